Context: an optimization exercise on an open-source flow, tuned for small area. The choices shown serve that exercise and are no tape-out recipe.
RTL that was checked went through simulation tests only; none was proved equivalent to the original.
The runs stand in the order in which they began. Some may have run side by side, so a run need not build on the results above it, and the first need not be the original design.
The series may have gaps, and a smaller design here may also do less where the tests do not look.
No functional check of the RTL was part of run 11.
The flow treats the clock pin as an ideal source, which a real chip does not have.
No activity file was given, so power comes from the tool's default toggle rates.

**design/flow/design.v**
```verilog
`timescale 1ns / 1ps
module Acker_Timer (clock, reset,
					start, done
				   );
parameter TIMER_WIDTH = 26;  
input clock, reset;
input [TIMER_WIDTH-1:0] start;
output done;
reg done;
reg [TIMER_WIDTH-1:0] counter, counter_next;
always @(posedge clock)
  begin
	if (reset == 1'b0)   
	  counter <= {TIMER_WIDTH{1'b0}};
	else
	  counter <= counter_next;
  end  
always @(counter or start)
  begin
	if (start != {TIMER_WIDTH{1'b0}})
	  counter_next = start;            
	else if (counter != {TIMER_WIDTH{1'b0}})
	  counter_next = counter - 1'b1;   
	else
	  counter_next = counter;          
  end  
always @(counter)   
  begin
	if (counter == {TIMER_WIDTH{1'b0}})
	  done = 1'b1;   
	else
	  done = 1'b0;   
  end  
endmodule  
 `timescale 1ns / 1ps
 module PWM (
    input	 wire	 clock,
    input  wire		reset,
    input wire power,
    input wire [7:0] voltage,
    output reg analogOutput
  );
  reg [7:0] count;
  always @(posedge clock)
  begin
    if(reset == 1'b0)   
      count <= 8'b0;
    else
    begin
      if(voltage > count)
        analogOutput <= 1'b1 & power;
      else
        analogOutput <= 1'b0;
      count <= count + 1;
    end
  end  
endmodule  
 `timescale 1ns / 1ps
 module order_control(
  input	 wire	clock,
  input   wire	reset,
 	input wire rs232_Data_out_valid, 
	input wire [7:0] rs232_Data_out, 
	output reg oc_rotation_on, 
	output reg [7:0] oc_distance, 
	output reg oc_power, 
	output reg oc_action, 
  output reg [INTERVAL_WIDTH-1:0] sampling_interval, 
  output reg [1:0] sampling_sensor, 
  output reg set_sampling_interval 
);
parameter TIMER_WIDTH = 25; 
parameter TIMER_START_PUMP = 25'd20_000_000;   
parameter TIMER_START_ROTATION = 25'd30000; 
parameter TIMER_ZERO = {TIMER_WIDTH{1'b0}};
parameter INTERVAL_WIDTH = 36;
parameter [INTERVAL_WIDTH-1:0] INTERVAL_UNIT = 36'd3_000_000_000;
reg [TIMER_WIDTH-1:0] timer_start;
wire timer_done;
Acker_Timer #(TIMER_WIDTH) order_timer (
.clock(clock),
.reset(reset),
.start(timer_start),
.done(timer_done)
);
parameter WATER_OUT = 1'b0, FERTILISER_OUT = 1'b1;
parameter SENSOR1 = 2'd0,
	  SENSOR2 = 2'd1,
	  SENSOR3 = 2'd2,
	  SENSOR4 = 2'd3;
parameter [2:0]
     RECEIVE_BYTE0_STATE = 3'd0,
	  RECEIVE_BYTE1_STATE = 3'd1,
	  RECEIVE_BYTE2_STATE = 3'd2,
	  ROTATION_STATE = 3'd3,
	  PUMP_STATE = 3'd4;
reg [2:0] state; 
reg [4:0] pump_time; 
reg [7:0] position; 
reg [7:0] last_position; 
reg last_rs232_Data_out_valid; 
reg [2:0] next_state;
reg [7:0] next_position;
reg [7:0] next_last_position;
reg [4:0] next_pump_time;
reg next_last_rs232_Data_out_valid;
reg [INTERVAL_WIDTH-1:0] next_sampling_interval;
reg [1:0] next_sampling_sensor;
reg next_set_sampling_interval;
reg [7:0] next_oc_distance;
reg next_oc_action;
reg next_oc_power;
reg next_oc_rotation_on;
always @ (posedge clock)
begin
  if(reset == 1'b0)  
  begin
    state <= RECEIVE_BYTE0_STATE; 
    last_rs232_Data_out_valid<= 1'b0;
	  pump_time <= 5'b0;
    position  <= 8'b0;
    last_position <= 8'b0;
    sampling_interval <= 35'b0;
    sampling_sensor <= SENSOR1;
    set_sampling_interval <= 1'b0;
    oc_rotation_on <= 1'b0;
    oc_distance <= 8'b0;
    oc_action <= WATER_OUT;
    oc_power <= 1'b0;
  end else 
  begin
    state <= next_state;
    position <= next_position;
	 last_position <= next_last_position;
    last_rs232_Data_out_valid<= next_last_rs232_Data_out_valid;
	 pump_time <= next_pump_time;
    sampling_interval <= next_sampling_interval;
    sampling_sensor <= next_sampling_sensor;
    set_sampling_interval <= next_set_sampling_interval;
    oc_distance <= next_oc_distance;
    oc_rotation_on <= next_oc_rotation_on;
    oc_power <= next_oc_power;
    oc_action <= next_oc_action;
  end
end
always @ (state, rs232_Data_out_valid, rs232_Data_out, timer_done,
last_rs232_Data_out_valid, oc_distance, position, last_position, oc_action, oc_power, pump_time)
begin
  next_last_rs232_Data_out_valid = rs232_Data_out_valid;
  case(state)
    RECEIVE_BYTE0_STATE: 
		 begin
		  if(rs232_Data_out_valid && (last_rs232_Data_out_valid == 1'b0) && rs232_Data_out[7:6] == 2'b00)
		  begin 
			next_pump_time = rs232_Data_out[4:0]; 
			next_oc_action = rs232_Data_out[5]; 
			next_state = RECEIVE_BYTE1_STATE; 
			next_sampling_interval = 35'b0;
			next_sampling_sensor = SENSOR1;
			next_set_sampling_interval = 1'b0;
		  end else if(rs232_Data_out_valid && (last_rs232_Data_out_valid == 1'b0) && rs232_Data_out[7:6] == 2'b01)
		  begin 
			next_sampling_interval = INTERVAL_UNIT * rs232_Data_out[3:0];
			next_sampling_sensor = rs232_Data_out[5:4]; 
			next_set_sampling_interval = 1'b1;
			next_pump_time = 5'b0;
			next_oc_action = WATER_OUT;
			next_state = RECEIVE_BYTE0_STATE; 
		  end else 
		  begin
			next_sampling_interval = 35'b0;
			next_sampling_sensor = SENSOR1;
			next_set_sampling_interval = 1'b0;
			next_pump_time = 5'b0;
			next_oc_action = WATER_OUT;
			next_state = RECEIVE_BYTE0_STATE; 
		  end 
			next_oc_distance = 8'b0; 
			next_oc_power = 1'b0; 
			next_oc_rotation_on = 1'b0; 
			next_position  = 8'b0;
			next_last_position = last_position;
			timer_start = TIMER_ZERO;
		 end 
    RECEIVE_BYTE1_STATE: 
		 begin
			if(rs232_Data_out_valid && (last_rs232_Data_out_valid == 1'b0))
			begin
			  next_position = rs232_Data_out - last_position; 
			  next_last_position = rs232_Data_out;
			  next_state = RECEIVE_BYTE2_STATE; 
			end else
			begin
			  next_position  = 8'b0;
			  next_last_position = last_position;
			  next_state = RECEIVE_BYTE1_STATE;
			end
			next_oc_action = oc_action; 
			next_oc_distance = 8'b0; 
			next_oc_power = 1'b0; 
			next_oc_rotation_on = 1'b0; 
			next_sampling_interval = 35'b0;
			next_sampling_sensor = SENSOR1;
			next_set_sampling_interval = 1'b0;
			next_pump_time = pump_time; 
			timer_start = TIMER_ZERO; 
		 end  
    RECEIVE_BYTE2_STATE: 
		 begin
			if(rs232_Data_out_valid && (last_rs232_Data_out_valid == 1'b0))
			begin
			 next_oc_distance = rs232_Data_out; 
			 next_oc_rotation_on = 1'b1; 
			 timer_start = TIMER_START_ROTATION; 
			 next_state = ROTATION_STATE; 
			end else
			begin
			  next_oc_distance = 8'b0;
			  next_oc_rotation_on = 1'b0; 
			  timer_start = TIMER_ZERO;
			  next_state = RECEIVE_BYTE2_STATE;
			end
			next_position = position; 
			next_last_position = last_position;
			next_pump_time = pump_time; 
			next_sampling_interval = 35'b0;
			next_sampling_sensor = SENSOR1;
			next_set_sampling_interval = 1'b0;
			next_oc_action = oc_action; 
			next_oc_power = 1'b0; 
		 end  
		ROTATION_STATE: 
		begin
		  if(position == 8'b0) 
		  begin
		    next_position = 8'b0; 
		    next_oc_rotation_on = 1'b0; 
		    timer_start = TIMER_START_PUMP; 
		    next_state = PUMP_STATE;
		  end else if(timer_done) 
		  begin
		    next_position = position - 1; 
		    next_oc_rotation_on = 1'b1; 
		    timer_start = TIMER_START_ROTATION; 
		    next_state = ROTATION_STATE; 
		  end else 
		  begin
		    next_position = position; 
		    next_oc_rotation_on = 1'b1; 
		    timer_start = TIMER_ZERO;
		    next_state = ROTATION_STATE; 
		  end
		  next_last_position = last_position;
		  next_pump_time = pump_time;
		  next_last_position = last_position;
		  next_sampling_interval = 35'b0;
		  next_sampling_sensor = SENSOR1;
		  next_set_sampling_interval = 1'b0;
		  next_oc_power = 1'b0; 
		  next_oc_action = oc_action;
		  next_oc_distance = oc_distance;
		end  
    PUMP_STATE: 
		 begin
			if(pump_time == 5'b0) 
			begin
			  next_pump_time = 5'b0; 
			  next_oc_power = 1'b0; 
			  next_oc_action = WATER_OUT; 
			  timer_start = TIMER_ZERO; 
			  next_state = RECEIVE_BYTE0_STATE;
			end else if(timer_done)
			begin
			  next_pump_time = pump_time - 1; 
			  next_oc_power = 1'b1; 
			  next_oc_action = oc_action; 
			  timer_start = TIMER_START_PUMP; 
			  next_state = PUMP_STATE; 
			end else 
			begin
			  next_pump_time = pump_time; 
			  next_oc_power = 1'b1; 
			  next_oc_action = oc_action; 
			  timer_start = TIMER_ZERO; 
			  next_state = PUMP_STATE; 
			end
			next_last_position = last_position;
			next_position = 8'b0;
			next_sampling_interval = 35'b0;
			next_sampling_sensor = SENSOR1;
			next_set_sampling_interval = 1'b0;
			next_oc_distance = oc_distance;
			next_oc_rotation_on = 1'b0; 
		 end 
    default:
		 begin
			next_oc_distance = 8'b0;
			next_oc_rotation_on = 1'b0;
			next_oc_action = WATER_OUT;
			next_oc_power = 1'b0;
			next_sampling_interval = 35'b0;
			next_sampling_sensor = SENSOR1;
			next_set_sampling_interval = 1'b0;
			timer_start = TIMER_ZERO;
			next_state = RECEIVE_BYTE0_STATE;
			next_last_rs232_Data_out_valid = 1'b0;
			next_pump_time = 5'b0;
			next_last_position = 8'b0;
			next_position  = 8'b0;
		 end 
  endcase 
end
endmodule  
 `timescale 1ns / 1ps
 module adc_controller (
  input	 wire	 clock,
  input  wire		reset,
 	input  wire		    adc_Data_out_valid, 
	input  wire	[13:0] adc_Data_out_ch0, 
	input  wire	[13:0] adc_Data_out_ch1, 
  input 	wire        da_Ready_for_Data_in,
  output reg  [13:0] da_Data_in,
  output reg		   da_Data_in_valid,
  output reg  [1:0]  da_sensor_type,
  input wire [TIMER_WIDTH-1:0] sampling_interval, 
  input wire [1:0] sampling_sensor, 
  input wire set_sampling_interval 
);
parameter SENSOR1 = 2'd0,
	  SENSOR2 = 2'd1,
	  SENSOR3 = 2'd2,
	  SENSOR4 = 2'd3;
parameter INTRO_STATE = 3'd0,
 SENSOR1_STATE = 3'd1,
 SENSOR2_STATE = 3'd2,
 SENSOR3_STATE = 3'd3,
 SENSOR4_STATE = 3'd4;
parameter TIMER_WIDTH = 36; 
parameter TIMER_ZERO = {TIMER_WIDTH{1'b0}};
parameter DELAY_START = 36'd5000000;
parameter [TIMER_WIDTH-1:0] DEFAULT_INTERVAL1 = 36'd20_000_000;
parameter [TIMER_WIDTH-1:0] DEFAULT_INTERVAL2 = 36'd21_000_000;
parameter [TIMER_WIDTH-1:0] DEFAULT_INTERVAL3 = 36'd22_000_000;
parameter [TIMER_WIDTH-1:0] DEFAULT_INTERVAL4 = 36'd23_000_000;
reg [TIMER_WIDTH-1:0] delay_start;
wire delay_done;
Acker_Timer #(TIMER_WIDTH) ADControl_delay (
.clock(clock),
.reset(reset),
.start(delay_start),
.done(delay_done)
);
reg [TIMER_WIDTH-1:0] timer1_start;
wire timer1_done;
Acker_Timer #(TIMER_WIDTH) ADControl_timer1 (
.clock(clock),
.reset(reset),
.start(timer1_start),
.done(timer1_done)
);
reg [TIMER_WIDTH-1:0] timer2_start;
wire timer2_done;
Acker_Timer #(TIMER_WIDTH) ADControl_timer2 (
.clock(clock),
.reset(reset),
.start(timer2_start),
.done(timer2_done)
);
reg [TIMER_WIDTH-1:0] timer3_start;
wire timer3_done;
Acker_Timer #(TIMER_WIDTH) ADControl_timer3 (
.clock(clock),
.reset(reset),
.start(timer3_start),
.done(timer3_done)
);
reg [TIMER_WIDTH-1:0] timer4_start;
wire timer4_done;
Acker_Timer #(TIMER_WIDTH) ADControl_timer4 (
.clock(clock),
.reset(reset),
.start(timer4_start),
.done(timer4_done)
);
reg [TIMER_WIDTH-1:0] sensor1_interval;
reg [TIMER_WIDTH-1:0] sensor2_interval;
reg [TIMER_WIDTH-1:0] sensor3_interval;
reg [TIMER_WIDTH-1:0] sensor4_interval;
reg [TIMER_WIDTH-1:0] next_sensor1_interval;
reg [TIMER_WIDTH-1:0] next_sensor2_interval;
reg [TIMER_WIDTH-1:0] next_sensor3_interval;
reg [TIMER_WIDTH-1:0] next_sensor4_interval;
reg [2:0] state;
reg [2:0] next_state;
reg next_da_Data_in_valid;
reg [13:0]  next_da_Data_in;
reg [1:0] next_da_sensor_type;
always@(posedge clock)
begin
  if(reset == 1'b0)   
  begin
    state <= INTRO_STATE;
    da_Data_in <= 14'b0;
    da_Data_in_valid <= 1'b0;
    da_sensor_type <= SENSOR1;
    sensor1_interval <= DEFAULT_INTERVAL1;
    sensor2_interval <= DEFAULT_INTERVAL2;
    sensor3_interval <= DEFAULT_INTERVAL3;
    sensor4_interval <= DEFAULT_INTERVAL4;
  end else 
  begin
    da_sensor_type <= next_da_sensor_type;
    da_Data_in <= next_da_Data_in;
    da_Data_in_valid <= next_da_Data_in_valid;
    sensor1_interval <= next_sensor1_interval;
    sensor2_interval <= next_sensor2_interval;
    sensor3_interval <= next_sensor3_interval;
    sensor4_interval <= next_sensor4_interval;
    state <= next_state;
  end
end
always@(state,timer1_done,timer2_done,timer3_done,delay_done,timer4_done,adc_Data_out_valid,
da_Ready_for_Data_in,da_sensor_type,adc_Data_out_ch0,adc_Data_out_ch1,
sampling_sensor,sampling_interval,set_sampling_interval,
sensor1_interval, sensor2_interval, sensor3_interval, sensor4_interval)
begin
  if(set_sampling_interval == 1'b1)
      case(sampling_sensor)
			SENSOR1:
			begin
			  next_sensor1_interval = sampling_interval;
			  timer1_start = sampling_interval;
			  next_sensor2_interval = sensor2_interval;
			  next_sensor3_interval = sensor3_interval;
			  next_sensor4_interval = sensor4_interval;
			end
			SENSOR2:
			begin
			  next_sensor1_interval = sensor1_interval;
			  next_sensor2_interval = sampling_interval;
			  timer2_start = sampling_interval;
			  next_sensor3_interval = sensor3_interval;
			  next_sensor4_interval = sensor4_interval;
			end
			SENSOR3:
			begin
			  next_sensor1_interval = sensor1_interval;
			  next_sensor2_interval = sensor2_interval;
			  next_sensor3_interval = sampling_interval;
			  timer3_start = sampling_interval;
			  next_sensor4_interval = sensor4_interval;
			end
			SENSOR4:
			begin
			  next_sensor1_interval = sensor1_interval;
			  next_sensor2_interval = sensor2_interval;
			  next_sensor3_interval = sensor3_interval;
			  next_sensor4_interval = sampling_interval;
			  timer4_start = sampling_interval;
			end
			default:
			begin
				next_sensor1_interval = DEFAULT_INTERVAL1;
				next_sensor2_interval = DEFAULT_INTERVAL2;
				next_sensor3_interval = DEFAULT_INTERVAL3;
				next_sensor4_interval = DEFAULT_INTERVAL4;
			end
		endcase 
  else
  begin
    next_sensor1_interval = sensor1_interval;
    next_sensor2_interval = sensor2_interval;
    next_sensor3_interval = sensor3_interval;
    next_sensor4_interval = sensor4_interval;
  end
  case(state)
    INTRO_STATE: 
    begin
		  next_da_Data_in = 14'b0;
		  next_da_Data_in_valid = 1'b0;
		  next_da_sensor_type = SENSOR1;
		  timer1_start = DEFAULT_INTERVAL1;
  		  timer2_start = DEFAULT_INTERVAL2;
		  timer3_start = DEFAULT_INTERVAL3;
		  timer4_start = DEFAULT_INTERVAL4;
		  delay_start = DELAY_START;
		  next_state = SENSOR1_STATE; 
    end
    SENSOR1_STATE: 
    begin
      if(adc_Data_out_valid && da_Ready_for_Data_in && timer1_done && delay_done)
      begin
        next_da_Data_in = adc_Data_out_ch0; 
        next_da_Data_in_valid = 1'b1;
		  next_da_sensor_type = SENSOR1;
        timer1_start = sensor1_interval;
		  delay_start = DELAY_START;
      end else
      begin
		  next_da_Data_in = da_Data_in;
        next_da_Data_in_valid = 1'b0;
		  next_da_sensor_type = da_sensor_type;
		  delay_start = TIMER_ZERO;
        timer1_start = TIMER_ZERO;
      end
		timer2_start = TIMER_ZERO;
		timer3_start = TIMER_ZERO;
      timer4_start = TIMER_ZERO;
		next_state = SENSOR2_STATE; 
    end 
    SENSOR2_STATE: 
    begin
      if(adc_Data_out_valid && da_Ready_for_Data_in && timer2_done && delay_done)
      begin
        next_da_Data_in = adc_Data_out_ch1;
        next_da_Data_in_valid = 1'b1;
        next_da_sensor_type = SENSOR2;
        timer2_start = sensor2_interval;
        delay_start = DELAY_START;
	  end else
	  begin
		 next_da_Data_in = da_Data_in;
		 next_da_Data_in_valid = 1'b0;
		 next_da_sensor_type = da_sensor_type;
		 timer2_start = TIMER_ZERO;
		 delay_start = TIMER_ZERO;
	  end
	  timer1_start = TIMER_ZERO;
	  timer3_start = TIMER_ZERO;
	  timer4_start = TIMER_ZERO;
	  next_state = SENSOR3_STATE; 
	  end 
    SENSOR3_STATE: 
    begin
      if(adc_Data_out_valid && da_Ready_for_Data_in && timer3_done && delay_done)
      begin
        next_da_Data_in = adc_Data_out_ch0;
        next_da_Data_in_valid = 1'b1;
        next_da_sensor_type = SENSOR3;
        timer3_start = sensor3_interval;
        delay_start = DELAY_START;
      end else
      begin
		  next_da_Data_in = da_Data_in;
        next_da_Data_in_valid = 1'b0;
        next_da_sensor_type = da_sensor_type;
        timer3_start = TIMER_ZERO;
        delay_start = TIMER_ZERO;
      end
      timer1_start = TIMER_ZERO;
      timer2_start = TIMER_ZERO;
      timer4_start = TIMER_ZERO;
      next_state = SENSOR4_STATE; 
    end 
    SENSOR4_STATE: 
    begin
      if(adc_Data_out_valid && da_Ready_for_Data_in && timer4_done && delay_done)
      begin
        next_da_Data_in = adc_Data_out_ch1;
        next_da_Data_in_valid = 1'b1;
        next_da_sensor_type = SENSOR4;
        timer4_start = sensor4_interval;
        delay_start = DELAY_START;
      end else
      begin
		  next_da_Data_in = da_Data_in;
        next_da_Data_in_valid = 1'b0;
		  next_da_sensor_type = da_sensor_type;
        timer4_start = TIMER_ZERO;
		  delay_start = TIMER_ZERO;
      end
      timer1_start = TIMER_ZERO;
      timer2_start = TIMER_ZERO;
      timer3_start = TIMER_ZERO;
      next_state = SENSOR1_STATE; 
    end 
    default:
    begin
      next_state = INTRO_STATE;
      next_da_Data_in = 14'b0;
      next_da_Data_in_valid = 1'b0;
		next_da_sensor_type = SENSOR1;
      timer1_start = DEFAULT_INTERVAL1;
      timer2_start = DEFAULT_INTERVAL2;
      timer3_start = DEFAULT_INTERVAL3;
      timer4_start = DEFAULT_INTERVAL4;
		delay_start = DELAY_START;
    end 
  endcase
end
endmodule 
 `timescale 1ns / 1ps
 module data_access(
  input	 wire	 clock,
  input  wire		reset,
  output 	reg          da_Ready_for_Data_in, 
  input 	 wire  [13:0]  da_Data_in, 
  input 	 wire		       da_Data_in_valid, 
  input 	 wire  [1:0]  da_sensor_type, 
  output reg rs232_Data_in_valid,  
  output reg [7:0] rs232_Data_in,        
  input wire rs232_Ready_for_Data_in          
  );
parameter TIMER_WIDTH = 13; 
parameter TIMER_START = 13'd5000;   
parameter TIMER_ZERO = {TIMER_WIDTH{1'b0}};
reg [TIMER_WIDTH-1:0] timer_start;
wire timer_done;
Acker_Timer #(TIMER_WIDTH) transmission_timer (
.clock(clock),
.reset(reset),
.start(timer_start),
.done(timer_done)
);
parameter [1:0] IDLE_STATE = 2'd0,
    BYTE0_SEND_STATE = 2'd1,
	  BYTE1_SEND_STATE = 2'd2;
reg [1:0] state;
reg [1:0] next_state;
reg next_da_Ready_for_Data_in; 
reg [7:0] next_rs232_Data_in;
reg next_rs232_Data_in_valid;
always@(posedge clock)
begin
  if(reset == 1'b0)   
  begin
    state <= IDLE_STATE;
    da_Ready_for_Data_in <= 1'b1;
    rs232_Data_in <= 8'b0;
    rs232_Data_in_valid <= 1'b0;
  end else 
  begin
    da_Ready_for_Data_in <= next_da_Ready_for_Data_in;
    rs232_Data_in <= next_rs232_Data_in;
    rs232_Data_in_valid <= next_rs232_Data_in_valid;
    state <= next_state;
  end
end
always@(state or rs232_Ready_for_Data_in or rs232_Data_in or da_Data_in_valid or da_Data_in or da_sensor_type or timer_done)
begin
  case(state)
    IDLE_STATE: 
    begin
      if(da_Data_in_valid)
		begin
        next_da_Ready_for_Data_in = 1'b0; 
		  next_state = BYTE0_SEND_STATE; 
		end else
		begin
		  next_da_Ready_for_Data_in = 1'b1; 
		  next_state = IDLE_STATE; 
      end
      next_rs232_Data_in = rs232_Data_in;
      next_rs232_Data_in_valid = 1'b0; 
		timer_start = TIMER_ZERO;
    end
    BYTE0_SEND_STATE: 
    begin
      if(rs232_Ready_for_Data_in == 1'b1)
      begin
        next_rs232_Data_in = {da_sensor_type, da_Data_in[13:8]}; 
        next_rs232_Data_in_valid = 1'b1; 
        next_state = BYTE1_SEND_STATE; 
		  timer_start = TIMER_START;
      end else
      begin
        next_rs232_Data_in = rs232_Data_in;
        next_rs232_Data_in_valid = 1'b0; 
        next_state = BYTE0_SEND_STATE; 
		  timer_start = TIMER_ZERO;
      end
      next_da_Ready_for_Data_in = 1'b0; 
    end
    BYTE1_SEND_STATE: 
    begin
      if(timer_done && rs232_Ready_for_Data_in)
      begin
        next_rs232_Data_in = da_Data_in[7:0]; 
        next_rs232_Data_in_valid = 1'b1; 
		  next_da_Ready_for_Data_in = 1'b1; 
        next_state = IDLE_STATE; 
      end else
		begin
		  next_rs232_Data_in = rs232_Data_in; 
		  next_rs232_Data_in_valid = 1'b0; 
		  next_da_Ready_for_Data_in = 1'b0; 
		  next_state = BYTE1_SEND_STATE; 
		end
		timer_start = TIMER_ZERO;
    end
    default:
    begin
		next_state = IDLE_STATE;
      next_rs232_Data_in = 8'b0;
		next_rs232_Data_in_valid = 1'b0;
		next_da_Ready_for_Data_in = 1'b1;
		timer_start = TIMER_ZERO;
    end
  endcase
end
 endmodule 
`timescale 1ns / 1ps
module ackerchip (
  input  wire        clock,
  input  wire        reset,                    
  input  wire        rs232_Data_out_valid,
  input  wire [7:0]  rs232_Data_out,
  input  wire        rs232_Ready_for_Data_in,
  output wire        rs232_Data_in_valid,
  output wire [7:0]  rs232_Data_in,
  input  wire        adc_Data_out_valid,
  input  wire [13:0] adc_Data_out_ch0,
  input  wire [13:0] adc_Data_out_ch1,
  output wire        oc_rotation_on,
  output wire        oc_power,
  output wire        oc_action,
  output wire        pwm_out
);
localparam INTERVAL_WIDTH = 19;
wire [7:0]  oc_distance;
wire [INTERVAL_WIDTH-1:0] sampling_interval;
wire [1:0]  sampling_sensor;
wire        set_sampling_interval;
wire        da_Ready_for_Data_in;
wire [13:0] da_Data_in;
wire        da_Data_in_valid;
wire [1:0]  da_sensor_type;
order_control #(
  .TIMER_WIDTH(12),
  .TIMER_START_PUMP(12'd2000),
  .TIMER_START_ROTATION(12'd30),
  .INTERVAL_WIDTH(INTERVAL_WIDTH),
  .INTERVAL_UNIT(19'd30000)
) u_order_control (
  .clock(clock),
  .reset(reset),
  .rs232_Data_out_valid(rs232_Data_out_valid),
  .rs232_Data_out(rs232_Data_out),
  .oc_rotation_on(oc_rotation_on),
  .oc_distance(oc_distance),
  .oc_power(oc_power),
  .oc_action(oc_action),
  .sampling_interval(sampling_interval),
  .sampling_sensor(sampling_sensor),
  .set_sampling_interval(set_sampling_interval)
);
PWM u_pwm (
  .clock(clock),
  .reset(reset),
  .power(oc_power),
  .voltage(oc_distance),
  .analogOutput(pwm_out)
);
adc_controller #(
  .TIMER_WIDTH(INTERVAL_WIDTH),
  .DELAY_START(19'd250),
  .DEFAULT_INTERVAL1(19'd6000),
  .DEFAULT_INTERVAL2(19'd6800),
  .DEFAULT_INTERVAL3(19'd7700),
  .DEFAULT_INTERVAL4(19'd8500)
) u_adc_controller (
  .clock(clock),
  .reset(reset),
  .adc_Data_out_valid(adc_Data_out_valid),
  .adc_Data_out_ch0(adc_Data_out_ch0),
  .adc_Data_out_ch1(adc_Data_out_ch1),
  .da_Ready_for_Data_in(da_Ready_for_Data_in),
  .da_Data_in(da_Data_in),
  .da_Data_in_valid(da_Data_in_valid),
  .da_sensor_type(da_sensor_type),
  .sampling_interval(sampling_interval),
  .sampling_sensor(sampling_sensor),
  .set_sampling_interval(set_sampling_interval)
);
data_access #(
  .TIMER_WIDTH(7),
  .TIMER_START(7'd50)
) u_data_access (
  .clock(clock),
  .reset(reset),
  .da_Ready_for_Data_in(da_Ready_for_Data_in),
  .da_Data_in(da_Data_in),
  .da_Data_in_valid(da_Data_in_valid),
  .da_sensor_type(da_sensor_type),
  .rs232_Data_in_valid(rs232_Data_in_valid),
  .rs232_Data_in(rs232_Data_in),
  .rs232_Ready_for_Data_in(rs232_Ready_for_Data_in)
);
endmodule
```
**design/flow/run.sh**
```bash
#!/bin/bash
# synth_recipe.tcl (not shown) runs the flow's synth.tcl, then flattens the netlist and writes it again
# the make line also repeats each setting of config.mk as NAME=value (left out here)
make -C /OpenROAD-flow-scripts/flow DESIGN_CONFIG=/design/flow/config.mk WORK_HOME=/design/flow/orfs CLKGATE_MAP_FILE= SYNTH_SCRIPT=/design/flow/synth_recipe.tcl finish
```
**design/flow/config.mk**
```make
export PLATFORM = sky130hd
export DESIGN_NAME = ackerchip
export DESIGN_NICKNAME = ackerchip
export VERILOG_FILES = /design/flow/design.v
export SDC_FILE = /design/flow/constraint.sdc
export NUM_CORES = 4
export LEC_CHECK = 0
export CAP_MARGIN = 20
export CORE_MARGIN = 2
export CORE_UTILIZATION = 40
export PLACE_DENSITY = 0.6
export SLEW_MARGIN = 20
```
**design/flow/constraint.sdc**
```tcl
create_clock -name core_clock -period 10.0 [get_ports {clock}]
set_input_delay 2.0000 -clock core_clock [delete_from_list [all_inputs] [get_ports {clock}]]
set_output_delay 2.0000 -clock core_clock [all_outputs]
set_load 0.01 [all_outputs]
```
==> results of run 1 <==
-- final cells by class --
class	instances	area [sq um]	share of cell area, %
multi-input cells	1243	7600	49.0
inverters	45	171	1.10
well taps	448	561	3.61
clock buffers	41	885	5.70
flip-flops and latches	271	5440	35.0
clock inverters	17	249	1.60
repair buffers	65	616	3.97
-- registers in the layout (all words and copies together), names as in the netlist, 12 cells and up --
signal / flops
u_adc_controller.sensor2_interval: 15
u_adc_controller.sensor4_interval: 16
u_adc_controller.sensor1_interval: 15
u_order_control.order_timer.counter: 12
u_adc_controller.ADControl_timer2.counter: 19
u_order_control.sampling_interval: 15
u_adc_controller.sensor3_interval: 16
u_adc_controller.ADControl_timer4.counter: 19
u_adc_controller.ADControl_delay.counter: 19
u_adc_controller.ADControl_timer3.counter: 19
u_adc_controller.ADControl_timer1.counter: 19
u_adc_controller.da_Data_in: 14
-- synth_stat cells (32+ instances only) --
cell / count / area, sq um
a22oi_1: 62 / 465
nor4_1: 47 / 294
nor3_1: 45 / 225
clkbuf_1: 64 / 240
nor2_1: 188 / 706
xor2_1: 55 / 482
nand2_1: 196 / 736
a21oi_1: 131 / 656
o21ai_0: 32 / 160
xnor2_1: 62 / 543
dfxtp_1: 270 / 5410
ha_1: 58 / 726
nand3_1: 85 / 425
inv_1: 45 / 169
-- cells by family after synthesis --
family / share of synthesized area [%]
buf+inv: 3.38
flops: 40.3
simple gates: 26.7
mux: 0.371
xor+xnor: 7.60
compound gates: 15.5
fa+ha+maj: 6.12
-- worst max-delay path by stage --
stage	end	slack, ns	depth (start not counted)
final	u_order_control.sampling_interval[18]	5.19	10
after global routing	u_order_control.sampling_interval[18]	4.90	12
after CTS	u_order_control.sampling_interval[18]	5.20	10
after detailed placement	u_order_control.sampling_interval[18]	4.61	10
after global placement	u_order_control.sampling_interval[18]	4.65	10
after floorplan	u_order_control.sampling_interval[18]	5.66	9
-- routing by layer --
metal	wire, um	part of all wire (%)	GRT usage [%]	vias up
met3	1570	4.6	2.66	57
met5	0	0	0	-
met4	868	2.5	5.09	0
li1	-	-	-	5801
met2	15800	46	32.6	263
met1	16100	47	25.5	5446
-- per-stage QoR --
| step | setup WS, ns | hold WS, ns | instance area (sq um) | power [uW] |
|---|---|---|---|---|
| finish | 5.19 | 0.447 | 15500 | 3150 |
| floorplan | 5.66 | 0.428 | 13500 | 1770 |
| global route | 4.90 | 0.474 | 15500 | 3310 |
| global placement | 4.65 | 0.435 | 14400 | 1910 |
| detailed placement | 4.61 | 0.443 | 14400 | 1920 |
| CTS | 5.20 | 0.451 | 15500 | 3170 |
-- placed cells by master (no fill, tap or decap), types with 13 or more instances in the layout --
master,count
dfxtp_1,270
nand2_1,196
nor2_1,188
a21oi_1,131
nand3_1,85
xnor2_1,62
a22oi_1,62
ha_1,58
xor2_1,55
clkdlybuf4s50_1,52
nor4_1,47
nor3_1,45
inv_1,44
o21ai_0,32
clkbuf_16,32
nand2b_1,27
or2_2,18
or3_1,17
and2_1,14
or4_1,13
-- power groups by stage --
stage	clock [uW]	combinational, uW	sequential (uW)
floorplan	0	526	1240
global placement	0	651	1260
detailed placement	0	661	1260
CTS	1270	666	1240
global route	1310	751	1250
finish	1240	666	1240
-- worst register-to-register path, cell delays in order (launching register included) --
cell	delay [ns]
dfxtp_1	0.35
inv_1	0.09
ha_1	0.20
nor4b_1	0.51
nand4_1	0.48
nor4_4	0.81
nand2_1	0.43
a21o_1	0.38
a21oi_1	0.15
==> notes.md, run 1 <==
Slew HR around 29%; crit-path max cell delay ~0.8 ns; slowest CP cell clkdlybuf4s50_1; internal power ~2200 uW; Critical Path Fanout Max 11; maxcap violations 0; Cell variety after synth just over 70; Ys Warns 7; DR iter-0 viols a little over 800; root cell of the clock tree clkbuf_16; initial antenna violation count 0; Longest Clk Path Bufs 3; layout cells sized above 1 about 6.5%; hold worst-path end u_data_access.transmission_timer.counter[6]; Buf/Inv on CP 2; final instance count without filler cells 2130; RSZ-0062 raised after global routing no; Critical R2R Capture u_adc_controller.ADControl_timer1.counter[7]; gpl congestion about 0.85; Die Wd 188 um; GRT overflow 0; leakage power 0.00584 uW; Worst Setup Start Kind primary input; Worst Hold Class flip-flop to flip-flop; post-route minimum period ~4.8 ns; beginning of the critical path rs232_Data_out[2]; HPWL after DPL 23900 um; CTS clk-pin slew, worst paths 0.06 ns; Register-to-Register Path Depth 8; DRC violations left 0; Critical Path AT approximately 5.3 ns; Setup-failing EPs final 0; cells after synthesis approximately 1600; Post-CTS Setup Repair Bufs 0; WS Path Type primary input to flip-flop; WL final approximately 34000 um; I/O pin total 54; NumNets Final around 1800; hold wc startpoint u_data_access.transmission_timer.counter[6]; worst slew pin tran ~1.1 ns; total negative slack 0 ns; Switching Fraction 29.3%; die height roughly 190 um; Fmax between 200 and 250 MHz; Peak VDD IR 0.000158 V; Area Overhead vs Synth 15.1%; fin. max-slew vios 0; CP required about 10 ns; die area approximately 35000 sq um; Primary FF master, synth dfxtp_1; # rows 67; largest net degree at the start of global routing 65; Clk pwr share between 30 and 40%; post-synthesis register bit count ~270; clock latency (worst-skew pair) 0.57 ns; Async SR Flop Fraction 0%; TritonCTS clock tree yes; Ant. Diodes 0; hold_buf cts 0; worst hold stages 2; critical-path cell list clkdlybuf4s50_1 > ha_1 > fa_1 > ha_1 > inv_1 > or3_1 > o21ai_0 > a2111oi_0 > or3_1 > a21oi_1; Final Hold Violating Endpoints 0; gr usage total about a fifth; Combinational Power Share 21.2%; PostCTS Resize Cnt 0; initial core utilization approximately two fifths; routed len/inst ~16 um; first-pass GRT wire length around 56000 um; port buffer count between 50 and 60; crit path capture type flip-flop; Period Utilization, post-route between 40% and 50%; status complete, no violations; clk_skew approximately 0.018 ns; CP delay by family, top adder cells; CTS Sinks 271; CTS buffer count 31; reg-to-reg startpoint u_adc_controller.ADControl_delay.counter[0]; Core ar. 33400 sq um; Avg Cell Area, Syn about 8.3 sq um; Sw Pwr roughly 920 uW; cell area after synthesis between 10000 and 15000 sq um; Routed Antenna Nets 0; H-tree Lvls 1; pwr dens approximately 200 nW/um^2; Post-synth EDFFs 1; Placed Cells 2072; vias between 10000 and 15000; number of global-route vias before repair roughly 11000; sequential share of the synthesized area approximately two fifths; via/cell ratio around 5.4; sequential power share roughly two fifths; post-layout util about 47%; internal reg-to-reg setup slack about 6.5 ns; DRT Pass-1 Iters 5; Fill cells ~3300
==> run 2, diff against run 1 <==
==> design/flow/design.v (replaced) <==
`timescale 1ns / 1ps
module ackerchip (
  input  wire        clock,
  input  wire        reset,                    
  input  wire        rs232_Data_out_valid,
  input  wire [7:0]  rs232_Data_out,
  input  wire        rs232_Ready_for_Data_in,
  output wire        rs232_Data_in_valid,
  output wire [7:0]  rs232_Data_in,
  input  wire        adc_Data_out_valid,
  input  wire [13:0] adc_Data_out_ch0,
  input  wire [13:0] adc_Data_out_ch1,
  output wire        oc_rotation_on,
  output wire        oc_power,
  output wire        oc_action,
  output wire        pwm_out
);
reg  [7:0] count;
reg        pwm_q;
reg  [7:0] distance;
reg        power;
always @(posedge clock) begin
  if (reset == 1'b0) count <= 8'd0;
  else               count <= count + 8'd1;
  pwm_q <= (distance > count) & power;
end
assign pwm_out = pwm_q;
reg F;
always @(posedge clock)
  if (reset == 1'b0)  F <= 1'b1;
  else if (count[2])  F <= 1'b0;
wire intro = F & (count[2:0] == 3'd0);    
wire first = F & (count[2:0] != 3'd0);    
wire [1:0] s = count[1:0] - 2'd1;          
reg [16:0] T0, T1, T2, T3;
reg [3:0]  K0, K1, K2, K3;
reg        D0, D1, D2, D3;                
reg [3:0]  set_k;
reg [1:0]  set_s;
reg        set_v;
reg  [7:0] delay;
wire       delay_done = (delay == 8'd0);
reg  [1:0] da_st;                          
wire       da_ready = ~da_st[1];
wire [3:0]  ho = T0[16:13];
wire [12:0] hi = T0[12:0];
wire hi_z = (hi == 13'd0);
wire ho_z = (ho == 4'd0);
wire tdone = hi_z & ho_z;
wire sample = ~F & adc_Data_out_valid & da_ready & tdone & delay_done;
reg [12:0] ldef, ldef1;
always @(*) begin
  case (s)
    2'd0: begin ldef = 13'd1500; ldef1 = 13'd1499; end
    2'd1: begin ldef = 13'd1700; ldef1 = 13'd1699; end
    2'd2: begin ldef = 13'd1925; ldef1 = 13'd1924; end
    default: begin ldef = 13'd2125; ldef1 = 13'd2124; end
  endcase
end
wire [12:0] i_dec = hi_z ? (ho_z ? 13'd0 : 13'd7499) : hi - 13'd1;
wire [3:0]  o_dec = (hi_z & ~ho_z) ? ho - 4'd1 : ho;
reg [16:0] t_new;
always @(*) begin
  if (first)       t_new = {4'd0, ldef1};
  else if (sample) t_new = D0 ? {4'd0, ldef} : {K0, 13'd0};
  else             t_new = {o_dec, i_dec};
end
wire [1:0] wslot = set_s - count[1:0];
wire w0 = set_v & (wslot == 2'd0);
wire w1 = set_v & (wslot == 2'd1);
wire w2 = set_v & (wslot == 2'd2);
wire w3 = set_v & (wslot == 2'd3);
always @(posedge clock) begin
  T0 <= T1; T1 <= T2; T2 <= T3; T3 <= t_new;
  K0 <= w0 ? set_k : K1;
  K1 <= w1 ? set_k : K2;
  K2 <= w2 ? set_k : K3;
  K3 <= w3 ? set_k : K0;
  if (reset == 1'b0) begin
    D0 <= 1'b1; D1 <= 1'b1; D2 <= 1'b1; D3 <= 1'b1;
  end else begin
    D0 <= ~w0 & D1;
    D1 <= ~w1 & D2;
    D2 <= ~w2 & D3;
    D3 <= ~w3 & D0;
  end
  delay <= (intro | sample) ? 8'd250 : (delay_done ? 8'd0 : delay - 8'd1);
end
reg [13:0] sdata;
reg [1:0]  stype;
reg [5:0]  t6;
reg        tx_valid;
reg [7:0]  tx_data;
wire t6_z  = (t6 == 6'd0);
wire send0 = (da_st == 2'd2) & rs232_Ready_for_Data_in;
wire send1 = (da_st == 2'd3) & rs232_Ready_for_Data_in & t6_z;
always @(posedge clock) begin
  if (sample) begin
    sdata <= s[0] ? adc_Data_out_ch1 : adc_Data_out_ch0;
    stype <= s;
  end
  t6 <= (da_st == 2'd2) ? 6'd50 : (t6_z ? 6'd0 : t6 - 6'd1);
  if (reset == 1'b0) begin
    da_st    <= 2'd0;
    tx_valid <= 1'b0;
    tx_data  <= 8'd0;
  end else begin
    case (da_st)
      2'd0: da_st <= sample ? 2'd1 : 2'd0;
      2'd1: da_st <= 2'd2;
      2'd2: da_st <= rs232_Ready_for_Data_in ? 2'd3 : 2'd2;
      default: da_st <= send1 ? 2'd0 : 2'd3;
    endcase
    tx_valid <= send0 | send1;
    if (send0)      tx_data <= {stype, sdata[13:8]};
    else if (send1) tx_data <= sdata[7:0];
  end
end
assign rs232_Data_in_valid = tx_valid;
assign rs232_Data_in       = tx_data;
reg        last_valid;
reg        rot;
reg  [1:0] q;
reg  [4:0] pump_time;
reg  [12:0] X;
reg  [7:0] last_pos;
reg        action;
wire rx   = rs232_Data_out_valid & ~last_valid;
wire [7:0] d = rs232_Data_out;
wire b0   = (q == 2'd0);
wire b1   = (q == 2'd1);
wire b2   = (q == 2'd2);
wire pump = (q == 2'd3) & ~rot;
wire pt_z = (pump_time == 5'd0);
wire px_z = (X[10:0] == 11'd0);
wire steps_z = (X[12:5] == 8'd0);
wire [12:0] xdec = X - 13'd1;
wire reload2000 = rot ? steps_z : px_z;
always @(posedge clock) begin
  if (~q[1])
    X <= {d - last_pos, 5'd30};
  else if (q[0])
    X <= reload2000 ? 13'd2000 : {xdec[12:1], xdec[0] & ~(rot & (X[4:0] == 5'd0))};
  if (b0)
    pump_time <= d[4:0];
  else if (pump & px_z & ~pt_z)
    pump_time <= pump_time - 5'd1;
  if (b2) distance <= d;
  set_k <= d[3:0];
  set_s <= d[5:4];
  if (reset == 1'b0) begin
    last_valid <= 1'b0;
    rot        <= 1'b0;
    q          <= 2'd0;
    last_pos   <= 8'd0;
    action     <= 1'b0;
    power      <= 1'b0;
    set_v      <= 1'b0;
  end else begin
    last_valid <= rs232_Data_out_valid;
    set_v      <= b0 & rx & (d[7:6] == 2'b01);
    power      <= pump & ~pt_z;
    if (b0)
      action <= rx & (d[7:5] == 3'b001);
    else if (pump & pt_z)
      action <= 1'b0;
    if (b1 & rx) last_pos <= d;
    case (q)
      2'd0: if (rx & (d[7:6] == 2'b00)) q <= 2'd1;
      2'd1: if (rx) q <= 2'd2;
      2'd2: if (rx) begin q <= 2'd3; rot <= 1'b1; end
      default:
        if (rot) begin
          if (steps_z) rot <= 1'b0;
        end else if (pt_z) q <= 2'd0;
    endcase
  end
end
assign oc_rotation_on = rot;
assign oc_power       = power;
assign oc_action      = action;
endmodule
==> notes.md, run 2 <==
clk_skew 0.0104 ns (-0.00788 ns); Routed Antenna Nets 0 (unchanged); Longest Clk Path Bufs 2 (-1); Period Utilization, post-route 38.2% (-9.8 points); Ant. Diodes 0 (unchanged); TritonCTS clock tree yes; Hold WS 0.326 ns (-0.120 ns); Fill cells 1709 (-48%); WS Path Type primary input to flip-flop; initial core utilization 40.8% (+0.43 points); cell area after synthesis 7640 sq um (-43%); Async SR Flop Fraction 0% (unchanged); Setup-failing EPs final 0 (unchanged); gr usage total 16.6% (-2.6 points); area share of the largest cell type after synthesis 39.0% (-1.0 points); slowest CP cell clkdlybuf4s50_1; routed len/inst 15.6 um (-3.2%); Critical Path Fanout Max 3 (-8); hold_buf cts 0 (unchanged); leakage power 0.00361 uW (-38%); post-synthesis register bit count 186 (-31%); Post-CTS Setup Repair Bufs 0 (unchanged); Synth top cells by count dfxtp_1, nand2_1, nor2_1, inv_1, ha_1; area leader, netlist dfxtp_1; die height 142 um (-24%); # rows 50 (-25%); DRT Pass-1 Iters 4 (-1); clock latency (worst-skew pair) 0.44 ns (-0.13 ns); CTS clk-pin slew, worst paths 0.07 ns (about the same); commonest non-fill, non-tap cell in the layout dfxtp_1; Post-synth EDFFs 37 (+36); sequential share of the synthesized area 53.6% (+13 points); Area Overhead vs Synth 17.8%; Fmax 262 MHz (+26%); Primary FF master, synth dfxtp_1; total power 2030 uW (-35%); Die Wd 142 um (-24%); Final Hold Violating Endpoints 0 (unchanged); initial antenna violation count 0 (unchanged); RSZ-0062 raised after global routing no; HPWL after DPL 11500 um (-52%); CP required 10.16 ns (-0.32 ns); port buffer count 53 (unchanged); Slew HR 35.1% (+6.4 points); maxcap violations 0 (unchanged); worst slew pin tran 0.973 ns (-0.0874 ns); largest net degree at the start of global routing 39 (-40%); Core ar. 18700 sq um (-44%); NumNets Final 849 (-52%); number of global-route vias before repair 5329 (-52%); Critical Path AT 3.98 ns (-1.31 ns); post-route minimum period 3.82 ns (-0.982 ns); critical-path cell list clkdlybuf4s50_1 > inv_1 > ha_1 > inv_1 > fa_1 > a211oi_1 > o21bai_1 > a21oi_1 > xor2_1 > o32ai_1; Area contributors post-synth dfxtp_1, edfxtp_1, ha_1; top sig layer met4; total negative slack 0 ns (unchanged); PostCTS Resize Cnt 0 (unchanged); cells after synthesis 709 (-57%); GRT overflow 0 (unchanged); crit-path max cell delay 0.44 ns (-0.36 ns); vias 5190 (-55%); CTS Sinks 186 (-31%); pwr dens 226 nW/um^2 (+11%); die area 20200 sq um (-43%); Avg Cell Area, Syn 10.8 sq um (+30%); final worst slack 6.18 ns (+0.982 ns); Buf/Inv on CP 3 (+1); wl on met1 7130 um (-56%); first-pass GRT wire length 26300 um (-53%); most common cell in the netlist dfxtp_1; Worst Setup Start Kind primary input; most frequent cells in the layout dfxtp_1, clkdlybuf4s50_1, nand2_1, nor2_1, inv_1; WL final 15800 um (-54%); DP Worst Slack 5.73 ns (+1.12 ns); H-tree Lvls 4 (+3); I/O pin total 54 (unchanged); via/cell ratio 5.12 (-5.7%); met2 wire len 7910 um (-50%); Worst Hold Class flip-flop to flip-flop; Cell variety after synth 63 (-11%); DR iter-0 viols 151 (-81%); most used cell, CP inv_1; Ys Warns 1 (-6); DRC violations left 0 (unchanged); CP delay by family, top buffers and inverters; layout cells sized above 1 10.3% (+3.8 points); gpl congestion 0.832 (-2.1%); root cell of the clock tree clkbuf_16; met3 WL 472 um (-70%); crit path capture type flip-flop; Peak VDD IR 0.000145 V (-8.3%); CTS buffer count 17 (-45%); fin. max-slew vios 0 (unchanged); status complete, no violations
## run 2: cell count changes after synthesis, sizes merged, moves of 55 or more
cell   delta
nor2    -143
nand3    -55
dfxtp   -121
a22oi    -59
nand2   -149
a21oi   -110
## run 2: final timing paths
kind	end	slack [ns]	from	depth (start not counted)
worst max-delay path	X[11]	6.18	rs232_Data_out[0]	10
worst min-delay path	T1[11]	0.33	T2[11]	0
worst max register to register	K3[1]	7.21	count[0]	5
worst min register to register	T1[11]	0.33	T2[11]	0
## run 2: power by group
part	total, uW	switching [uW]	leakage (uW)	internal, uW
Sequential	1020	96.3	0.00158	928
Clock	650	300	0.000275	350
Combinational	360	186	0.00175	174
## run 2: layer usage
metal | up-vias | track usage (%)
li1 | 2607 | -
met1 | 2490 | 19.5
met2 | 68 | 29.1
met3 | 25 | 3.84
met4 | 0 | 6.89
met5 | - | 0
## run 2: layout make-up
class | instances | area (sq um) | area share, %
Sequential cell | 186 | 4090 | 45.5
Multi-Input combinational cell | 458 | 3300 | 36.6
Timing Repair Buffer | 58 | 576 | 6.39
Clock buffer | 18 | 429 | 4.77
Tap cell | 234 | 293 | 3.25
Inverter | 46 | 173 | 1.92
Clock inverter | 14 | 140 | 1.56
## run 2: kinds of logic after synthesis
family                   after synthesis  synth area share, %
buffers and inverters                 65                 3.24
AND/OR/NAND/NOR                      227                 16.1
flip-flops                           186                 53.6
AO/OA/AOI/OAI                        108                 9.55
adder cells (fa/ha/maj)               41                 6.81
multiplexers                          48                 6.80
XOR/XNOR                              34                 3.90
## run 2: stage by stage
| stage | utilization, % | cells | instance area (sq um) |
|---|---|---|---|
| 2_1_floorplan | - | 709 | 7640 |
| 3_3_place_gp | 45.0 | 981 | 8420 |
| 3_5_place_dp | 45.0 | 981 | 8420 |
| 4_1_cts | 48.0 | 1013 | 8990 |
| 5_1_grt | 48.1 | 1014 | 9000 |
| 6_report | 48.1 | 1014 | 9000 |
## run 2: worst register-to-register path: cells and delay by family (launching register included)
family,cells,cell delay (ns)
fa+ha+maj,1,0.30
xor+xnor,2,0.27
mux,1,0.42
flops,1,0.96
simple gates,1,0.73
==> run 3, diff against run 2 <==
--- a/design/flow/config.mk
+++ b/design/flow/config.mk
@@ -9,4 +9,7 @@
 export CORE_MARGIN = 2
-export CORE_UTILIZATION = 40
-export PLACE_DENSITY = 0.6
+export CORE_UTILIZATION = 60
+export CTS_BUF_LIST = sky130_fd_sc_hd__clkbuf_8
+export CTS_CLUSTER_DIAMETER = 100
+export CTS_CLUSTER_SIZE = 30
+export PLACE_DENSITY = 0.7
 export SLEW_MARGIN = 20
==> notes.md, run 3 <==
placed cell areas 8340 sq um (-0.92%); Synth top cells by count dfxtp_1, nand2_1, nor2_1, inv_1, ha_1; critical-path cell list clkdlybuf4s50_1 > inv_1 > ha_1 > inv_1 > fa_1 > a211oi_1 > o21bai_1 > a21oi_1 > xor2_1 > o32ai_1; met2 wire len 7660 um (-3.1%); Fmax 262 MHz (+0.28%); GRT overflow 0 (unchanged); worst slew pin tran 0.764 ns (-0.208 ns); total negative slack 0 ns (unchanged); status complete, no violations; clk_skew 0.00658 ns (-0.00386 ns); maxcap violations 0 (unchanged); met3 WL 548 um (+16%); most frequent cells in the layout dfxtp_1, clkdlybuf4s50_1, nand2_1, nor2_1, inv_1; most used cell, CP inv_1; WL final 15500 um (-2.1%); port buffer count 53 (unchanged); clock latency (worst-skew pair) 0.46 ns (+0.02 ns); post-route minimum period 3.81 ns (-0.0107 ns); WS Path Type primary input to flip-flop; Critical R2R Capture q[1]; Slew HR 48.3% (+13 points); sequential power share 53.9% (+3.5 points); CTS Sinks 186 (unchanged); HPWL after DPL 11200 um (-2.7%); commonest non-fill, non-tap cell in the layout dfxtp_1; Clk pwr share 26.8% (-5.2 points); Die Wd 117 um (-18%); Core ar. 12500 sq um (-33%); area share of the largest cell type after synthesis 39.0% (unchanged); fin. max-slew vios 0 (unchanged); Placed Cells 919 (-6.3%); most common cell in the netlist dfxtp_1; Post-CTS Setup Repair Bufs 0 (unchanged); die area 13700 sq um (-32%); Switching Fraction 29.5% (+0.90 points); Cell variety after synth 63 (unchanged); Setup-failing EPs final 0 (unchanged); Ys Warns 1 (unchanged); DR iter-0 viols 343 (+130%); reg-to-reg startpoint q[1]; Critical Path Fanout Max 3 (unchanged); Period Utilization, post-route 38.1% (-0.11 points); final instance count without filler cells 952 (-6.1%); Sw Pwr 560 uW (-3.7%); Buf/Inv on CP 3 (unchanged); gpl congestion 0.835 (+0.35%); Area Overhead vs Synth 14.7%; Combinational Power Share 19.4% (+1.7 points); Peak VDD IR 0.000131 V (-9.8%); internal reg-to-reg setup slack 7.40 ns (+0.19 ns); leakage power 0.00354 uW (-1.9%); Primary FF master, synth dfxtp_1; I/O pin total 54 (unchanged); slowest CP cell clkdlybuf4s50_1; # rows 41 (-18%); CTS clk-pin slew, worst paths 0.10 ns (+0.03 ns); Ant. Diodes 0 (unchanged); H-tree Lvls 4 (unchanged); Async SR Flop Fraction 0% (unchanged); initial antenna violation count 0 (unchanged); internal power 1340 uW (-7.9%); CP delay by family, top buffers and inverters; cell area after synthesis 7640 sq um (unchanged); area leader, netlist dfxtp_1; hold wc startpoint T2[1]; NumNets Final 849 (unchanged); hold_buf cts 0 (unchanged); initial core utilization 61.0% (+20 points); DRT Pass-1 Iters 5 (+1); cells after synthesis 709 (unchanged); Register-to-Register Path Depth 6 (+1); Post-synth EDFFs 37 (unchanged); TritonCTS clock tree yes; Avg Cell Area, Syn 10.8 sq um (unchanged); pwr dens 217 nW/um^2 (-4.1%); CTS buffer count 17 (unchanged); Area contributors post-synth dfxtp_1, edfxtp_1, ha_1; PostCTS Resize Cnt 0 (unchanged); root cell of the clock tree clkbuf_8; sequential share of the synthesized area 53.6% (unchanged); routed len/inst 16.3 um (+4.3%); layout cells sized above 1 10.6% (+0.38 points); post-synthesis register bit count 186 (unchanged); top sig layer met4; DRC violations left 0 (unchanged); number of global-route vias before repair 4996 (-6.2%); total power 1900 uW (-6.7%); crit-path max cell delay 0.45 ns (about the same); Routed Antenna Nets 0 (unchanged); Worst Hold Class flip-flop to flip-flop; via/cell ratio 5.51 (+7.7%); crit path capture type flip-flop; die height 117 um (-18%); Final Hold Violating Endpoints 0 (unchanged); Critical Path AT 3.99 ns (about the same); first-pass GRT wire length 24800 um (-5.6%); Worst Setup Start Kind primary input; CP required 10.18 ns (+0.02 ns); vias 5248 (+1.1%); Fill cells 965 (-44%); largest net degree at the start of global routing 39 (unchanged); RSZ-0062 raised after global routing no; wl on met1 7030 um (-1.4%); gr usage total 24.0% (+7.4 points); Longest Clk Path Bufs 2 (unchanged); hold worst-path end T1[1]; worst hold stages 0 (unchanged); design area 8760 sq um (-2.6%)
[run 3: cell count changes in the layout (fill, tap and decap cells not counted), sizes merged]
cell / previous run / this run
bufinv: 1 / 2
clkinv: 7 / 5
clkinvlp: 2 / 1
inv: 50 / 52
[run 3: power by group through the flow]
stage	combinational, uW	clock, uW	sequential, uW
2_1_floorplan	280	0	1010
3_3_place_gp	348	0	1030
3_5_place_dp	362	0	1040
4_1_cts	366	518	1020
5_1_grt	411	554	1040
6_report	367	508	1020
[run 3: layout make-up]
cell class | count | area (sq um) | share of cell area (%)
inverters | 46 | 173 | 1.97
repair buffers | 58 | 572 | 6.52
multi-input cells | 458 | 3300 | 37.7
clock buffers | 18 | 248 | 2.83
flip-flops and latches | 186 | 4090 | 46.7
well taps | 172 | 215 | 2.46
clock inverters | 14 | 159 | 1.81
[run 3: worst max-delay path by stage]
stage                      startpoint     to  slack [ns]  cells past startpoint
CTS                 rs232_Data_out[0]  X[11]        6.24                     10
detailed placement  rs232_Data_out[0]  X[11]        5.77                     10
finish              rs232_Data_out[0]  X[11]        6.19                     10
floorplan           rs232_Data_out[0]  X[11]        6.36                      9
global placement    rs232_Data_out[0]  X[11]        5.80                     10
global route        rs232_Data_out[0]  X[11]        6.01                     10
[run 3: through the flow]
step | hold WS, ns | utilization, % | setup slack, ns
finish | 0.333 | 70.0 | 6.19
detailed placement | 0.312 | 66.6 | 5.77
CTS | 0.335 | 69.9 | 6.24
global placement | 0.309 | 66.6 | 5.80
floorplan | 0.310 | - | 6.36
global route | 0.339 | 70.0 | 6.01
[run 3: cell families (layout without fill, tap and decap cells)]
family                   Yosys count  after routing  synth area share [%]
AND/OR/NAND/NOR                  227            227                  16.1
XOR/XNOR                          34             34                  3.90
adder cells (fa/ha/maj)           41             41                  6.81
flip-flops                       186            186                  53.6
buffers and inverters             65            136                  3.24
AO/OA/AOI/OAI                    108            108                  9.55
multiplexers                      48             48                  6.80
[run 3: per-layer routing]
metal / track usage (%) / up-vias
met5: 0 / -
met3: 5.87 / 24
li1: - / 2596
met4: 7.69 / 0
met2: 40.4 / 98
met1: 30.5 / 2530
==> run 4, diff against run 3 <==
--- a/design/flow/design.v
+++ b/design/flow/design.v
@@ -53,10 +53,13 @@
   case (s)
-    2'd0: begin ldef = 13'd1500; ldef1 = 13'd1499; end
-    2'd1: begin ldef = 13'd1700; ldef1 = 13'd1699; end
-    2'd2: begin ldef = 13'd1925; ldef1 = 13'd1924; end
-    default: begin ldef = 13'd2125; ldef1 = 13'd2124; end
+    2'd0: begin ldef = 13'd2353; ldef1 = 13'd4707; end    
+    2'd1: begin ldef = 13'd1574; ldef1 = 13'd3149; end    
+    2'd2: begin ldef = 13'd7127; ldef1 = 13'd6063; end    
+    default: begin ldef = 13'd5175; ldef1 = 13'd2159; end  
   endcase
 end
-wire [12:0] i_dec = hi_z ? (ho_z ? 13'd0 : 13'd7499) : hi - 13'd1;
-wire [3:0]  o_dec = (hi_z & ~ho_z) ? ho - 4'd1 : ho;
+wire hi_fb = (hi[12] ^ hi[3] ^ hi[2] ^ hi[0]) & (hi[11:0] != 12'd0);
+wire [12:0] hi_step = {hi[11:0], hi_fb};
+wire wrap = hi_z & ~ho_z;
+wire [12:0] i_dec = hi_step | (wrap ? 13'd676 : 13'd0);    
+wire [3:0]  o_dec = wrap ? ho - 4'd1 : ho;
 reg [16:0] t_new;
@@ -86,3 +89,3 @@
   end
-  delay <= (intro | sample) ? 8'd250 : (delay_done ? 8'd0 : delay - 8'd1);
+  delay <= (intro | sample) ? 8'd35 : {delay[6:0], (delay[7] ^ delay[5] ^ delay[4] ^ delay[3]) & (delay[6:0] != 7'd0)};   
 end
@@ -101,3 +104,3 @@
   end
-  t6 <= (da_st == 2'd2) ? 6'd50 : (t6_z ? 6'd0 : t6 - 6'd1);
+  t6 <= (da_st == 2'd2) ? 6'd10 : {t6[4:0], (t6[5] ^ t6[4]) & (t6[4:0] != 5'd0)};   
   if (reset == 1'b0) begin
@@ -135,10 +138,14 @@
 wire px_z = (X[10:0] == 11'd0);
-wire steps_z = (X[12:5] == 8'd0);
-wire [12:0] xdec = X - 13'd1;
-wire reload2000 = rot ? steps_z : px_z;
+wire at_target = (last_pos == X[12:5]);
+wire rt_e = (X[4:0] == 5'b00001);
+wire px_fb = (X[10] ^ X[8]) & (X[9:0] != 10'd0);
+wire [10:0] px_step = {X[9:0], px_fb} | (px_z ? 11'd13 : 11'd0);
 always @(posedge clock) begin
   if (~q[1])
-    X <= {d - last_pos, 5'd30};
-  else if (q[0])
-    X <= reload2000 ? 13'd2000 : {xdec[12:1], xdec[0] & ~(rot & (X[4:0] == 5'd0))};
+    X <= {d, 5'b00010};
+  else if (rot) begin
+    if (at_target) X[10:0] <= 11'd13;
+    else           X[4:0]  <= {X[3:0], X[4] ^ X[2]};
+  end else if (q[0])
+    X[10:0] <= px_step;
   if (b0)
@@ -166,3 +173,3 @@
       action <= 1'b0;
-    if (b1 & rx) last_pos <= d;
+    if (rot & rt_e & ~at_target) last_pos <= last_pos + 8'd1;
     case (q)
@@ -173,3 +180,3 @@
         if (rot) begin
-          if (steps_z) rot <= 1'b0;
+          if (at_target) rot <= 1'b0;
         end else if (pt_z) q <= 2'd0;
--- a/design/flow/config.mk
+++ b/design/flow/config.mk
@@ -11,4 +11,2 @@
 export CTS_BUF_LIST = sky130_fd_sc_hd__clkbuf_8
-export CTS_CLUSTER_DIAMETER = 100
-export CTS_CLUSTER_SIZE = 30
 export PLACE_DENSITY = 0.7
==> notes.md, run 4 <==
CTS Sinks 186 (unchanged); first-pass GRT wire length 21700 um (-12%); Async SR Flop Fraction 0% (unchanged); total negative slack 0 ns (unchanged); Avg Cell Area, Syn 11.7 sq um (+9.0%); cells after synthesis 584 (-18%); Cell variety after synth 61 (-3.2%); initial antenna violation count 0 (unchanged); beginning of the critical path rot; largest net degree at the start of global routing 46 (+18%); Worst Hold Class flip-flop to flip-flop; Core ar. 11300 sq um (-9.9%); hold wc startpoint T2[10]; number of global-route vias before repair 4522 (-9.5%); critical-path cell list clkdlybuf4s50_1; hold worst-path end T1[10]; via/cell ratio 5.47 (-0.85%); Peak VDD IR 0.000224 V (+71%); Fmax 268 MHz (+2.1%); Critical Path AT 1.74 ns (-2.25 ns); design area 7950 sq um (-9.3%); H-tree Lvls 4 (unchanged); crit path capture type output pin; met2 wire len 6170 um (-19%); slowest CP cell dfxtp_1; worst slew pin tran 0.960 ns (+0.196 ns); crit-path max cell delay 0.64 ns (+0.19 ns); Post-synth EDFFs 37 (unchanged); Synth top cells by count dfxtp_1, edfxtp_1, nand2_1, inv_1, mux2_2; GRT overflow 0 (unchanged); port buffer count 53 (unchanged); root cell of the clock tree clkbuf_8; worst hold stages 0 (unchanged); initial core utilization 60.9% (-0.17 points); PostCTS Resize Cnt 0 (unchanged); CP delay by family, top flip-flops; cell area after synthesis 6860 sq um (-10%); Critical Path Fanout Max 13 (+10); Longest Clk Path Bufs 2 (unchanged); internal reg-to-reg setup slack 7.34 ns (-0.06 ns); reg-to-reg startpoint X[6]; Setup-failing EPs final 0 (unchanged); wl on met1 5970 um (-15%); DRC violations left 0 (unchanged); hold_buf cts 0 (unchanged); Ant. Diodes 0 (unchanged); status complete, no violations; leakage power 0.00314 uW (-11%); Critical R2R Capture X[10]; top sig layer met4; CP required 8.00 ns (-2.18 ns); WL final 12700 um (-18%); clk_skew 0.0105 ns (+0.00389 ns); layout cells sized above 1 11.8% (+1.1 points); die height 111 um (-5.1%); fin. max-slew vios 0 (unchanged); RSZ-0062 raised after global routing no; Area contributors post-synth dfxtp_1, edfxtp_1, mux2_2; CTS buffer count 17 (unchanged); clock latency (worst-skew pair) 0.47 ns (about the same); Slew HR 36.0% (-12 points); routed len/inst 15.9 um (-2.4%); post-route minimum period 3.74 ns (-0.0772 ns); most frequent cells in the layout dfxtp_1, clkdlybuf4s50_1, edfxtp_1, nand2_1, inv_1; pwr dens 223 nW/um^2 (+2.9%); commonest non-fill, non-tap cell in the layout dfxtp_1; Primary FF master, synth dfxtp_1; TritonCTS clock tree yes; die area 12300 sq um (-9.9%); most common cell in the netlist dfxtp_1; sequential share of the synthesized area 59.7% (+6.1 points); vias 4356 (-17%); Area Overhead vs Synth 15.9%; # rows 39 (-4.9%); CTS clk-pin slew, worst paths 0.10 ns (about the same); DR iter-0 viols 168 (-51%); met3 WL 362 um (-34%); Post-CTS Setup Repair Bufs 0 (unchanged); placed cell areas 7520 sq um (-9.8%); Routed Antenna Nets 0 (unchanged); area leader, netlist dfxtp_1; WS Path Type flip-flop to output pin; I/O pin total 54 (unchanged); Period Utilization, post-route 37.4% (-0.77 points); Register-to-Register Path Depth 5 (-1); gr usage total 22.2% (-1.8 points); Buf/Inv on CP 1 (-2); Final Hold Violating Endpoints 0 (unchanged); maxcap violations 0 (unchanged); post-synthesis register bit count 186 (unchanged); Ys Warns 1 (unchanged); gpl congestion 0.816 (-2.3%); area share of the largest cell type after synthesis 43.5% (+4.4 points); Worst Setup Start Kind flip-flop; NumNets Final 708 (-17%); Die Wd 111 um (-5.1%); DRT Pass-1 Iters 4 (-1); HPWL after DPL 8890 um (-20%)
## run 4: routing by layer
metal	global-route usage, %	up-vias
met1	27.9	2104
met4	7.83	0
met5	0	-
met2	37.3	63
li1	-	2175
met3	5.69	14
## run 4: final cells by class
| cell class | instances | area, sq um |
|---|---|---|
| Sequential cell | 186 | 4090 |
| Fill cell | 857 | 3320 |
| Multi-Input combinational cell | 346 | 2570 |
| Timing Repair Buffer | 55 | 546 |
| Clock buffer | 17 | 234 |
| Clock inverter | 15 | 199 |
| Tap cell | 143 | 179 |
| Inverter | 35 | 131 |
## run 4: worst max-delay path by stage
stage	to	cells after the start
5_1_grt	delay[3]	7
3_3_place_gp	delay[7]	7
6_report	oc_rotation_on	1
3_5_place_dp	delay[7]	7
2_1_floorplan	delay[2]	6
4_1_cts	oc_rotation_on	1
## run 4: logic make-up (layout without fill, tap and decap cells)
| family | after synthesis | after routing | share of synthesized area, % |
|---|---|---|---|
| flops | 186 | 186 | 59.7 |
| fa+ha+maj | 26 | 26 | 4.74 |
| buf+inv | 52 | 122 | 2.86 |
| simple gates | 151 | 151 | 12.2 |
| mux | 47 | 47 | 7.44 |
| compound gates | 92 | 92 | 9.28 |
| xor+xnor | 30 | 30 | 3.83 |
## run 4: stage by stage
stage | util (%) | instances | total power (uW) | hold WS (ns) | setup WS, ns
6_report | 70.6 | 797 | 1770 | 0.334 | 6.26
5_1_grt | 70.6 | 797 | 1860 | 0.338 | 6.12
4_1_cts | 70.6 | 797 | 1790 | 0.336 | 6.23
3_5_place_dp | 66.7 | 765 | 1250 | 0.312 | 5.84
3_3_place_gp | 66.7 | 765 | 1230 | 0.310 | 5.91
2_1_floorplan | - | 584 | 1160 | 0.310 | 6.68
## run 4: power by group
part | internal (uW) | switching (uW)
registers | 909 | 73.2
clock network | 258 | 279
logic | 129 | 124
==> run 5, diff against run 4 <==
==> design/flow/flow/run.sh (new file) <==
#!/bin/bash
# Own layout flow: the standard flow (standard synthesis unchanged), with
# the port buffers made from buf_1 cells and clock tree synthesis run without
# dummy loads. Each tool's output goes to the ORFS logs under orfs/logs; make's
# own output goes to standard.log in this folder.
set -euo pipefail
export BUFFER_PORTS_ARGS="-buffer_cell sky130_fd_sc_hd__buf_1"
export CTS_ARGS="-sink_clustering_enable -repair_clock_nets -dont_use_dummy_load -buf_list sky130_fd_sc_hd__clkbuf_8"
bash standard.sh > standard.log 2>&1
==> design/flow/standard.sh (new file) <==
#!/bin/bash
# synth_recipe.tcl (not shown) runs the flow's synth.tcl, then flattens the netlist and writes it again
# the make line also repeats each setting of config.mk as NAME=value (left out here)
make -C /OpenROAD-flow-scripts/flow DESIGN_CONFIG=/design/flow/config.mk WORK_HOME=/design/flow/orfs CLKGATE_MAP_FILE= SYNTH_SCRIPT=/design/flow/synth_recipe.tcl "${@:-finish}"
removed: design/flow/run.sh
==> notes.md, run 5 <==
Routed Antenna Nets 0 (unchanged); most frequent cells in the layout dfxtp_1, buf_1, edfxtp_1, nand2_1, inv_1; CP required 10.34 ns (+2.34 ns); maxcap violations 0 (unchanged); crit-path max cell delay 0.39 ns (-0.25 ns); initial core utilization 60.9% (unchanged); beginning of the critical path adc_Data_out_valid; CTS Sinks 186 (unchanged); Sw Pwr 406 uW (-15%); NumNets Final 708 (unchanged); cells after synthesis 584 (unchanged); Ys Warns 1 (unchanged); Worst Setup Start Kind primary input; Fill cells 895 (+4.4%); Setup-failing EPs final 0 (unchanged); Period Utilization, post-route 32.9% (-4.5 points); Peak VDD IR 0.000159 V (-29%); largest net degree at the start of global routing 46 (unchanged); first-pass GRT wire length 20300 um (-6.4%); Final Hold Violating Endpoints 0 (unchanged); HPWL after DPL 8600 um (-3.3%); Post-synth EDFFs 37 (unchanged); H-tree Lvls 4 (unchanged); initial antenna violation count 0 (unchanged); Combinational Power Share 15.2% (+0.9 points); TritonCTS clock tree yes; Post-CTS Setup Repair Bufs 0 (unchanged); Cell variety after synth 61 (unchanged); area share of the largest cell type after synthesis 43.5% (unchanged); PostCTS Resize Cnt 0 (unchanged); routed len/inst 15.4 um (-3.0%); Fmax 304 MHz (+14%); Worst Hold Class flip-flop to flip-flop; slowest CP cell inv_2; sequential share of the synthesized area 59.7% (unchanged); DP Worst Slack 6.23 ns (+0.392 ns); Switching Fraction 25.6% (-1.2 points); hold_buf cts 0 (unchanged); GRT overflow 0 (unchanged); layout cells sized above 1 9.70% (-2.1 points); Synth top cells by count dfxtp_1, edfxtp_1, nand2_1, inv_1, mux2_2; clock latency (worst-skew pair) 0.46 ns (about the same); hold wc startpoint T3[5]; gr usage total 20.8% (-1.3 points); post-route minimum period 3.29 ns (-0.447 ns); vias 4343 (-0.30%); via/cell ratio 5.55 (+1.6%); total power 1580 uW (-11%); Slew HR 30.2% (-5.8 points); # rows 39 (unchanged); WL final 12000 um (-4.8%); sequential power share 62.0% (+6.6 points); Ant. Diodes 0 (unchanged); crit path capture type flip-flop; Core ar. 11300 sq um (unchanged); Primary FF master, synth dfxtp_1; critical-path cell list buf_1 > nor4b_1 > and4b_1 > nand2_2 > inv_2 > a31oi_1 > and2_1; met2 wire len 5800 um (-6.1%); port buffer count 53 (unchanged); root cell of the clock tree clkbuf_8; RSZ-0062 raised after global routing no; status complete, no violations; CTS buffer count 17 (unchanged); CTS clk-pin slew, worst paths 0.10 ns (about the same); most common cell in the netlist dfxtp_1; DR iter-0 viols 208 (+24%); Die Wd 111 um (unchanged); post-synthesis register bit count 186 (unchanged); cell area after synthesis 6860 sq um (unchanged); Area Overhead vs Synth 8.19%; reg-to-reg startpoint X[6]; WS Path Type primary input to flip-flop; wl on met1 5570 um (-6.7%); top sig layer met4; leakage power 0.00290 uW (-7.5%); I/O pin total 54 (unchanged); worst slew pin tran 1.05 ns (+0.0877 ns); area leader, netlist dfxtp_1; Async SR Flop Fraction 0% (unchanged); die area 12300 sq um (unchanged); gpl congestion 0.818 (+0.22%); Critical Path AT 3.62 ns (+1.88 ns); internal power 1180 uW (-9.1%); met3 WL 516 um (+43%); total negative slack 0 ns (unchanged); die height 111 um (unchanged); Critical Path Fanout Max 22 (+9); DRC violations left 0 (unchanged); pwr dens 214 nW/um^2 (-4.2%); fin. max-slew vios 0 (unchanged); Longest Clk Path Bufs 2 (unchanged); Avg Cell Area, Syn 11.7 sq um (unchanged); DRT Pass-1 Iters 8 (+4); clk_skew 0.0292 ns (+0.0187 ns); final worst slack 6.71 ns (+0.447 ns); Area contributors post-synth dfxtp_1, edfxtp_1, mux2_2; number of global-route vias before repair 4226 (-6.5%); commonest non-fill, non-tap cell in the layout dfxtp_1; Clk pwr share 22.8% (-7.5 points)
[run 5: cell types whose count changed in the layout (fill, tap and decap cells not counted)]
cell and change:
buf_1 +53, clkdlybuf4s50_1 -53, inv_6 -7, bufinv_16 -3
inv_8 -3, clkinvlp_4 -1, inv_4 -1
[run 5: power groups by stage]
stage	registers, uW	logic, uW	clock network (uW)
6_report	983	241	361
5_1_grt	997	273	400
4_1_cts	983	243	372
3_5_place_dp	998	240	0
3_3_place_gp	993	230	0
2_1_floorplan	969	194	0
[run 5: layout make-up]
cell class	instances	area [sq um]	share of cell area, %
clock buffer	17	234	3.15
inverter	35	131	1.77
multi-input combinational	346	2570	34.6
sequential	186	4090	55.2
tap	143	179	2.41
timing repair buffer	55	214	2.88
[run 5: cells by family after synthesis]
kind of cell | Yosys count | share of synthesized area [%]
flip-flops | 186 | 59.7
AND/OR/NAND/NOR | 151 | 12.2
AO/OA/AOI/OAI | 92 | 9.28
buffers and inverters | 52 | 2.86
multiplexers | 47 | 7.44
XOR/XNOR | 30 | 3.83
adder cells (fa/ha/maj) | 26 | 4.74
[run 5: metal layers]
layer | GRT usage (%) | vias to the layer above
li1 | - | 2158
met1 | 27.5 | 2076
met2 | 33.6 | 95
met3 | 5.74 | 14
met4 | 6.58 | 0
met5 | 0 | -
[run 5: path summary, 6_finish.rpt]
| kind | to | slack, ns | cells after the start |
|---|---|---|---|
| max | delay[2] | 6.71 | 7 |
| min | T2[5] | 0.31 | 0 |
| max reg2reg | X[10] | 7.34 | 5 |
| min reg2reg | T2[5] | 0.31 | 0 |
[run 5: critical path: cells and delay by family]
family / cells / cell delay (ns)
AO/OA/AOI/OAI: 1 / 0.21
buffers and inverters: 2 / 0.47
AND/OR/NAND/NOR: 4 / 0.94
[run 5: per-stage QoR]
stage               instance area [sq um]  std cells  util (%)  hold WS, ns
global route                         7420        782      65.8        0.324
CTS                                  7420        782      65.8        0.316
detailed placement                   7190        765      63.8        0.312
floorplan                            6860        584         -        0.310
global placement                     7190        765      63.8        0.310
finish                               7420        782      65.8        0.310
==> run 6, diff against run 5 <==
--- a/design/flow/design.v
+++ b/design/flow/design.v
@@ -37,5 +37,5 @@
 reg        D0, D1, D2, D3;                
-reg [3:0]  set_k;
-reg [1:0]  set_s;
-reg        set_v;
+reg        set_v;                          
+wire [3:0] set_k;
+wire [1:0] set_s;
 reg  [7:0] delay;
@@ -93,5 +93,5 @@
 reg [1:0]  stype;
-reg [5:0]  t6;
 reg        tx_valid;
 reg [7:0]  tx_data;
+wire [5:0] t6 = sdata[13:8];
 wire t6_z  = (t6 == 6'd0);
@@ -103,4 +103,6 @@
     stype <= s;
-  end
-  t6 <= (da_st == 2'd2) ? 6'd10 : {t6[4:0], (t6[5] ^ t6[4]) & (t6[4:0] != 5'd0)};   
+  end else if (send0)
+    sdata[13:8] <= 6'd10;
+  else if (da_st == 2'd3)
+    sdata[13:8] <= {t6[4:0], (t6[5] ^ t6[4]) & (t6[4:0] != 5'd0)};
   if (reset == 1'b0) begin
@@ -131,2 +133,4 @@
 wire rx   = rs232_Data_out_valid & ~last_valid;
+assign set_k = X[8:5];
+assign set_s = X[10:9];
 wire [7:0] d = rs232_Data_out;
@@ -155,4 +159,2 @@
   if (b2) distance <= d;
-  set_k <= d[3:0];
-  set_s <= d[5:4];
   if (reset == 1'b0) begin
==> notes.md, run 6 <==
status complete, no violations; DRT Pass-1 Iters 5 (-3); Critical Path AT 3.91 ns (+0.29 ns); port buffer count 53 (unchanged); hold_buf cts 0 (unchanged); design area 7280 sq um (-1.9%); Critical Path Fanout Max 17 (-23%); layout cells sized above 1 8.89% (-0.81 points); clock latency (worst-skew pair) 0.45 ns (about the same); Area contributors post-synth dfxtp_1, edfxtp_1, ha_1; clk_skew 0.0303 ns (+0.00108 ns); busiest layer in global routing met2; Ys Warns 1 (unchanged); die height 110 um (-0.66%); placed cell areas 7050 sq um (-2.0%); DR iter-0 viols 196 (-5.8%); commonest non-fill, non-tap cell in the layout dfxtp_1; via/cell ratio 5.69 (+2.4%); Post-CTS Setup Repair Bufs 0 (unchanged); CP required 10.12 ns (-0.22 ns); # rows 38 (-2.6%); critical-path cell list buf_1 > nor4b_1 > and3_1 > nand3_4 > clkinv_2 > or3_1; initial antenna violation count 0 (unchanged); CTS clk-pin slew, worst paths 0.09 ns (about the same); met1 usage 27.6% (+0.045 points); worst slew pin tran 0.892 ns (-0.155 ns); initial core utilization 61.9% (+1.0 points); maxcap violations 0 (unchanged); Synth top cells by count dfxtp_1, nand2_1, edfxtp_1, inv_1, ha_1; I/O pin total 54 (unchanged); worst hold stages 0 (unchanged); sequential share of the synthesized area 57.0% (-2.7 points); area leader, netlist dfxtp_1; H-tree Lvls 4 (unchanged); area share of the largest cell type after synthesis 40.5% (-2.9 points); RSZ-0062 raised after global routing no; WS Path Type primary input to flip-flop; internal reg-to-reg setup slack 7.13 ns (-0.21 ns); FF+latch area 3850 sq um (-5.9%); routing usage on met2 38.4% (+4.9 points); vias 4441 (+2.3%); number of global-route vias before repair 4333 (+2.5%); routed len/inst 16.0 um (+4.2%); crit path capture type flip-flop; footprint of the multi-input gates 2690 sq um (+4.6%); Critical R2R Capture sdata[11]; Fmax 264 MHz (-13%); Fill cells 883 (-1.3%); GRT overflow 0 (unchanged); Routed Antenna Nets 0 (unchanged); most common cell in the netlist dfxtp_1; largest net degree at the start of global routing 25 (-46%); Cell variety after synth 58 (-4.9%); Worst Setup Start Kind primary input; leakage power 0.00283 uW (-2.5%); Setup-failing EPs final 0 (unchanged); root cell of the clock tree clkbuf_8; DRC violations left 0 (unchanged); Slew HR 40.5% (+10 points); post-route minimum period 3.79 ns (+0.505 ns); gpl congestion 0.772 (-5.5%); crit-path max cell delay 0.49 ns (+0.10 ns); Register-to-Register Path Depth 5 (unchanged); beginning of the critical path adc_Data_out_valid; Die Wd 110 um (-0.66%); Final Hold Violating Endpoints 0 (unchanged); WL final 12500 um (+4.0%); TritonCTS clock tree yes; hold wc startpoint T3[0]; gr usage total 22.5% (+1.7 points); slowest CP cell nor4b_1; Longest Clk Path Bufs 2 (unchanged); Peak VDD IR 0.000181 V (+14%); NumNets Final 711 (+0.42%); met3 Use GR 6.58% (+0.84 points); cells after synthesis 588 (+0.68%); CTS buffer count 17 (unchanged); Period Utilization, post-route 37.9% (+5.1 points); die area 12100 sq um (-1.3%); first-pass GRT wire length 20600 um (+1.2%); post-synthesis register bit count 174 (-6.5%); PostCTS Resize Cnt 0 (unchanged); HPWL after DPL 8970 um (+4.3%); Ant. Diodes 0 (unchanged); CTS Sinks 174 (-6.5%); reg-to-reg startpoint T0[7]; Area Overhead vs Synth 7.58%; fin. max-slew vios 0 (unchanged); Worst Hold Class flip-flop to flip-flop; cell area after synthesis 6770 sq um (-1.4%); Primary FF master, synth dfxtp_1; total negative slack 0 ns (unchanged); Core ar. 10900 sq um (-3.0%); Async SR Flop Fraction 0% (unchanged); pwr dens 206 nW/um^2 (-3.7%); most frequent cells in the layout dfxtp_1, buf_1, nand2_1, edfxtp_1, inv_1; Avg Cell Area, Syn 11.5 sq um (-2.0%); Post-synth EDFFs 37 (unchanged); capture point of the worst path sdata[11]
[run 6: report_power, final]
| part | internal [uW] | total, uW | switching [uW] |
|---|---|---|---|
| Combinational | 108 | 226 | 118 |
| Clock | 150 | 354 | 204 |
| Sequential | 849 | 917 | 67.9 |
[run 6: logic make-up (layout without fill, tap and decap cells)]
family	count (synthesis)	after routing	share of synthesized area [%]
AOI/OAI and AO/OA	102	102	10.5
xor gates and xnor gates	31	31	4.01
adders and majority gates	27	27	4.99
buffers and inverters	49	102	3.31
DFF	174	174	57.0
muxes	46	46	7.27
and+or+nand+nor	159	159	12.9
[run 6: layout make-up]
type                       instances  area share [%]
clock buffer                      17            3.21
inverter                          30            1.56
multi-input combinational        365            36.9
sequential                       174            52.9
tap                              140            2.41
timing repair buffer              55            2.94
[run 6: per-layer routing]
metal	vias to the layer above	routed length, um
met5	-	0
met4	0	95
met3	6	561
met2	98	6290
met1	2152	5580
li1	2185	-
[run 6: worst min-delay path by stage]
stage,to,slack (ns)
2_1_floorplan,T0[0],0.31
6_report,T2[0],0.33
5_1_grt,T2[12],0.33
3_5_place_dp,T1[4],0.31
3_3_place_gp,T1[9],0.31
4_1_cts,T2[0],0.32
[run 6: worst max-delay path: cells and delay by family]
| kind | cells | cell delay, ns |
|---|---|---|
| buffers and inverters | 2 | 0.44 |
| and+or+nand+nor | 4 | 1.46 |
[run 6: through the flow]
step | std cells | power, uW | util, % | setup slack [ns] | hold WS (ns)
5_1_grt | 781 | 1580 | 66.6 | 6.08 | 0.335
2_1_floorplan | 588 | 1090 | - | 6.34 | 0.310
3_3_place_gp | 764 | 1150 | 64.4 | 5.89 | 0.310
3_5_place_dp | 764 | 1160 | 64.4 | 5.79 | 0.312
4_1_cts | 781 | 1510 | 66.6 | 6.26 | 0.324
6_report | 781 | 1500 | 66.6 | 6.21 | 0.325
==> run 7, diff against run 6 <==
--- a/design/flow/config.mk
+++ b/design/flow/config.mk
@@ -9,5 +9,5 @@
 export CORE_MARGIN = 2
-export CORE_UTILIZATION = 60
+export CORE_UTILIZATION = 75
 export CTS_BUF_LIST = sky130_fd_sc_hd__clkbuf_8
-export PLACE_DENSITY = 0.7
+export PLACE_DENSITY = 0.85
 export SLEW_MARGIN = 20
==> notes.md, run 7 <==
status complete, no violations; Period Utilization, post-route 38.3% (+0.34 points); Area Overhead vs Synth 6.99%; Fill cells 512 (-42%); CTS clk-pin slew, worst paths 0.09 ns (about the same); DRT Pass-1 Iters 5 (unchanged); # rows 34 (-11%); Post-CTS Setup Repair Bufs 0 (unchanged); FF+latch area 3850 sq um (unchanged); Ys Warns 1 (unchanged); DRC violations left 0 (unchanged); Longest Clk Path Bufs 2 (unchanged); number of global-route vias before repair 4601 (+6.2%); routed len/inst 17.5 um (+9.0%); GRT overflow 0 (unchanged); Routed Antenna Nets 0 (unchanged); area share of the largest cell type after synthesis 40.5% (unchanged); post-synthesis register bit count 174 (unchanged); gr usage total 28.1% (+5.6 points); routing usage on met2 47.8% (+9.4 points); Ant. Diodes 0 (unchanged); Switching Fraction 26.7% (+0.63 points); H-tree Lvls 4 (unchanged); CP required 10.08 ns (-0.04 ns); Post-synth EDFFs 37 (unchanged); Area contributors post-synth dfxtp_1, edfxtp_1, ha_1; I/O pin total 54 (unchanged); TritonCTS clock tree yes; layout cells sized above 1 8.89% (unchanged); clock latency (worst-skew pair) 0.44 ns (about the same); Die Wd 99.0 um (-10%); worst hold stages 0 (unchanged); Setup-failing EPs final 0 (unchanged); commonest non-fill, non-tap cell in the layout dfxtp_1; gpl congestion 0.821 (+6.3%); HPWL after DPL 9350 um (+4.3%); fin. max-slew vios 0 (unchanged); internal power 1110 uW (about the same); initial core utilization 77.6% (+16 points); internal reg-to-reg setup slack 7.04 ns (-0.09 ns); Synth top cells by count dfxtp_1, nand2_1, edfxtp_1, inv_1, ha_1; CTS Sinks 174 (unchanged); sequential power share 61.4% (about the same); Hold WS 0.315 ns (-0.00983 ns); maxcap violations 0 (unchanged); cell area after synthesis 6770 sq um (unchanged); Slew HR 43.3% (+2.8 points); hold_buf cts 0 (unchanged); area leader, netlist dfxtp_1; Async SR Flop Fraction 0% (unchanged); Register-to-Register Path Depth 5 (unchanged); post-route minimum period 3.83 ns (+0.0336 ns); clk_skew 0.0413 ns (+0.0110 ns); Sw Pwr 403 uW (+3.4%); WL final 13100 um (+4.5%); PostCTS Resize Cnt 0 (unchanged); RSZ-0062 raised after global routing no; Avg Cell Area, Syn 11.5 sq um (unchanged); first-pass GRT wire length 21600 um (+5.2%); Critical Path AT 3.91 ns (about the same); NumNets Final 711 (unchanged); die height 99.0 um (-10%); root cell of the clock tree clkbuf_8; Worst Setup Start Kind primary input; DR iter-0 viols 234 (+19%); worst slew pin tran 0.848 ns (-0.0437 ns); Peak VDD IR 0.000149 V (-18%); CTS buffer count 17 (unchanged); Fmax 261 MHz (-0.88%); Clk pwr share 23.3% (-0.3 points); vias 4560 (+2.7%); post-layout util 83.0% (+16 points); Primary FF master, synth dfxtp_1; met3 Use GR 5.25% (-1.3 points); initial antenna violation count 0 (unchanged); crit path capture type flip-flop; met1 usage 35.1% (+7.6 points); sequential share of the synthesized area 57.0% (unchanged); most frequent cells in the layout dfxtp_1, buf_1, nand2_1, edfxtp_1, inv_1; Worst Hold Class flip-flop to flip-flop; footprint of the multi-input gates 2690 sq um (unchanged); die area 9800 sq um (-19%); Final Hold Violating Endpoints 0 (unchanged); pwr dens 209 nW/um^2 (+1.5%); Core ar. 8720 sq um (-20%); port buffer count 53 (unchanged); largest net degree at the start of global routing 37 (+48%); most common cell in the netlist dfxtp_1; via/cell ratio 6.09 (+7.1%); leakage power 0.00283 uW (unchanged); Critical Path Fanout Max 17 (unchanged); cells after synthesis 588 (unchanged); busiest layer in global routing met2; Combinational Power Share 15.3% (+0.2 points); WS Path Type primary input to flip-flop; total negative slack 0 ns (unchanged); Cell variety after synth 58 (unchanged)
==> run 7: cell counts in the layout (fill, tap and decap cells not counted) <==
Identical to the previous run, type by type.
==> run 7: worst max-delay path, cell delays in order <==
cell and delay [ns]:
buf_1 0.10, nor4b_1 0.50, and3_1 0.48, nand3_4 0.19
clkinv_2 0.32, or3_1 0.32
==> run 7: power groups by stage <==
stage | clock (uW) | combinational (uW) | sequential, uW
3_3_place_gp | 0 | 211 | 932
3_5_place_dp | 0 | 226 | 941
4_1_cts | 356 | 230 | 928
5_1_grt | 381 | 255 | 940
2_1_floorplan | 0 | 183 | 906
6_report | 352 | 231 | 927
==> run 7: logic make-up after synthesis <==
family,count (synthesis),synth area share (%)
DFF,174,57.0
and+or+nand+nor,159,12.9
AOI/OAI and AO/OA,102,10.5
buffers and inverters,49,3.31
muxes,46,7.27
xor gates and xnor gates,31,4.01
adders and majority gates,27,4.99
==> run 7: cell type report <==
class                      count  area share (%)
sequential                   174            53.2
multi-input combinational    365            37.1
clock buffer                  17            3.23
timing repair buffer          55            2.96
tap                          108            1.87
inverter                      30            1.57
==> run 7: worst paths after layout <==
check	start	end
hold reg to reg	T2[0]	T1[0]
hold / removal	T2[0]	T1[0]
setup / recovery	adc_Data_out_valid	sdata[12]
setup reg to reg	T0[0]	sdata[12]
==> run 7: layer usage <==
metal	vias up	part of all wire [%]	routed length [um]
met5	-	0	0
met2	185	49	6390
met1	2140	43	5600
met4	0	3.0	393
li1	2188	-	-
met3	47	5.4	704
==> run 7: through the flow <==
stage	cells	worst slack (ns)	power, uW	instance area (sq um)
finish	749	6.17	1510	7240
global route	749	6.08	1580	7240
CTS	749	6.21	1510	7240
detailed placement	732	5.78	1170	7010
global placement	732	5.91	1140	7010
floorplan	588	6.34	1090	6770
==> run 8, diff against run 7 <==
--- a/design/flow/design.v
+++ b/design/flow/design.v
@@ -21,2 +21,9 @@
 reg        power;
+reg pwm_gt;
+integer gi;
+always @(*) begin
+  pwm_gt = 1'b0;
+  for (gi = 0; gi < 8; gi = gi + 1)
+    pwm_gt = count[gi] ? (distance[gi] & pwm_gt) : (distance[gi] | pwm_gt);
+end
 always @(posedge clock) begin
@@ -24,3 +31,3 @@
   else               count <= count + 8'd1;
-  pwm_q <= (distance > count) & power;
+  pwm_q <= pwm_gt & power;
 end
@@ -97,4 +104,4 @@
 wire t6_z  = (t6 == 6'd0);
-wire send0 = (da_st == 2'd2) & rs232_Ready_for_Data_in;
-wire send1 = (da_st == 2'd3) & rs232_Ready_for_Data_in & t6_z;
+wire send0 = (da_st == 2'd3) & rs232_Ready_for_Data_in;
+wire send1 = (da_st == 2'd2) & rs232_Ready_for_Data_in & t6_z;
 always @(posedge clock) begin
@@ -105,3 +112,3 @@
     sdata[13:8] <= 6'd10;
-  else if (da_st == 2'd3)
+  else if (da_st == 2'd2)
     sdata[13:8] <= {t6[4:0], (t6[5] ^ t6[4]) & (t6[4:0] != 5'd0)};
@@ -114,5 +121,5 @@
       2'd0: da_st <= sample ? 2'd1 : 2'd0;
-      2'd1: da_st <= 2'd2;
-      2'd2: da_st <= rs232_Ready_for_Data_in ? 2'd3 : 2'd2;
-      default: da_st <= send1 ? 2'd0 : 2'd3;
+      2'd1: da_st <= 2'd3;
+      2'd3: da_st <= rs232_Ready_for_Data_in ? 2'd2 : 2'd3;
+      default: da_st <= send1 ? 2'd0 : 2'd2;
     endcase
@@ -138,4 +145,4 @@
 wire b1   = (q == 2'd1);
-wire b2   = (q == 2'd2);
-wire pump = (q == 2'd3) & ~rot;
+wire b2   = (q == 2'd3);
+wire pump = (q == 2'd2) & ~rot;
 wire pt_z = (pump_time == 5'd0);
@@ -152,3 +159,3 @@
     else           X[4:0]  <= {X[3:0], X[4] ^ X[2]};
-  end else if (q[0])
+  end else if (~q[0])
     X[10:0] <= px_step;
@@ -178,4 +185,4 @@
       2'd0: if (rx & (d[7:6] == 2'b00)) q <= 2'd1;
-      2'd1: if (rx) q <= 2'd2;
-      2'd2: if (rx) begin q <= 2'd3; rot <= 1'b1; end
+      2'd1: if (rx) q <= 2'd3;
+      2'd3: if (rx) begin q <= 2'd2; rot <= 1'b1; end
       default:
--- a/design/flow/config.mk
+++ b/design/flow/config.mk
@@ -9,5 +9,5 @@
 export CORE_MARGIN = 2
-export CORE_UTILIZATION = 75
+export CORE_UTILIZATION = 60
 export CTS_BUF_LIST = sky130_fd_sc_hd__clkbuf_8
-export PLACE_DENSITY = 0.85
+export PLACE_DENSITY = 0.7
 export SLEW_MARGIN = 20
==> notes.md, run 8 <==
Period Utilization, post-route 33.2% (-5.1 points); Ant. Diodes 0 (unchanged); met1 usage 29.5% (-5.6 points); Die Wd 108 um (+9.3%); Peak VDD IR 0.000167 V (+12%); cells after synthesis 568 (-3.4%); slowest CP cell nor4_2; Post-CTS Setup Repair Bufs 0 (unchanged); met3 Use GR 5.91% (+0.66 points); I/O pin total 54 (unchanged); Synth top cells by count dfxtp_1, nand2_1, edfxtp_1, mux2_2; crit path capture type flip-flop; most common cell in the netlist dfxtp_1; Setup-failing EPs final 0 (unchanged); Slew HR 34.4% (-8.9 points); hold_buf cts 0 (unchanged); fin. max-slew vios 0 (unchanged); Area contributors post-synth dfxtp_1, edfxtp_1, mux2_2; final worst slack 6.68 ns (+0.511 ns); leakage power 0.00283 uW (+0.12%); area share of the largest cell type after synthesis 42.1% (+1.6 points); worst slew pin tran 0.980 ns (+0.131 ns); TritonCTS clock tree yes; commonest non-fill, non-tap cell in the layout dfxtp_1; gpl congestion 0.871 (+6.1%); internal power 1150 uW (+3.9%); die height 108 um (+9.3%); pwr dens 226 nW/um^2 (+8.1%); routed len/inst 16.4 um (-6.3%); Async SR Flop Fraction 0% (unchanged); initial core utilization 60.9% (-17 points); via/cell ratio 5.61 (-7.9%); CP required 10.34 ns (+0.26 ns); Routed Antenna Nets 0 (unchanged); Switching Fraction 27.8% (+1.1 points); clk_skew 0.0321 ns (-0.00915 ns); Primary FF master, synth dfxtp_1; layout cells sized above 1 9.15% (+0.26 points); port buffer count 53 (unchanged); FF+latch area 3850 sq um (unchanged); H-tree Lvls 4 (unchanged); Ys Warns 1 (unchanged); Sw Pwr 442 uW (+9.8%); cell area after synthesis 6510 sq um (-3.8%); Core ar. 10700 sq um (+23%); gr usage total 22.8% (-5.3 points); area leader, netlist dfxtp_1; GRT overflow 0 (unchanged); CP delay by family, top simple AND/OR/NAND/NOR gates; DR iter-0 viols 237 (+1.3%); Buf/Inv on CP 1 (-1); CTS Sinks 174 (unchanged); die area 11700 sq um (+19%); HPWL after DPL 8940 um (-4.4%); first-pass GRT wire length 20300 um (-6.4%); post-route minimum period 3.32 ns (-0.511 ns); most frequent cells in the layout dfxtp_1, buf_1, nand2_1, edfxtp_1, mux2_2; Clk pwr share 22.1% (-1.2 points); CTS clk-pin slew, worst paths 0.09 ns (about the same); Fmax 302 MHz (+15%); critical-path cell list buf_1 > nand3_1 > nor4_2 > nor2_1 > a32oi_1 > o21ai_1; Critical Path AT 3.65 ns (-0.26 ns); NumNets Final 681 (-4.2%); Area Overhead vs Synth 8.49%; sequential share of the synthesized area 59.2% (+2.2 points); Worst Hold Class flip-flop to flip-flop; routing usage on met2 36.9% (-11 points); Critical Path Fanout Max 11 (-6); Post-synth EDFFs 37 (unchanged); Fill cells 865 (+69%); number of global-route vias before repair 4173 (-9.3%); largest net degree at the start of global routing 33 (-11%); RSZ-0062 raised after global routing no; # rows 38 (+12%); status complete, no violations; Final Hold Violating Endpoints 0 (unchanged); CTS buffer count 17 (unchanged); vias 4277 (-6.2%); root cell of the clock tree clkbuf_8; initial antenna violation count 0 (unchanged); Avg Cell Area, Syn 11.5 sq um (-0.38%); clock latency (worst-skew pair) 0.45 ns (about the same); sequential power share 60.0% (-1.4 points); DRC violations left 0 (unchanged); PostCTS Resize Cnt 0 (unchanged); Combinational Power Share 17.9% (+2.6 points); Hold WS 0.315 ns (+0.000172 ns); WL final 12500 um (-4.6%); total power 1590 uW (+5.5%); maxcap violations 0 (unchanged); post-layout util 66.0% (-17 points); Worst Setup Start Kind primary input; footprint of the multi-input gates 2500 sq um (-7.1%); busiest layer in global routing met2; total negative slack 0 ns (unchanged); crit-path max cell delay 0.74 ns (+0.24 ns); WS Path Type primary input to flip-flop; Cell variety after synth 60 (+3.4%); post-synthesis register bit count 174 (unchanged); DP Worst Slack 6.32 ns (+0.536 ns); Longest Clk Path Bufs 2 (unchanged); DRT Pass-1 Iters 4 (-1)
run 8: cell count changes after synthesis, moves of 5 or more:
cell / previous run / this run
a21oi_1: 20 / 13
ha_1: 27 / 15
inv_1: 28 / 23
nand4_1: 10 / 5
nor2_1: 17 / 24
nor2b_1: 3 / 8
nor3_1: 17 / 9
nor4_1: 3 / 10
o21ai_1: 1 / 8
or4_1: 5 / 0
xnor2_1: 26 / 16
xor2_1: 5 / 21
run 8: path summary, 6_finish.rpt:
path	from	to	slack, ns	cells after the start
setup reg to reg	T0[3]	T3[10]	7.36	6
hold reg to reg	T3[12]	T2[12]	0.32	0
setup / recovery	adc_Data_out_valid	T3[10]	6.68	6
hold / removal	T3[12]	T2[12]	0.32	0
run 8: metrics by stage:
| step | std cells | instance area, sq um |
|---|---|---|
| after CTS | 763 | 7060 |
| final | 763 | 7060 |
| after global routing | 763 | 7060 |
| after global placement | 746 | 6820 |
| after floorplan | 568 | 6510 |
| after detailed placement | 746 | 6820 |
run 8: power groups by stage:
| stage | Clock, uW | Combinational [uW] | Sequential, uW |
|---|---|---|---|
| final | 353 | 285 | 955 |
| after global routing | 390 | 321 | 971 |
| after CTS | 364 | 286 | 956 |
| after detailed placement | 0 | 284 | 971 |
| after global placement | 0 | 274 | 967 |
| after floorplan | 0 | 234 | 934 |
run 8: cells by family after synthesis:
logic type	share of synthesized area (%)
buffers and inverters	2.69
flip-flops	59.2
adder cells (fa/ha/maj)	3.04
AND/OR/NAND/NOR	13.5
XOR/XNOR	4.98
AO/OA/AOI/OAI	9.65
multiplexers	6.94
run 8: layout make-up:
type | instances | share of cell area [%]
inverters | 24 | 1.28
clock buffers | 17 | 3.31
multi-input cells | 353 | 35.4
well taps | 140 | 2.48
repair buffers | 55 | 3.03
flip-flops and latches | 174 | 54.6
run 8: routing by layer:
| metal | up-vias | part of all wire [%] |
|---|---|---|
| li1 | 2093 | - |
| met1 | 2066 | 46 |
| met2 | 99 | 48 |
| met3 | 19 | 4.2 |
| met4 | 0 | 1.6 |
| met5 | - | 0 |
run 8: worst reg2reg max path: stages, from the launching register on:
cell     delay, ns
dfxtp_1       0.36
nor4_1        0.34
nand3_1       0.31
nor4_2        0.88
nor2_1        0.34
a32oi_1       0.24
o21ai_1       0.08
==> run 9, diff against run 8 <==
--- a/design/flow/design.v
+++ b/design/flow/design.v
@@ -156,2 +156,4 @@
     X <= {d, 5'b00010};
+  else if (q[0])
+    X[4:0] <= 5'b00010;
   else if (rot) begin
@@ -159,3 +161,3 @@
     else           X[4:0]  <= {X[3:0], X[4] ^ X[2]};
-  end else if (~q[0])
+  end else
     X[10:0] <= px_step;
@@ -163,5 +165,5 @@
     pump_time <= d[4:0];
-  else if (pump & px_z & ~pt_z)
+  else if (pump & px_z)                     
     pump_time <= pump_time - 5'd1;
-  if (b2) distance <= d;
+  if (q[0]) distance <= d;                  
   if (reset == 1'b0) begin
==> design/flow/flow/run.sh (replaced) <==
#!/bin/bash
# Own layout flow: the standard flow (standard synthesis unchanged), with
#  - the port buffers made from buf_1 cells,
#  - clock tree synthesis without dummy loads, and each clock buffer then
#    sized down to the smallest size that keeps its sinks' clock slew within
#    CTS_SINK_SLEW_MAX (flow/post_cts.tcl).
# make's output goes to flow_make.log in this folder; each tool's full output
# is in the ORFS logs under orfs/logs.
set -euo pipefail
HERE=$(pwd)
export BUFFER_PORTS_ARGS="-buffer_cell sky130_fd_sc_hd__buf_1"
export CTS_ARGS="-sink_clustering_enable -repair_clock_nets -dont_use_dummy_load -buf_list sky130_fd_sc_hd__clkbuf_8"
export POST_CTS_TCL="$HERE/flow/post_cts.tcl"
export CTS_SINK_SLEW_MAX=0.125
bash standard.sh > "$HERE/flow_make.log" 2>&1
==> design/flow/flow/post_cts.tcl (new file) <==
# After clock tree synthesis: give each clock buffer the smallest size whose
# sinks still see a clock edge of at most CTS_SINK_SLEW_MAX (ns, with
# placement parasitics), then legalize the placement again.
set sizes {sky130_fd_sc_hd__clkbuf_2 sky130_fd_sc_hd__clkbuf_4 sky130_fd_sc_hd__clkbuf_8 sky130_fd_sc_hd__clkbuf_16}
proc worst_sink_slew { inst } {
  set out [get_pins -of_objects $inst -filter "direction==output"]
  set worst 0
  foreach p [get_pins -of_objects [get_nets -of_objects $out] -filter "direction==input"] {
    set s [get_property $p slew_max]
    if { $s > $worst } { set worst $s }
  }
  return $worst
}
set limit $::env(CTS_SINK_SLEW_MAX)
estimate_parasitics -placement
set bufs {}
foreach inst [get_cells *] {
  if { [string match "sky130_fd_sc_hd__clkbuf_*" [get_property $inst ref_name]] } { lappend bufs $inst }
}
foreach inst $bufs {
  set orig [get_property $inst ref_name]
  set chosen ""
  foreach size $sizes {
    replace_cell $inst $size
    estimate_parasitics -placement
    set w [worst_sink_slew $inst]
    foreach p [get_pins -of_objects [get_nets -of_objects [get_pins -of_objects $inst -filter "direction==output"]] -filter "direction==input"] {
      set c [get_cells -of_objects $p]
      if { [string match "sky130_fd_sc_hd__clkbuf_*" [get_property $c ref_name]] } {
        set w2 [worst_sink_slew $c]
        if { $w2 > $w } { set w $w2 }
      }
    }
    if { $w <= $limit } { set chosen $size; break }
  }
  if { $chosen eq "" } { set chosen $orig; replace_cell $inst $orig }
  puts "clock buffer [get_property $inst full_name]: $orig -> $chosen"
}
estimate_parasitics -placement
detailed_placement
check_placement -verbose
estimate_parasitics -placement
==> notes.md, run 9 <==
Placed Cells 727 (-2.5%); via/cell ratio 5.58 (-0.46%); I/O pin total 54 (unchanged); Area Overhead vs Synth 7.01%; port buffer count 53 (unchanged); TritonCTS clock tree yes; worst hold stages 0 (unchanged); Primary FF master, synth dfxtp_1; Register-to-Register Path Depth 8 (+2); Critical R2R Capture delay[2]; maxcap violations 0 (unchanged); Post-synth EDFFs 37 (unchanged); post-route minimum period 3.59 ns (+0.278 ns); CTS clk-pin slew, worst paths 0.11 ns (+0.02 ns); leakage power 0.00272 uW (-4.0%); status complete, no violations; area leader, netlist dfxtp_1; WS Path Type primary input to flip-flop; initial antenna violation count 0 (unchanged); DRC violations left 0 (unchanged); hold worst-path end T2[11]; CP delay by family, top simple AND/OR/NAND/NOR gates; Combinational Power Share 9.9% (-8.0 points); FF+latch area 3850 sq um (unchanged); fin. max-slew vios 0 (unchanged); largest net degree at the start of global routing 42 (+27%); gr usage total 22.0% (-0.85 points); sequential power share 67.5% (+7.5 points); WL final 11500 um (-7.7%); die height 107 um (-0.80%); Ant. Diodes 0 (unchanged); Avg Cell Area, Syn 11.5 sq um (+0.47%); Die Wd 107 um (-0.80%); DRT Pass-1 Iters 4 (unchanged); sequential share of the synthesized area 60.2% (+0.99 points); final instance count without filler cells 745 (-2.4%); cell area after synthesis 6400 sq um (-1.7%); Cell variety after synth 54 (-10%); hold wc startpoint T3[11]; total negative slack 0 ns (unchanged); Worst Setup Start Kind primary input; most common cell in the netlist dfxtp_1; die area 11500 sq um (-1.6%); # rows 37 (-2.6%); pwr dens 186 nW/um^2 (-17%); CP required 10.34 ns (about the same); number of global-route vias before repair 3999 (-4.2%); vias 4157 (-2.8%); Final Hold Violating Endpoints 0 (unchanged); Area contributors post-synth dfxtp_1, edfxtp_1, mux2_2; critical-path cell list buf_1 > or4b_1 > nor4_4 > nand2_2 > inv_2 > a31oi_1 > and2_1; crit path capture type flip-flop; Period Utilization, post-route 35.9% (+2.8 points); Clk pwr share 22.6% (+0.5 points); cells after synthesis 556 (-2.1%); initial core utilization 62.0% (+1.2 points); CTS Sinks 174 (unchanged); Fmax 278 MHz (-7.7%); Slew HR 41.5% (+7.0 points); Switching Fraction 23.6% (-4.2 points); DR iter-0 viols 172 (-27%); post-synthesis register bit count 174 (unchanged); footprint of the multi-input gates 2370 sq um (-5.1%); crit-path max cell delay 0.48 ns (-0.26 ns); first-pass GRT wire length 19500 um (-3.7%); commonest non-fill, non-tap cell in the layout dfxtp_1; post-layout util 66.4% (+0.34 points); Synth top cells by count dfxtp_1, edfxtp_1, nand2_1; Sw Pwr 302 uW (-32%); reg-to-reg startpoint T0[13]; internal power 977 uW (-15%); layout cells sized above 1 8.70% (-0.45 points); Fill cells 837 (-3.2%); NumNets Final 663 (-2.6%); Peak VDD IR 0.000147 V (-12%); area share of the largest cell type after synthesis 42.8% (+0.71 points); Core ar. 10300 sq um (-3.5%); Buf/Inv on CP 2 (+1); routed len/inst 15.5 um (-5.5%); Ys Warns 1 (unchanged); RSZ-0062 raised after global routing no; Critical Path AT 3.93 ns (+0.28 ns); Worst Hold Class flip-flop to flip-flop; Critical Path Fanout Max 20 (+9); Setup-failing EPs final 0 (unchanged); gpl congestion 0.835 (-4.2%); slowest CP cell or4b_1; HPWL after DPL 8250 um (-7.8%); internal reg-to-reg setup slack 7.32 ns (-0.04 ns); Routed Antenna Nets 0 (unchanged); GRT overflow 0 (unchanged); most frequent cells in the layout dfxtp_1, buf_1, edfxtp_1, nand2_1; Async SR Flop Fraction 0% (unchanged); clk_skew 0.0398 ns (+0.00767 ns); clock latency (worst-skew pair) 0.44 ns (about the same); worst slew pin tran 0.878 ns (-0.102 ns)
[run 9: through the flow]
stage | worst slack, ns | hold WS [ns] | cell area, sq um | power [uW]
after floorplan | 6.48 | 0.310 | 6400 | 959
after global placement | 5.98 | 0.310 | 6700 | 997
after detailed placement | 5.95 | 0.312 | 6700 | 1010
after global routing | 6.30 | 0.309 | 6850 | 1340
final | 6.41 | 0.304 | 6850 | 1280
[run 9: layout make-up]
class | instances | share of cell area, %
clock buffers | 17 | 2.19
multi-input cells | 339 | 34.6
well taps | 136 | 2.48
repair buffers | 56 | 3.23
inverters | 23 | 1.26
flip-flops and latches | 174 | 56.2
[run 9: worst max path at each step]
stage	start	end	slack, ns	depth (start not counted)
final	adc_Data_out_valid	delay[2]	6.41	7
after global routing	adc_Data_out_valid	delay[3]	6.30	7
after detailed placement	adc_Data_out_valid	delay[4]	5.95	7
after global placement	adc_Data_out_valid	delay[4]	5.98	7
after floorplan	adc_Data_out_valid	sdata[10]	6.48	6
[run 9: per-layer routing]
| metal | global-route usage [%] | part of all wire (%) |
|---|---|---|
| met1 | 28.7 | 47 |
| met2 | 35.7 | 48 |
| met3 | 4.90 | 3.9 |
| met4 | 8.63 | 1.8 |
| met5 | 0 | 0 |
[run 9: power by group through the flow]
stage          registers [uW]  clock network [uW]  logic (uW)
2_1_floorplan             859                   0         100
3_3_place_gp              876                   0         121
6_report                  863                 289         126
5_1_grt                   874                 327         141
3_5_place_dp              880                   0         126
[run 9: worst reg2reg max path: cells and delay by family (launching register included)]
| kind | cells | cell delay (ns) |
|---|---|---|
| adder cells (fa/ha/maj) | 1 | 0.19 |
| AND/OR/NAND/NOR | 4 | 1.38 |
| flip-flops | 1 | 0.35 |
| AO/OA/AOI/OAI | 1 | 0.20 |
| buffers and inverters | 2 | 0.47 |
[run 9: kinds of logic (layout without fill, tap and decap cells)]
family	Yosys count	in the layout	share of synthesized area, %
DFF	174	174	60.2
and+or+nand+nor	156	156	13.3
AOI/OAI and AO/OA	107	107	11.5
buffers and inverters	43	96	2.79
muxes	35	35	5.94
xor gates and xnor gates	30	30	4.10
adders and majority gates	11	11	2.15
==> run 10, diff against run 9 <==
--- a/design/flow/design.v
+++ b/design/flow/design.v
@@ -60,19 +60,15 @@
   case (s)
-    2'd0: begin ldef = 13'd2353; ldef1 = 13'd4707; end    
-    2'd1: begin ldef = 13'd1574; ldef1 = 13'd3149; end    
-    2'd2: begin ldef = 13'd7127; ldef1 = 13'd6063; end    
-    default: begin ldef = 13'd5175; ldef1 = 13'd2159; end  
+    2'd0: begin ldef = 13'd5360; ldef1 = 13'd2528; end    
+    2'd1: begin ldef = 13'd5493; ldef1 = 13'd2795; end    
+    2'd2: begin ldef = 13'd2402; ldef1 = 13'd4805; end    
+    default: begin ldef = 13'd1378; ldef1 = 13'd2757; end  
   endcase
 end
-wire hi_fb = (hi[12] ^ hi[3] ^ hi[2] ^ hi[0]) & (hi[11:0] != 12'd0);
+wire hi_fb = (hi[12] ^ hi[11] ^ hi[10] ^ hi[9] ^ hi[8] ^ hi[1]) & (hi[11:0] != 12'd0);
 wire [12:0] hi_step = {hi[11:0], hi_fb};
 wire wrap = hi_z & ~ho_z;
-wire [12:0] i_dec = hi_step | (wrap ? 13'd676 : 13'd0);    
+wire [12:0] i_dec = hi_step | (wrap ? 13'd7905 : 13'd0);    
 wire [3:0]  o_dec = wrap ? ho - 4'd1 : ho;
-reg [16:0] t_new;
-always @(*) begin
-  if (first)       t_new = {4'd0, ldef1};
-  else if (sample) t_new = D0 ? {4'd0, ldef} : {K0, 13'd0};
-  else             t_new = {o_dec, i_dec};
-end
+wire [16:0] t_new = first ? {4'd0, ldef1}
+                          : ({o_dec, i_dec} | (sample ? (D0 ? {4'd0, ldef} : {K0, 13'd0}) : 17'd0));
 wire [1:0] wslot = set_s - count[1:0];
==> notes.md, run 10 <==
status complete, no violations; fin. max-slew vios 0 (unchanged); GRT overflow 0 (unchanged); Final Hold Violating Endpoints 0 (unchanged); Fmax 326 MHz (+17%); Peak VDD IR 0.000104 V (-29%); post-route minimum period 3.07 ns (-0.526 ns); Fill cells 845 (+0.96%); WS Path Type flip-flop to output pin; Cell variety after synth 50 (-7.4%); clk_skew 0.0368 ns (-0.00296 ns); Area Overhead vs Synth 7.58%; Area contributors post-synth dfxtp_1, edfxtp_1, mux2_2; sequential share of the synthesized area 60.8% (+0.64 points); clock latency (worst-skew pair) 0.43 ns (about the same); port buffer count 53 (unchanged); Period Utilization, post-route 30.7% (-5.3 points); CP required 8.00 ns (-2.34 ns); Avg Cell Area, Syn 11.4 sq um (-0.88%); area leader, netlist dfxtp_1; initial antenna violation count 0 (unchanged); maxcap violations 0 (unchanged); crit-path max cell delay 0.46 ns (-0.02 ns); CTS Sinks 174 (unchanged); Die Wd 107 um (-0.51%); FF+latch area 3850 sq um (unchanged); NumNets Final 665 (+0.30%); pwr dens 188 nW/um^2 (+0.56%); vias 4079 (-1.9%); die height 107 um (-0.51%); total negative slack 0 ns (unchanged); Critical Path Fanout Max 8 (-60%); cells after synthesis 555 (-0.18%); number of global-route vias before repair 3936 (-1.6%); # rows 37 (unchanged); Async SR Flop Fraction 0% (unchanged); WL final 11400 um (-1.0%); area share of the largest cell type after synthesis 43.3% (+0.46 points); cell area after synthesis 6340 sq um (-1.1%); Ant. Diodes 0 (unchanged); gr usage total 21.6% (-0.37 points); Critical Path AT 1.07 ns (-2.86 ns); Setup-failing EPs final 0 (unchanged); most common cell in the netlist dfxtp_1; Slew HR 35.0% (-6.5 points); Core ar. 10300 sq um (-0.45%); Primary FF master, synth dfxtp_1; routed len/inst 15.3 um (-1.4%); Post-synth EDFFs 37 (unchanged); Routed Antenna Nets 0 (unchanged); Worst Hold Class flip-flop to flip-flop; crit path capture type output pin; first-pass GRT wire length 18800 um (-3.7%); TritonCTS clock tree yes; initial core utilization 61.7% (-0.38 points); slowest CP cell dfxtp_1; via/cell ratio 5.45 (-2.3%); leakage power 0.00271 uW (-0.31%); DR iter-0 viols 205 (+19%); CP delay by family, top flip-flops; Worst Setup Start Kind flip-flop; Synth top cells by count dfxtp_1, nand2_1, edfxtp_1, a21oi_1, inv_1; commonest non-fill, non-tap cell in the layout dfxtp_1; DRT Pass-1 Iters 5 (+1); I/O pin total 54 (unchanged); most frequent cells in the layout dfxtp_1, buf_1, nand2_1, edfxtp_1, a21oi_1; Buf/Inv on CP 1 (-1); DRC violations left 0 (unchanged); critical-path cell list buf_1; worst slew pin tran 0.971 ns (+0.0936 ns); gpl congestion 0.875 (+4.8%); largest net degree at the start of global routing 40 (-4.8%); Ys Warns 1 (unchanged); layout cells sized above 1 8.66% (-0.043 points); post-synthesis register bit count 174 (unchanged); RSZ-0062 raised after global routing no; Hold WS 0.294 ns (-0.00957 ns); die area 11400 sq um (-1.0%); HPWL after DPL 8120 um (-1.5%); CTS clk-pin slew, worst paths 0.12 ns (about the same); footprint of the multi-input gates 2320 sq um (-2.2%)
-- run 10: final cells by class --
class	instances	area share [%]
Clock buffer	17	2.15
Tap cell	136	2.50
Inverter	26	1.43
Sequential cell	174	56.5
Multi-Input combinational cell	338	34.0
Timing Repair Buffer	57	3.36
-- run 10: through the flow --
stage / std cells / instance area (sq um) / worst slack (ns) / utilization, % / total power, uW
floorplan: 555 / 6340 / 6.56 / - / 964
global placement: 731 / 6670 / 6.63 / 64.9 / 1000
detailed placement: 731 / 6670 / 6.56 / 64.9 / 1010
global route: 748 / 6820 / 6.84 / 66.3 / 1340
finish: 748 / 6820 / 6.93 / 66.3 / 1280
-- run 10: layer usage --
layer  share of wire [%]  global-route usage [%]  vias to the layer above
met5                   0                       0                        -
met3                 5.1                    6.02                       15
met4                 1.4                    8.91                        0
met2                  48                    35.6                      109
met1                  46                    26.8                     1915
li1                    -                       -                     2040
-- run 10: where the power goes --
part | internal (uW) | switching [uW]
Clock | 92.1 | 193
Combinational | 68.1 | 64.3
Sequential | 817 | 44.4
Total | 977 | 301
-- run 10: final timing paths --
kind | from | slack, ns | cells past startpoint | end
worst max-delay path | rot | 6.93 | 1 | oc_rotation_on
worst min-delay path | T3[6] | 0.29 | 0 | T2[6]
worst max register to register | X[5] | 7.38 | 6 | X[10]
worst min register to register | T3[6] | 0.29 | 0 | T2[6]
-- run 10: logic make-up (layout without fill, tap and decap cells) --
family / count (synthesis) / in the layout / synth area share (%)
DFF: 174 / 174 / 60.8
and+or+nand+nor: 171 / 171 / 14.5
AOI/OAI and AO/OA: 81 / 81 / 8.41
buffers and inverters: 43 / 100 / 2.57
muxes: 38 / 38 / 6.48
xor gates and xnor gates: 37 / 37 / 5.11
adders and majority gates: 11 / 11 / 2.13
==> run 11, diff against run 10 <==
--- a/design/flow/design.v
+++ b/design/flow/design.v
@@ -60,12 +60,12 @@
   case (s)
-    2'd0: begin ldef = 13'd5360; ldef1 = 13'd2528; end    
-    2'd1: begin ldef = 13'd5493; ldef1 = 13'd2795; end    
-    2'd2: begin ldef = 13'd2402; ldef1 = 13'd4805; end    
-    default: begin ldef = 13'd1378; ldef1 = 13'd2757; end  
+    2'd0: begin ldef = 13'd2353; ldef1 = 13'd4707; end    
+    2'd1: begin ldef = 13'd1574; ldef1 = 13'd3149; end    
+    2'd2: begin ldef = 13'd7127; ldef1 = 13'd6063; end    
+    default: begin ldef = 13'd5175; ldef1 = 13'd2159; end  
   endcase
 end
-wire hi_fb = (hi[12] ^ hi[11] ^ hi[10] ^ hi[9] ^ hi[8] ^ hi[1]) & (hi[11:0] != 12'd0);
+wire hi_fb = (hi[12] ^ hi[3] ^ hi[2] ^ hi[0]) & (hi[11:0] != 12'd0);
 wire [12:0] hi_step = {hi[11:0], hi_fb};
 wire wrap = hi_z & ~ho_z;
-wire [12:0] i_dec = hi_step | (wrap ? 13'd7905 : 13'd0);    
+wire [12:0] i_dec = hi_step | (wrap ? 13'd676 : 13'd0);    
 wire [3:0]  o_dec = wrap ? ho - 4'd1 : ho;
==> notes.md, run 11 <==
leakage power 0.00264 uW (-2.7%); crit path capture type flip-flop; commonest non-fill, non-tap cell in the layout dfxtp_1; most frequent cells in the layout dfxtp_1, buf_1, nor2_1, edfxtp_1, nand2_1; Synth top cells by count dfxtp_1, nor2_1, edfxtp_1, nand2_1, mux2_2; GRT overflow 0 (unchanged); maxcap violations 0 (unchanged); Setup-failing EPs final 0 (unchanged); crit-path max cell delay 0.94 ns (+0.48 ns); largest net degree at the start of global routing 35 (-13%); gr usage total 22.7% (+1.1 points); DP Worst Slack 5.93 ns (-0.635 ns); DRT Pass-1 Iters 8 (+3); gpl congestion 0.785 (-10%); Fill cells 827 (-2.1%); routing usage on met2 33.8% (-1.9 points); clock latency (worst-skew pair) 0.44 ns (about the same); HPWL after DPL 8300 um (+2.3%); DRC violations left 0 (unchanged); Critical Path Fanout Max 26 (+18); die area 11500 sq um (+0.46%); cell area after synthesis 6370 sq um (+0.47%); Slew HR 39.8% (+4.8 points); die height 107 um (+0.23%); post-route minimum period 3.59 ns (+0.520 ns); worst slew pin tran 0.897 ns (-0.0739 ns); Avg Cell Area, Syn 11.4 sq um (-0.25%); met3 Use GR 6.69% (+0.67 points); CTS clk-pin slew, worst paths 0.11 ns (about the same); most common cell in the netlist dfxtp_1; NumNets Final 668 (+0.45%); met1 usage 31.5% (+4.7 points); Final Hold Violating Endpoints 0 (unchanged); area leader, netlist dfxtp_1; post-synthesis mux area share 6.66% (+0.19 points); Ys Warns 1 (unchanged); Routed Antenna Nets 0 (unchanged); RSZ-0062 raised after global routing no; initial core utilization 61.7% (about the same); initial antenna violation count 0 (unchanged); I/O pin total 54 (unchanged); Fmax 279 MHz (-14%); Area Overhead vs Synth 7.39%; post-layout util 66.2% (-0.10 points); Ant. Diodes 0 (unchanged); Die Wd 107 um (+0.23%); Cell variety after synth 60 (+20%); Period Utilization, post-route 35.9% (+5.2 points); total power 1290 uW (+0.79%); busiest layer in global routing met2; # rows 37 (unchanged); cells after synthesis 559 (+0.72%); Worst Hold Class flip-flop to flip-flop; clk_skew 0.0324 ns (-0.00436 ns); total negative slack 0 ns (unchanged); simple-gate portion of the synthesized area 13.5% (-0.97 points); sequential share of the synthesized area 60.5% (-0.29 points); Core ar. 10300 sq um (+0.45%); Post-synth EDFFs 37 (unchanged); first-pass GRT wire length 19800 um (+5.5%); Synth Area in XOR/XNOR 4.26% (-0.85 points); Async SR Flop Fraction 0% (unchanged); area share of the largest cell type after synthesis 43.1% (-0.20 points); layout cells sized above 1 9.12% (+0.46 points); slowest CP cell clkinv_1; TritonCTS clock tree yes; Hold WS 0.297 ns (+0.00318 ns); fin. max-slew vios 0 (unchanged); post-synthesis register bit count 174 (unchanged); Worst Setup Start Kind primary input; post-synthesis compound-gate area fraction 10.2% (+1.8 points); final worst slack 6.41 ns (-0.520 ns); Synth Area in Adders 2.16% (+0.029 points); Peak VDD IR 0.000132 V (+27%); number of global-route vias before repair 4019 (+2.1%); CP required 10.33 ns (+2.33 ns); main combinational cell family by area after synthesis simple AND/OR/NAND/NOR gates; Area contributors post-synth dfxtp_1, edfxtp_1, mux2_2; routed len/inst 15.9 um (+4.1%); via/cell ratio 5.63 (+3.3%); pwr dens 188 nW/um^2 (+0.50%); WS Path Type primary input to flip-flop; status complete, no violations; critical-path cell list buf_1 > clkinv_1 > a211oi_1; port buffer count 53 (unchanged); Primary FF master, synth dfxtp_1; CTS Sinks 174 (unchanged); vias 4225 (+3.6%); WL final 11900 um (+4.4%); Critical Path AT 3.92 ns (+2.85 ns); DR iter-0 viols 275 (+34%)
[run 11: cell count changes after synthesis, moves of 4 or more]
| cell | delta |
|---|---|
| nor2b_1 | -6 |
| o211a_1 | -6 |
| and2_1 | -15 |
| nor2_1 | +22 |
| xnor2_1 | -7 |
| a31oi_1 | +6 |
| clkbuf_1 | -4 |
| nand4_1 | -4 |
| o21ai_0 | +4 |
[run 11: cell type report]
type / instances / area (sq um) / share of cell area, %
clock buffer: 17 / 159 / 2.32
inverter: 25 / 93.8 / 1.37
multi-input combinational: 343 / 2350 / 34.3
sequential: 174 / 3850 / 56.4
tap: 136 / 170 / 2.49
timing repair buffer: 55 / 214 / 3.13
[run 11: logic make-up after synthesis]
kind of cell,count (synthesis)
AND/OR/NAND/NOR,164
XOR/XNOR,31
flip-flops,174
AO/OA/AOI/OAI,98
buffers and inverters,42
multiplexers,39
adder cells (fa/ha/maj),11
[run 11: per-stage QoR]
step           std cells  cell area (sq um)
2_1_floorplan        559               6370
6_report             750               6840
3_3_place_gp         733               6680
3_5_place_dp         733               6680
5_1_grt              750               6840
[run 11: routing by layer]
layer,wire [um],part of all wire (%),vias up
li1,-,-,2082
met1,5610,47,1989
met2,5350,45,139
met3,721,6.1,15
met4,225,1.9,0
met5,0,0,-
[run 11: worst max-delay path, delay by kind of cell]
kind | cells | cell delay (ns)
buffers and inverters | 2 | 1.47
AO/OA/AOI/OAI | 1 | 0.44
[run 11: worst paths after layout]
kind          start  slack (ns)  depth (start not counted)          to
max           reset        6.41                          3  tx_data[7]
min           T1[3]        0.30                          0       T0[3]
max reg2reg  T0[14]        7.25                          6   sdata[11]
min reg2reg   T1[3]        0.30                          0       T0[3]
[run 11: report_power, final]
group | leakage (uW) | internal (uW) | switching (uW) | total, uW
clock | 0.0000912 | 100 | 195 | 296
combinational | 0.00107 | 65.9 | 63.7 | 130
sequential | 0.00148 | 819 | 44.4 | 863
==> run 12, diff against run 11 <==
--- a/design/flow/design.v
+++ b/design/flow/design.v
@@ -60,12 +60,12 @@
   case (s)
-    2'd0: begin ldef = 13'd2353; ldef1 = 13'd4707; end    
-    2'd1: begin ldef = 13'd1574; ldef1 = 13'd3149; end    
-    2'd2: begin ldef = 13'd7127; ldef1 = 13'd6063; end    
-    default: begin ldef = 13'd5175; ldef1 = 13'd2159; end  
+    2'd0: begin ldef = 13'd5360; ldef1 = 13'd2528; end    
+    2'd1: begin ldef = 13'd5493; ldef1 = 13'd2795; end    
+    2'd2: begin ldef = 13'd2402; ldef1 = 13'd4805; end    
+    default: begin ldef = 13'd1378; ldef1 = 13'd2757; end  
   endcase
 end
-wire hi_fb = (hi[12] ^ hi[3] ^ hi[2] ^ hi[0]) & (hi[11:0] != 12'd0);
+wire hi_fb = (hi[12] ^ hi[11] ^ hi[10] ^ hi[9] ^ hi[8] ^ hi[1]) & (hi[11:0] != 12'd0);
 wire [12:0] hi_step = {hi[11:0], hi_fb};
 wire wrap = hi_z & ~ho_z;
-wire [12:0] i_dec = hi_step | (wrap ? 13'd676 : 13'd0);    
+wire [12:0] i_dec = hi_step | (wrap ? 13'd7905 : 13'd0);    
 wire [3:0]  o_dec = wrap ? ho - 4'd1 : ho;
--- a/design/flow/flow/run.sh
+++ b/design/flow/flow/run.sh
@@ -13,3 +13,3 @@
 export POST_CTS_TCL="$HERE/flow/post_cts.tcl"
-export CTS_SINK_SLEW_MAX=0.125
+export CTS_SINK_SLEW_MAX=0.12
 bash standard.sh > "$HERE/flow_make.log" 2>&1
==> design/flow/flow/post_cts.tcl (replaced) <==
# After clock tree synthesis: give each clock buffer the smallest size that
# keeps every flip-flop clock pin it drives (directly or through further
# clock buffers) at a slew of at most CTS_SINK_SLEW_MAX (ns, placement
# parasitics). Leaf buffers are sized first, then the buffers above them,
# then the leaves again; the placement is legalized at the end.
set clkbuf_sizes {sky130_fd_sc_hd__clkbuf_1 sky130_fd_sc_hd__clkbuf_2 sky130_fd_sc_hd__clkbuf_4
  sky130_fd_sc_hd__clkbuf_8 sky130_fd_sc_hd__clkbuf_16}
proc is_clkbuf { inst } {
  return [string match "sky130_fd_sc_hd__clkbuf_*" [get_property $inst ref_name]]
}
proc load_pins { inst } {
  set out [get_pins -of_objects $inst -filter "direction==output"]
  return [get_pins -of_objects [get_nets -of_objects $out] -filter "direction==input"]
}
# worst slew over the register clock pins below inst
proc worst_sink_slew { inst } {
  set worst 0
  foreach p [load_pins $inst] {
    set c [get_cells -of_objects $p]
    if { [is_clkbuf $c] } {
      set s [worst_sink_slew $c]
    } else {
      set s [get_property $p slew_max]
    }
    if { $s > $worst } { set worst $s }
  }
  return $worst
}
proc drives_clkbuf { inst } {
  foreach p [load_pins $inst] {
    if { [is_clkbuf [get_cells -of_objects $p]] } { return 1 }
  }
  return 0
}
proc size_buffer { inst limit } {
  global clkbuf_sizes
  set orig [get_property $inst ref_name]
  foreach size $clkbuf_sizes {
    replace_cell $inst $size
    estimate_parasitics -placement
    if { [worst_sink_slew $inst] <= $limit } {
      if { $size ne $orig } { puts "clock buffer [get_property $inst full_name]: $orig -> $size" }
      return
    }
  }
  replace_cell $inst $orig
  estimate_parasitics -placement
}
set limit $::env(CTS_SINK_SLEW_MAX)
estimate_parasitics -placement
set leaves {}
set upper {}
foreach inst [get_cells *] {
  if { [is_clkbuf $inst] } {
    if { [drives_clkbuf $inst] } { lappend upper $inst } else { lappend leaves $inst }
  }
}
foreach inst $leaves { size_buffer $inst $limit }
foreach inst $upper { size_buffer $inst $limit }
foreach inst $leaves { size_buffer $inst $limit }
detailed_placement
check_placement -verbose
estimate_parasitics -placement
==> notes.md, run 12 <==
Synth top cells by count dfxtp_1, nand2_1, edfxtp_1, a21oi_1, inv_1; cell area after synthesis 6340 sq um (-0.47%); status did not finish; Exit stage clock tree synthesis; sequential share of the synthesized area 60.8% (+0.29 points); area share of the largest cell type after synthesis 43.3% (+0.20 points); gpl congestion 0.875 (+11%); Log Error Error: cts.tcl, 90 can't read "clkbuf_sizes": no such variable; Ys Warns 1 (unchanged); CTS Sinks 174 (unchanged); Primary FF master, synth dfxtp_1; cells after synthesis 555 (-0.72%); Die Wd 107 um (-0.23%); HPWL after DPL 8120 um (-2.2%); area leader, netlist dfxtp_1; Async SR Flop Fraction 0% (unchanged); most common cell in the netlist dfxtp_1; Area contributors post-synth dfxtp_1, edfxtp_1, mux2_2; post-synthesis register bit count 174 (unchanged); Cell variety after synth 50 (-17%); Placed Cells 731 (-0.27%); die height 107 um (-0.23%); Post-synth EDFFs 37 (unchanged); port buffer count 53 (unchanged); # rows 37 (unchanged); I/O pin total 54 (unchanged); initial core utilization 61.7% (about the same); Avg Cell Area, Syn 11.4 sq um (+0.25%)
==> run 12: changes by cell type after synthesis, sizes merged, moves of 4 or more <==
cell and change:
buf -4, nor2b +6, xnor2 +7, o211a +6, o21ai -4, nand4 +4, and2 +15, a31oi -6
clkbuf +4, nor2 -21, nor3 +4
==> run 12: worst min path at each step <==
stage / slack, ns / to / cells after the start / from
3_5_place_dp: 0.31 / T0[0] / 0 / T1[0]
3_3_place_gp: 0.31 / T1[0] / 0 / T2[0]
2_1_floorplan: 0.31 / T0[0] / 0 / T1[0]
==> run 12: through the flow <==
stage / util, % / total power [uW] / area, sq um / hold slack [ns] / setup slack [ns]
3_3_place_gp: 64.9 / 1000 / 6670 / 0.310 / 6.63
3_5_place_dp: 64.9 / 1010 / 6670 / 0.312 / 6.56
2_1_floorplan: - / 964 / 6340 / 0.310 / 6.56
==> run 12: cell families after synthesis <==
group,synth area share (%)
xor gates and xnor gates,5.11
muxes,6.48
DFF,60.8
buffers and inverters,2.57
and+or+nand+nor,14.5
AOI/OAI and AO/OA,8.41
adders and majority gates,2.13
==> run 12: power groups by stage <==
| stage | Combinational [uW] | Sequential [uW] | Clock (uW) |
|---|---|---|---|
| 2_1_floorplan | 103 | 860 | 0 |
| 3_3_place_gp | 126 | 875 | 0 |
| 3_5_place_dp | 131 | 877 | 0 |
==> run 13, diff against run 12 <==
--- a/design/flow/config.mk
+++ b/design/flow/config.mk
@@ -9,5 +9,5 @@
 export CORE_MARGIN = 2
-export CORE_UTILIZATION = 60
+export CORE_UTILIZATION = 75
 export CTS_BUF_LIST = sky130_fd_sc_hd__clkbuf_8
-export PLACE_DENSITY = 0.7
+export PLACE_DENSITY = 0.85
 export SLEW_MARGIN = 20
==> notes.md, run 13 <==
status did not finish; Exit stage clock tree synthesis; Log Error Error: cts.tcl, 90 can't read "clkbuf_sizes": no such variable; Ys Warns 1 (unchanged); Post-synth EDFFs 37 (unchanged); sequential share of the synthesized area 60.8% (unchanged); main combinational cell family by area after synthesis simple AND/OR/NAND/NOR gates; simple-gate portion of the synthesized area 14.5% (unchanged); Die Wd 95.9 um (-10%); Synth Area in XOR/XNOR 5.11% (unchanged); post-synthesis register bit count 174 (unchanged); Async SR Flop Fraction 0% (unchanged); Primary FF master, synth dfxtp_1; Cell variety after synth 50 (unchanged); area share of the largest cell type after synthesis 43.3% (unchanged); placed cell areas 6620 sq um (-0.81%); Area contributors post-synth dfxtp_1, edfxtp_1, mux2_2; initial core utilization 77.1% (+15 points); cells after synthesis 555 (unchanged); post-synthesis mux area share 6.48% (unchanged); HPWL after DPL 8290 um (+2.1%); die height 95.9 um (-10%); I/O pin total 54 (unchanged); port buffer count 53 (unchanged); post-synthesis compound-gate area fraction 8.41% (unchanged); # rows 33 (-11%); area leader, netlist dfxtp_1; most common cell in the netlist dfxtp_1; Synth top cells by count dfxtp_1, nand2_1, edfxtp_1, a21oi_1, inv_1; cell area after synthesis 6340 sq um (unchanged); CTS Sinks 174 (unchanged); Synth Area in Adders 2.13% (unchanged); gpl congestion 0.892 (+1.9%); Avg Cell Area, Syn 11.4 sq um (unchanged)
[run 13: cell families after synthesis]
group	after synthesis
flip-flops	174
AND/OR/NAND/NOR	171
AO/OA/AOI/OAI	81
buffers and inverters	43
multiplexers	38
XOR/XNOR	37
adder cells (fa/ha/maj)	11
[run 13: per-stage QoR]
stage | util, % | cells | total power, uW | worst slack [ns]
detailed placement | 80.5 | 698 | 1010 | 6.21
global placement | 80.5 | 698 | 999 | 6.25
floorplan | - | 555 | 964 | 6.56
[run 13: power groups by stage]
stage	combinational, uW	sequential [uW]	clock [uW]
floorplan	103	860	0
global placement	123	876	0
detailed placement	130	881	0
[run 13: worst max-delay path by stage]
stage               slack (ns)                from  depth (start not counted)        to
floorplan                 6.56  adc_Data_out_valid                          3  sdata[0]
global placement          6.25  adc_Data_out_valid                          4  sdata[0]
detailed placement        6.21  adc_Data_out_valid                          4  sdata[0]
==> run 14, diff against run 13 <==
--- a/design/flow/flow/post_cts.tcl
+++ b/design/flow/flow/post_cts.tcl
@@ -5,3 +5,3 @@
 # then the leaves again; the placement is legalized at the end.
-set clkbuf_sizes {sky130_fd_sc_hd__clkbuf_1 sky130_fd_sc_hd__clkbuf_2 sky130_fd_sc_hd__clkbuf_4
+set ::clkbuf_sizes {sky130_fd_sc_hd__clkbuf_1 sky130_fd_sc_hd__clkbuf_2 sky130_fd_sc_hd__clkbuf_4
   sky130_fd_sc_hd__clkbuf_8 sky130_fd_sc_hd__clkbuf_16}
@@ -35,5 +35,5 @@
 proc size_buffer { inst limit } {
-  global clkbuf_sizes
+
   set orig [get_property $inst ref_name]
-  foreach size $clkbuf_sizes {
+  foreach size $::clkbuf_sizes {
     replace_cell $inst $size
--- a/design/flow/config.mk
+++ b/design/flow/config.mk
@@ -9,5 +9,5 @@
 export CORE_MARGIN = 2
-export CORE_UTILIZATION = 75
+export CORE_UTILIZATION = 60
 export CTS_BUF_LIST = sky130_fd_sc_hd__clkbuf_8
-export PLACE_DENSITY = 0.85
+export PLACE_DENSITY = 0.7
 export SLEW_MARGIN = 20
==> notes.md, run 14 <==
status complete, no violations; Ys Warns 1 (unchanged); die area roughly 11000 sq um; final instance count without filler cells around 750; Worst Setup Start Kind flip-flop; placed cell areas 6670 sq um (+0.81%); Peak VDD IR 0.000104 V; worst hold stages 0; commonest non-fill, non-tap cell in the layout dfxtp_1; most frequent cells in the layout dfxtp_1, buf_1, nand2_1, edfxtp_1, a21oi_1; initial antenna violation count 0; vias 4060; routed len/inst 15.2 um; # rows 37 (+12%); pwr dens roughly 190 nW/um^2; Ant. Diodes 0; via/cell ratio between 5 and 6; clock latency (worst-skew pair) about 0.45 ns; Routed Antenna Nets 0; Placed Cells 731 (+4.7%); most common cell in the netlist dfxtp_1; GRT overflow 0; post-route minimum period around 3 ns; Die Wd 107 um (+11%); fin. max-slew vios 0; crit-path max cell delay approximately 0.46 ns; area leader, netlist dfxtp_1; Area Overhead vs Synth 7.88%; critical-path cell list buf_1; reg-to-reg startpoint X[5]; worst slew pin tran approximately 0.95 ns; post-synthesis register bit count 174 (unchanged); Post-synth EDFFs 37 (unchanged); RSZ-0062 raised after global routing no; Avg Cell Area, Syn 11.4 sq um (unchanged); cells after synthesis 555 (unchanged); HPWL after DPL 8120 um (-2.1%); maxcap violations 0; port buffer count 53 (unchanged); hold worst-path end T1[0]; Critical Path AT about 1.1 ns; Final Hold Violating Endpoints 0; Primary FF master, synth dfxtp_1; gr usage total between 20% and 30%; Buf/Inv on CP 1; Critical Path Fanout Max 8; number of global-route vias before repair approximately 3900; Register-to-Register Path Depth 6; largest net degree at the start of global routing 40; Core ar. between 10000 and 15000 sq um; Cell variety after synth 50 (unchanged); WS Path Type flip-flop to output pin; Period Utilization, post-route between 30 and 40%; Hold WS approximately 0.28 ns; hold wc startpoint T2[0]; slowest CP cell dfxtp_1; DRT Pass-1 Iters 7; design area about 6800 sq um; Slew HR a little over a third; DR iter-0 viols 222; die height 107 um (+11%); Fill cells between 800 and 900; clk_skew 0.0429 ns; WL final ~11000 um; CP delay by family, top flip-flops; leakage power between 0.002 and 0.003 uW; Async SR Flop Fraction 0% (unchanged); CP required ~8.0 ns; TritonCTS clock tree yes; first-pass GRT wire length between 15000 and 20000 um; internal reg-to-reg setup slack between 7 and 8 ns; total negative slack 0 ns; I/O pin total 54 (unchanged); Critical R2R Capture X[10]; layout cells sized above 1 just under 9%; gpl congestion 0.875 (-1.9%); DRC violations left 0; CTS clk-pin slew, worst paths around 0.12 ns; Synth top cells by count dfxtp_1, nand2_1, edfxtp_1, a21oi_1, inv_1; Fmax roughly 320 MHz; NumNets Final between 600 and 700; post-layout util between 60 and 70%; Setup-failing EPs final 0; initial core utilization 61.7% (-15 points); crit path capture type output pin; Area contributors post-synth dfxtp_1, edfxtp_1, mux2_2; sequential share of the synthesized area 60.8% (unchanged); cell area after synthesis 6340 sq um (unchanged); CTS Sinks 174 (unchanged); Worst Hold Class flip-flop to flip-flop; area share of the largest cell type after synthesis 43.3% (unchanged)
run 14: cell counts after synthesis:
Identical to the previous run, type by type.
run 14: cell type report:
cell class	count	area, sq um	area share, %
Inverter	26	97.6	1.43
Timing Repair Buffer	57	229	3.35
Tap cell	136	170	2.49
Multi-Input combinational cell	338	2320	33.9
Sequential cell	174	3850	56.4
Clock buffer	17	165	2.42
run 14: kinds of logic (layout without fill, tap and decap cells):
group	Yosys count	after routing	synth area share (%)
XOR/XNOR	37	37	5.11
flip-flops	174	174	60.8
AND/OR/NAND/NOR	171	171	14.5
multiplexers	38	38	6.48
buffers and inverters	43	100	2.57
adder cells (fa/ha/maj)	11	11	2.13
AO/OA/AOI/OAI	81	81	8.41
run 14: where the power goes:
group	switching, uW	internal, uW
clock network	194	105
registers	44.5	817
logic	64.2	68.1
total	303	990
run 14: metrics by stage:
step           worst slack (ns)  power (uW)
3_5_place_dp               6.56        1010
6_report                   6.92        1290
5_1_grt                    6.83        1350
2_1_floorplan              6.56         964
3_3_place_gp               6.63        1000
run 14: worst max path at each step:
stage / to / cells after the start / slack (ns) / from
floorplan: sdata[0] / 3 / 6.56 / adc_Data_out_valid
global placement: sdata[11] / 4 / 6.63 / adc_Data_out_valid
detailed placement: tx_data[4] / 5 / 6.56 / rs232_Ready_for_Data_in
global route: oc_rotation_on / 1 / 6.83 / rot
finish: oc_rotation_on / 1 / 6.92 / rot
run 14: layer usage:
metal / wire, um / part of all wire (%) / up-vias / track usage (%)
li1: - / - / 2037 / -
met1: 5180 / 45 / 1906 / 26.8
met2: 5490 / 48 / 100 / 35.6
met3: 573 / 5.0 / 17 / 6.02
met4: 163 / 1.4 / 0 / 8.91
met5: 0 / 0 / - / 0
==> run 15, diff against run 14 <==
--- a/design/flow/config.mk
+++ b/design/flow/config.mk
@@ -9,5 +9,5 @@
 export CORE_MARGIN = 2
-export CORE_UTILIZATION = 60
+export CORE_UTILIZATION = 75
 export CTS_BUF_LIST = sky130_fd_sc_hd__clkbuf_8
-export PLACE_DENSITY = 0.7
+export PLACE_DENSITY = 0.85
 export SLEW_MARGIN = 20
==> notes.md, run 15 <==
initial antenna violation count 0 (unchanged); Synth Area in Adders 2.13% (unchanged); Cell variety after synth 50 (unchanged); clk_skew 0.0516 ns (+0.00870 ns); Register-to-Register Path Depth 5 (-1); WL final 12000 um (+5.5%); Critical Path Fanout Max 8 (unchanged); main combinational cell family by area after synthesis simple AND/OR/NAND/NOR gates; via/cell ratio 5.97 (+10%); initial core utilization 77.1% (+15 points); Worst Hold Class flip-flop to flip-flop; Ant. Diodes 0 (unchanged); pwr dens 190 nW/um^2 (+0.33%); maxcap violations 0 (unchanged); total negative slack 0 ns (unchanged); DR iter-0 viols 276 (+24%); simple-gate portion of the synthesized area 14.5% (unchanged); Worst Setup Start Kind flip-flop; CP delay by family, top flip-flops; area leader, netlist dfxtp_1; worst slew pin tran 0.979 ns (+0.0253 ns); Area contributors post-synth dfxtp_1, edfxtp_1, mux2_2; DRT Pass-1 Iters 7 (unchanged); Area Overhead vs Synth 6.83%; TritonCTS clock tree yes; first-pass GRT wire length 19500 um (+3.9%); total power 1280 uW (-0.64%); Setup-failing EPs final 0 (unchanged); Async SR Flop Fraction 0% (unchanged); status complete, no violations; most frequent cells in the layout dfxtp_1, buf_1, nand2_1, edfxtp_1, a21oi_1; Fmax 311 MHz (-4.1%); crit path capture type output pin; Period Utilization, post-route 32.1% (+1.3 points); cell area after synthesis 6340 sq um (unchanged); cells after synthesis 555 (unchanged); routed len/inst 16.8 um (+10%); CTS clk-pin slew, worst paths 0.12 ns (about the same); CP required 8.00 ns (about the same); Buf/Inv on CP 1 (unchanged); # rows 33 (-11%); Primary FF master, synth dfxtp_1; Routed Antenna Nets 0 (unchanged); critical path depth 1 (unchanged); post-synthesis compound-gate area fraction 8.41% (unchanged); NumNets Final 663 (-0.30%); leakage power 0.00270 uW (-0.61%); sequential share of the synthesized area 60.8% (unchanged); slowest CP cell dfxtp_1; gpl congestion 0.892 (+1.9%); die height 95.9 um (-10%); Peak VDD IR 0.000184 V (+77%); Critical Path AT 1.21 ns (+0.13 ns); Synth top cells by count dfxtp_1, nand2_1, edfxtp_1, a21oi_1, inv_1; die area 9200 sq um (-19%); HPWL after DPL 8290 um (+2.1%); Synth Area in XOR/XNOR 5.11% (unchanged); Final Hold Violating Endpoints 0 (unchanged); critical-path cell list buf_1; layout cells sized above 1 8.52% (-0.14 points); Ys Warns 1 (unchanged); crit-path max cell delay 0.49 ns (+0.03 ns); Core ar. 8220 sq um (-20%); Post-synth EDFFs 37 (unchanged); FF+latch area 3850 sq um (unchanged); post-synthesis mux area share 6.48% (unchanged); post-synthesis register bit count 174 (unchanged); number of global-route vias before repair 4195 (+6.5%); vias 4272 (+5.2%); port buffer count 53 (unchanged); Die Wd 95.9 um (-10%); Slew HR 34.5% (-1.7 points); post-route minimum period 3.21 ns (+0.131 ns); clock latency (worst-skew pair) 0.55 ns (+0.10 ns); commonest non-fill, non-tap cell in the layout dfxtp_1; area share of the largest cell type after synthesis 43.3% (unchanged); Avg Cell Area, Syn 11.4 sq um (unchanged); most common cell in the netlist dfxtp_1; Fill cells 495 (-41%); footprint of the multi-input gates 2320 sq um (+0.22%); worst hold stages 0 (unchanged); GRT overflow 0 (unchanged); largest net degree at the start of global routing 40 (unchanged); fin. max-slew vios 0 (unchanged); WS Path Type flip-flop to output pin; DRC violations left 0 (unchanged); CTS Sinks 174 (unchanged); RSZ-0062 raised after global routing no; gr usage total 28.4% (+6.8 points); I/O pin total 54 (unchanged)
-- run 15: cell count changes in the layout (fill, tap and decap cells not counted) --
cell	previous run	this run
nor3_2	1	2
buf_4	4	2
clkbuf_8	6	4
clkbuf_2	0	2
nor3_1	12	11
-- run 15: through the flow --
stage	utilization [%]	hold slack, ns	worst slack [ns]	cell area, sq um	cells
2_1_floorplan	-	0.310	6.56	6340	555
3_3_place_gp	80.5	0.310	6.25	6620	698
3_5_place_dp	80.5	0.312	6.21	6620	698
5_1_grt	82.4	0.297	6.70	6770	715
6_report	82.4	0.290	6.79	6770	715
-- run 15: path summary, 6_finish.rpt --
kind / slack, ns / startpoint / endpoint
setup / recovery: 6.79 / rot / oc_rotation_on
setup reg to reg: 7.20 / count[0] / K3[2]
hold / removal: 0.29 / T3[11] / T2[11]
hold reg to reg: 0.29 / T3[11] / T2[11]
-- run 15: final cells by class --
type / instances / share of cell area (%)
well taps: 105 / 1.94
clock buffers: 17 / 2.18
repair buffers: 55 / 3.16
flip-flops and latches: 174 / 56.9
inverters: 26 / 1.44
multi-input cells: 338 / 34.3
-- run 15: kinds of logic (layout without fill, tap and decap cells) --
logic type      after synthesis  count (layout)
fa+ha+maj                    11              11
mux                          38              38
simple gates                171             171
flops                       174             174
buf+inv                      43              98
xor+xnor                     37              37
compound gates               81              81
-- run 15: report_power, final --
part | internal (uW) | total (uW) | switching, uW
Combinational | 67.9 | 132 | 63.7
Sequential | 817 | 868 | 50.9
Clock | 90.8 | 285 | 194
-- run 15: routing by layer --
layer  global-route usage [%]  wire [um]  share of wire (%)  vias to the layer above
li1                         -          -                  -                     2033
met4                     13.6        295                2.5                        0
met5                        0          0                  0                        -
met3                     6.89        575                4.8                       28
met2                     47.4       5960                 50                      166
met1                     34.7       5200                 43                     2045
==> run 16, diff against run 15 <==
--- a/design/flow/flow/run.sh
+++ b/design/flow/flow/run.sh
@@ -13,3 +13,3 @@
 export POST_CTS_TCL="$HERE/flow/post_cts.tcl"
-export CTS_SINK_SLEW_MAX=0.12
+export CTS_SINK_SLEW_MAX=0.125
 bash standard.sh > "$HERE/flow_make.log" 2>&1
==> design/flow/flow/post_cts.tcl (replaced) <==
# After clock tree synthesis: give each clock buffer the smallest size whose
# sinks still see a clock edge of at most CTS_SINK_SLEW_MAX (ns, with
# placement parasitics), then legalize the placement again.
set sizes {sky130_fd_sc_hd__clkbuf_2 sky130_fd_sc_hd__clkbuf_4 sky130_fd_sc_hd__clkbuf_8 sky130_fd_sc_hd__clkbuf_16}
proc worst_sink_slew { inst } {
  set out [get_pins -of_objects $inst -filter "direction==output"]
  set worst 0
  foreach p [get_pins -of_objects [get_nets -of_objects $out] -filter "direction==input"] {
    set s [get_property $p slew_max]
    if { $s > $worst } { set worst $s }
  }
  return $worst
}
set limit $::env(CTS_SINK_SLEW_MAX)
estimate_parasitics -placement
set bufs {}
foreach inst [get_cells *] {
  if { [string match "sky130_fd_sc_hd__clkbuf_*" [get_property $inst ref_name]] } { lappend bufs $inst }
}
foreach inst $bufs {
  set orig [get_property $inst ref_name]
  set chosen ""
  foreach size $sizes {
    replace_cell $inst $size
    estimate_parasitics -placement
    set w [worst_sink_slew $inst]
    foreach p [get_pins -of_objects [get_nets -of_objects [get_pins -of_objects $inst -filter "direction==output"]] -filter "direction==input"] {
      set c [get_cells -of_objects $p]
      if { [string match "sky130_fd_sc_hd__clkbuf_*" [get_property $c ref_name]] } {
        set w2 [worst_sink_slew $c]
        if { $w2 > $w } { set w $w2 }
      }
    }
    if { $w <= $limit } { set chosen $size; break }
  }
  if { $chosen eq "" } { set chosen $orig; replace_cell $inst $orig }
  puts "clock buffer [get_property $inst full_name]: $orig -> $chosen"
}
estimate_parasitics -placement
detailed_placement
check_placement -verbose
estimate_parasitics -placement
--- a/design/flow/config.mk
+++ b/design/flow/config.mk
@@ -7,7 +7,7 @@
 export LEC_CHECK = 0
-export CAP_MARGIN = 20
+export CAP_MARGIN = 0
 export CORE_MARGIN = 2
-export CORE_UTILIZATION = 75
+export CORE_UTILIZATION = 60
 export CTS_BUF_LIST = sky130_fd_sc_hd__clkbuf_8
-export PLACE_DENSITY = 0.85
-export SLEW_MARGIN = 20
+export PLACE_DENSITY = 0.7
+export SLEW_MARGIN = 0
==> notes.md, run 16 <==
CTS Sinks 174 (unchanged); layout cells sized above 1 8.66% (+0.14 points); WL final 11400 um (-5.2%); Async SR Flop Fraction 0% (unchanged); port buffer count 53 (unchanged); vias 4079 (-4.5%); TritonCTS clock tree yes; Area contributors post-synth dfxtp_1, edfxtp_1, mux2_2; Fmax 326 MHz (+4.7%); worst hold stages 0 (unchanged); Synth Area in Adders 2.13% (unchanged); routed len/inst 15.3 um (-9.4%); first-pass GRT wire length 18800 um (-3.7%); Ant. Diodes 0 (unchanged); initial antenna violation count 0 (unchanged); pwr dens 188 nW/um^2 (-1.2%); CTS clk-pin slew, worst paths 0.12 ns (about the same); fin. max-slew vios 0 (unchanged); CP delay by family, top flip-flops; commonest non-fill, non-tap cell in the layout dfxtp_1; sequential share of the synthesized area 60.8% (unchanged); simple-gate portion of the synthesized area 14.5% (unchanged); post-synthesis compound-gate area fraction 8.41% (unchanged); gr usage total 21.6% (-6.8 points); Post-synth EDFFs 37 (unchanged); main combinational cell family by area after synthesis simple AND/OR/NAND/NOR gates; Synth Area in XOR/XNOR 5.11% (unchanged); DP Worst Slack 6.56 ns (+0.355 ns); worst slew pin tran 0.971 ns (-0.00796 ns); clock latency (worst-skew pair) 0.43 ns (-0.12 ns); I/O pin total 54 (unchanged); Final Hold Violating Endpoints 0 (unchanged); Setup-failing EPs final 0 (unchanged); Primary FF master, synth dfxtp_1; Worst Setup Start Kind flip-flop; initial core utilization 61.7% (-15 points); Die Wd 107 um (+11%); Avg Cell Area, Syn 11.4 sq um (unchanged); Ys Warns 1 (unchanged); GRT overflow 0 (unchanged); crit-path max cell delay 0.46 ns (-0.03 ns); Routed Antenna Nets 0 (unchanged); leakage power 0.00271 uW (+0.32%); die area 11400 sq um (+24%); CP required 8.00 ns (about the same); Area Overhead vs Synth 7.58%; number of global-route vias before repair 3936 (-6.2%); slowest CP cell dfxtp_1; most common cell in the netlist dfxtp_1; DRC violations left 0 (unchanged); gpl congestion 0.875 (-1.9%); Synth top cells by count dfxtp_1, nand2_1, edfxtp_1, a21oi_1, inv_1; area leader, netlist dfxtp_1; crit path capture type output pin; reg-to-reg startpoint X[5]; maxcap violations 0 (unchanged); die height 107 um (+11%); DR iter-0 viols 205 (-26%); hold worst-path end T2[6]; beginning of the critical path rot; hold wc startpoint T3[6]; Peak VDD IR 0.000104 V (-44%); status complete, no violations; via/cell ratio 5.45 (-8.7%); largest net degree at the start of global routing 40 (unchanged); cell area after synthesis 6340 sq um (unchanged); cells after synthesis 555 (unchanged); Worst Hold Class flip-flop to flip-flop; clk_skew 0.0368 ns (-0.0148 ns); post-synthesis register bit count 174 (unchanged); NumNets Final 665 (+0.30%); WS Path Type flip-flop to output pin; Buf/Inv on CP 1 (unchanged); critical-path cell list buf_1; DRT Pass-1 Iters 5 (-2); most frequent cells in the layout dfxtp_1, buf_1, nand2_1, edfxtp_1, a21oi_1; post-route minimum period 3.07 ns (-0.143 ns); Period Utilization, post-route 30.7% (-1.4 points); Hold WS 0.294 ns (+0.00436 ns); final worst slack 6.93 ns (+0.143 ns); Critical Path AT 1.07 ns (-0.14 ns); Core ar. 10300 sq um (+25%); Slew HR 35.0% (+0.53 points); internal reg-to-reg setup slack 7.38 ns (+0.18 ns); area share of the largest cell type after synthesis 43.3% (unchanged); Critical Path Fanout Max 8 (unchanged); # rows 37 (+12%); RSZ-0062 raised after global routing no; Cell variety after synth 50 (unchanged); HPWL after DPL 8120 um (-2.1%); post-synthesis mux area share 6.48% (unchanged); Register-to-Register Path Depth 6 (+1); Critical R2R Capture X[10]; total negative slack 0 ns (unchanged)
[run 16: cell counts after synthesis]
Identical to the previous run, type by type.
[run 16: report_power, final]
group          internal [uW]  switching [uW]
clock                   92.1             193
combinational           68.1            64.3
sequential               817            44.4
total                    977             301
[run 16: worst max-delay path by stage]
stage,slack (ns),end,cells after the start
after floorplan,6.56,sdata[0],3
after global placement,6.63,sdata[11],4
after detailed placement,6.56,tx_data[4],5
after global routing,6.84,oc_rotation_on,1
final,6.93,oc_rotation_on,1
[run 16: area by class of cell]
class                      count  area, sq um
sequential                   174         3850
fill                         845         3460
multi-input combinational    338         2320
timing repair buffer          57          229
tap                          136          170
clock buffer                  17          146
inverter                      26         97.6
[run 16: kinds of logic after synthesis]
group | Yosys count
flops | 174
simple gates | 171
compound gates | 81
buf+inv | 43
mux | 38
xor+xnor | 37
fa+ha+maj | 11
[run 16: worst register-to-register path, stage by stage, from the launching register on]
cell,delay [ns]
edfxtp_1,0.54
xor2_1,0.19
nor4_1,0.54
nand2_1,0.11
nand2_1,0.11
inv_1,0.06
o21ai_0,0.70
[run 16: layer usage]
metal	vias to the layer above	GRT usage (%)	wire length [um]
met4	0	8.91	160
met5	-	0	0
met1	1915	26.8	5190
met3	15	6.02	577
li1	2040	-	-
met2	109	35.6	5480
[run 16: per-stage QoR]
stage / utilization, % / cell area [sq um] / instances / total power (uW)
after floorplan: - / 6340 / 555 / 964
after global placement: 64.9 / 6670 / 731 / 1000
after detailed placement: 64.9 / 6670 / 731 / 1010
after global routing: 66.3 / 6820 / 748 / 1340
final: 66.3 / 6820 / 748 / 1280
==> run 17, diff against run 16 <==
--- a/design/flow/flow/run.sh
+++ b/design/flow/flow/run.sh
@@ -13,3 +13,4 @@
 export POST_CTS_TCL="$HERE/flow/post_cts.tcl"
-export CTS_SINK_SLEW_MAX=0.125
+export CTS_SINK_SLEW_MAX=0.115
+export REMOVE_ABC_BUFFERS=1
 bash standard.sh > "$HERE/flow_make.log" 2>&1
==> design/flow/flow/post_cts.tcl (replaced) <==
# After clock tree synthesis: give each clock buffer the smallest size that
# keeps every flip-flop clock pin it drives (directly or through further
# clock buffers) at a slew of at most CTS_SINK_SLEW_MAX (ns, placement
# parasitics). Leaf buffers are sized first, then the buffers above them,
# then the leaves again; the placement is legalized at the end.
set ::clkbuf_sizes {sky130_fd_sc_hd__clkbuf_1 sky130_fd_sc_hd__clkbuf_2 sky130_fd_sc_hd__clkbuf_4
  sky130_fd_sc_hd__clkbuf_8 sky130_fd_sc_hd__clkbuf_16}
proc is_clkbuf { inst } {
  return [string match "sky130_fd_sc_hd__clkbuf_*" [get_property $inst ref_name]]
}
proc load_pins { inst } {
  set out [get_pins -of_objects $inst -filter "direction==output"]
  return [get_pins -of_objects [get_nets -of_objects $out] -filter "direction==input"]
}
# worst slew over the register clock pins below inst
proc worst_sink_slew { inst } {
  set worst 0
  foreach p [load_pins $inst] {
    set c [get_cells -of_objects $p]
    if { [is_clkbuf $c] } {
      set s [worst_sink_slew $c]
    } else {
      set s [get_property $p slew_max]
    }
    if { $s > $worst } { set worst $s }
  }
  return $worst
}
proc drives_clkbuf { inst } {
  foreach p [load_pins $inst] {
    if { [is_clkbuf [get_cells -of_objects $p]] } { return 1 }
  }
  return 0
}
proc size_buffer { inst limit } {

  set orig [get_property $inst ref_name]
  foreach size $::clkbuf_sizes {
    replace_cell $inst $size
    estimate_parasitics -placement
    if { [worst_sink_slew $inst] <= $limit } {
      if { $size ne $orig } { puts "clock buffer [get_property $inst full_name]: $orig -> $size" }
      return
    }
  }
  replace_cell $inst $orig
  estimate_parasitics -placement
}
set limit $::env(CTS_SINK_SLEW_MAX)
estimate_parasitics -placement
set leaves {}
set upper {}
foreach inst [get_cells *] {
  if { [is_clkbuf $inst] } {
    if { [drives_clkbuf $inst] } { lappend upper $inst } else { lappend leaves $inst }
  }
}
foreach inst $leaves { size_buffer $inst $limit }
foreach inst $upper { size_buffer $inst $limit }
foreach inst $leaves { size_buffer $inst $limit }
detailed_placement
check_placement -verbose
estimate_parasitics -placement
--- a/design/flow/config.mk
+++ b/design/flow/config.mk
@@ -7,3 +7,3 @@
 export LEC_CHECK = 0
-export CAP_MARGIN = 0
+export CAP_MARGIN = 20
 export CORE_MARGIN = 2
@@ -11,3 +11,4 @@
 export CTS_BUF_LIST = sky130_fd_sc_hd__clkbuf_8
+export GPL_TIMING_DRIVEN = 0
 export PLACE_DENSITY = 0.7
-export SLEW_MARGIN = 0
+export SLEW_MARGIN = 20
==> notes.md, run 17 <==
vias 4014 (-1.6%); HPWL after DPL 7820 um (-3.7%); Critical Path Fanout Max 8 (unchanged); Core ar. 10300 sq um (unchanged); area share of the largest cell type after synthesis 43.3% (unchanged); gr usage total 20.6% (-1.0 points); Fill cells 812 (-3.9%); Area Overhead vs Synth 7.52% (about the same); leakage power 0.00270 uW (-0.33%); final instance count without filler cells 745 (-0.40%); CP required 8.00 ns (about the same); status complete, no violations; Setup-failing EPs final 0 (unchanged); Ys Warns 1 (unchanged); port buffer count 53 (unchanged); Die Wd 107 um (unchanged); Cell variety after synth 50 (unchanged); slowest CP cell dfxtp_1; critical-path cell list buf_1; Synth top cells by count dfxtp_1, nand2_1, edfxtp_1, a21oi_1, inv_1; pwr dens 187 nW/um^2 (-0.31%); fin. max-slew vios 0 (unchanged); NumNets Final 662 (-0.45%); DRC violations left 0 (unchanged); Worst Hold Class flip-flop to flip-flop; Final Hold Violating Endpoints 0 (unchanged); Placed Cells 728 (-0.41%); first-pass GRT wire length 17900 um (-4.7%); die area 11400 sq um (unchanged); via/cell ratio 5.39 (-1.2%); CTS clk-pin slew, worst paths 0.10 ns (-0.02 ns); sequential share of the synthesized area 60.8% (unchanged); Primary FF master, synth dfxtp_1; commonest non-fill, non-tap cell in the layout dfxtp_1; WS Path Type flip-flop to output pin; Period Utilization, post-route 32.1% (+1.4 points); clock latency (worst-skew pair) 0.54 ns (+0.11 ns); worst slew pin tran 1.02 ns (+0.0514 ns); cells after synthesis 555 (unchanged); Hold WS 0.304 ns (+0.0103 ns); Buf/Inv on CP 1 (unchanged); clk_skew 0.0322 ns (-0.00464 ns); post-route minimum period 3.21 ns (+0.145 ns); Async SR Flop Fraction 0% (unchanged); most frequent cells in the layout dfxtp_1, buf_1, nand2_1, edfxtp_1, a21oi_1; die height 107 um (unchanged); Peak VDD IR 0.000124 V (+19%); largest net degree at the start of global routing 40 (unchanged); Avg Cell Area, Syn 11.4 sq um (unchanged); crit path capture type output pin; routed len/inst 14.6 um (-4.5%); Ant. Diodes 0 (unchanged); area leader, netlist dfxtp_1; Critical Path AT 1.21 ns (+0.14 ns); GRT overflow 0 (unchanged); gpl congestion 0.783 (-10%); # rows 37 (unchanged); Post-synth EDFFs 37 (unchanged); Routed Antenna Nets 0 (unchanged); maxcap violations 0 (unchanged); Slew HR 31.7% (-3.3 points); DR iter-0 viols 212 (+3.4%); DRT Pass-1 Iters 4 (-1); initial antenna violation count 0 (unchanged); CP delay by family, top flip-flops; CTS Sinks 174 (unchanged); Fmax 311 MHz (-4.5%); post-layout util 66.3% (about the same); most common cell in the netlist dfxtp_1; I/O pin total 54 (unchanged); crit-path max cell delay 0.50 ns (+0.04 ns); post-synthesis register bit count 174 (unchanged); number of global-route vias before repair 3776 (-4.1%); initial core utilization 61.7% (unchanged); WL final 10800 um (-4.9%); TritonCTS clock tree yes; Worst Setup Start Kind flip-flop; Area contributors post-synth dfxtp_1, edfxtp_1, mux2_2; RSZ-0062 raised after global routing no; cell area after synthesis 6340 sq um (unchanged); total negative slack 0 ns (unchanged); layout cells sized above 1 8.87% (+0.21 points)
## run 17: cell counts after synthesis
Identical to the previous run, type by type.
## run 17: per-stage QoR
step | total power (uW) | setup WS, ns | instance area, sq um
6_report | 1270 | 6.79 | 6810
2_1_floorplan | 961 | 6.56 | 6270
5_1_grt | 1340 | 6.68 | 6810
3_5_place_dp | 1010 | 6.44 | 6660
3_3_place_gp | 997 | 5.95 | 6640
## run 17: layer usage
layer	vias up	global-route usage, %	share of wire [%]
li1	2034	-	-
met1	1868	26.8	47
met2	94	32.1	47
met3	18	6.38	4.2
met4	0	8.35	1.8
met5	-	0	0
## run 17: area by class of cell
type                       count  area [sq um]  share of cell area [%]
inverter                      26          97.6                    1.43
clock buffer                  17           153                    2.24
sequential                   174          3850                    56.6
timing repair buffer          54           208                    3.05
tap                          136           170                    2.50
multi-input combinational    338          2330                    34.2
## run 17: path summary, 6_finish.rpt
kind                                from             end  slack (ns)  cells past startpoint
worst max-delay path                 rot  oc_rotation_on        6.79                      1
worst min-delay path              T1[15]          T0[15]        0.30                      0
worst max register to register  count[0]           T3[0]        7.25                      6
worst min register to register    T1[15]          T0[15]        0.30                      0
## run 17: logic make-up (layout without fill, tap and decap cells)
kind of cell / after synthesis / count (layout) / synth area share, %
AOI/OAI and AO/OA: 81 / 81 / 8.41
adders and majority gates: 11 / 11 / 2.13
and+or+nand+nor: 171 / 171 / 14.5
DFF: 174 / 174 / 60.8
muxes: 38 / 38 / 6.48
xor gates and xnor gates: 37 / 37 / 5.11
buffers and inverters: 43 / 97 / 2.57
## run 17: power by group
group / internal [uW] / leakage [uW] / switching (uW) / total (uW)
logic: 66.9 / 0.00113 / 59.8 / 127
clock network: 94.6 / 0.0000886 / 189 / 284
registers: 817 / 0.00148 / 46.7 / 864
==> run 18, diff against run 17 <==
--- a/design/flow/flow/run.sh
+++ b/design/flow/flow/run.sh
@@ -15,2 +15,4 @@
 export REMOVE_ABC_BUFFERS=1
+export POST_GLOBAL_ROUTE_TCL="$HERE/flow/post_grt.tcl"
+export CTS_SINK_SLEW_MAX_GRT=0.122
 bash standard.sh > "$HERE/flow_make.log" 2>&1
==> design/flow/flow/post_grt.tcl (new file) <==
# After global routing: re-check each clock buffer's size with global-routing
# parasitics. A buffer is given the smallest size that keeps every flip-flop
# clock pin below it at a slew of at most CTS_SINK_SLEW_MAX_GRT (ns). Then
# the placement is legalized and the changed nets are routed again.
set ::grt_clkbuf_sizes {sky130_fd_sc_hd__clkbuf_1 sky130_fd_sc_hd__clkbuf_2 sky130_fd_sc_hd__clkbuf_4
  sky130_fd_sc_hd__clkbuf_8 sky130_fd_sc_hd__clkbuf_16}
proc grt_is_clkbuf { inst } {
  return [string match "sky130_fd_sc_hd__clkbuf_*" [get_property $inst ref_name]]
}
proc grt_load_pins { inst } {
  set out [get_pins -of_objects $inst -filter "direction==output"]
  return [get_pins -of_objects [get_nets -of_objects $out] -filter "direction==input"]
}
proc grt_worst_sink_slew { inst } {
  set worst 0
  foreach p [grt_load_pins $inst] {
    set c [get_cells -of_objects $p]
    if { [grt_is_clkbuf $c] } {
      set s [grt_worst_sink_slew $c]
    } else {
      set s [get_property $p slew_max]
    }
    if { $s > $worst } { set worst $s }
  }
  return $worst
}
proc grt_drives_clkbuf { inst } {
  foreach p [grt_load_pins $inst] {
    if { [grt_is_clkbuf [get_cells -of_objects $p]] } { return 1 }
  }
  return 0
}
proc grt_size_buffer { inst limit } {
  set orig [get_property $inst ref_name]
  foreach size $::grt_clkbuf_sizes {
    replace_cell $inst $size
    estimate_parasitics -global_routing
    if { [grt_worst_sink_slew $inst] <= $limit } {
      if { $size ne $orig } { puts "clock buffer [get_property $inst full_name]: $orig -> $size" }
      return
    }
  }
  replace_cell $inst sky130_fd_sc_hd__clkbuf_16
  estimate_parasitics -global_routing
}
proc grt_size_clock_buffers { limit } {
  set leaves {}
  set upper {}
  foreach inst [get_cells *] {
    if { [grt_is_clkbuf $inst] } {
      if { [grt_drives_clkbuf $inst] } { lappend upper $inst } else { lappend leaves $inst }
    }
  }
  global_route -start_incremental
  estimate_parasitics -global_routing
  foreach inst $leaves { grt_size_buffer $inst $limit }
  foreach inst $upper { grt_size_buffer $inst $limit }
  foreach inst $leaves { grt_size_buffer $inst $limit }
  detailed_placement
  check_placement -verbose
  global_route -end_incremental
  estimate_parasitics -global_routing
}
grt_size_clock_buffers $::env(CTS_SINK_SLEW_MAX_GRT)
==> notes.md, run 18 <==
worst slew pin tran 1.01 ns (-0.00777 ns); Ant. Diodes 0 (unchanged); Routed Antenna Nets 0 (unchanged); GRT overflow 0 (unchanged); cell area after synthesis 6340 sq um (unchanged); gr usage total 20.6% (unchanged); via/cell ratio 5.38 (about the same); crit-path max cell delay 0.49 ns (about the same); CTS Sinks 174 (unchanged); # rows 37 (unchanged); Core ar. 10300 sq um (unchanged); Avg Cell Area, Syn 11.4 sq um (unchanged); pwr dens 188 nW/um^2 (+0.66%); maxcap violations 0 (unchanged); Critical Path AT 1.06 ns (-0.15 ns); Area contributors post-synth dfxtp_1, edfxtp_1, mux2_2; Register-to-Register Path Depth 6 (unchanged); most common cell in the netlist dfxtp_1; Critical R2R Capture T3[0]; post-layout util 66.4% (+0.12 points); Fmax 326 MHz (+4.8%); leakage power 0.00271 uW (+0.19%); CP required 8.00 ns (about the same); Cell variety after synth 50 (unchanged); DRT Pass-1 Iters 5 (+1); Peak VDD IR 0.000132 V (+6.8%); TritonCTS clock tree yes; CP delay by family, top flip-flops; area share of the largest cell type after synthesis 43.3% (unchanged); Critical Path Fanout Max 8 (unchanged); post-synthesis register bit count 174 (unchanged); critical-path cell list buf_1; total negative slack 0 ns (unchanged); Async SR Flop Fraction 0% (unchanged); Primary FF master, synth dfxtp_1; number of global-route vias before repair 3776 (unchanged); Post-synth EDFFs 37 (unchanged); clk_skew 0.0299 ns (-0.00222 ns); cells after synthesis 555 (unchanged); Buf/Inv on CP 1 (unchanged); Ys Warns 1 (unchanged); reg-to-reg startpoint count[0]; final worst slack 6.94 ns (+0.148 ns); Die Wd 107 um (unchanged); crit path capture type output pin; layout cells sized above 1 8.87% (unchanged); beginning of the critical path rot; Combinational Power Share 9.9% (about the same); Placed Cells 728 (unchanged); vias 4011 (-0.075%); total power 1280 uW (+0.85%); status complete, no violations; first-pass GRT wire length 17900 um (unchanged); sequential share of the synthesized area 60.8% (unchanged); gpl congestion 0.783 (unchanged); final instance count without filler cells 745 (unchanged); critical path depth 1 (unchanged); clock latency (worst-skew pair) 0.42 ns (-0.12 ns); largest net degree at the start of global routing 40 (unchanged); WL final 10900 um (+0.20%); HPWL after DPL 7820 um (unchanged); commonest non-fill, non-tap cell in the layout dfxtp_1; routed len/inst 14.6 um (+0.20%); CTS clk-pin slew, worst paths 0.10 ns (about the same); initial antenna violation count 0 (unchanged); Fill cells 809 (-0.37%); port buffer count 53 (unchanged); NumNets Final 662 (unchanged); worst hold stages 0 (unchanged); Worst Setup Start Kind flip-flop; WS Path Type flip-flop to output pin; die area 11400 sq um (unchanged); fin. max-slew vios 0 (unchanged); Final Hold Violating Endpoints 0 (unchanged); sequential power share 67.2% (-0.6 points); area leader, netlist dfxtp_1; DRC violations left 0 (unchanged); capture point of the worst path oc_rotation_on; Switching Fraction 23.0% (-0.14 points); Clk pwr share 22.9% (+0.6 points); most frequent cells in the layout dfxtp_1, buf_1, nand2_1, edfxtp_1, a21oi_1; die height 107 um (unchanged); post-route minimum period 3.06 ns (-0.148 ns); internal reg-to-reg setup slack 7.27 ns (+0.02 ns); DP Worst Slack 6.44 ns (unchanged); initial core utilization 61.7% (unchanged); Synth top cells by count dfxtp_1, nand2_1, edfxtp_1, a21oi_1, inv_1; Setup-failing EPs final 0 (unchanged); Worst Hold Class flip-flop to flip-flop; Period Utilization, post-route 30.6% (-1.5 points); Area Overhead vs Synth 7.72%; internal power 988 uW (+1.0%); DR iter-0 viols 223 (+5.2%); slowest CP cell dfxtp_1; Sw Pwr 296 uW (+0.22%); I/O pin total 54 (unchanged); Slew HR 32.2% (+0.52 points)
[run 18: cell counts after synthesis]
Identical to the previous run, type by type.
[run 18: kinds of logic (layout without fill, tap and decap cells)]
logic type | after synthesis | after routing | share of synthesized area, %
AO/OA/AOI/OAI | 81 | 81 | 8.41
multiplexers | 38 | 38 | 6.48
buffers and inverters | 43 | 97 | 2.57
flip-flops | 174 | 174 | 60.8
XOR/XNOR | 37 | 37 | 5.11
AND/OR/NAND/NOR | 171 | 171 | 14.5
adder cells (fa/ha/maj) | 11 | 11 | 2.13
[run 18: per-stage QoR]
step | area, sq um | hold slack (ns)
final | 6830 | 0.306
after detailed placement | 6660 | 0.312
after floorplan | 6270 | 0.310
after global placement | 6640 | 0.310
[run 18: area by class of cell]
class / count / area [sq um] / area share (%)
clock buffer: 17 / 165 / 2.42
tap: 136 / 170 / 2.49
inverter: 26 / 97.6 / 1.43
multi-input combinational: 338 / 2330 / 34.2
timing repair buffer: 54 / 208 / 3.04
sequential: 174 / 3850 / 56.5
[run 18: power by group through the flow]
stage                     logic, uW  registers [uW]  clock network (uW)
after floorplan                98.1             863                   0
after global placement          121             876                   0
after detailed placement        127             880                   0
final                           127             863                 294
[run 18: routing by layer]
layer,vias to the layer above,part of all wire (%),GRT usage (%)
met5,-,0,0
met4,0,1.8,8.35
met3,20,4.3,6.38
met2,91,47,32.1
met1,1868,47,26.8
li1,2032,-,-
[run 18: worst min-delay path by stage]
stage	to	start
floorplan	T0[0]	T1[0]
global placement	T2[8]	T3[8]
detailed placement	T1[0]	T2[0]
finish	T0[15]	T1[15]
==> run 19, diff against run 18 <==
--- a/design/flow/flow/run.sh
+++ b/design/flow/flow/run.sh
@@ -13,6 +13,4 @@
 export POST_CTS_TCL="$HERE/flow/post_cts.tcl"
-export CTS_SINK_SLEW_MAX=0.115
+export CTS_SINK_SLEW_MAX=0.125
 export REMOVE_ABC_BUFFERS=1
-export POST_GLOBAL_ROUTE_TCL="$HERE/flow/post_grt.tcl"
-export CTS_SINK_SLEW_MAX_GRT=0.122
 bash standard.sh > "$HERE/flow_make.log" 2>&1
removed: design/flow/flow/post_grt.tcl
==> notes.md, run 19 <==
Die Wd 107 um (unchanged); Post-synth EDFFs 37 (unchanged); CTS Sinks 174 (unchanged); Slew HR 32.2% (-0.057 points); clk_skew 0.0425 ns (+0.0126 ns); post-route minimum period 3.10 ns (+0.0337 ns); Area contributors post-synth dfxtp_1, edfxtp_1, mux2_2; Core ar. 10300 sq um (unchanged); CTS clk-pin slew, worst paths 0.11 ns (about the same); Critical Path AT 1.10 ns (+0.04 ns); Final Hold Violating Endpoints 0 (unchanged); maxcap violations 0 (unchanged); CP delay by family, top flip-flops; die height 107 um (unchanged); I/O pin total 54 (unchanged); CP required 8.00 ns (about the same); final instance count without filler cells 745 (unchanged); Worst Hold Class flip-flop to flip-flop; Synth top cells by count dfxtp_1, nand2_1, edfxtp_1, a21oi_1, inv_1; RSZ-0062 raised after global routing no; Register-to-Register Path Depth 6 (unchanged); Ant. Diodes 0 (unchanged); worst slew pin tran 1.02 ns (+0.000857 ns); Cell variety after synth 50 (unchanged); layout cells sized above 1 8.87% (unchanged); status complete, no violations; # rows 37 (unchanged); WL final 10900 um (+0.48%); Area Overhead vs Synth 7.52%; final worst slack 6.90 ns (-0.0337 ns); Worst Setup Start Kind flip-flop; DP Worst Slack 6.44 ns (unchanged); largest net degree at the start of global routing 40 (unchanged); slowest CP cell dfxtp_1; DRT Pass-1 Iters 4 (-1); Buf/Inv on CP 1 (unchanged); TritonCTS clock tree yes; gr usage total 20.5% (-0.039 points); design area 6810 sq um (-0.18%); worst hold stages 0 (unchanged); gpl congestion 0.783 (unchanged); footprint of the multi-input gates 2330 sq um (unchanged); initial antenna violation count 0 (unchanged); leakage power 0.00270 uW (-0.19%); Fill cells 812 (+0.37%); DRC violations left 0 (unchanged); WS Path Type flip-flop to output pin; clock latency (worst-skew pair) 0.43 ns (about the same); placed cell areas 6660 sq um (unchanged); Ys Warns 1 (unchanged); commonest non-fill, non-tap cell in the layout dfxtp_1; Period Utilization, post-route 31.0% (+0.34 points); crit-path max cell delay 0.50 ns (about the same); hold wc startpoint T1[12]; Avg Cell Area, Syn 11.4 sq um (unchanged); Critical R2R Capture T3[0]; hold worst-path end T0[12]; DR iter-0 viols 191 (-14%); Primary FF master, synth dfxtp_1; cells after synthesis 555 (unchanged); critical-path cell list buf_1; post-synthesis register bit count 174 (unchanged); first-pass GRT wire length 17900 um (-0.12%); crit path capture type output pin; sequential share of the synthesized area 60.8% (unchanged); HPWL after DPL 7820 um (unchanged); area leader, netlist dfxtp_1; reg-to-reg startpoint count[0]; Routed Antenna Nets 0 (unchanged); initial core utilization 61.7% (unchanged); total negative slack 0 ns (unchanged); port buffer count 53 (unchanged); cell area after synthesis 6340 sq um (unchanged); Setup-failing EPs final 0 (unchanged); most common cell in the netlist dfxtp_1; post-layout util 66.3% (-0.12 points); internal reg-to-reg setup slack 7.27 ns (about the same); routed len/inst 14.7 um (+0.48%); via/cell ratio 5.40 (+0.27%); FF+latch area 3850 sq um (unchanged); Fmax 323 MHz (-1.1%); die area 11400 sq um (unchanged); Async SR Flop Fraction 0% (unchanged); Placed Cells 728 (unchanged); fin. max-slew vios 0 (unchanged); GRT overflow 0 (unchanged); Critical Path Fanout Max 8 (unchanged); pwr dens 187 nW/um^2 (-0.53%); area share of the largest cell type after synthesis 43.3% (unchanged); number of global-route vias before repair 3779 (+0.079%); NumNets Final 662 (unchanged); Peak VDD IR 0.000124 V (-6.2%); vias 4022 (+0.27%); most frequent cells in the layout dfxtp_1, buf_1, nand2_1, edfxtp_1, a21oi_1
## run 19: cell count changes in the layout (fill, tap and decap cells not counted)
cell,before,now
clkbuf_8,6,4
clkbuf_4,11,13
## run 19: area by class of cell
cell class / count / area share, %
sequential: 174 / 56.6
multi-input combinational: 338 / 34.2
timing repair buffer: 54 / 3.05
inverter: 26 / 1.43
tap: 136 / 2.50
clock buffer: 17 / 2.24
## run 19: logic make-up (layout without fill, tap and decap cells)
group	after synthesis	after routing	share of synthesized area [%]
buffers and inverters	43	97	2.57
and+or+nand+nor	171	171	14.5
xor gates and xnor gates	37	37	5.11
DFF	174	174	60.8
adders and majority gates	11	11	2.13
muxes	38	38	6.48
AOI/OAI and AO/OA	81	81	8.41
## run 19: where the power goes
group          switching [uW]  leakage (uW)  total [uW]  internal (uW)
clock network             189     0.0000886         285           96.4
registers                46.7       0.00148         864            817
logic                    59.8       0.00113         127           66.9
total                     295       0.00270        1280            980
## run 19: worst max path at each step
stage | start | endpoint | slack [ns] | depth (start not counted)
final | rot | oc_rotation_on | 6.90 | 1
after global routing | rot | oc_rotation_on | 6.83 | 1
after detailed placement | rs232_Ready_for_Data_in | tx_data[4] | 6.44 | 5
after global placement | adc_Data_out_valid | sdata[3] | 5.95 | 4
after floorplan | adc_Data_out_valid | sdata[0] | 6.56 | 3
## run 19: layer usage
layer / wire length [um] / GRT usage (%) / up-vias
met5: 0 / 0 / -
met1: 5200 / 26.8 / 1881
met3: 466 / 6.20 / 20
met2: 5060 / 32.1 / 88
li1: - / - / 2033
met4: 197 / 8.35 / 0
## run 19: per-stage QoR
stage | hold slack, ns | power [uW]
2_1_floorplan | 0.310 | 961
3_3_place_gp | 0.310 | 997
3_5_place_dp | 0.312 | 1010
5_1_grt | 0.328 | 1350
6_report | 0.310 | 1280
==> run 20, diff against run 19 <==
--- a/design/flow/flow/run.sh
+++ b/design/flow/flow/run.sh
@@ -13,3 +13,3 @@
 export POST_CTS_TCL="$HERE/flow/post_cts.tcl"
-export CTS_SINK_SLEW_MAX=0.125
+export CTS_SINK_SLEW_MAX=0.12
 export REMOVE_ABC_BUFFERS=1
==> notes.md, run 20 <==
most frequent cells in the layout dfxtp_1, buf_1, nand2_1, edfxtp_1, a21oi_1; CP required 8.00 ns (about the same); commonest non-fill, non-tap cell in the layout dfxtp_1; Cell variety after synth 50 (unchanged); initial core utilization 61.7% (unchanged); via/cell ratio 5.39 (-0.22%); Async SR Flop Fraction 0% (unchanged); die area 11400 sq um (unchanged); Setup-failing EPs final 0 (unchanged); Area contributors post-synth dfxtp_1, edfxtp_1, mux2_2; initial antenna violation count 0 (unchanged); post-synthesis register bit count 174 (unchanged); most common cell in the netlist dfxtp_1; port buffer count 53 (unchanged); routed len/inst 14.6 um (-0.64%); CTS clk-pin slew, worst paths 0.10 ns (about the same); Hold WS 0.301 ns (-0.00858 ns); cells after synthesis 555 (unchanged); Worst Setup Start Kind flip-flop; largest net degree at the start of global routing 40 (unchanged); Buf/Inv on CP 1 (unchanged); DRC violations left 0 (unchanged); design area 6810 sq um (about the same); clock latency (worst-skew pair) 0.69 ns (+0.26 ns); critical-path cell list buf_1; slowest CP cell dfxtp_1; leakage power 0.00270 uW (about the same); cell area after synthesis 6340 sq um (unchanged); crit path capture type output pin; Worst Hold Class flip-flop to flip-flop; final worst slack 6.63 ns (-0.271 ns); Area Overhead vs Synth 7.48% (about the same); Synth top cells by count dfxtp_1, nand2_1, edfxtp_1, a21oi_1, inv_1; status complete, no violations; CP delay by family, top flip-flops; maxcap violations 0 (unchanged); TritonCTS clock tree yes; CTS Sinks 174 (unchanged); DR iter-0 viols 212 (+11%); Ant. Diodes 0 (unchanged); gr usage total 20.6% (+0.039 points); crit-path max cell delay 0.50 ns (about the same); placed cell areas 6660 sq um (unchanged); post-route minimum period 3.37 ns (+0.271 ns); Avg Cell Area, Syn 11.4 sq um (unchanged); first-pass GRT wire length 17900 um (+0.12%); DP Worst Slack 6.44 ns (unchanged); I/O pin total 54 (unchanged); layout cells sized above 1 8.87% (unchanged); Slew HR 31.7% (-0.46 points); WL final 10900 um (-0.64%); Routed Antenna Nets 0 (unchanged); Critical Path Fanout Max 8 (unchanged); total negative slack 0 ns (unchanged); Ys Warns 1 (unchanged); Primary FF master, synth dfxtp_1; WS Path Type flip-flop to output pin; Peak VDD IR 0.000124 V (-0.26%); number of global-route vias before repair 3776 (-0.079%); area leader, netlist dfxtp_1; Period Utilization, post-route 33.7% (+2.7 points); HPWL after DPL 7820 um (unchanged); Post-synth EDFFs 37 (unchanged); die height 107 um (unchanged); gpl congestion 0.783 (unchanged); Core ar. 10300 sq um (unchanged); GRT overflow 0 (unchanged); Critical Path AT 1.37 ns (+0.27 ns); Final Hold Violating Endpoints 0 (unchanged); pwr dens 187 nW/um^2 (-0.27%); Fmax 297 MHz (-8.1%); RSZ-0062 raised after global routing no; DRT Pass-1 Iters 4 (unchanged); NumNets Final 662 (unchanged); area share of the largest cell type after synthesis 43.3% (unchanged); vias 4013 (-0.22%); # rows 37 (unchanged); worst slew pin tran 1.02 ns (+0.00693 ns); fin. max-slew vios 0 (unchanged); Die Wd 107 um (unchanged); clk_skew 0.0365 ns (-0.00595 ns); sequential share of the synthesized area 60.8% (unchanged)
## run 20: changes by cell type in the layout (fill, tap and decap cells not counted)
cell / delta
clkbuf_4: -1
clkbuf_2: +1
## run 20: path summary, 6_finish.rpt
path / startpoint / slack, ns / cells after the start / endpoint
worst max-delay path: rot / 6.63 / 1 / oc_rotation_on
worst min-delay path: T1[15] / 0.30 / 0 / T0[15]
worst max register to register: count[0] / 7.25 / 6 / T3[0]
worst min register to register: T1[15] / 0.30 / 0 / T0[15]
## run 20: kinds of logic after synthesis
kind of cell,after synthesis,share of synthesized area [%]
AOI/OAI and AO/OA,81,8.41
and+or+nand+nor,171,14.5
adders and majority gates,11,2.13
buffers and inverters,43,2.57
DFF,174,60.8
muxes,38,6.48
xor gates and xnor gates,37,5.11
## run 20: metrics by stage
stage                     utilization (%)  power (uW)  std cells
after floorplan                         -         961        538
after global placement               64.6         997        727
after detailed placement             64.8        1010        728
after global routing                 66.3        1340        745
final                                66.3        1270        745
## run 20: cell type report
type | instances | area (sq um)
Multi-Input combinational cell | 338 | 2330
Sequential cell | 174 | 3850
Inverter | 26 | 97.6
Tap cell | 136 | 170
Timing Repair Buffer | 54 | 208
Clock buffer | 17 | 150
Fill cell | 813 | 3470
## run 20: report_power, final
part | leakage (uW) | switching, uW | internal, uW
clock network | 0.0000881 | 189 | 92.2
logic | 0.00113 | 59.8 | 66.9
registers | 0.00148 | 46.7 | 817
total | 0.00270 | 296 | 976
## run 20: layer usage
layer  vias up  global-route usage (%)  routed length [um]
met5         -                       0                   0
met4         0                    8.35                 196
met3        18                    6.38                 455
met2        92                    32.1                5070
met1      1869                    26.8                5140
li1       2034                       -                   -
==> run 21, diff against run 20 <==
==> design/flow/flow/run.sh (replaced) <==
#!/bin/bash
# Own layout flow: the standard flow (standard synthesis unchanged), with
#  - the port buffers made from buf_1 cells,
set -euo pipefail
HERE=$(pwd)
export BUFFER_PORTS_ARGS="-buffer_cell sky130_fd_sc_hd__buf_1"
export CTS_ARGS="-sink_clustering_enable -repair_clock_nets -dont_use_dummy_load -buf_list sky130_fd_sc_hd__clkbuf_8"
export POST_CTS_TCL="$HERE/flow/post_cts.tcl"
export CTS_SINK_SLEW_MAX=0.115
export REMOVE_ABC_BUFFERS=1
bash standard.sh > "$HERE/flow_make.log" 2>&1
==> notes.md, run 21 <==
post-layout util 66.3% (about the same); slowest CP cell dfxtp_1; most common cell in the netlist dfxtp_1; total negative slack 0 ns (unchanged); Critical Path Fanout Max 8 (unchanged); cells after synthesis 555 (unchanged); Buf/Inv on CP 1 (unchanged); maxcap violations 0 (unchanged); initial antenna violation count 0 (unchanged); fin. max-slew vios 0 (unchanged); HPWL after DPL 7820 um (unchanged); Post-synth EDFFs 37 (unchanged); GRT overflow 0 (unchanged); Period Utilization, post-route 32.1% (-1.6 points); I/O pin total 54 (unchanged); layout cells sized above 1 8.87% (unchanged); status complete, no violations; Placed Cells 728 (unchanged); Ant. Diodes 0 (unchanged); Primary FF master, synth dfxtp_1; Critical Path AT 1.21 ns (-0.16 ns); pwr dens 187 nW/um^2 (+0.14%); Area contributors post-synth dfxtp_1, edfxtp_1, mux2_2; gr usage total 20.6% (unchanged); Slew HR 31.7% (about the same); DR iter-0 viols 212 (unchanged); commonest non-fill, non-tap cell in the layout dfxtp_1; Routed Antenna Nets 0 (unchanged); gpl congestion 0.783 (unchanged); Async SR Flop Fraction 0% (unchanged); Cell variety after synth 50 (unchanged); Core ar. 10300 sq um (unchanged); crit path capture type output pin; leakage power 0.00270 uW (about the same); clock latency (worst-skew pair) 0.54 ns (-0.15 ns); sequential share of the synthesized area 60.8% (unchanged); number of global-route vias before repair 3776 (unchanged); CTS Sinks 174 (unchanged); Fmax 311 MHz (+4.9%); hold wc startpoint T1[15]; cell area after synthesis 6340 sq um (unchanged); Die Wd 107 um (unchanged); WS Path Type flip-flop to output pin; DRC violations left 0 (unchanged); total power 1270 uW (+0.18%); post-route minimum period 3.21 ns (-0.157 ns); Peak VDD IR 0.000124 V (about the same); die area 11400 sq um (unchanged); Area Overhead vs Synth 7.52% (about the same); Synth top cells by count dfxtp_1, nand2_1, edfxtp_1, a21oi_1, inv_1; post-synthesis register bit count 174 (unchanged); routed len/inst 14.6 um (about the same); port buffer count 53 (unchanged); CP delay by family, top flip-flops; Ys Warns 1 (unchanged); TritonCTS clock tree yes; Worst Setup Start Kind flip-flop; largest net degree at the start of global routing 40 (unchanged); CP required 8.00 ns (about the same); initial core utilization 61.7% (unchanged); worst slew pin tran 1.02 ns (-0.0000145 ns); final instance count without filler cells 745 (unchanged); RSZ-0062 raised after global routing no; area share of the largest cell type after synthesis 43.3% (unchanged); # rows 37 (unchanged); crit-path max cell delay 0.50 ns (about the same); reg-to-reg startpoint count[0]; Setup-failing EPs final 0 (unchanged); via/cell ratio 5.39 (about the same); most frequent cells in the layout dfxtp_1, buf_1, nand2_1, edfxtp_1, a21oi_1; Hold WS 0.304 ns (+0.00307 ns); DRT Pass-1 Iters 4 (unchanged); NumNets Final 662 (unchanged); vias 4014 (+0.025%); first-pass GRT wire length 17900 um (unchanged); clk_skew 0.0322 ns (-0.00438 ns); die height 107 um (unchanged); CTS clk-pin slew, worst paths 0.10 ns (about the same); WL final 10800 um (about the same); critical-path cell list buf_1; area leader, netlist dfxtp_1; Worst Hold Class flip-flop to flip-flop; Final Hold Violating Endpoints 0 (unchanged); Avg Cell Area, Syn 11.4 sq um (unchanged); beginning of the critical path rot
[run 21: cell counts after synthesis]
No cell type changed its count.
[run 21: report_power, final]
group / switching, uW / internal, uW
Sequential: 46.7 / 817
Combinational: 59.8 / 66.9
Clock: 189 / 94.6
Total: 295 / 978
[run 21: cell families after synthesis]
kind of cell	Yosys count	share of synthesized area (%)
AO/OA/AOI/OAI	81	8.41
adder cells (fa/ha/maj)	11	2.13
buffers and inverters	43	2.57
AND/OR/NAND/NOR	171	14.5
XOR/XNOR	37	5.11
flip-flops	174	60.8
multiplexers	38	6.48
[run 21: stage by stage]
step | cell area (sq um) | worst slack [ns]
floorplan | 6270 | 6.56
global placement | 6640 | 5.95
detailed placement | 6660 | 6.44
global route | 6810 | 6.68
finish | 6810 | 6.79
[run 21: final cells by class]
type,instances,area [sq um]
flip-flops and latches,174,3850
clock buffers,17,153
well taps,136,170
fillers,812,3460
inverters,26,97.6
repair buffers,54,208
multi-input cells,338,2330
[run 21: path summary, 6_finish.rpt]
| path | to | slack (ns) | depth (start not counted) |
|---|---|---|---|
| max | oc_rotation_on | 6.79 | 1 |
| min | T0[15] | 0.30 | 0 |
| max reg2reg | T3[0] | 7.25 | 6 |
| min reg2reg | T0[15] | 0.30 | 0 |
[run 21: per-layer routing]
metal,wire (um),vias to the layer above,track usage [%]
met5,0,-,0
met3,461,18,6.38
met2,5060,94,32.1
li1,-,2034,-
met1,5130,1868,26.8
met4,196,0,8.35

==> re-timing with driven ports <==
The results above use ideal ports. As a check the final layouts listed here were re-extracted and re-timed, cells and wires unchanged.
Step 1, drivers: a clkbuf_16 drives clock and a buf_2 each remaining input, both assumed.
Step 2 times the ports against the registers' clock, not the clock port: input delays grow and output delays shrink by t, the midpoint of the rising clock arrivals with the driver on.
Three values: no drivers, after step 1, after step 2; two values: the first two.
| run | shift t [ns] | slack for setup (ns) | worst setup path at the end | worst register clock-pin slew, ns |
|---|---|---|---|---|
| run 1 | 0.603 | 5.195 / 5.207 / 4.604 | input to register | 0.06 / 0.06 |
| run 2 | 0.477 | 6.177 / 6.200 / 5.723 | input to register | 0.07 / 0.07 |
| run 3 | 0.492 | 6.188 / 6.203 / 5.711 | input to register | 0.10 / 0.10 |
| run 4 | 0.493 | 6.265 / 6.232 / 5.837 | input to register | 0.10 / 0.10 |
| run 5 | 0.476 | 6.712 / 6.710 / 6.243 | input to register | 0.10 / 0.10 |
| run 6 | 0.472 | 6.207 / 6.219 / 5.747 | input to register | 0.09 / 0.09 |
| run 7 | 0.455 | 6.173 / 6.182 / 5.727 | input to register | 0.10 / 0.10 |
| run 8 | 0.467 | 6.684 / 6.685 / 6.218 | input to register | 0.09 / 0.09 |
| run 9 | 0.454 | 6.407 / 6.416 / 5.962 | input to register | 0.12 / 0.12 |
| run 10 | 0.450 | 6.933 / 6.899 / 6.525 | input to register | 0.12 / 0.12 |
| run 11 | 0.455 | 6.413 / 6.421 / 5.966 | input to register | 0.11 / 0.11 |
| run 14 | 0.459 | 6.921 / 6.887 / 6.516 | input to register | 0.12 / 0.12 |
| run 15 | 0.554 | 6.789 / 6.757 / 6.460 | input to register | 0.12 / 0.12 |
| run 16 | 0.450 | 6.933 / 6.899 / 6.525 | input to register | 0.12 / 0.12 |
| run 17 | 0.553 | 6.788 / 6.757 / 6.475 | input to register | 0.11 / 0.11 |
| run 18 | 0.439 | 6.935 / 6.904 / 6.497 | input to register | 0.11 / 0.11 |
| run 19 | 0.444 | 6.902 / 6.870 / 6.484 | input to register | 0.13 / 0.13 |
| run 20 | 0.706 | 6.630 / 6.601 / 6.478 | input to register | 0.11 / 0.11 |
| run 21 | 0.553 | 6.788 / 6.757 / 6.475 | input to register | 0.11 / 0.11 |
After both steps every run listed still meets setup and hold. For run 1, which loses most, drivers alone change the setup slack by +0.012 ns; drivers and shift together by -0.591 ns.
